From an optimization exercise on the open Yosys and OpenROAD flow, aimed at small area and a short achievable clock period; shortcuts taken in it are not production practice. At most, simulation tests tie the RTL to the original design; equivalence was not proved. Order is by start time. A run may have started before the one above it ended, and the first run may already hold edits. The series may have gaps, and a smaller design here may also do less where the tests do not look. Only the layout flow was run in runs 2, 3, 8, 10, 11 and 14; the RTL was not checked for function there.

[design/flow/design.v]
module FIFO (clk,rst,en,wdata,wr_rd,rdata,valid,full,empty);
  input clk;
  input rst;
  input en;
  input wr_rd;
  input [7:0] wdata;
  output reg [7:0] rdata;
  output valid;
  output full;
  output empty;
  reg [7:0] mem[0:127];
  reg [6:0] wr_adress;
  reg [6:0] rd_adress;
  reg [7:0] status_counter;
  assign full= (status_counter==128);
  assign empty= (status_counter==0);
  assign valid =en & (!wr_rd);
  always @ (posedge clk) begin 
    if (rst) wr_adress<=0;
    else begin 
      if (en && wr_rd && !full) begin 
        mem[wr_adress]<=wdata;
        wr_adress<=wr_adress+1;
      end
    end
  end
  always @ (posedge clk) begin 
    if (rst) begin 
      rd_adress<=0;
      rdata<=0;
    end
    else begin 
      if (en && !wr_rd && !empty) begin 
        rdata<=mem[rd_adress];
        rd_adress<=rd_adress+1;
      end
    end
  end
  always @ (posedge clk) begin 
    if (rst) status_counter<=0;
    else begin 
      if (en && wr_rd && !full) status_counter<=status_counter+1;
      if (en && !wr_rd && !empty) status_counter<=status_counter-1;
    end
  end
endmodule
[design/flow/run.sh]
#!/bin/bash
# synth_recipe.tcl (not shown) runs the flow's synth.tcl, then flattens the netlist and writes it again
# the make line also repeats each setting of config.mk as NAME=value (left out here)
make -C /OpenROAD-flow-scripts/flow DESIGN_CONFIG=/design/flow/config.mk WORK_HOME=/design/flow/orfs CLKGATE_MAP_FILE= SYNTH_SCRIPT=/design/flow/synth_recipe.tcl finish
[design/flow/config.mk]
export PLATFORM = sky130hd
export DESIGN_NAME = FIFO
export DESIGN_NICKNAME = FIFO
export VERILOG_FILES = /design/flow/design.v
export SDC_FILE = /design/flow/constraint.sdc
export NUM_CORES = 4
export LEC_CHECK = 0
export CAP_MARGIN = 20
export CORE_MARGIN = 2
export CORE_UTILIZATION = 40
export SLEW_MARGIN = 20
[design/flow/constraint.sdc]
create_clock -name core_clock -period 3.5 [get_ports {clk}]
set_input_delay 0.7000 -clock core_clock [delete_from_list [all_inputs] [get_ports {clk}]]
set_output_delay 0.7000 -clock core_clock [all_outputs]
set_load 0.01 [all_outputs]
==> results of run 1 <==
-- final timing paths --
kind	from	to	slack [ns]	depth (start not counted)
max reg2reg	rd_adress[2]$_SDFFE_PP0P_	rdata[0]$_SDFFE_PP0P_	0.30	7
max	status_counter[4]$_SDFFE_PP0P_	full	0.22	4
min reg2reg	status_counter[2]$_SDFFE_PP0P_	status_counter[2]$_SDFFE_PP0P_	0.54	2
min	wdata[4]	mem[34][4]$_DFFE_PP_	0.44	1
-- cells in the mapped netlist (4+ instances only) --
cell type | number | area [um2]
a22o_1 | 13 | 114
dfxtp_1 | 30 | 601
inv_1 | 4 | 15.0
clkbuf_1 | 40 | 150
xor2_1 | 8 | 70.1
or3_1 | 9 | 56.3
buf_6 | 10 | 113
or2_2 | 6 | 37.5
edfxtp_1 | 1024 | 30700
a2111oi_0 | 5 | 43.8
o22ai_1 | 40 | 250
and3_1 | 5 | 31.3
nor2b_1 | 11 | 68.8
buf_1 | 4 | 15.0
ha_1 | 8 | 100
a21oi_1 | 41 | 205
a22oi_1 | 45 | 338
o21bai_1 | 4 | 30.0
mux4_2 | 154 | 3470
nand2_1 | 42 | 158
mux2i_1 | 237 | 2370
buf_4 | 26 | 195
o21ai_0 | 15 | 75.1
nor4_1 | 16 | 100
a31oi_1 | 9 | 56.3
o31ai_1 | 5 | 37.5
and2_1 | 4 | 25.0
buf_2 | 44 | 220
o221ai_1 | 18 | 158
nand3b_1 | 9 | 67.6
a221oi_1 | 5 | 43.8
nand2b_1 | 12 | 75.1
a211oi_1 | 35 | 263
nand3_1 | 27 | 135
xnor2_1 | 5 | 43.8
nor3_1 | 4 | 20.0
nor2_1 | 181 | 679
-- layout by cell type, fill, tap and decap left out, drive strengths merged, types with 15 or more instances in the layout --
cell type  synthesis  final
mux4             154    154
a21oi             41     41
a211oi            35     35
clkbuf            40    117
o21ai             15     15
mux2i            237    237
a22oi             45     45
o22ai             40     40
nor4              16     16
clkinv             0     47
bufinv             0     18
nor2             183    183
dfxtp             30     30
nand2             42     42
edfxtp          1024   1024
o221ai            18     18
buf               86    264
nand3             27     27
-- state kept, by name (all words and copies together) (netlist names) --
| signal | count |
|---|---|
| rd_adress | 7 |
| mem | 1024 |
| status_counter | 8 |
| wr_adress | 7 |
| rdata | 8 |
-- critical path, cell delays in order (launching register included) --
cell and delay (ns):
dfxtp_1 0.35, nor4_1 0.44, nand2_1 0.12, nor2_1 0.38, clkdlybuf4s50_1 0.63
-- metrics by stage --
step                area, um2  setup WS, ns
global route            48400         0.134
CTS                     48400         0.284
floorplan               41500         0.215
global placement        44900         0.142
finish                  48400         0.216
detailed placement      44900        0.0991
-- per-layer routing --
layer / track usage / part of all wire
met5: 0 / 0.000099
met4: 0.0623 / 0.028
met1: 0.266 / 0.43
met2: 0.308 / 0.48
met3: 0.0272 / 0.064
-- cell type report --
type	instances	area (um2)	area share
flip-flops and latches	1054	31400	0.648
well taps	1380	1730	0.0357
clock inverters	73	816	0.0168
inverters	4	15.0	0.000310
repair buffers	278	2420	0.0500
multi-input cells	1004	9420	0.195
clock buffers	117	2660	0.0549
-- cell families (layout without fill, tap and decap cells) --
group                      after synthesis  in the layout
DFF                                   1054           1054
muxes                                  391            391
and+or+nand+nor                        340            340
AOI/OAI and AO/OA                      251            251
buffers and inverters                  130            472
xor gates and xnor gates                13             13
adders and majority gates                9              9
==> Flow_metrics.wiki, run 1 <==
{| class="wikitable"
! Metric !! Value
|-
| Remaining antenna violation count || 0
|-
| # port buffers || 22
|-
| Final worst path period share || 0.938
|-
| Startpoint-to-endpoint class of the critical path || reg -> out
|-
| Clock transition at the register clock pins on the worst setup and hold paths after CTS || 0.06 ns
|-
| Via/cell ratio || 5.53
|-
| Most used flip-flop cell after synthesis || edfxtp_1
|-
| Number of diodes added for antenna fixing || 0
|-
| Number of clock sinks || 1054
|-
| Clock buffers created by TritonCTS || 101
|-
| CTS tree || built
|-
| Remaining global-route overflow || 0
|-
| Wire per inst || 26.0 um
|-
| Number of global-route vias before repair || 22100
|-
| Final sum of negative setup slack || 0 ns
|-
| Die span in y || ~330 um
|-
| Biggest fanout along the worst timing path || 4
|-
| Mapped Nets || 2209
|-
| Number of unique standard cell types used by synthesis || 56
|-
| Largest net degree at the start of global routing || 81
|-
| Utilization after layout || 0.469
|-
| Wire length of the first global-routing pass || 149000 um
|-
| Clock latency on the worst-skew pair || 0.68 ns
|-
| Flip-flop and latch count after synthesis || 1054
|-
| Number of fillers in the final layout || 8569
|-
| Actual transition at the worst max-transition pin || 0.947 ns
|-
| Worst hold slack || 0.437 ns
|-
| Root Driver || clkbuf_16
|-
| Share of final-layout standard cells stronger than drive strength 1 || 0.236
|-
| Type of the worst min-delay path || in -> reg
|-
| Synth Area in Compound Gates || 0.0426
|-
| Worst clock skew || around 0.023 ns
|-
| Post-synthesis adder-cell area fraction || 0.00289
|-
| Share of flip-flops with an asynchronous set or reset after synthesis || 0
|-
| RSZ-0062 raised after global routing || no
|-
| Die extent in x || around 330 um
|-
| Layout area overhead || 16.7%
|-
| Core Box Area || a little over 0.1 mm2
|-
| Gpl congestion || approximately 0.9
|-
| Warnings from Yosys || 1
|-
| Summed instance area of the synthesized netlist || 0.0415 mm2
|-
| Data arrival time at the worst-slack endpoint || about 2.6 ns
|-
| Relative slew slack || 0.368
|-
| Die area || 0.106 mm2
|-
| DRC errors left || 0
|-
| Starting utilization of the core area || 0.402
|-
| Min cycle time layout || 3.28 ns
|-
| Kind of start point of the critical path || register
|-
| Antenna violations before repair || 2
|-
| Hold bufs inserted after CTS || 0
|-
| Final hold vios || 0
|-
| Final non-filler cell total || 3910
|-
| Placement row count || between 100 and 150
|-
| Number of DRC markers after the initial detailed-route iteration || between 2000 and 2500
|-
| Final setup violation count || 0
|-
| Number of max-slew violations in the final report || 0
|-
| Synthesized instance count || approximately 2200
|-
| Combinational family with the most area after synthesis || multiplexers
|-
| TritonRoute pass-1 iters || 6
|-
| Overall track demand over capacity in global routing || 0.190
|-
| Sequential element share of the synthesized area || 0.756
|-
| Placed Cells || 3720
|-
| Average cell area after synthesis || 19.0 um2
|-
| Number of enable-type register cells in the synthesized netlist || between 1000 and 1500
|-
| Required time at the worst-slack endpoint || 2.80 ns
|-
| Overall routed net length || between 100000 and 150000 um
|-
| Achievable clock frequency || 0.305 GHz
|-
| Total via count in the routed design || 21600
|-
| Area fraction in and, or, nand and nor cells after synthesis || 0.0377
|-
| Max-Cap Viols || 0
|-
| CTS Buffer Depth || 3
|-
| Total I/O pin count || 23
|-
| Post-CTS setup buffers || 0
|-
| Count of cells resized by post-cts repair || 0
|-
| Mux cell area share after synthesis || 0.141
|-
| Endpoint class of the critical path || output port
|-
| Outcome || timing/DRC/antenna clean
|-
| Fraction of synthesized cell area in xor and xnor cells || 0.00274
|-
| Post-layout net count || 2464
|-
| Final HPWL from detailed placement || between 60000 and 70000 um
|-
| H-tree level count || 3
|}
Power of run 1 is not shown: the default activity estimate is doubtful for this run.
==> run 2: changes to the inputs <==
==> design/flow/design.v (replaced) <==
module FIFO (clk,rst,en,wdata,wr_rd,rdata,valid,full,empty);
  input clk;
  input rst;
  input en;
  input wr_rd;
  input [7:0] wdata;
  output reg [7:0] rdata;
  output valid;
  output reg full;
  output reg empty;
  reg [7:0] mem[0:127];
  reg [6:0] head;
  wire wr = en & wr_rd & ~full;
  wire rd = en & ~wr_rd & ~empty;
  assign valid = en & ~wr_rd;
  integer i;
  always @(posedge clk) begin
    if (wr) begin
      mem[0] <= wdata;
      for (i = 1; i < 128; i = i + 1) mem[i] <= mem[i-1];
    end
  end
  always @(posedge clk) begin
    if (rst) begin
      head  <= 7'd127;
      full  <= 1'b0;
      empty <= 1'b1;
      rdata <= 8'd0;
    end else if (wr) begin
      head  <= head + 7'd1;
      empty <= 1'b0;
      full  <= (head == 7'd126);
    end else if (rd) begin
      head  <= head - 7'd1;
      full  <= 1'b0;
      empty <= (head == 7'd0);
      rdata <= mem[head];
    end
  end
endmodule
==> run 2 against run 1 <==
Compared with the run above: the layout now fails its checks (setup timing); design area is 0.45% lower; sequential share of layout area shrank 0.25 points; global-route usage grew 22 points; largest cell class unchanged; routed wire length grew 100%; critical path type is now reg -> reg; via count is 34% higher; utilization up 3.0 points.
==> Flow_metrics.wiki, run 2 <==
{| class="wikitable"
! Metric !! Value
|-
| Final worst path period share || 1.01
|-
| Largest cells by area after synthesis || edfxtp_1 (79%), a22oi_1 (7.1%), nor2_1 (1.3%)
|-
| Synthesized instance count || 2246
|-
| Final hold vios || 0
|-
| Clock transition at the register clock pins on the worst setup and hold paths after CTS || around 0.070 ns
|-
| Type of the worst min-delay path || reg -> reg
|-
| Register with the most flip-flops || mem
|-
| Antenna violations before repair || 26
|-
| Hold bufs inserted after CTS || 0
|-
| Critical-path cell with the highest stage delay || nor3b_1
|-
| Worst Min Path Start || mem[58][0]$_DFFE_PP_
|-
| Starting utilization of the core area || 0.403
|-
| Most used flip-flop cell after synthesis || edfxtp_1
|-
| H-tree level count || 3
|-
| Startpoint-to-endpoint class of the critical path || reg -> reg
|-
| RSZ-0062 raised after global routing || no
|-
| Flip-flop count of the largest register after layout || 1024
|-
| Summed instance area of the synthesized netlist || ~0.039 mm2
|-
| Relative slew slack || 0.121
|-
| Kind of start point of the critical path || register
|-
| Slowest Stage Delay on Critical Path || 0.99 ns
|-
| Via/cell ratio || around 7
|-
| Commonest non-fill, non-tap cells in the layout || edfxtp_1 (1024), buf_4 (391), a22oi_1 (364)
|-
| Layout area overhead || 23.7%
|-
| # port buffers || 22
|-
| Number of unique standard cell types used by synthesis || about 70
|-
| Origin of the critical flop-to-flop path || head[0]$_SDFFE_PP1P_
|-
| Worst hold slack || approximately 0.43 ns
|-
| Endpoint class of the critical path || register
|-
| Crit path cell chain || buf_4, ha_2, buf_12, nor3b_1, buf_4, mux2i_1, nor2_1, nand4b_1, a2111o_1, buf_4, nor4b_4, buf_12, a221o_1
|-
| CTS Buffer Depth || 3
|-
| Final setup violation count || 5
|-
| Actual transition at the worst max-transition pin || 1.31 ns
|-
| Average cell area after synthesis || 17.3 um2
|-
| Number of enable-type register cells in the synthesized netlist || 1024
|-
| End of the worst register-to-register path || rdata[1]$_SDFFE_PP0P_
|-
| Number of max-slew violations in the final report || 0
|-
| Hold-critical path depth || 0
|-
| Share of final-layout standard cells stronger than drive strength 1 || 0.235
|-
| Remaining global-route overflow || 0
|-
| Flip-flop and latch count after synthesis || 1041
|-
| Largest area contributor in the netlist || edfxtp_1
|-
| Sequential element share of the synthesized area || 0.798
|-
| Post-layout worst setup margin || -0.0237 ns
|-
| Clock buffers created by TritonCTS || 107
|-
| Remaining antenna violation count || 0
|-
| Placement row count || 114
|-
| Overall track demand over capacity in global routing || 0.407
|-
| Wire per inst || 49.6 um
|-
| CTS tree || built
|-
| Gpl congestion || 1.10
|-
| Die area || ~0.10 mm2
|-
| Core Box Area || approximately 0.097 mm2
|-
| Final non-filler cell total || a little over 4000
|-
| Cell count of the worst reg-to-reg path || 13
|-
| Crit path max-delay family || simple AND/OR/NAND/NOR gates
|-
| Violated layout checks || setup timing
|-
| Placed Cells || 3915
|-
| R2R setup slack || -0.02 ns
|-
| Die span in y || between 300 and 400 um
|-
| Achievable clock frequency || 0.284 GHz
|-
| Biggest fanout along the worst timing path || 18
|-
| Total I/O pin count || 23
|-
| Overall routed net length || 205000 um
|-
| Number of global-route vias before repair || between 20000 and 30000
|-
| Leading post-synthesis cells by instance count || edfxtp_1 (1024), a22oi_1 (366), nor2_1 (139)
|-
| Required time at the worst-slack endpoint || 4.11 ns
|-
| Number of DRC markers after the initial detailed-route iteration || 6289
|-
| Final HPWL from detailed placement || 153000 um
|-
| Cell repeated most along the worst path || buf_4
|-
| Outcome || failed layout checks
|-
| Worst clock skew || 0.0244 ns
|-
| TritonRoute pass-1 iters || 9
|-
| Clock latency on the worst-skew pair || 0.74 ns
|-
| Utilization after layout || 0.499
|-
| Most common cell after layout, fill and taps aside || edfxtp_1
|-
| Hold path endpoint || mem[59][0]$_DFFE_PP_
|-
| Mapped Nets || between 2000 and 2500
|-
| Wire length of the first global-routing pass || 261000 um
|-
| Warnings from Yosys || 2
|-
| Post-layout net count || about 2800
|-
| Die extent in x || 316 um
|-
| Min cycle time layout || 3.52 ns
|-
| Area share of the largest cell type after synthesis || 0.789
|-
| DRC errors left || 0
|-
| Max-Cap Viols || 0
|-
| Largest net degree at the start of global routing || 113
|-
| Number of clock sinks || 1041
|-
| Buffer and inverter count on the worst path || 5
|-
| Share of flip-flops with an asynchronous set or reset after synthesis || 0
|-
| Data arrival time at the worst-slack endpoint || 4.14 ns
|-
| Top-count cell post-synth || edfxtp_1
|-
| Top flop regs || mem x1024, rdata x8, head x7
|-
| Root Driver || clkbuf_16
|-
| Total via count in the routed design || about 29000
|-
| Post-CTS setup buffers || 0
|}
## run 2: cell types whose count changed after synthesis, sizes merged, moves of 34 or more
cell / delta
nor2: -42
o22ai: -34
mux2i: -228
a22oi: +321
mux4: -154
nand4: +56
buf: -60
## run 2: logic make-up (layout without fill, tap and decap cells)
group | Yosys count | in the layout | share of synthesized area
AO/OA/AOI/OAI | 576 | 576 | 0.114
XOR/XNOR | 6 | 6 | 0.00135
adder cells (fa/ha/maj) | 6 | 6 | 0.00186
buffers and inverters | 89 | 669 | 0.00973
flip-flops | 1041 | 1041 | 0.798
multiplexers | 18 | 18 | 0.00491
other | 0 | 24 | 0
AND/OR/NAND/NOR | 510 | 510 | 0.0702
## run 2: layout make-up
type | count | area (um2)
fill | 8062 | 48400
sequential | 1041 | 31100
multi-input combinational | 1116 | 7670
timing repair buffer | 472 | 4320
clock buffer | 121 | 2750
tap | 1276 | 1600
clock inverter | 66 | 673
antenna | 24 | 60.1
inverter | 10 | 37.5
## run 2: repair_timing
action                     4_1_cts  5_1_grt
pin swaps                        0        3
gates cloned                     0        0
setup endpoints to repair        8        8
gates resized for setup          1       20
## run 2: how the worst max path moves through the flow
stage	depth (start not counted)	startpoint	slack (ns)	end
5_1_grt	13	head[0]$_SDFFE_PP1P_	0.004	rdata[6]$_SDFFE_PP0P_
3_5_place_dp	12	head[4]$_SDFFE_PP1P_	-0.04	rdata[0]$_SDFFE_PP0P_
3_3_place_gp	12	head[0]$_SDFFE_PP1P_	-0.23	rdata[3]$_SDFFE_PP0P_
6_report	13	head[0]$_SDFFE_PP1P_	-0.02	rdata[1]$_SDFFE_PP0P_
4_1_cts	11	head[1]$_SDFFE_PP1P_	0.01	rdata[6]$_SDFFE_PP0P_
2_1_floorplan	6	en	-0.74	head[2]$_SDFFE_PP1P_
## run 2: stage by stage
step	cell area [um2]	setup slack, ns	setup TNS [ns]
6_report	48200	-0.0237	-0.0718
3_3_place_gp	44600	-0.233	-1.26
2_1_floorplan	39000	-0.739	-378.77
3_5_place_dp	44700	-0.0356	-0.135
5_1_grt	48100	0.00368	0
4_1_cts	48100	0.0129	0
## run 2: per-layer routing
metal,GRT usage,part of all wire
met1,0.545,0.37
met2,0.552,0.41
met3,0.155,0.14
met4,0.269,0.078
met5,0,0.00082
Power of run 2 is not shown: the default activity estimate is doubtful for this run.
==> run 3: changes to the inputs <==
==> design/flow/design.v (replaced) <==
module FIFO (clk,rst,en,wdata,wr_rd,rdata,valid,full,empty);
  input clk;
  input rst;
  input en;
  input wr_rd;
  input [7:0] wdata;
  output reg [7:0] rdata;
  output valid;
  output reg full;
  output reg empty;
  reg [7:0] mem[0:127];
  reg [6:0] wp;
  reg [6:0] rp;
  wire wr = en & wr_rd & ~full;
  wire rd = en & ~wr_rd & ~empty;
  assign valid = en & ~wr_rd;
  always @(posedge clk)
    if (wr) mem[wp] <= wdata;
  always @(posedge clk) begin
    if (rst) begin
      wp    <= 7'd0;
      rp    <= 7'd0;
      full  <= 1'b0;
      empty <= 1'b1;
      rdata <= 8'd0;
    end else if (wr) begin
      wp    <= wp + 7'd1;
      empty <= 1'b0;
      full  <= (wp + 7'd1 == rp);
    end else if (rd) begin
      rp    <= rp + 7'd1;
      full  <= 1'b0;
      empty <= (rp + 7'd1 == wp);
      rdata <= mem[rp];
    end
  end
endmodule
--- a/design/flow/config.mk
+++ b/design/flow/config.mk
@@ -8,4 +8,5 @@
 export CAP_MARGIN = 20
 export CORE_MARGIN = 2
 export CORE_UTILIZATION = 40
+export SETUP_SLACK_MARGIN = 1.6
 export SLEW_MARGIN = 20
==> run 3 against run 2 <==
Compared with the run above: now clean on timing, DRC and antenna; die area rose by 5.7%; non-clock buffer count down 272; largest cell class unchanged; clock-buffer cell count is 9 higher; first-iteration DRC count down 63%; final cell count decreased by 8.7%; routed wire length is 50% lower; clock skew up 0.0080 ns; synthesized cell count shrank 5.6%; via count decreased by 27%.
==> Flow_metrics.wiki, run 3 <==
{| class="wikitable"
! Metric !! Value
|-
| RSZ-0062 raised after global routing || yes
|-
| Top flop regs || mem x1024, rdata x8
|-
| CTS Buffer Depth || 3
|-
| Number of clock sinks || roughly 1000
|-
| Required time at the worst-slack endpoint || 4.05 ns
|-
| Wire length of the first global-routing pass || roughly 150000 um
|-
| Number of enable-type register cells in the synthesized netlist || roughly 1000
|-
| Average cell area after synthesis || 19.4 um2
|-
| End of the worst register-to-register path || rdata[2]$_SDFFE_PP0P_
|-
| Outcome || timing/DRC/antenna clean
|-
| Synthesized instance count || 2120
|-
| Largest net degree at the start of global routing || 81
|-
| Largest area contributor in the netlist || edfxtp_1
|-
| Hold bufs inserted after CTS || 0
|-
| Most used flip-flop cell after synthesis || edfxtp_1
|-
| Endpoint class of the critical path || register
|-
| Overall track demand over capacity in global routing || 0.193
|-
| Via/cell ratio || 5.62
|-
| TritonRoute pass-1 iters || 6
|-
| Flip-flop and latch count after synthesis || 1048
|-
| Flip-flop count of the largest register after layout || 1024
|-
| Cell Area, Placed || 0.0442 mm2
|-
| Final sum of negative setup slack || 0 ns
|-
| Final worst path period share || 0.721
|-
| Relative slew slack || 0.418
|-
| Area share of the largest cell type after synthesis || 0.746
|-
| Biggest fanout along the worst timing path || 8
|-
| End point of the critical path || rdata[2]$_SDFFE_PP0P_
|-
| Number of unique standard cell types used by synthesis || 55
|-
| Largest cells by area after synthesis || edfxtp_1 (75%), mux4_2 (8.6%), mux2i_1 (4.9%)
|-
| Number of max-slew violations in the final report || 0
|-
| Die extent in x || approximately 320 um
|-
| Die area || approximately 0.11 mm2
|-
| DRC errors left || 0
|-
| Layout area overhead || 20.0%
|-
| Commonest non-fill, non-tap cells in the layout || edfxtp_1 (1024), mux2i_1 (200), mux4_2 (167)
|-
| H-tree level count || 3
|-
| Placement row count || 117
|-
| Most common cell after layout, fill and taps aside || edfxtp_1
|-
| Antenna violations before repair || 0
|-
| Startpoint-to-endpoint class of the critical path || reg -> reg
|-
| Length of routed met2 wiring || 50000 um
|-
| Worst Setup Slack post-DPL || approximately 0.32 ns
|-
| Root Driver || clkbuf_16
|-
| Sequential element share of the synthesized area || 0.758
|-
| Data arrival time at the worst-slack endpoint || 3.08 ns
|-
| Final HPWL from detailed placement || 63600 um
|-
| Clock buffers created by TritonCTS || 106
|-
| Cell count of the worst reg-to-reg path || 7
|-
| Register with the most flip-flops || mem
|-
| Total via count in the routed design || 21200
|-
| Wire per inst || 27.2 um
|-
| Clock transition at the register clock pins on the worst setup and hold paths after CTS || 0.06 ns
|-
| Post-layout net count || 2320
|-
| Top layer reached by signal wires || met4
|-
| Remaining antenna violation count || 0
|-
| Final setup violation count || 0
|-
| Actual transition at the worst max-transition pin || between 0.8 and 0.9 ns
|-
| # port buffers || 22
|-
| Final instance area || 0.0494 mm2
|-
| Starting utilization of the core area || 0.404
|-
| Achievable clock frequency || 0.396 GHz
|-
| Setup crit start || rp[0]$_SDFFE_PP0P_
|-
| Origin of the critical flop-to-flop path || rp[0]$_SDFFE_PP0P_
|-
| Number of global-route vias before repair || 21400
|-
| Share of flip-flops with an asynchronous set or reset after synthesis || 0
|-
| Gpl congestion || ~0.9
|-
| Min cycle time layout || around 2.5 ns
|-
| Hold-critical path depth || 1
|-
| Max-Cap Viols || 0
|-
| Die span in y || 325 um
|-
| Post-layout worst setup margin || 0.976 ns
|-
| Clock latency on the worst-skew pair || 0.69 ns
|-
| CTS tree || built
|-
| Core Box Area || just over 0.1 mm2
|-
| Number of DRC markers after the initial detailed-route iteration || 2321
|-
| Final hold vios || 0
|-
| Worst clock skew || 0.0324 ns
|-
| Met3 wire len || 6610 um
|-
| Type of the worst min-delay path || in -> reg
|-
| Leading post-synthesis cells by instance count || edfxtp_1 (1024), mux2i_1 (202), mux4_2 (157)
|-
| Remaining global-route overflow || 0
|-
| Overall routed net length || 103000 um
|-
| R2R setup slack || 0.98 ns
|-
| Summed instance area of the synthesized netlist || 0.0412 mm2
|-
| Met1 routed wirelength after detailed routing || 43600 um
|-
| Top-count cell post-synth || edfxtp_1
|-
| Warnings from Yosys || 1
|-
| Kind of start point of the critical path || register
|-
| Total I/O pin count || 23
|-
| Share of final-layout standard cells stronger than drive strength 1 || 0.310
|-
| Mapped Nets || 2134
|}
## run 3: cell types whose count changed in the layout (fill, tap and decap cells not counted), moves of 33 or more
cell and delta:
a221oi_1 -33, a22oi_1 -273, nand4_1 -42, nor2_4 +117
nor2_1 -88, mux2i_1 +191, mux4_2 +167, buf_4 -278
a22o_1 -38
## run 3: how the worst min path moves through the flow
stage,slack (ns),end,from
2_1_floorplan,0.49,rdata[1]$_SDFFE_PP0P_,rdata[1]$_SDFFE_PP0P_
3_3_place_gp,0.55,rdata[1]$_SDFFE_PP0P_,rdata[1]$_SDFFE_PP0P_
3_5_place_dp,0.55,rdata[1]$_SDFFE_PP0P_,rdata[1]$_SDFFE_PP0P_
4_1_cts,0.42,mem[13][4]$_DFFE_PP_,wdata[4]
5_1_grt,0.45,mem[22][4]$_DFFE_PP_,wdata[4]
6_report,0.45,mem[13][4]$_DFFE_PP_,wdata[4]
## run 3: cells by family (layout without fill, tap and decap cells)
| kind of cell | count (synthesis) | count (layout) | share of synthesized area |
|---|---|---|---|
| AOI/OAI and AO/OA | 198 | 198 | 0.0342 |
| xor gates and xnor gates | 21 | 21 | 0.00446 |
| adders and majority gates | 2 | 2 | 0.000607 |
| buffers and inverters | 123 | 399 | 0.0170 |
| DFF | 1048 | 1048 | 0.758 |
| muxes | 377 | 377 | 0.146 |
| other | 0 | 1 | 0 |
| and+or+nand+nor | 351 | 351 | 0.0395 |
## run 3: critical path: stages, from the launching register on
cell and delay, ns:
dfxtp_4 0.36, buf_12 0.17, buf_16 0.16, mux4_2 0.54
mux4_2 0.60, nor2b_4 0.18, o211ai_4 0.24, nand3_1 0.10
## run 3: area by class of cell
type,instances,area (um2)
Timing Repair Buffer,200,2450
Inverter,1,3.75
Tap cell,1368,1710
Clock buffer,130,2780
Clock inverter,68,579
Antenna cell,1,2.50
Fill cell,8297,52600
Multi-Input combinational cell,949,10600
Sequential cell,1048,31300
## run 3: routing by layer
layer  vias up  GRT usage
li1       9069          -
met2       815      0.315
met4         0     0.0506
met3       158     0.0315
met1     11100      0.271
met5         -          0
## run 3: what timing repair did
| item | CTS | global route |
|---|---|---|
| setup endpoints to repair | 1052 | 701 |
| cloned | 5 | 1 |
| resized for setup | 229 | 44 |
| setup buffers | 54 | 22 |
| pin swaps | 34 | 22 |
## run 3: through the flow
step                      utilization  hold WS, ns  instances
after floorplan                     -        0.492       2120
after global placement          0.433        0.553       3484
after detailed placement        0.433        0.554       3484
after CTS                       0.480        0.423       3741
after global routing            0.485        0.450       3764
final                           0.485        0.455       3765
Power of run 3 is not shown: the default activity estimate is doubtful for this run.
==> run 4: changes to the inputs <==
==> design/flow/design.v (replaced) <==
module FIFO (clk,rst,en,wdata,wr_rd,rdata,valid,full,empty);
  input clk;
  input rst;
  input en;
  input wr_rd;
  input [7:0] wdata;
  output reg [7:0] rdata;
  output valid;
  output reg full;
  output reg empty;
  reg [7:0] mem[0:127];
  reg [7:0]  lo;    
  reg [15:0] hi;    
  wire wr = en & wr_rd & ~full;
  wire rd = en & ~wr_rd & ~empty;
  assign valid = en & ~wr_rd;
  integer i;
  always @(posedge clk) begin
    if (wr) begin
      mem[0] <= wdata;
      for (i = 1; i < 128; i = i + 1) mem[i] <= mem[i-1];
    end
  end
  reg [7:0] grp[0:15];
  reg [7:0] q;
  integer g, k;
  always @* begin
    for (g = 0; g < 16; g = g + 1) begin
      grp[g] = 8'd0;
      for (k = 0; k < 8; k = k + 1)
        grp[g] = grp[g] | (mem[8*g+k] & {8{lo[k]}});
    end
    q = 8'd0;
    for (g = 0; g < 16; g = g + 1)
      q = q | (grp[g] & {8{hi[g]}});
  end
  always @(posedge clk) begin
    if (rst) begin
      lo    <= 8'h80;
      hi    <= 16'h8000;
      full  <= 1'b0;
      empty <= 1'b1;
      rdata <= 8'd0;
    end else if (wr) begin
      lo    <= {lo[6:0], lo[7]};
      if (lo[7]) hi <= {hi[14:0], hi[15]};
      empty <= 1'b0;
      full  <= lo[6] & hi[15];
    end else if (rd) begin
      lo    <= {lo[0], lo[7:1]};
      if (lo[0]) hi <= {hi[0], hi[15:1]};
      full  <= 1'b0;
      empty <= lo[0] & hi[0];
      rdata <= q;
    end
  end
endmodule
--- a/design/flow/config.mk
+++ b/design/flow/config.mk
@@ -7,6 +7,8 @@
 export LEC_CHECK = 0
 export CAP_MARGIN = 20
 export CORE_MARGIN = 2
-export CORE_UTILIZATION = 40
-export SETUP_SLACK_MARGIN = 1.6
+export CORE_UTILIZATION = 65
+export CTS_CLUSTER_DIAMETER = 60
+export CTS_CLUSTER_SIZE = 30
+export SETUP_SLACK_MARGIN = 1.8
 export SLEW_MARGIN = 20
==> run 4 against run 3 <==
Compared with the run above: synthesized area is 7.1% lower; global-route usage is 16 points higher; worst setup slack better by 0.21 ns; first-iteration DRC count is 78% higher; clock skew hardly changed; die area is 42% lower; register-to-register slack better by 0.21 ns; sequential cell count is 10 higher; via count is 17% higher; largest cell class unchanged; still clean; sequential share of layout area is 0.41 points lower; non-clock buffer count is 293 higher.
==> Flow_metrics.wiki, run 4 <==
{| class="wikitable"
! Metric !! Value
|-
| Overall track demand over capacity in global routing || 0.357
|-
| Die span in y || 247 um
|-
| Clock buffers created by TritonCTS || 52
|-
| H-tree level count || 2
|-
| Worst clock skew || 0.0320 ns
|-
| Number of max-slew violations in the final report || 0
|-
| Final worst path period share || 0.660
|-
| Area fraction in and, or, nand and nor cells after synthesis || 0.0277
|-
| Kind of start point of the critical path || register
|-
| Mux cell area share after synthesis || 0
|-
| Most used flip-flop cell after synthesis || edfxtp_1
|-
| Overall routed net length || 119000 um
|-
| Number of unique standard cell types used by synthesis || 33
|-
| Commonest non-fill, non-tap cells in the layout || edfxtp_1 (1024), a22oi_1 (483), buf_16 (121)
|-
| Post-synthesis adder-cell area fraction || 0
|-
| Setup crit start || lo[1]$_SDFFE_PP0P_
|-
| Starting utilization of the core area || 0.660
|-
| Crit path cell chain || buf_12, buf_4, a22oi_1, a41oi_1, nor4_4, nand4_1, o21a_1
|-
| # port buffers || 22
|-
| Remaining global-route overflow || 0
|-
| CTS Buffer Depth || 3
|-
| Post-layout worst setup margin || 1.19 ns
|-
| R2R setup slack || 1.19 ns
|-
| Die area || around 0.061 mm2
|-
| Number of global-route vias before repair || 23000
|-
| Core Box Area || between 0.05 and 0.06 mm2
|-
| Flip-flop and latch count after synthesis || about 1100
|-
| Die extent in x || around 250 um
|-
| Summed instance area of the synthesized netlist || 0.0383 mm2
|-
| Endpoint class of the critical path || register
|-
| Final hold vios || 0
|-
| Achievable clock frequency || 0.433 GHz
|-
| Post-layout net count || about 2500
|-
| Mapped Nets || 2066
|-
| Fraction of synthesized cell area in xor and xnor cells || 0
|-
| Final HPWL from detailed placement || 48300 um
|-
| Data arrival time at the worst-slack endpoint || 2.86 ns
|-
| Top-count cell post-synth || edfxtp_1
|-
| Flip-flop count of the largest register after layout || 1024
|-
| DRC errors left || 0
|-
| Actual transition at the worst max-transition pin || 1.37 ns
|-
| End point of the critical path || rdata[5]$_SDFFE_PP0P_
|-
| CTS tree || built
|-
| Type of the worst min-delay path || reg -> reg
|-
| Critical-path cell with the highest stage delay || nor4_4
|-
| Clock latency on the worst-skew pair || between 0.6 and 0.7 ns
|-
| Share of final-layout standard cells stronger than drive strength 1 || 0.284
|-
| Origin of the critical flop-to-flop path || lo[1]$_SDFFE_PP0P_
|-
| TritonRoute pass-1 iters || 8
|-
| Largest cells by area after synthesis || edfxtp_1 (80%), a22oi_1 (10%), dfxtp_1 (1.8%)
|-
| Leading post-synthesis cells by instance count || edfxtp_1 (1024), a22oi_1 (527), nand4_1 (99)
|-
| Top flop regs || mem x1024, hi x16
|-
| Number of fillers in the final layout || 2225
|-
| Number of DRC markers after the initial detailed-route iteration || 4123
|-
| Combinational family with the most area after synthesis || compound AO/OA/AOI/OAI gates
|-
| RSZ-0062 raised after global routing || yes
|-
| Via/cell ratio || 7.58
|-
| Relative slew slack || 0.0851
|-
| Gpl congestion || 0.809
|-
| Register with the most flip-flops || mem
|-
| Wire per inst || 36.5 um
|-
| Hold bufs inserted after CTS || 0
|-
| End of the worst register-to-register path || rdata[5]$_SDFFE_PP0P_
|-
| Remaining antenna violation count || 0
|-
| Antenna violations before repair || 1
|-
| Clock transition at the register clock pins on the worst setup and hold paths after CTS || 0.11 ns
|-
| Final setup violation count || 0
|-
| Largest net degree at the start of global routing || 52
|-
| Synth Area in Compound Gates || 0.128
|-
| Number of enable-type register cells in the synthesized netlist || slightly above 1000
|-
| Sequential element share of the synthesized area || 0.821
|-
| Total via count in the routed design || 24700
|-
| Most common cell after layout, fill and taps aside || edfxtp_1
|-
| Total I/O pin count || 23
|-
| Number of diodes added for antenna fixing || 0
|-
| Synthesized instance count || 2054
|-
| Area share of the largest cell type after synthesis || 0.803
|-
| Min cycle time layout || 2.31 ns
|-
| Number of clock sinks || 1058
|-
| Average cell area after synthesis || 18.6 um2
|-
| Startpoint-to-endpoint class of the critical path || reg -> reg
|-
| Share of flip-flops with an asynchronous set or reset after synthesis || 0
|-
| Root Driver || clkbuf_16
|-
| Required time at the worst-slack endpoint || 4.05 ns
|-
| Largest area contributor in the netlist || edfxtp_1
|-
| Biggest fanout along the worst timing path || 8
|-
| Placement row count || 88
|-
| Worst Setup Slack post-DPL || 0.563 ns
|-
| Slowest Stage Delay on Critical Path || 0.46 ns
|-
| Cell count of the worst reg-to-reg path || 7
|-
| Warnings from Yosys || 3
|-
| Outcome || timing/DRC/antenna clean
|-
| Max-Cap Viols || 0
|-
| Layout area overhead || 30.8%
|-
| Wire length of the first global-routing pass || 157000 um
|}
[run 4: layer usage]
metal  up-vias  GRT usage  routed length (um)  share of wire
met1     12500      0.515               41600           0.35
met5         -          0                   0              0
met4         0      0.135                6850          0.057
met3       470     0.0765               16100           0.13
met2      2227      0.545               54800           0.46
li1       9577          -                   -              -
[run 4: area by class of cell]
| class | instances | area (um2) | share of cell area |
|---|---|---|---|
| Clock inverter | 35 | 455 | 0.00910 |
| Sequential cell | 1058 | 31500 | 0.629 |
| Tap cell | 765 | 957 | 0.0191 |
| Multi-Input combinational cell | 844 | 6530 | 0.130 |
| Inverter | 6 | 53.8 | 0.00107 |
| Clock buffer | 61 | 1400 | 0.0279 |
| Timing Repair Buffer | 493 | 9160 | 0.183 |
| Timing Repair inverter | 2 | 20.0 | 0.000400 |
[run 4: through the flow]
step	utilization	std cells	setup TNS (ns)	cell area, um2	hold slack [ns]
2_1_floorplan	-	2054	-440.52	38300	0.427
3_3_place_gp	0.683	2778	0	39600	0.428
3_5_place_dp	0.683	2778	0	39600	0.434
4_1_cts	0.820	3160	0	47600	0.444
5_1_grt	0.863	3264	0	50100	0.453
6_report	0.863	3264	0	50100	0.439
[run 4: what timing repair did]
item	4_1_cts	5_1_grt
endpoints found under the setup margin	1051	987
setup buffers	188	42
gates cloned	98	62
pin swaps	44	57
resized for setup	365	183
hold endpoints to repair	0	0
[run 4: worst min path at each step]
| stage | from | endpoint | slack (ns) | cells after the start |
|---|---|---|---|---|
| final | mem[77][4]$_DFFE_PP_ | mem[78][4]$_DFFE_PP_ | 0.44 | 0 |
| after global routing | mem[13][6]$_DFFE_PP_ | mem[14][6]$_DFFE_PP_ | 0.45 | 0 |
| after CTS | mem[13][6]$_DFFE_PP_ | mem[14][6]$_DFFE_PP_ | 0.44 | 0 |
| after detailed placement | mem[101][3]$_DFFE_PP_ | mem[102][3]$_DFFE_PP_ | 0.43 | 0 |
| after global placement | mem[116][1]$_DFFE_PP_ | mem[117][1]$_DFFE_PP_ | 0.43 | 0 |
| after floorplan | mem[99][0]$_DFFE_PP_ | mem[100][0]$_DFFE_PP_ | 0.43 | 0 |
[run 4: worst max-delay path, delay by kind of cell, from the launching register on]
kind / cells / cell delay (ns)
flip-flops: 1 / 0.45
AO/OA/AOI/OAI: 3 / 0.77
buffers and inverters: 2 / 0.35
AND/OR/NAND/NOR: 2 / 0.63
[run 4: cells by family after synthesis]
| kind of cell | after synthesis |
|---|---|
| AND/OR/NAND/NOR | 204 |
| buffers and inverters | 152 |
| flip-flops | 1058 |
| AO/OA/AOI/OAI | 640 |
Power of run 4 is not shown: the default activity estimate is doubtful for this run.
==> run 5: changes to the inputs <==
==> design/flow/config.mk (replaced) <==
export PLATFORM = sky130hd
export DESIGN_NAME = FIFO
export DESIGN_NICKNAME = FIFO
export VERILOG_FILES = /design/flow/design.v
export SDC_FILE = /design/flow/constraint.sdc
export NUM_CORES = 4
export LEC_CHECK = 0
export CAP_MARGIN = 20
export CORE_MARGIN = 2
export CORE_UTILIZATION = 40
export SETUP_SLACK_MARGIN = 1.6
export SLEW_MARGIN = 20
==> run 5 against run 4 <==
Compared with the run above: utilization decreased by 38 points; worst hold slack better by 0.0018 ns; register-to-register slack better by 0.27 ns; synthesized area unchanged; still clean on timing, DRC and antenna.
==> Flow_metrics.wiki, run 5 <==
{| class="wikitable"
! Metric !! Value
|-
| Final HPWL from detailed placement || roughly 48000 um
|-
| Biggest fanout along the worst timing path || 8
|-
| Share of final-layout standard cells stronger than drive strength 1 || 0.184
|-
| Placement row count || 113
|-
| Most used flip-flop cell after synthesis || edfxtp_1
|-
| Startpoint-to-endpoint class of the critical path || reg -> reg
|-
| Crit path max-delay family || buffers and inverters
|-
| Number of diodes added for antenna fixing || 0
|-
| Number of enable-type register cells in the synthesized netlist || slightly above 1000
|-
| DRC errors left || 0
|-
| Top-count cell post-synth || edfxtp_1
|-
| Crit path cell chain || inv_1, a41oi_1, nor4_2, nand4_1, o21a_1
|-
| TritonRoute pass-1 iters || 6
|-
| Summed instance area of the synthesized netlist || 0.0383 mm2
|-
| Number of max-slew violations in the final report || 0
|-
| Antenna violations before repair || 3
|-
| Largest area contributor in the netlist || edfxtp_1
|-
| Mapped Nets || 2066
|-
| Average cell area after synthesis || 18.6 um2
|-
| Outcome || timing/DRC/antenna clean
|-
| Met3 wire len || roughly 11000 um
|-
| Most common cell after layout, fill and taps aside || edfxtp_1
|-
| Final sum of negative setup slack || 0 ns
|-
| Remaining antenna violation count || 0
|-
| Actual transition at the worst max-transition pin || between 1 and 1.5 ns
|-
| Gpl congestion || 0.789
|-
| Die area || 0.0982 mm2
|-
| Sequential element share of the synthesized area || 0.821
|-
| Die span in y || 313 um
|-
| Post-layout net count || 2214
|-
| Commonest non-fill, non-tap cells in the layout || edfxtp_1 (1024), a22oi_1 (479), clkbuf_16 (106)
|-
| Layout area overhead || 18.5%
|-
| Clock latency on the worst-skew pair || 0.67 ns
|-
| Synthesized instance count || 2054
|-
| Die extent in x || 313 um
|-
| Number of DRC markers after the initial detailed-route iteration || 3062
|-
| Root Driver || clkbuf_16
|-
| Number of global-route vias before repair || 21700
|-
| Max-Cap Viols || 0
|-
| Wire length of the first global-routing pass || about 150000 um
|-
| Clock transition at the register clock pins on the worst setup and hold paths after CTS || 0.06 ns
|-
| Length of routed met2 wiring || 44800 um
|-
| Endpoint class of the critical path || register
|-
| Worst Setup Slack post-DPL || 0.683 ns
|-
| Relative slew slack || 0.278
|-
| Final worst path period share || 0.582
|-
| Number of unique standard cell types used by synthesis || 33
|-
| Wire per inst || 28.4 um
|-
| Required time at the worst-slack endpoint || 4.06 ns
|-
| Final setup violation count || 0
|-
| H-tree level count || 3
|-
| Min cycle time layout || 2.04 ns
|-
| Largest cells by area after synthesis || edfxtp_1 (80%), a22oi_1 (10%), dfxtp_1 (1.8%)
|-
| Final hold vios || 0
|-
| Overall routed net length || about 100000 um
|-
| Type of the worst min-delay path || reg -> reg
|-
| # port buffers || 22
|-
| Data arrival time at the worst-slack endpoint || 2.60 ns
|-
| Warnings from Yosys || 3
|-
| Core Box Area || 0.0949 mm2
|-
| Slowest Stage Delay on Critical Path || between 0.6 and 0.7 ns
|-
| Post-layout worst setup margin || 1.46 ns
|-
| CTS Buffer Depth || 3
|-
| Via/cell ratio || 6.19
|-
| CTS tree || built
|-
| Number of clock sinks || 1058
|-
| Total I/O pin count || 23
|-
| Achievable clock frequency || 0.491 GHz
|-
| Starting utilization of the core area || 0.404
|-
| RSZ-0062 raised after global routing || yes
|-
| Met1 routed wirelength after detailed routing || 41600 um
|-
| Area share of the largest cell type after synthesis || 0.803
|-
| Kind of start point of the critical path || register
|-
| Top flop regs || mem x1024, hi x16
|-
| Register with the most flip-flops || mem
|-
| Clock buffers created by TritonCTS || 103
|-
| Critical-path cell with the highest stage delay || inv_1
|-
| Top layer reached by signal wires || met4
|-
| Largest net degree at the start of global routing || 84
|-
| Flip-flop and latch count after synthesis || 1058
|-
| Remaining global-route overflow || 0
|-
| Overall track demand over capacity in global routing || 0.200
|-
| Flip-flop count of the largest register after layout || 1024
|-
| Worst clock skew || 0.0166 ns
|-
| Share of flip-flops with an asynchronous set or reset after synthesis || 0
|-
| Buffer and inverter count on the worst path || 1
|-
| Total via count in the routed design || 22000
|-
| Leading post-synthesis cells by instance count || edfxtp_1 (1024), a22oi_1 (527), nand4_1 (99)
|}
-- run 5: metal layers --
metal | global-route usage | up-vias
met4 | 0.0620 | 0
met3 | 0.0554 | 217
met1 | 0.288 | 11400
li1 | - | 9037
met5 | 0 | -
met2 | 0.296 | 1334
-- run 5: layout make-up --
| type | count | area [um2] |
|---|---|---|
| fillers | 7690 | 49500 |
| flip-flops and latches | 1058 | 31500 |
| multi-input cells | 844 | 6320 |
| clock buffers | 145 | 2810 |
| repair buffers | 188 | 2660 |
| well taps | 1265 | 1580 |
| clock inverters | 45 | 445 |
| inverters | 6 | 58.8 |
| repair inverters | 1 | 8.76 |
-- run 5: worst paths after layout --
| check | cells past startpoint | slack [ns] | endpoint | startpoint |
|---|---|---|---|---|
| setup / recovery | 5 | 1.46 | rdata[7]$_SDFFE_PP0P_ | hi[12]$_SDFFE_PP0P_ |
| hold reg to reg | 0 | 0.44 | mem[100][2]$_DFFE_PP_ | mem[99][2]$_DFFE_PP_ |
| setup reg to reg | 5 | 1.46 | rdata[7]$_SDFFE_PP0P_ | hi[12]$_SDFFE_PP0P_ |
| hold / removal | 0 | 0.44 | mem[100][2]$_DFFE_PP_ | mem[99][2]$_DFFE_PP_ |
-- run 5: stage by stage --
stage                     hold WS [ns]  std cells  utilization  area, um2
after floorplan                  0.427       2054            -      38300
after global placement           0.428       3272        0.424      40200
after detailed placement         0.433       3272        0.424      40200
after CTS                        0.445       3539        0.473      44900
after global routing             0.454       3552        0.478      45400
final                            0.441       3552        0.478      45400
-- run 5: cell families (layout without fill, tap and decap cells) --
| group | after synthesis | count (layout) | synth area share |
|---|---|---|---|
| DFF | 1058 | 1058 | 0.821 |
| AOI/OAI and AO/OA | 640 | 640 | 0.128 |
| buffers and inverters | 152 | 385 | 0.0234 |
| and+or+nand+nor | 204 | 204 | 0.0277 |
-- run 5: timing repair --
item,CTS,global route
hold buffers,0,0
endpoints found under the hold margin,0,0
pin swaps,43,41
setup buffers,69,10
endpoints found under the setup margin,935,161
resized for setup,129,74
cloned,8,3
Power of run 5 is not shown: the default activity estimate is doubtful for this run.
==> run 6: changes to the inputs <==
==> design/flow/flow/run.sh (new file) <==
#!/bin/bash
set -euo pipefail
export CTS_ARGS="-sink_clustering_enable -repair_clock_nets -dont_use_dummy_load -sink_clustering_size 24 -sink_clustering_max_diameter 80"
bash standard.sh finish > standard_flow.log 2>&1
==> design/flow/standard.sh (new file) <==
#!/bin/bash
# synth_recipe.tcl (not shown) runs the flow's synth.tcl, then flattens the netlist and writes it again
# the make line also repeats each setting of config.mk as NAME=value (left out here)
make -C /OpenROAD-flow-scripts/flow DESIGN_CONFIG=/design/flow/config.mk WORK_HOME=/design/flow/orfs CLKGATE_MAP_FILE= SYNTH_SCRIPT=/design/flow/synth_recipe.tcl "${@:-finish}"
--- a/design/flow/config.mk
+++ b/design/flow/config.mk
@@ -7,6 +7,6 @@
 export LEC_CHECK = 0
 export CAP_MARGIN = 20
 export CORE_MARGIN = 2
-export CORE_UTILIZATION = 40
+export CORE_UTILIZATION = 65
 export SETUP_SLACK_MARGIN = 1.6
 export SLEW_MARGIN = 20
removed: design/flow/run.sh
==> run 6 against run 5 <==
Compared with the run above: sequential share of layout area grew 4.6 points; sequential cell count unchanged; worst setup slack got worse by 0.024 ns; routed wire length down 5.1%; register-to-register slack worse by 0.02 ns; clock-buffer cell count decreased by 95; non-clock buffer count down 3; synthesized cell count stayed put; worst hold slack got worse by 0.016 ns; critical path depth grew 2; via count shrank 2.0%; critical path type unchanged; critical endpoint is now rdata[3]$_SDFFE_PP0P_.
==> Flow_metrics.wiki, run 6 <==
{| class="wikitable"
! Metric !! Value
|-
| Min cycle time layout || 2.06 ns
|-
| Core Box Area || 0.0580 mm2
|-
| Layout area overhead || 11.1%
|-
| Number of diodes added for antenna fixing || 0
|-
| Post-layout net count || 2157
|-
| Area share of the largest cell type after synthesis || 0.803
|-
| Sequential element share of the synthesized area || 0.821
|-
| Die area || 0.0609 mm2
|-
| Clock buffers created by TritonCTS || 50
|-
| Worst clock skew || 0.0388 ns
|-
| Utilization after layout || 0.733
|-
| Placement row count || 88
|-
| # port buffers || 22
|-
| Synthesized instance count || 2054
|-
| Worst hold slack || 0.425 ns
|-
| Relative slew slack || 0.234
|-
| Commonest non-fill, non-tap cells in the layout || edfxtp_1 (1024), a22oi_1 (490), nand4_1 (99)
|-
| Via/cell ratio || 7.41
|-
| Largest cells by area after synthesis || edfxtp_1 (80%), a22oi_1 (10%), dfxtp_1 (1.8%)
|-
| Largest net degree at the start of global routing || 123
|-
| Remaining global-route overflow || 0
|-
| Area of all sequential standard cells || about 0.031 mm2
|-
| Data arrival time at the worst-slack endpoint || 2.57 ns
|-
| CTS Buffer Depth || 3
|-
| Max-Cap Viols || 0
|-
| Root Driver || clkbuf_16
|-
| Average cell area after synthesis || 18.6 um2
|-
| Endpoint class of the critical path || register
|-
| Clock transition at the register clock pins on the worst setup and hold paths after CTS || ~0.10 ns
|-
| Biggest fanout along the worst timing path || 8
|-
| Most used flip-flop cell after synthesis || edfxtp_1
|-
| Clock latency on the worst-skew pair || 0.64 ns
|-
| Antenna violations before repair || 0
|-
| Hold path endpoint || mem[29][2]$_DFFE_PP_
|-
| Overall track demand over capacity in global routing || 0.313
|-
| R2R setup slack || 1.44 ns
|-
| Gpl congestion || a little under 0.8
|-
| Required time at the worst-slack endpoint || 4.01 ns
|-
| Number of max-slew violations in the final report || 0
|-
| Flip-flop count of the largest register after layout || 1024
|-
| Largest area contributor in the netlist || edfxtp_1
|-
| Actual transition at the worst max-transition pin || 1.15 ns
|-
| Share of final-layout standard cells stronger than drive strength 1 || 0.146
|-
| Top-count cell post-synth || edfxtp_1
|-
| Number of enable-type register cells in the synthesized netlist || 1024
|-
| Wire per inst || 32.9 um
|-
| Cell count of the worst reg-to-reg path || 7
|-
| Flip-flop and latch count after synthesis || 1058
|-
| Type of the worst min-delay path || reg -> reg
|-
| Warnings from Yosys || 3
|-
| Final hold vios || 0
|-
| Summed instance area of the synthesized netlist || 0.0383 mm2
|-
| Top flop regs || mem x1024, hi x16
|-
| Register with the most flip-flops || mem
|-
| Remaining antenna violation count || 0
|-
| TritonRoute pass-1 iters || 5
|-
| Final setup violation count || 0
|-
| Share of flip-flops with an asynchronous set or reset after synthesis || 0
|-
| RSZ-0062 raised after global routing || yes
|-
| Hold-critical path depth || 0
|-
| Mapped Nets || 2066
|-
| Final worst path period share || 0.589
|-
| H-tree level count || 2
|-
| Wire length of the first global-routing pass || around 140000 um
|-
| Total area of multi-input combinational cells || 0.00624 mm2
|-
| Hold bufs inserted after CTS || 0
|-
| Total I/O pin count || 23
|-
| Final HPWL from detailed placement || 46000 um
|-
| Number of clock sinks || 1058
|-
| Total via count in the routed design || ~22000
|-
| Number of DRC markers after the initial detailed-route iteration || approximately 3200
|-
| Startpoint-to-endpoint class of the critical path || reg -> reg
|-
| Outcome || timing/DRC/antenna clean
|-
| Worst Min Path Start || mem[28][2]$_DFFE_PP_
|-
| Overall routed net length || 95500 um
|-
| Number of global-route vias before repair || 20700
|-
| End of the worst register-to-register path || rdata[3]$_SDFFE_PP0P_
|-
| Most common cell after layout, fill and taps aside || edfxtp_1
|-
| Die span in y || 247 um
|-
| Achievable clock frequency || 0.485 GHz
|-
| DRC errors left || 0
|-
| Die extent in x || 247 um
|-
| Leading post-synthesis cells by instance count || edfxtp_1 (1024), a22oi_1 (527), nand4_1 (99)
|-
| Number of fillers in the final layout || 3379
|-
| Kind of start point of the critical path || register
|-
| CTS tree || built
|-
| Number of unique standard cell types used by synthesis || 33
|-
| Origin of the critical flop-to-flop path || lo[5]$_SDFFE_PP0P_
|-
| Starting utilization of the core area || 0.660
|}
## run 6: cell counts after synthesis
Identical to the previous run, type by type.
## run 6: logic make-up after synthesis
kind of cell	count (synthesis)	share of synthesized area
and+or+nand+nor	204	0.0277
DFF	1058	0.821
AOI/OAI and AO/OA	640	0.128
buffers and inverters	152	0.0234
## run 6: stage by stage
| step | area (um2) | TNS (ns) | std cells | setup WS (ns) |
|---|---|---|---|---|
| detailed placement | 39500 | 0 | 2764 | 0.684 |
| CTS | 42000 | 0 | 2883 | 1.48 |
| global placement | 39500 | 0 | 2764 | 0.754 |
| floorplan | 38300 | -440.52 | 2054 | -0.458 |
| global route | 42600 | 0 | 2908 | 1.37 |
| finish | 42600 | 0 | 2908 | 1.44 |
## run 6: what timing repair did
| action | 4_1_cts | 5_1_grt |
|---|---|---|
| gates cloned | 7 | 8 |
| resized for setup | 127 | 44 |
| endpoints found under the setup margin | 932 | 478 |
| pin swaps | 55 | 23 |
| setup buffers | 62 | 17 |
## run 6: area by class of cell
| class | instances | share of cell area |
|---|---|---|
| Clock buffer | 50 | 0.0294 |
| Sequential cell | 1058 | 0.740 |
| Multi-Input combinational cell | 844 | 0.147 |
| Timing Repair Buffer | 185 | 0.0601 |
| Tap cell | 765 | 0.0225 |
| Inverter | 6 | 0.00147 |
## run 6: how the worst max path moves through the flow
stage	startpoint	to	slack (ns)
finish	lo[5]$_SDFFE_PP0P_	rdata[3]$_SDFFE_PP0P_	1.44
global route	lo[5]$_SDFFE_PP0P_	rdata[6]$_SDFFE_PP0P_	1.37
CTS	lo[2]$_SDFFE_PP0P_	rdata[3]$_SDFFE_PP0P_	1.48
detailed placement	wr_rd	mem[94][2]$_DFFE_PP_	0.68
global placement	wr_rd	mem[94][2]$_DFFE_PP_	0.75
floorplan	wr_rd	hi[13]$_SDFFE_PP0P_	-0.46
## run 6: critical path: stages, from the launching register on
cell,delay (ns)
dfxtp_4,0.44
buf_12,0.18
buf_6,0.12
a22oi_2,0.14
nand4_1,0.16
a222oi_1,0.39
nand4_1,0.26
o21a_1,0.24
## run 6: per-layer routing
| layer | up-vias | part of all wire | GRT usage | wire (um) |
|---|---|---|---|---|
| met2 | 1451 | 0.46 | 0.466 | 44000 |
| li1 | 8835 | - | - | - |
| met4 | 0 | 0.031 | 0.102 | 2950 |
| met3 | 167 | 0.11 | 0.0532 | 10800 |
| met1 | 11100 | 0.40 | 0.480 | 37800 |
| met5 | - | 0 | 0 | 0 |
Power of run 6 is not shown: the default activity estimate is doubtful for this run.
==> run 7: changes to the inputs <==
==> design/flow/design.v (replaced) <==
module FIFO (clk,rst,en,wdata,wr_rd,rdata,valid,full,empty);
  input clk;
  input rst;
  input en;
  input wr_rd;
  input [7:0] wdata;
  output reg [7:0] rdata;
  output valid;
  output reg full;
  output reg empty;
  reg [7:0] mem[0:127];
  reg [7:0]  lo[0:3];   
  reg [15:0] hi;        
  wire wr = en & wr_rd & ~full;
  wire rd = en & ~wr_rd & ~empty;
  assign valid = en & ~wr_rd;
  integer i;
  always @(posedge clk) begin
    if (wr) begin
      mem[0] <= wdata;
      for (i = 1; i < 128; i = i + 1) mem[i] <= mem[i-1];
    end
  end
  reg [7:0] grp[0:15];
  reg [7:0] q;
  integer g, k;
  always @* begin
    for (g = 0; g < 16; g = g + 1) begin
      grp[g] = 8'd0;
      for (k = 0; k < 8; k = k + 1)
        grp[g] = grp[g] | (mem[8*g+k] & {{2{lo[3][k]}}, {2{lo[2][k]}}, {2{lo[1][k]}}, {2{lo[0][k]}}});
    end
    q = 8'd0;
    for (g = 0; g < 16; g = g + 1)
      q = q | (grp[g] & {8{hi[g]}});
  end
  integer c;
  always @(posedge clk) begin
    if (rst) begin
      for (c = 0; c < 4; c = c + 1) lo[c] <= 8'h80;
      hi    <= 16'h8000;
      full  <= 1'b0;
      empty <= 1'b1;
      rdata <= 8'd0;
    end else if (wr) begin
      for (c = 0; c < 4; c = c + 1) lo[c] <= {lo[c][6:0], lo[c][7]};
      if (lo[0][7]) hi <= {hi[14:0], hi[15]};
      empty <= 1'b0;
      full  <= lo[0][6] & hi[15];
    end else if (rd) begin
      for (c = 0; c < 4; c = c + 1) lo[c] <= {lo[c][0], lo[c][7:1]};
      if (lo[0][0]) hi <= {hi[0], hi[15:1]};
      full  <= 1'b0;
      empty <= lo[0][0] & hi[0];
      rdata <= q;
    end
  end
endmodule
==> run 7 against run 6 <==
Compared with the run above: utilization shrank 1.6 points; final cell count grew 4.3%; fmax is 7.9% higher; critical endpoint is now rdata[2]$_SDFFE_PP0P_; critical path type unchanged; sequential share of layout area increased by 0.26 points; first-iteration DRC count is 14% lower; global-route usage fell by 3.2 points; synthesized area grew 3.0%.
==> Flow_metrics.wiki, run 7 <==
{| class="wikitable"
! Metric !! Value
|-
| Outcome || timing/DRC/antenna clean
|-
| Final HPWL from detailed placement || about 50000 um
|-
| Number of fillers in the final layout || between 3000 and 4000
|-
| Total via count in the routed design || 21500
|-
| Actual transition at the worst max-transition pin || 1.19 ns
|-
| Kind of start point of the critical path || register
|-
| Placed Cells || 2908
|-
| Type of the worst min-delay path || reg -> reg
|-
| Final non-filler cell total || slightly above 3000
|-
| DRC errors left || 0
|-
| # port buffers || 22
|-
| Cell Area, Placed || 0.0406 mm2
|-
| Die extent in x || 250 um
|-
| RSZ-0062 raised after global routing || yes
|-
| Endpoint class of the critical path || register
|-
| Top flop regs || mem x1024, lo x32, hi x16
|-
| Antenna violations before repair || 2
|-
| CTS Buffer Depth || 3
|-
| Largest area contributor in the netlist || edfxtp_1
|-
| Average cell area after synthesis || 18.2 um2
|-
| Number of diodes added for antenna fixing || 0
|-
| Gpl congestion || 0.794
|-
| Area of all sequential standard cells || 0.0320 mm2
|-
| Worst clock skew || 0.0366 ns
|-
| Sequential element share of the synthesized area || 0.809
|-
| Warnings from Yosys || 4
|-
| Mapped Nets || approximately 2200
|-
| Top-count cell post-synth || edfxtp_1
|-
| Most used flip-flop cell after synthesis || edfxtp_1
|-
| Leading post-synthesis cells by instance count || edfxtp_1 (1024), a22oi_1 (536), nand4_1 (98)
|-
| CTS tree || built
|-
| Max-Cap Viols || 0
|-
| Summed instance area of the synthesized netlist || 0.0394 mm2
|-
| Number of enable-type register cells in the synthesized netlist || 1024
|-
| Remaining antenna violation count || 0
|-
| Remaining global-route overflow || 0
|-
| Total area of multi-input combinational cells || 0.00670 mm2
|-
| Register with the most flip-flops || mem
|-
| Placement row count || 90
|-
| Share of final-layout standard cells stronger than drive strength 1 || 0.155
|-
| Number of DRC markers after the initial detailed-route iteration || 2725
|-
| Die span in y || 250 um
|-
| Flip-flop and latch count after synthesis || 1082
|-
| Core Box Area || 0.0601 mm2
|-
| Die area || 0.0626 mm2
|-
| Largest net degree at the start of global routing || 120
|-
| Achievable clock frequency || 0.524 GHz
|-
| Number of unique standard cell types used by synthesis || 33
|-
| H-tree level count || 2
|-
| Post-layout net count || 2265
|-
| Number of max-slew violations in the final report || 0
|-
| Number of global-route vias before repair || 21100
|-
| Commonest non-fill, non-tap cells in the layout || edfxtp_1 (1024), a22oi_1 (503), buf_4 (102)
|-
| Clock latency on the worst-skew pair || 0.63 ns
|-
| Relative slew slack || 0.206
|-
| Data arrival time at the worst-slack endpoint || 2.43 ns
|-
| Area share of the largest cell type after synthesis || 0.780
|-
| Clock transition at the register clock pins on the worst setup and hold paths after CTS || 0.10 ns
|-
| Final hold vios || 0
|-
| Layout area overhead || 9.44%
|-
| Share of flip-flops with an asynchronous set or reset after synthesis || 0
|-
| Post-layout worst setup margin || 1.59 ns
|-
| Number of clock sinks || approximately 1100
|-
| Min cycle time layout || 1.91 ns
|-
| Wire length of the first global-routing pass || 132000 um
|-
| Root Driver || clkbuf_16
|-
| Final sum of negative setup slack || 0 ns
|-
| Worst Setup Slack post-DPL || 0.644 ns
|-
| Flip-flop count of the largest register after layout || 1024
|-
| Most common cell after layout, fill and taps aside || edfxtp_1
|-
| Synthesized instance count || 2170
|-
| Final instance area || 0.0431 mm2
|-
| TritonRoute pass-1 iters || 6
|-
| Biggest fanout along the worst timing path || 11
|-
| Startpoint-to-endpoint class of the critical path || reg -> reg
|-
| Wire per inst || 29.6 um
|-
| Overall track demand over capacity in global routing || 0.280
|-
| Total I/O pin count || 23
|-
| Starting utilization of the core area || 0.656
|-
| Via/cell ratio || a little over 7
|-
| Largest cells by area after synthesis || edfxtp_1 (78%), a22oi_1 (10%), dfxtp_1 (2.9%)
|-
| Clock buffers created by TritonCTS || just over 50
|-
| Overall routed net length || 89800 um
|-
| Hold bufs inserted after CTS || 0
|-
| Final worst path period share || 0.546
|-
| Required time at the worst-slack endpoint || 4.02 ns
|-
| Final setup violation count || 0
|}
==> run 7: changes by cell type after synthesis, moves of 4 or more <==
cell,delta
buf_1,+10
nand2_1,+33
buf_6,+20
nor2_1,-7
nand2b_1,+4
buf_2,-11
a211oi_1,-5
a22oi_2,+14
a22oi_1,+9
dfxtp_1,+24
a21oi_1,+18
==> run 7: final cells by class <==
| cell class | count | share of cell area |
|---|---|---|
| well taps | 782 | 0.0227 |
| repair buffers | 192 | 0.0480 |
| multi-input cells | 918 | 0.155 |
| repair inverters | 2 | 0.000406 |
| inverters | 6 | 0.00157 |
| flip-flops and latches | 1082 | 0.743 |
| clock buffers | 51 | 0.0296 |
==> run 7: what timing repair did <==
item	in CTS	in global routing
resized for setup	140	77
pin swaps	7	33
setup endpoints to repair	1012	248
gates cloned	0	6
buffers inserted	12	56
endpoints found under the hold margin	0	0
==> run 7: routing by layer <==
layer / global-route usage / vias up / part of all wire / wire length (um)
li1: - / 9198 / - / -
met1: 0.416 / 11000 / 0.41 / 36600
met2: 0.423 / 1102 / 0.46 / 41600
met3: 0.0560 / 189 / 0.094 / 8410
met4: 0.100 / 4 / 0.035 / 3190
met5: 0 / - / 0.00020 / 18
==> run 7: metrics by stage <==
| stage | hold slack (ns) | util |
|---|---|---|
| final | 0.422 | 0.718 |
| after global routing | 0.423 | 0.718 |
| after CTS | 0.399 | 0.701 |
| after detailed placement | 0.435 | 0.675 |
| after global placement | 0.429 | 0.675 |
| after floorplan | 0.427 | - |
==> run 7: worst paths after layout <==
kind | slack, ns | depth (start not counted) | startpoint | to
hold / removal | 0.42 | 0 | mem[5][4]$_DFFE_PP_ | mem[6][4]$_DFFE_PP_
setup / recovery | 1.59 | 7 | lo[1][5]$_SDFFE_PP0P_ | rdata[2]$_SDFFE_PP0P_
hold reg to reg | 0.42 | 0 | mem[5][4]$_DFFE_PP_ | mem[6][4]$_DFFE_PP_
setup reg to reg | 1.59 | 7 | lo[1][5]$_SDFFE_PP0P_ | rdata[2]$_SDFFE_PP0P_
==> run 7: cells by family (layout without fill, tap and decap cells) <==
| logic type | after synthesis | after routing | synth area share |
|---|---|---|---|
| DFF | 1082 | 1082 | 0.809 |
| AOI/OAI and AO/OA | 683 | 683 | 0.133 |
| buffers and inverters | 170 | 251 | 0.0276 |
| and+or+nand+nor | 235 | 235 | 0.0301 |
==> run 7: critical path, stage by stage (launching register included) <==
cell and delay [ns]:
dfxtp_4 0.38, buf_6 0.16, buf_4 0.19, a22oi_2 0.17, a41oi_2 0.18, a2111oi_4 0.32
nand4_1 0.16, o21a_1 0.22
Power of run 7 is not shown: the default activity estimate is doubtful for this run.
==> run 8: changes to the inputs <==
--- a/design/flow/design.v
+++ b/design/flow/design.v
@@ -9,7 +9,7 @@
   output reg full;
   output reg empty;
   reg [7:0] mem[0:127];
-  reg [7:0]  lo[0:3];   
+  reg [7:0]  lo[0:7];   
   reg [15:0] hi;        
   wire wr = en & wr_rd & ~full;
   wire rd = en & ~wr_rd & ~empty;
@@ -28,7 +28,7 @@
     for (g = 0; g < 16; g = g + 1) begin
       grp[g] = 8'd0;
       for (k = 0; k < 8; k = k + 1)
-        grp[g] = grp[g] | (mem[8*g+k] & {{2{lo[3][k]}}, {2{lo[2][k]}}, {2{lo[1][k]}}, {2{lo[0][k]}}});
+        grp[g] = grp[g] | (mem[8*g+k] & {lo[7][k], lo[6][k], lo[5][k], lo[4][k], lo[3][k], lo[2][k], lo[1][k], lo[0][k]});
     end
     q = 8'd0;
     for (g = 0; g < 16; g = g + 1)
@@ -37,18 +37,18 @@
   integer c;
   always @(posedge clk) begin
     if (rst) begin
-      for (c = 0; c < 4; c = c + 1) lo[c] <= 8'h80;
+      for (c = 0; c < 8; c = c + 1) lo[c] <= 8'h80;
       hi    <= 16'h8000;
       full  <= 1'b0;
       empty <= 1'b1;
       rdata <= 8'd0;
     end else if (wr) begin
-      for (c = 0; c < 4; c = c + 1) lo[c] <= {lo[c][6:0], lo[c][7]};
+      for (c = 0; c < 8; c = c + 1) lo[c] <= {lo[c][6:0], lo[c][7]};
       if (lo[0][7]) hi <= {hi[14:0], hi[15]};
       empty <= 1'b0;
       full  <= lo[0][6] & hi[15];
     end else if (rd) begin
-      for (c = 0; c < 4; c = c + 1) lo[c] <= {lo[c][0], lo[c][7:1]};
+      for (c = 0; c < 8; c = c + 1) lo[c] <= {lo[c][0], lo[c][7:1]};
       if (lo[0][0]) hi <= {hi[0], hi[15:1]};
       full  <= 1'b0;
       empty <= lo[0][0] & hi[0];
==> run 8 against run 7 <==
Compared with the run above: first-iteration DRC count grew 3.6%; critical path type unchanged; sequential share of layout area is 1.9 points higher; critical path depth shrank 4; die area increased by 2.9%; utilization fell by 2.2 points; register-to-register slack barely moved; worst hold slack better by 0.019 ns; final cell count increased by 2.2%; clock skew decreased by 0.0074 ns; clock-buffer cell count grew 1; synthesized cell count grew 6.9%; still clean.
==> Flow_metrics.wiki, run 8 <==
{| class="wikitable"
! Metric !! Value
|-
| Sequential element share of the synthesized area || 0.802
|-
| Worst Setup Slack post-DPL || 0.588 ns
|-
| Largest cells by area after synthesis || edfxtp_1 (76%), a22oi_1 (11%), dfxtp_1 (4.4%)
|-
| Setup crit start || full$_SDFFE_PP0P_
|-
| Mapped Nets || 2332
|-
| Total I/O pin count || 23
|-
| Relative slew slack || 0.195
|-
| Actual transition at the worst max-transition pin || between 1 and 1.5 ns
|-
| Core Box Area || 0.0617 mm2
|-
| Number of global-route vias before repair || 21200
|-
| Die area || roughly 0.064 mm2
|-
| Met1 routed wirelength after detailed routing || 37200 um
|-
| Remaining antenna violation count || 0
|-
| Via/cell ratio || 7.07
|-
| Clock transition at the register clock pins on the worst setup and hold paths after CTS || 0.09 ns
|-
| Overall routed net length || 86000 um
|-
| Post-layout worst setup margin || 1.59 ns
|-
| Commonest non-fill, non-tap cells in the layout || edfxtp_1 (1024), a22oi_1 (575), nand2_1 (109)
|-
| Data arrival time at the worst-slack endpoint || 2.16 ns
|-
| Required time at the worst-slack endpoint || 3.75 ns
|-
| Met3 wire len || approximately 7000 um
|-
| Number of diodes added for antenna fixing || 0
|-
| Flip-flop and latch count after synthesis || 1114
|-
| Top layer reached by signal wires || met5
|-
| Synthesized instance count || roughly 2300
|-
| Number of clock sinks || 1114
|-
| Worst Min Path Start || mem[24][2]$_DFFE_PP_
|-
| H-tree level count || 2
|-
| Endpoint class of the critical path || register
|-
| Antenna violations before repair || 1
|-
| Die extent in x || 254 um
|-
| Largest area contributor in the netlist || edfxtp_1
|-
| Remaining global-route overflow || 0
|-
| Type of the worst min-delay path || reg -> reg
|-
| Achievable clock frequency || 0.524 GHz
|-
| Warnings from Yosys || 4
|-
| Average cell area after synthesis || 17.5 um2
|-
| Outcome || timing/DRC/antenna clean
|-
| Number of max-slew violations in the final report || 0
|-
| Min cycle time layout || 1.91 ns
|-
| Wire per inst || 27.7 um
|-
| Flip-flop count of the largest register after layout || 1024
|-
| Overall track demand over capacity in global routing || 0.266
|-
| Final worst path period share || 0.545
|-
| Gpl congestion || 0.798
|-
| TritonRoute pass-1 iters || 6
|-
| Placement row count || 91
|-
| Register with the most flip-flops || mem
|-
| Leading post-synthesis cells by instance count || edfxtp_1 (1024), a22oi_1 (585), nand2_1 (109)
|-
| Top flop regs || mem x1024, lo x64, hi x16
|-
| Final HPWL from detailed placement || 45600 um
|-
| Root Driver || clkbuf_16
|-
| Final hold vios || 0
|-
| Final setup violation count || 0
|-
| Post-layout net count || 2276
|-
| Worst clock skew || 0.0293 ns
|-
| Total via count in the routed design || 21900
|-
| Top-count cell post-synth || edfxtp_1
|-
| Clock buffers created by TritonCTS || 52
|-
| Share of final-layout standard cells stronger than drive strength 1 || 0.101
|-
| Biggest fanout along the worst timing path || 117
|-
| Starting utilization of the core area || 0.658
|-
| Layout area overhead || 5.76%
|-
| Summed instance area of the synthesized netlist || 0.0406 mm2
|-
| Number of enable-type register cells in the synthesized netlist || slightly above 1000
|-
| Startpoint-to-endpoint class of the critical path || reg -> reg
|-
| Most used flip-flop cell after synthesis || edfxtp_1
|-
| Clock latency on the worst-skew pair || 0.64 ns
|-
| CTS Buffer Depth || 3
|-
| Area share of the largest cell type after synthesis || 0.758
|-
| Most common cell after layout, fill and taps aside || edfxtp_1
|-
| Origin of the critical flop-to-flop path || full$_SDFFE_PP0P_
|-
| Share of flip-flops with an asynchronous set or reset after synthesis || 0
|-
| # port buffers || 22
|-
| Number of DRC markers after the initial detailed-route iteration || 2822
|-
| Hold bufs inserted after CTS || 0
|-
| Length of routed met2 wiring || 40000 um
|-
| DRC errors left || 0
|-
| Max-Cap Viols || 0
|-
| CTS tree || built
|-
| Kind of start point of the critical path || register
|-
| Die span in y || 254 um
|-
| Number of unique standard cell types used by synthesis || 32
|-
| RSZ-0062 raised after global routing || yes
|-
| Largest net degree at the start of global routing || 140
|-
| Wire length of the first global-routing pass || 130000 um
|}
## run 8: per-layer routing
| metal | track usage | vias to the layer above |
|---|---|---|
| li1 | - | 9451 |
| met1 | 0.414 | 11300 |
| met2 | 0.402 | 1000 |
| met3 | 0.0379 | 116 |
| met4 | 0.0714 | 6 |
| met5 | 0 | - |
## run 8: repair_timing
action / in CTS / in global routing
gates resized for setup: 134 / 28
setup endpoints to repair: 639 / 337
pin swaps: 2 / 6
setup buffers: 2 / 6
cloned: 2 / 1
## run 8: cells by family after synthesis
kind of cell,count (synthesis),share of synthesized area
AO/OA/AOI/OAI,743,0.139
buffers and inverters,184,0.0256
AND/OR/NAND/NOR,279,0.0338
flip-flops,1114,0.802
## run 8: layout make-up
class                   count  area, um2
multi-input cells        1023       7110
clock buffers              52       1300
flip-flops and latches   1114      32700
well taps                 837       1050
repair buffers             68        737
inverters                   5       50.0
fillers                  3968      18800
## run 8: per-stage QoR
stage           util  cell area [um2]  hold WS (ns)  setup TNS [ns]  std cells
3_3_place_gp   0.670            41300         0.429               0       3036
6_report       0.696            42900         0.442               0       3099
3_5_place_dp   0.670            41300         0.433               0       3036
2_1_floorplan      -            40700         0.427         -515.50       2320
4_1_cts        0.693            42700         0.441               0       3092
5_1_grt        0.696            42900         0.456               0       3099
## run 8: final timing paths
check / end / slack, ns / cells past startpoint
max: mem[24][2]$_DFFE_PP_ / 1.59 / 3
min: mem[25][2]$_DFFE_PP_ / 0.44 / 0
max reg2reg: mem[24][2]$_DFFE_PP_ / 1.59 / 3
min reg2reg: mem[25][2]$_DFFE_PP_ / 0.44 / 0
## run 8: critical path: stages, from the launching register on
cell and delay, ns:
dfxtp_2 0.34, nand3b_4 0.22, inv_16 0.30, buf_12 0.47
Power of run 8 is not shown: the default activity estimate is doubtful for this run.
==> run 9: changes to the inputs <==
--- a/design/flow/design.v
+++ b/design/flow/design.v
@@ -11,15 +11,18 @@
   reg [7:0] mem[0:127];
   reg [7:0]  lo[0:7];   
   reg [15:0] hi;        
+  reg  [7:0] fullc;    
   wire wr = en & wr_rd & ~full;
+  wire [7:0] wrb = {8{en & wr_rd}} & ~fullc;   
   wire rd = en & ~wr_rd & ~empty;
   assign valid = en & ~wr_rd;
-  integer i;
+  integer i, b;
   always @(posedge clk) begin
-    if (wr) begin
-      mem[0] <= wdata;
-      for (i = 1; i < 128; i = i + 1) mem[i] <= mem[i-1];
-    end
+    for (b = 0; b < 8; b = b + 1)
+      if (wrb[b]) begin
+        mem[0][b] <= wdata[b];
+        for (i = 1; i < 128; i = i + 1) mem[i][b] <= mem[i-1][b];
+      end
   end
   reg [7:0] grp[0:15];
   reg [7:0] q;
@@ -40,6 +43,7 @@
       for (c = 0; c < 8; c = c + 1) lo[c] <= 8'h80;
       hi    <= 16'h8000;
       full  <= 1'b0;
+      fullc <= 8'd0;
       empty <= 1'b1;
       rdata <= 8'd0;
     end else if (wr) begin
@@ -47,10 +51,12 @@
       if (lo[0][7]) hi <= {hi[14:0], hi[15]};
       empty <= 1'b0;
       full  <= lo[0][6] & hi[15];
+      for (c = 0; c < 8; c = c + 1) fullc[c] <= lo[c][6] & hi[15];
     end else if (rd) begin
       for (c = 0; c < 8; c = c + 1) lo[c] <= {lo[c][0], lo[c][7:1]};
       if (lo[0][0]) hi <= {hi[0], hi[15:1]};
       full  <= 1'b0;
+      fullc <= 8'd0;
       empty <= lo[0][0] & hi[0];
       rdata <= q;
     end
==> run 9 against run 8 <==
Compared with the run above: still clean on timing, DRC and antenna; fmax rose by 2.4%; design area rose by 1.0%; worst setup slack improved by 0.044 ns; via count rose by 2.3%; critical path depth fell by 2; clock skew fell by 0.0063 ns; routed wire length rose by 2.7%; utilization rose by 0.58 points; global-route usage rose by 0.54 points; worst hold slack improved by 0.0025 ns; synthesized area rose by 0.33%; final cell count rose by 1.2%; critical path type is now reg -> out; largest cell class unchanged.
==> Flow_metrics.wiki, run 9 <==
{| class="wikitable"
! Metric !! Value
|-
| Outcome || timing/DRC/antenna clean
|-
| Number of DRC markers after the initial detailed-route iteration || 3471
|-
| Die span in y || 254 um
|-
| Largest cells by area after synthesis || edfxtp_1 (76%), a22oi_1 (11%), dfxtp_1 (4.8%)
|-
| Average cell area after synthesis || 17.4 um2
|-
| Area share of the largest cell type after synthesis || 0.755
|-
| Number of max-slew violations in the final report || 0
|-
| Final worst path period share || 0.533
|-
| Total I/O pin count || 23
|-
| Largest net degree at the start of global routing || 129
|-
| Final hold vios || 0
|-
| Most common cell after layout, fill and taps aside || edfxtp_1
|-
| Min cycle time layout || 1.86 ns
|-
| Endpoint class of the critical path || output port
|-
| Worst Min Path Start || mem[20][2]$_DFFE_PP_
|-
| Remaining global-route overflow || 0
|-
| Synthesized instance count || around 2300
|-
| Crit path cell chain || buf_4
|-
| Register with the most flip-flops || mem
|-
| Number of global-route vias before repair || 21500
|-
| Number of fillers in the final layout || ~4000
|-
| Type of the worst min-delay path || reg -> reg
|-
| Cell count of the worst reg-to-reg path || 4
|-
| Kind of start point of the critical path || register
|-
| CTS tree || built
|-
| Required time at the worst-slack endpoint || 2.80 ns
|-
| Number of clock sinks || 1121
|-
| Wire per inst || approximately 28 um
|-
| Number of unique standard cell types used by synthesis || 35
|-
| Summed instance area of the synthesized netlist || 0.0407 mm2
|-
| Gpl congestion || 0.796
|-
| Worst hold slack || 0.444 ns
|-
| Worst clock skew || between 0.02 and 0.025 ns
|-
| Total via count in the routed design || around 22000
|-
| Max-Cap Viols || 0
|-
| Flip-flop count of the largest register after layout || 1024
|-
| RSZ-0062 raised after global routing || yes
|-
| Largest area contributor in the netlist || edfxtp_1
|-
| Clock buffers created by TritonCTS || 52
|-
| Area of all sequential standard cells || roughly 0.033 mm2
|-
| Die extent in x || 254 um
|-
| Remaining antenna violation count || 0
|-
| Most used flip-flop cell after synthesis || edfxtp_1
|-
| Top-count cell post-synth || edfxtp_1
|-
| Post-layout worst setup margin || approximately 1.6 ns
|-
| Critical-path cell with the highest stage delay || dfxtp_4
|-
| Origin of the critical flop-to-flop path || hi[2]$_SDFFE_PP0P_
|-
| Die area || 0.0647 mm2
|-
| Antenna violations before repair || 3
|-
| Via/cell ratio || 7.15
|-
| Clock transition at the register clock pins on the worst setup and hold paths after CTS || around 0.10 ns
|-
| Top flop regs || mem x1024, lo x64, hi x16
|-
| Layout area overhead || 6.48%
|-
| Wire length of the first global-routing pass || 132000 um
|-
| Crit path max-delay family || flip-flops
|-
| Hold bufs inserted after CTS || 0
|-
| CTS Buffer Depth || 3
|-
| Commonest non-fill, non-tap cells in the layout || edfxtp_1 (1024), a22oi_1 (589), nand4_1 (109)
|-
| Achievable clock frequency || 0.537 GHz
|-
| Leading post-synthesis cells by instance count || edfxtp_1 (1024), a22oi_1 (590), nand4_1 (109)
|-
| Root Driver || clkbuf_16
|-
| Share of flip-flops with an asynchronous set or reset after synthesis || 0
|-
| Share of final-layout standard cells stronger than drive strength 1 || 0.102
|-
| Placement row count || 91
|-
| Starting utilization of the core area || 0.659
|-
| Data arrival time at the worst-slack endpoint || approximately 1.2 ns
|-
| Clock latency on the worst-skew pair || roughly 0.64 ns
|-
| Warnings from Yosys || 4
|-
| End of the worst register-to-register path || rdata[4]$_SDFFE_PP0P_
|-
| Final setup violation count || 0
|-
| Buffer and inverter count on the worst path || 1
|-
| Total area of multi-input combinational cells || 0.00711 mm2
|-
| Hold path endpoint || mem[21][2]$_DFFE_PP_
|-
| Count of cell instances traversed by the critical path || 1
|-
| Final HPWL from detailed placement || 48100 um
|-
| Core Box Area || 0.0618 mm2
|-
| Overall track demand over capacity in global routing || 0.272
|-
| Mapped Nets || 2346
|-
| Biggest fanout along the worst timing path || 2
|-
| # port buffers || 22
|-
| Post-layout net count || approximately 2300
|-
| DRC errors left || 0
|-
| Sequential element share of the synthesized area || 0.803
|-
| Number of enable-type register cells in the synthesized netlist || 1024
|-
| R2R setup slack || 1.66 ns
|-
| Worst Setup Slack post-DPL || approximately 0.55 ns
|-
| Actual transition at the worst max-transition pin || 1.18 ns
|-
| Relative slew slack || 0.212
|-
| Hold-critical path depth || 0
|-
| H-tree level count || 2
|-
| Overall routed net length || approximately 88000 um
|-
| Startpoint-to-endpoint class of the critical path || reg -> out
|-
| Final sum of negative setup slack || 0 ns
|-
| Slowest Stage Delay on Critical Path || about 0.36 ns
|-
| TritonRoute pass-1 iters || 5
|-
| Flip-flop and latch count after synthesis || 1121
|}
run 9: cell count changes after synthesis, moves of 7 or more:
cell / before / now
a311oi_2: 11 / 0
nor2_1: 37 / 54
dfxtp_1: 90 / 97
a221oi_1: 1 / 8
nand2_1: 109 / 90
nand2b_1: 9 / 0
nand3_1: 16 / 0
run 9: how the worst max path moves through the flow:
stage / from / to / slack, ns
after floorplan: wr_rd / mem[0][1]$_DFFE_PP_ / 0.24
after global placement: wr_rd / lo[6][4]$_SDFFE_PP0P_ / 0.63
after detailed placement: wr_rd / lo[6][5]$_SDFFE_PP0P_ / 0.55
after CTS: en / valid / 1.54
after global routing: lo[1][0]$_SDFFE_PP0P_ / rdata[1]$_SDFFE_PP0P_ / 1.57
final: fullc[0]$_SDFFE_PP0P_ / full / 1.64
run 9: what timing repair did:
action,CTS,global route
endpoints found under the setup margin,1054,17
resized for setup,132,19
pin swaps,4,10
setup buffers,5,3
cloned,0,1
run 9: cell families (layout without fill, tap and decap cells):
kind of cell,count (synthesis),count (layout),synth area share
AND/OR/NAND/NOR,263,263,0.0318
buffers and inverters,187,151,0.0260
other,0,1,0
multiplexers,1,1,0.000246
flip-flops,1121,1121,0.803
AO/OA/AOI/OAI,762,762,0.139
run 9: routing by layer:
layer | share of wire | up-vias | wire, um | global-route usage
met5 | 0 | - | 0 | 0
met4 | 0.025 | 0 | 2230 | 0.0837
met3 | 0.092 | 134 | 8110 | 0.0502
met2 | 0.46 | 1113 | 40400 | 0.405
met1 | 0.43 | 11600 | 37600 | 0.414
li1 | - | 9573 | - | -
run 9: through the flow:
stage | util | instance area (um2) | std cells
after floorplan | - | 40800 | 2334
after global placement | 0.676 | 41800 | 3074
after detailed placement | 0.676 | 41800 | 3074
after CTS | 0.699 | 43200 | 3131
after global routing | 0.701 | 43400 | 3135
final | 0.701 | 43400 | 3136
run 9: area by class of cell:
class / instances / area share
well taps: 837 / 0.0242
flip-flops and latches: 1121 / 0.757
multi-input cells: 1026 / 0.164
diodes: 1 / 0.0000577
clock buffers: 52 / 0.0300
repair buffers: 94 / 0.0245
inverters: 5 / 0.000664
Power of run 9 is not shown: the default activity estimate is doubtful for this run.
==> run 10: changes to the inputs <==
--- a/design/flow/design.v
+++ b/design/flow/design.v
@@ -9,7 +9,7 @@
   output reg full;
   output reg empty;
   reg [7:0] mem[0:127];
-  reg [7:0]  lo[0:7];   
+  reg [7:0]  lo[0:3];   
   reg [15:0] hi;        
   reg  [7:0] fullc;    
   wire wr = en & wr_rd & ~full;
@@ -31,7 +31,7 @@
     for (g = 0; g < 16; g = g + 1) begin
       grp[g] = 8'd0;
       for (k = 0; k < 8; k = k + 1)
-        grp[g] = grp[g] | (mem[8*g+k] & {lo[7][k], lo[6][k], lo[5][k], lo[4][k], lo[3][k], lo[2][k], lo[1][k], lo[0][k]});
+        grp[g] = grp[g] | (mem[8*g+k] & {{2{lo[3][k]}}, {2{lo[2][k]}}, {2{lo[1][k]}}, {2{lo[0][k]}}});
     end
     q = 8'd0;
     for (g = 0; g < 16; g = g + 1)
@@ -40,20 +40,20 @@
   integer c;
   always @(posedge clk) begin
     if (rst) begin
-      for (c = 0; c < 8; c = c + 1) lo[c] <= 8'h80;
+      for (c = 0; c < 4; c = c + 1) lo[c] <= 8'h80;
       hi    <= 16'h8000;
       full  <= 1'b0;
       fullc <= 8'd0;
       empty <= 1'b1;
       rdata <= 8'd0;
     end else if (wr) begin
-      for (c = 0; c < 8; c = c + 1) lo[c] <= {lo[c][6:0], lo[c][7]};
+      for (c = 0; c < 4; c = c + 1) lo[c] <= {lo[c][6:0], lo[c][7]};
       if (lo[0][7]) hi <= {hi[14:0], hi[15]};
       empty <= 1'b0;
       full  <= lo[0][6] & hi[15];
-      for (c = 0; c < 8; c = c + 1) fullc[c] <= lo[c][6] & hi[15];
+      for (c = 0; c < 8; c = c + 1) fullc[c] <= lo[c/2][6] & hi[15];
     end else if (rd) begin
-      for (c = 0; c < 8; c = c + 1) lo[c] <= {lo[c][0], lo[c][7:1]};
+      for (c = 0; c < 4; c = c + 1) lo[c] <= {lo[c][0], lo[c][7:1]};
       if (lo[0][0]) hi <= {hi[0], hi[15:1]};
       full  <= 1'b0;
       fullc <= 8'd0;
==> run 10 against run 9 <==
Compared with the run above: utilization rose by 0.53 points; via count decreased by 3.3%; synthesized area decreased by 3.4%; critical endpoint is now rdata[3]$_SDFFE_PP0P_; still clean on timing, DRC and antenna; worst hold slack got worse by 0.011 ns; non-clock buffer count grew 68.
==> Flow_metrics.wiki, run 10 <==
{| class="wikitable"
! Metric !! Value
|-
| Post-layout net count || 2236
|-
| Share of flip-flops with an asynchronous set or reset after synthesis || 0
|-
| Flip-flop count of the largest register after layout || 1024
|-
| Wire length of the first global-routing pass || 131000 um
|-
| Most common cell after layout, fill and taps aside || edfxtp_1
|-
| Overall track demand over capacity in global routing || 0.279
|-
| Leading post-synthesis cells by instance count || edfxtp_1 (1024), a22oi_1 (559), nand4_1 (99)
|-
| Layout area overhead || 8.07%
|-
| Register with the most flip-flops || mem
|-
| Final hold vios || 0
|-
| Starting utilization of the core area || 0.654
|-
| Top-count cell post-synth || edfxtp_1
|-
| Final worst path period share || 0.543
|-
| Top flop regs || mem x1024, lo x32, hi x16
|-
| Commonest non-fill, non-tap cells in the layout || edfxtp_1 (1024), a22oi_1 (551), nand4_1 (99)
|-
| Placement row count || 90
|-
| Largest cells by area after synthesis || edfxtp_1 (78%), a22oi_1 (11%), dfxtp_1 (3.1%)
|-
| Min cycle time layout || around 1.9 ns
|-
| Overall routed net length || between 80000 and 90000 um
|-
| Die area || 0.0625 mm2
|-
| Data arrival time at the worst-slack endpoint || 2.42 ns
|-
| Area of all sequential standard cells || around 0.032 mm2
|-
| Total I/O pin count || 23
|-
| Cell Area, Placed || 0.0406 mm2
|-
| Warnings from Yosys || 4
|-
| Startpoint-to-endpoint class of the critical path || reg -> reg
|-
| Clock transition at the register clock pins on the worst setup and hold paths after CTS || 0.09 ns
|-
| Remaining global-route overflow || 0
|-
| Share of final-layout standard cells stronger than drive strength 1 || 0.122
|-
| Number of DRC markers after the initial detailed-route iteration || 2938
|-
| Clock buffers created by TritonCTS || 51
|-
| Placed Cells || 2911
|-
| Number of enable-type register cells in the synthesized netlist || 1024
|-
| Number of diodes added for antenna fixing || 0
|-
| Largest net degree at the start of global routing || a little under 100
|-
| Flip-flop and latch count after synthesis || 1085
|-
| Die span in y || 250 um
|-
| Summed instance area of the synthesized netlist || between 0.03 and 0.04 mm2
|-
| Remaining antenna violation count || 0
|-
| CTS tree || built
|-
| Number of global-route vias before repair || 20900
|-
| Kind of start point of the critical path || register
|-
| Antenna violations before repair || 0
|-
| Hold-critical path depth || 0
|-
| Actual transition at the worst max-transition pin || 1.14 ns
|-
| Most used flip-flop cell after synthesis || edfxtp_1
|-
| Largest area contributor in the netlist || edfxtp_1
|-
| Total area of multi-input combinational cells || 0.00654 mm2
|-
| Number of unique standard cell types used by synthesis || 38
|-
| Wire per inst || 29.4 um
|-
| Gpl congestion || roughly 0.8
|-
| Relative slew slack || 0.242
|-
| Final non-filler cell total || 3004
|-
| DRC errors left || 0
|-
| Die extent in x || 250 um
|-
| RSZ-0062 raised after global routing || yes
|-
| Type of the worst min-delay path || reg -> reg
|-
| Number of max-slew violations in the final report || 0
|-
| Endpoint class of the critical path || register
|-
| Via/cell ratio || 7.21
|-
| Cell count of the worst reg-to-reg path || 6
|-
| # port buffers || 22
|-
| Final setup violation count || 0
|-
| Sequential element share of the synthesized area || 0.813
|-
| CTS Buffer Depth || 3
|-
| Area share of the largest cell type after synthesis || 0.782
|-
| Max-Cap Viols || 0
|-
| Outcome || timing/DRC/antenna clean
|-
| TritonRoute pass-1 iters || 5
|-
| Synthesized instance count || 2174
|-
| Worst clock skew || 0.0254 ns
|-
| Final instance area || 0.0425 mm2
|-
| Average cell area after synthesis || 18.1 um2
|-
| Achievable clock frequency || approximately 0.53 GHz
|-
| Core Box Area || 0.0601 mm2
|-
| Biggest fanout along the worst timing path || 13
|-
| Final HPWL from detailed placement || between 40000 and 50000 um
|-
| Number of fillers in the final layout || between 3000 and 4000
|-
| Total via count in the routed design || 21700
|-
| Clock latency on the worst-skew pair || between 0.6 and 0.7 ns
|-
| Mapped Nets || about 2200
|-
| Required time at the worst-slack endpoint || 4.02 ns
|-
| Root Driver || clkbuf_16
|-
| H-tree level count || 2
|-
| Number of clock sinks || 1085
|}
==> run 10: cell count changes after synthesis, sizes merged, moves of 3 or more <==
cell	change
a21oi	-22
a221oi	-4
a22oi	-29
a32oi	-3
buf	-43
clkbuf	+26
dfxtp	-36
nand2	-31
nand3	+8
nand4	-10
nor2	-10
o21ai	-10
==> run 10: worst max-delay path, cell delays in order, from the launching register on <==
cell and delay (ns):
dfxtp_4 0.42, buf_4 0.22, a22oi_1 0.26, a41oi_2 0.22
nor4_4 0.37, nand4_1 0.12, o21a_1 0.17
==> run 10: metrics by stage <==
| step | hold WS (ns) | setup slack (ns) | TNS, ns | utilization |
|---|---|---|---|---|
| finish | 0.433 | 1.60 | 0 | 0.707 |
| CTS | 0.433 | 1.52 | 0 | 0.700 |
| global route | 0.436 | 1.53 | 0 | 0.707 |
| global placement | 0.428 | 0.579 | 0 | 0.675 |
| detailed placement | 0.434 | 0.497 | 0 | 0.675 |
| floorplan | 0.427 | -1.46 | -1114.28 | - |
==> run 10: final timing paths <==
path | to | slack (ns) | start
min reg2reg | mem[20][5]$_DFFE_PP_ | 0.43 | mem[19][5]$_DFFE_PP_
max | rdata[3]$_SDFFE_PP0P_ | 1.60 | lo[1][0]$_SDFFE_PP0P_
max reg2reg | rdata[3]$_SDFFE_PP0P_ | 1.60 | lo[1][0]$_SDFFE_PP0P_
min | mem[20][5]$_DFFE_PP_ | 0.43 | mem[19][5]$_DFFE_PP_
==> run 10: layout make-up <==
type / count / area share
multi-input cells: 918 / 0.154
flip-flops and latches: 1085 / 0.755
well taps: 782 / 0.0230
repair buffers: 162 / 0.0371
inverters: 6 / 0.000913
clock buffers: 51 / 0.0300
==> run 10: timing repair <==
action / in CTS / in global routing
hold buffers: 0 / 0
setup buffers: 14 / 28
gates resized for setup: 117 / 51
hold endpoints to repair: 0 / 0
setup endpoints to repair: 846 / 31
pin swaps: 8 / 17
==> run 10: logic make-up (layout without fill, tap and decap cells) <==
kind of cell / Yosys count / after routing / share of synthesized area
AOI/OAI and AO/OA: 694 / 694 / 0.133
buffers and inverters: 171 / 219 / 0.0250
and+or+nand+nor: 223 / 223 / 0.0287
DFF: 1085 / 1085 / 0.813
muxes: 1 / 1 / 0.000255
==> run 10: layer usage <==
| layer | routed length [um] | GRT usage | vias to the layer above |
|---|---|---|---|
| li1 | - | - | 9164 |
| met1 | 37800 | 0.436 | 11200 |
| met4 | 2490 | 0.0873 | 0 |
| met5 | 0 | 0 | - |
| met3 | 7830 | 0.0419 | 147 |
| met2 | 40300 | 0.413 | 1136 |
Power of run 10 is not shown: the default activity estimate is doubtful for this run.
==> run 11: changes to the inputs <==
==> design/flow/flow/run.sh (replaced) <==
#!/bin/bash
set -euo pipefail
export CTS_ARGS="-sink_clustering_enable -repair_clock_nets -dont_use_dummy_load -sink_clustering_size 24 -sink_clustering_max_diameter 80"
export IO_CONSTRAINTS="$(pwd)/flow/io.tcl"
bash standard.sh finish > standard_flow.log 2>&1
==> design/flow/flow/io.tcl (new file) <==
set_io_pin_constraint -pin_names {clk} -region left:115-140
--- a/design/flow/config.mk
+++ b/design/flow/config.mk
@@ -8,5 +8,5 @@
 export CAP_MARGIN = 20
 export CORE_MARGIN = 2
 export CORE_UTILIZATION = 65
-export SETUP_SLACK_MARGIN = 1.6
+export SETUP_SLACK_MARGIN = 1.7
 export SLEW_MARGIN = 20
==> run 11 against run 10 <==
Compared with the run above: die area did not move; non-clock buffer count up 60; via count grew 1.3%; routed wire length rose by 3.5%; sequential cell count did not move; synthesized cell count unchanged; fmax rose by 1.8%; clock-buffer cell count unchanged; worst setup slack better by 0.033 ns; utilization rose by 2.6 points; worst hold slack better by 0.0085 ns.
==> Flow_metrics.wiki, run 11 <==
{| class="wikitable"
! Metric !! Value
|-
| Final non-filler cell total || 3067
|-
| Overall track demand over capacity in global routing || 0.282
|-
| Relative slew slack || 0.133
|-
| Warnings from Yosys || 4
|-
| Number of clock sinks || 1085
|-
| Type of the worst min-delay path || reg -> reg
|-
| Wire per inst || approximately 30 um
|-
| Number of enable-type register cells in the synthesized netlist || 1024
|-
| Post-layout net count || ~2300
|-
| Cell repeated most along the worst path || nand4_1
|-
| Most common cell after layout, fill and taps aside || edfxtp_1
|-
| Largest cells by area after synthesis || edfxtp_1 (78%), a22oi_1 (11%), dfxtp_1 (3.1%)
|-
| Core Box Area || 0.0601 mm2
|-
| Total I/O pin count || 23
|-
| Final HPWL from detailed placement || 48400 um
|-
| Number of DRC markers after the initial detailed-route iteration || slightly above 3000
|-
| Post-layout worst setup margin || about 1.6 ns
|-
| Sequential element share of the synthesized area || 0.813
|-
| Worst clock skew || between 0.04 and 0.05 ns
|-
| RSZ-0062 raised after global routing || yes
|-
| Crit path cell chain || buf_12, a22oi_2, nand4_1, a2111oi_4, nand4_1, o21a_1
|-
| Max-Cap Viols || 0
|-
| Data arrival time at the worst-slack endpoint || 2.40 ns
|-
| Flip-flop count of the largest register after layout || 1024
|-
| Worst Setup Slack post-DPL || 0.504 ns
|-
| Cell count of the worst reg-to-reg path || 6
|-
| CTS tree || built
|-
| Number of diodes added for antenna fixing || 0
|-
| Average cell area after synthesis || 18.1 um2
|-
| Total via count in the routed design || 21900
|-
| Largest net degree at the start of global routing || between 100 and 150
|-
| DRC errors left || 0
|-
| Min cycle time layout || 1.87 ns
|-
| Mapped Nets || 2186
|-
| Remaining global-route overflow || 0
|-
| Top flop regs || mem x1024, lo x32, hi x16
|-
| Outcome || timing/DRC/antenna clean
|-
| Clock buffers created by TritonCTS || about 50
|-
| Die area || roughly 0.062 mm2
|-
| Achievable clock frequency || ~0.54 GHz
|-
| Number of max-slew violations in the final report || 0
|-
| Clock transition at the register clock pins on the worst setup and hold paths after CTS || ~0.1 ns
|-
| Final hold vios || 0
|-
| Layout area overhead || 12.1%
|-
| Number of global-route vias before repair || 21100
|-
| Kind of start point of the critical path || register
|-
| Antenna violations before repair || 0
|-
| Share of final-layout standard cells stronger than drive strength 1 || 0.179
|-
| Actual transition at the worst max-transition pin || approximately 1.3 ns
|-
| Final sum of negative setup slack || 0 ns
|-
| Gpl congestion || 0.793
|-
| Wire length of the first global-routing pass || between 100000 and 150000 um
|-
| Flip-flop and latch count after synthesis || 1085
|-
| Placed Cells || just under 3000
|-
| Most used flip-flop cell after synthesis || edfxtp_1
|-
| Remaining antenna violation count || 0
|-
| # port buffers || 22
|-
| Biggest fanout along the worst timing path || 15
|-
| Placement row count || 90
|-
| Commonest non-fill, non-tap cells in the layout || edfxtp_1 (1024), a22oi_1 (497), buf_4 (115)
|-
| Number of unique standard cell types used by synthesis || 38
|-
| Synthesized instance count || between 2000 and 2500
|-
| Share of flip-flops with an asynchronous set or reset after synthesis || 0
|-
| Hold-critical path depth || 0
|-
| Summed instance area of the synthesized netlist || just under 0.04 mm2
|-
| Endpoint class of the critical path || register
|-
| Clock latency on the worst-skew pair || 0.64 ns
|-
| Largest area contributor in the netlist || edfxtp_1
|-
| Startpoint-to-endpoint class of the critical path || reg -> reg
|-
| Final worst path period share || 0.534
|-
| Top-count cell post-synth || edfxtp_1
|-
| Leading post-synthesis cells by instance count || edfxtp_1 (1024), a22oi_1 (559), nand4_1 (99)
|-
| Die extent in x || 250 um
|-
| Slowest Stage Delay on Critical Path || between 0.4 and 0.5 ns
|-
| Hold bufs inserted after CTS || 0
|-
| Root Driver || clkbuf_16
|-
| Critical-path cell with the highest stage delay || a2111oi_4
|-
| Area share of the largest cell type after synthesis || 0.782
|-
| Die span in y || 250 um
|-
| Overall routed net length || 91500 um
|-
| Starting utilization of the core area || 0.654
|-
| CTS Buffer Depth || 3
|-
| Final setup violation count || 0
|-
| TritonRoute pass-1 iters || 6
|-
| Required time at the worst-slack endpoint || 4.03 ns
|-
| H-tree level count || 2
|-
| Register with the most flip-flops || mem
|-
| Via/cell ratio || 7.15
|}
[run 11: cell count changes in the layout (fill, tap and decap cells not counted), sizes merged]
cell / change
a22o: +1
buf: +51
bufbuf: +4
bufinv: +1
clkbuf: +5
clkinv: -1
clkinvlp: +2
[run 11: layer usage]
| metal | routed length, um | track usage |
|---|---|---|
| met5 | 0 | 0 |
| met4 | 1980 | 0.0741 |
| met3 | 8460 | 0.0431 |
| met2 | 42300 | 0.426 |
| met1 | 38700 | 0.440 |
[run 11: kinds of logic after synthesis]
family                 Yosys count  synth area share
multiplexers                     1          0.000255
AO/OA/AOI/OAI                  694             0.133
buffers and inverters          171            0.0250
AND/OR/NAND/NOR                223            0.0287
flip-flops                    1085             0.813
[run 11: cell type report]
cell class | instances | area (um2)
clock buffers | 51 | 1280
fillers | 3611 | 16100
inverters | 6 | 62.6
multi-input cells | 919 | 6910
flip-flops and latches | 1085 | 32100
well taps | 782 | 978
repair buffers | 222 | 2720
repair inverters | 2 | 17.5
[run 11: critical path, delay by kind of cell, from the launching register on]
family	cells	cell delay, ns
AOI/OAI and AO/OA	3	0.77
and+or+nand+nor	2	0.43
DFF	1	0.39
buffers and inverters	1	0.16
[run 11: worst paths after layout]
path / end / slack, ns / start
worst max-delay path: rdata[7]$_SDFFE_PP0P_ / 1.63 / lo[3][7]$_SDFFE_PP1P_
worst min-delay path: mem[16][5]$_DFFE_PP_ / 0.44 / mem[15][5]$_DFFE_PP_
worst max register to register: rdata[7]$_SDFFE_PP0P_ / 1.63 / lo[3][7]$_SDFFE_PP1P_
worst min register to register: mem[16][5]$_DFFE_PP_ / 0.44 / mem[15][5]$_DFFE_PP_
[run 11: what timing repair did]
item | CTS | global route
endpoints found under the setup margin | 1026 | 127
cloned | 6 | 11
buffers inserted | 58 | 41
pin swaps | 23 | 42
resized for setup | 205 | 118
[run 11: per-stage QoR]
| stage | hold slack [ns] | area [um2] | utilization |
|---|---|---|---|
| after detailed placement | 0.434 | 40500 | 0.673 |
| after global placement | 0.428 | 40500 | 0.673 |
| final | 0.442 | 44100 | 0.733 |
| after CTS | 0.442 | 42900 | 0.714 |
| after global routing | 0.450 | 44100 | 0.733 |
| after floorplan | 0.427 | 39400 | - |
Power of run 11 is not shown: the default activity estimate is doubtful for this run.
==> run 12: changes to the inputs <==
--- a/design/flow/design.v
+++ b/design/flow/design.v
@@ -9,7 +9,7 @@
   output reg full;
   output reg empty;
   reg [7:0] mem[0:127];
-  reg [7:0]  lo[0:3];   
+  reg [7:0]  lo[0:7];   
   reg [15:0] hi;        
   reg  [7:0] fullc;    
   wire wr = en & wr_rd & ~full;
@@ -31,7 +31,7 @@
     for (g = 0; g < 16; g = g + 1) begin
       grp[g] = 8'd0;
       for (k = 0; k < 8; k = k + 1)
-        grp[g] = grp[g] | (mem[8*g+k] & {{2{lo[3][k]}}, {2{lo[2][k]}}, {2{lo[1][k]}}, {2{lo[0][k]}}});
+        grp[g] = grp[g] | (mem[8*g+k] & {lo[7][k], lo[6][k], lo[5][k], lo[4][k], lo[3][k], lo[2][k], lo[1][k], lo[0][k]});
     end
     q = 8'd0;
     for (g = 0; g < 16; g = g + 1)
@@ -40,20 +40,20 @@
   integer c;
   always @(posedge clk) begin
     if (rst) begin
-      for (c = 0; c < 4; c = c + 1) lo[c] <= 8'h80;
+      for (c = 0; c < 8; c = c + 1) lo[c] <= 8'h80;
       hi    <= 16'h8000;
       full  <= 1'b0;
       fullc <= 8'd0;
       empty <= 1'b1;
       rdata <= 8'd0;
     end else if (wr) begin
-      for (c = 0; c < 4; c = c + 1) lo[c] <= {lo[c][6:0], lo[c][7]};
+      for (c = 0; c < 8; c = c + 1) lo[c] <= {lo[c][6:0], lo[c][7]};
       if (lo[0][7]) hi <= {hi[14:0], hi[15]};
       empty <= 1'b0;
       full  <= lo[0][6] & hi[15];
-      for (c = 0; c < 8; c = c + 1) fullc[c] <= lo[c/2][6] & hi[15];
+      for (c = 0; c < 8; c = c + 1) fullc[c] <= lo[c][6] & hi[15];
     end else if (rd) begin
-      for (c = 0; c < 4; c = c + 1) lo[c] <= {lo[c][0], lo[c][7:1]};
+      for (c = 0; c < 8; c = c + 1) lo[c] <= {lo[c][0], lo[c][7:1]};
       if (lo[0][0]) hi <= {hi[0], hi[15:1]};
       full  <= 1'b0;
       fullc <= 8'd0;
==> run 12 against run 11 <==
Compared with the run above: clock-buffer cell count up 1; design area down 0.50%; non-clock buffer count fell by 94; die area rose by 3.5%; first-iteration DRC count increased by 9.4%; still clean on timing, DRC and antenna; clock skew decreased by 0.010 ns; register-to-register slack better by 0.09 ns; fmax grew 0.81%; critical endpoint is now empty; synthesized cell count rose by 7.4%; sequential share of layout area increased by 2.3 points.
==> Flow_metrics.wiki, run 12 <==
{| class="wikitable"
! Metric !! Value
|-
| Die span in y || 254 um
|-
| Most common cell after layout, fill and taps aside || edfxtp_1
|-
| Clock transition at the register clock pins on the worst setup and hold paths after CTS || 0.09 ns
|-
| CTS Buffer Depth || 3
|-
| Largest net degree at the start of global routing || around 130
|-
| Slowest Stage Delay on Critical Path || about 0.39 ns
|-
| Crit path max-delay family || flip-flops
|-
| Flip-flop count of the largest register after layout || 1024
|-
| Data arrival time at the worst-slack endpoint || 1.15 ns
|-
| Area of all sequential standard cells || 0.0329 mm2
|-
| Starting utilization of the core area || 0.659
|-
| Number of DRC markers after the initial detailed-route iteration || between 3000 and 4000
|-
| Startpoint-to-endpoint class of the critical path || reg -> out
|-
| Flip-flop and latch count after synthesis || ~1100
|-
| H-tree level count || 2
|-
| Register with the most flip-flops || mem
|-
| Final setup violation count || 0
|-
| Kind of start point of the critical path || register
|-
| Total I/O pin count || 23
|-
| Warnings from Yosys || 4
|-
| Synthesized instance count || 2334
|-
| RSZ-0062 raised after global routing || yes
|-
| CTS tree || built
|-
| Die area || 0.0647 mm2
|-
| Min cycle time layout || 1.85 ns
|-
| DRC errors left || 0
|-
| Most used flip-flop cell after synthesis || edfxtp_1
|-
| Overall routed net length || about 89000 um
|-
| Gpl congestion || slightly above 0.8
|-
| Post-layout net count || 2347
|-
| Worst clock skew || 0.0304 ns
|-
| Overall track demand over capacity in global routing || 0.270
|-
| Total via count in the routed design || 22500
|-
| Number of fillers in the final layout || 3869
|-
| Summed instance area of the synthesized netlist || slightly above 0.04 mm2
|-
| Number of global-route vias before repair || 21500
|-
| Antenna violations before repair || 1
|-
| Largest area contributor in the netlist || edfxtp_1
|-
| Final hold vios || 0
|-
| Mapped Nets || 2346
|-
| Wire length of the first global-routing pass || 132000 um
|-
| Via/cell ratio || 7.11
|-
| Clock buffers created by TritonCTS || 52
|-
| Actual transition at the worst max-transition pin || between 1 and 1.5 ns
|-
| Area share of the largest cell type after synthesis || 0.755
|-
| Average cell area after synthesis || 17.4 um2
|-
| Crit path cell chain || buf_6
|-
| Final sum of negative setup slack || 0 ns
|-
| Clock latency on the worst-skew pair || 0.63 ns
|-
| Outcome || timing/DRC/antenna clean
|-
| Top-count cell post-synth || edfxtp_1
|-
| Number of clock sinks || 1121
|-
| Commonest non-fill, non-tap cells in the layout || edfxtp_1 (1024), a22oi_1 (585), nand4_1 (109)
|-
| Top flop regs || mem x1024, lo x64, hi x16
|-
| Remaining global-route overflow || 0
|-
| TritonRoute pass-1 iters || 6
|-
| Wire per inst || between 20 and 30 um
|-
| Number of enable-type register cells in the synthesized netlist || roughly 1000
|-
| Max-Cap Viols || 0
|-
| Type of the worst min-delay path || reg -> reg
|-
| Final worst path period share || 0.530
|-
| Remaining antenna violation count || 0
|-
| Number of max-slew violations in the final report || 0
|-
| Layout area overhead || 7.68%
|-
| Buffer and inverter count on the worst path || 1
|-
| Relative slew slack || 0.199
|-
| Required time at the worst-slack endpoint || 2.80 ns
|-
| Achievable clock frequency || 0.539 GHz
|-
| Number of unique standard cell types used by synthesis || 35
|-
| Leading post-synthesis cells by instance count || edfxtp_1 (1024), a22oi_1 (590), nand4_1 (109)
|-
| Endpoint class of the critical path || output port
|-
| Root Driver || clkbuf_16
|-
| Core Box Area || 0.0618 mm2
|-
| Biggest fanout along the worst timing path || 3
|-
| Share of flip-flops with an asynchronous set or reset after synthesis || 0
|-
| Utilization after layout || 0.709
|-
| # port buffers || 22
|-
| Largest cells by area after synthesis || edfxtp_1 (76%), a22oi_1 (11%), dfxtp_1 (4.8%)
|-
| Final HPWL from detailed placement || 47600 um
|-
| Share of final-layout standard cells stronger than drive strength 1 || 0.122
|-
| Total area of multi-input combinational cells || 0.00714 mm2
|-
| Critical-path cell with the highest stage delay || dfxtp_4
|-
| Die extent in x || 254 um
|-
| Sequential element share of the synthesized area || 0.803
|-
| Placement row count || 91
|}
[run 12: final timing paths]
path                         startpoint                    end  slack [ns]  depth (start not counted)
setup / recovery     empty$_SDFFE_PP1P_                  empty        1.65                          1
hold / removal     mem[93][1]$_DFFE_PP_   mem[94][1]$_DFFE_PP_        0.44                          0
setup reg to reg  lo[1][0]$_SDFFE_PP0P_  rdata[1]$_SDFFE_PP0P_        1.72                          6
hold reg to reg    mem[93][1]$_DFFE_PP_   mem[94][1]$_DFFE_PP_        0.44                          0
[run 12: final cells by class]
type	count	share of cell area
Timing Repair Buffer	128	0.0318
Sequential cell	1121	0.751
Multi-Input combinational cell	1027	0.163
Clock buffer	52	0.0297
Inverter	5	0.000685
Antenna cell	1	0.0000571
Tap cell	837	0.0239
[run 12: cells by family (layout without fill, tap and decap cells)]
group                  Yosys count  in the layout  synth area share
AO/OA/AOI/OAI                  762            763             0.139
AND/OR/NAND/NOR                263            263            0.0318
multiplexers                     1              1          0.000246
flip-flops                    1121           1121             0.803
other                            0              1                 0
buffers and inverters          187            185            0.0260
[run 12: repair_timing]
action / 4_1_cts / 5_1_grt
endpoints found under the setup margin: 1117 / 41
setup buffers: 11 / 46
gates resized for setup: 182 / 54
hold buffers: 0 / 0
pin swaps: 5 / 20
cloned: 0 / 2
[run 12: metal layers]
layer	global-route usage	up-vias	wire length, um
met1	0.427	11600	38400
met3	0.0345	115	7940
met5	0	-	0
li1	-	9652	-
met4	0.0704	0	1880
met2	0.405	1183	40900
[run 12: stage by stage]
step	hold slack (ns)	worst slack (ns)	instances	cell area, um2
after floorplan	0.427	0.242	2334	40800
after global placement	0.429	0.471	3058	41600
after detailed placement	0.434	0.492	3058	41600
after CTS	0.436	1.62	3121	43200
after global routing	0.445	1.60	3170	43800
final	0.442	1.65	3171	43800
Power of run 12 is not shown: the default activity estimate is doubtful for this run.
==> run 13: changes to the inputs <==
--- a/design/flow/config.mk
+++ b/design/flow/config.mk
@@ -8,5 +8,5 @@
 export CAP_MARGIN = 20
 export CORE_MARGIN = 2
 export CORE_UTILIZATION = 65
-export SETUP_SLACK_MARGIN = 1.7
+export SETUP_SLACK_MARGIN = 1.6
 export SLEW_MARGIN = 20
==> run 13 against run 12 <==
Compared with the run above: still clean on timing, DRC and antenna; critical path depth increased by 4; global-route usage fell by 0.090 points; worst setup slack worse by 0.015 ns; routed wire length shrank 1.9%; fmax shrank 0.80%; synthesized cell count is the same; design area is 0.94% lower; register-to-register slack got worse by 0.09 ns; final cell count is 0.85% lower; clock-buffer cell count is the same; utilization is 0.67 points lower; largest cell class unchanged; highest routed layer unchanged.
==> Flow_metrics.wiki, run 13 <==
{| class="wikitable"
! Metric !! Value
|-
| Total I/O pin count || 23
|-
| Summed instance area of the synthesized netlist || 0.0407 mm2
|-
| Kind of start point of the critical path || register
|-
| # port buffers || 22
|-
| R2R setup slack || 1.63 ns
|-
| Type of the worst min-delay path || reg -> reg
|-
| Starting utilization of the core area || 0.659
|-
| Wire length of the first global-routing pass || about 130000 um
|-
| Startpoint-to-endpoint class of the critical path || reg -> reg
|-
| Origin of the critical flop-to-flop path || lo[1][1]$_SDFFE_PP0P_
|-
| Wire per inst || 27.8 um
|-
| Mapped Nets || 2346
|-
| Top flop regs || mem x1024, lo x64, hi x16
|-
| Remaining global-route overflow || 0
|-
| Area share of the largest cell type after synthesis || 0.755
|-
| Number of enable-type register cells in the synthesized netlist || 1024
|-
| End of the worst register-to-register path || rdata[1]$_SDFFE_PP0P_
|-
| Cell Area, Placed || 0.0417 mm2
|-
| Required time at the worst-slack endpoint || 4.03 ns
|-
| RSZ-0062 raised after global routing || no
|-
| End point of the critical path || rdata[1]$_SDFFE_PP0P_
|-
| Register with the most flip-flops || mem
|-
| Die area || between 0.06 and 0.07 mm2
|-
| Die span in y || 254 um
|-
| Max-Cap Viols || 0
|-
| Setup crit start || lo[1][1]$_SDFFE_PP0P_
|-
| Endpoint class of the critical path || register
|-
| Most used flip-flop cell after synthesis || edfxtp_1
|-
| Clock transition at the register clock pins on the worst setup and hold paths after CTS || 0.09 ns
|-
| Actual transition at the worst max-transition pin || 1.23 ns
|-
| Final setup violation count || 0
|-
| Leading post-synthesis cells by instance count || edfxtp_1 (1024), a22oi_1 (590), nand4_1 (109)
|-
| Synthesized instance count || 2334
|-
| Number of unique standard cell types used by synthesis || 35
|-
| Post-layout net count || 2321
|-
| Commonest non-fill, non-tap cells in the layout || edfxtp_1 (1024), a22oi_1 (585), nand4_1 (109)
|-
| Warnings from Yosys || 4
|-
| Clock latency on the worst-skew pair || about 0.63 ns
|-
| Final worst path period share || 0.534
|-
| Achievable clock frequency || about 0.54 GHz
|-
| DRC errors left || 0
|-
| Clock buffers created by TritonCTS || 52
|-
| Die extent in x || ~250 um
|-
| Overall track demand over capacity in global routing || 0.269
|-
| Fraction of synthesized cell area in xor and xnor cells || 0
|-
| Core Box Area || 0.0618 mm2
|-
| Number of global-route vias before repair || about 22000
|-
| Synth Area in Compound Gates || 0.139
|-
| Number of clock sinks || approximately 1100
|-
| Worst Setup Slack post-DPL || 0.508 ns
|-
| Relative slew slack || 0.176
|-
| Final hold vios || 0
|-
| Overall routed net length || 87500 um
|-
| TritonRoute pass-1 iters || 5
|-
| Final sum of negative setup slack || 0 ns
|-
| Most common cell after layout, fill and taps aside || edfxtp_1
|-
| Biggest fanout along the worst timing path || 19
|-
| Placement row count || 91
|-
| Post-layout worst setup margin || approximately 1.6 ns
|-
| Root Driver || clkbuf_16
|-
| Share of flip-flops with an asynchronous set or reset after synthesis || 0
|-
| Flip-flop and latch count after synthesis || 1121
|-
| Number of diodes added for antenna fixing || 0
|-
| Combinational family with the most area after synthesis || compound AO/OA/AOI/OAI gates
|-
| Top-count cell post-synth || edfxtp_1
|-
| Largest cells by area after synthesis || edfxtp_1 (76%), a22oi_1 (11%), dfxtp_1 (4.8%)
|-
| Mux cell area share after synthesis || 0.000246
|-
| Cell count of the worst reg-to-reg path || 5
|-
| CTS tree || built
|-
| Flip-flop count of the largest register after layout || slightly above 1000
|-
| Total via count in the routed design || roughly 22000
|-
| Post-synthesis adder-cell area fraction || 0
|-
| Sequential element share of the synthesized area || 0.803
|-
| Final HPWL from detailed placement || 48000 um
|-
| Worst clock skew || 0.0272 ns
|-
| Average cell area after synthesis || 17.4 um2
|-
| CTS Buffer Depth || 3
|-
| Number of DRC markers after the initial detailed-route iteration || roughly 3000
|-
| Final instance area || 0.0434 mm2
|-
| Gpl congestion || 0.794
|-
| Hold bufs inserted after CTS || 0
|-
| Data arrival time at the worst-slack endpoint || 2.40 ns
|-
| Remaining antenna violation count || 0
|-
| Via/cell ratio || 7.09
|-
| Largest area contributor in the netlist || edfxtp_1
|-
| H-tree level count || 2
|-
| Number of max-slew violations in the final report || 0
|-
| Antenna violations before repair || 0
|-
| Layout area overhead || 6.66%
|-
| Min cycle time layout || between 1.5 and 2 ns
|-
| Share of final-layout standard cells stronger than drive strength 1 || 0.110
|-
| Area fraction in and, or, nand and nor cells after synthesis || 0.0318
|-
| Outcome || timing/DRC/antenna clean
|-
| Largest net degree at the start of global routing || 129
|}
## run 13: layout make-up
| cell class | count | area, um2 |
|---|---|---|
| flip-flops and latches | 1121 | 32900 |
| repair buffers | 103 | 1050 |
| well taps | 837 | 1050 |
| fillers | 3935 | 18400 |
| multi-input cells | 1026 | 7150 |
| clock buffers | 52 | 1300 |
| inverters | 5 | 28.8 |
## run 13: stage by stage
| stage | util | std cells | hold slack (ns) |
|---|---|---|---|
| after floorplan | - | 2334 | 0.427 |
| after global placement | 0.674 | 3066 | 0.429 |
| after detailed placement | 0.674 | 3066 | 0.433 |
| after CTS | 0.697 | 3122 | 0.437 |
| after global routing | 0.703 | 3144 | 0.455 |
| final | 0.703 | 3144 | 0.441 |
## run 13: layer usage
layer,GRT usage,vias up,share of wire
met2,0.404,1107,0.46
met4,0.0709,0,0.025
li1,-,9603,-
met1,0.420,11500,0.44
met3,0.0414,132,0.083
met5,0,-,0
## run 13: what timing repair did
item / 4_1_cts / 5_1_grt
cloned: 0 / 0
gates resized for setup: 134 / 46
pin swaps: 2 / 15
setup buffers: 4 / 22
endpoints found under the setup margin: 882 / 24
## run 13: logic make-up after synthesis
group | after synthesis
AO/OA/AOI/OAI | 762
buffers and inverters | 187
flip-flops | 1121
multiplexers | 1
AND/OR/NAND/NOR | 263
## run 13: worst min path at each step
stage | startpoint | endpoint | slack [ns] | depth (start not counted)
final | mem[19][3]$_DFFE_PP_ | mem[20][3]$_DFFE_PP_ | 0.44 | 0
after global placement | mem[124][2]$_DFFE_PP_ | mem[125][2]$_DFFE_PP_ | 0.43 | 0
after floorplan | mem[99][0]$_DFFE_PP_ | mem[100][0]$_DFFE_PP_ | 0.43 | 0
after global routing | mem[19][3]$_DFFE_PP_ | mem[20][3]$_DFFE_PP_ | 0.46 | 0
after CTS | mem[19][3]$_DFFE_PP_ | mem[20][3]$_DFFE_PP_ | 0.44 | 0
after detailed placement | mem[23][3]$_DFFE_PP_ | mem[24][3]$_DFFE_PP_ | 0.43 | 0
## run 13: critical path: stages, from the launching register on
cell       delay [ns]
dfxtp_2          0.50
a22oi_1          0.23
nand4_1          0.27
a2111oi_4        0.44
nand4_1          0.14
o21a_1           0.19
Power of run 13 is not shown: the default activity estimate is doubtful for this run.
==> run 14: changes to the inputs <==
--- a/design/flow/design.v
+++ b/design/flow/design.v
@@ -10,7 +10,8 @@
   output reg empty;
   reg [7:0] mem[0:127];
   reg [7:0]  lo[0:7];   
-  reg [15:0] hi;        
+  reg [3:0]  hb;        
+  wire [15:0] hi = 16'd1 << hb;   
   reg  [7:0] fullc;    
   wire wr = en & wr_rd & ~full;
   wire [7:0] wrb = {8{en & wr_rd}} & ~fullc;   
@@ -41,20 +42,20 @@
   always @(posedge clk) begin
     if (rst) begin
       for (c = 0; c < 8; c = c + 1) lo[c] <= 8'h80;
-      hi    <= 16'h8000;
+      hb    <= 4'd15;
       full  <= 1'b0;
       fullc <= 8'd0;
       empty <= 1'b1;
       rdata <= 8'd0;
     end else if (wr) begin
       for (c = 0; c < 8; c = c + 1) lo[c] <= {lo[c][6:0], lo[c][7]};
-      if (lo[0][7]) hi <= {hi[14:0], hi[15]};
+      if (lo[0][7]) hb <= hb + 4'd1;
       empty <= 1'b0;
       full  <= lo[0][6] & hi[15];
       for (c = 0; c < 8; c = c + 1) fullc[c] <= lo[c][6] & hi[15];
     end else if (rd) begin
       for (c = 0; c < 8; c = c + 1) lo[c] <= {lo[c][0], lo[c][7:1]};
-      if (lo[0][0]) hi <= {hi[0], hi[15:1]};
+      if (lo[0][0]) hb <= hb - 4'd1;
       full  <= 1'b0;
       fullc <= 8'd0;
       empty <= lo[0][0] & hi[0];
--- a/design/flow/config.mk
+++ b/design/flow/config.mk
@@ -8,5 +8,5 @@
 export CAP_MARGIN = 20
 export CORE_MARGIN = 2
 export CORE_UTILIZATION = 65
-export SETUP_SLACK_MARGIN = 1.6
+export SETUP_SLACK_MARGIN = 1.7
 export SLEW_MARGIN = 20
==> run 14 against run 13 <==
Compared with the run above: critical path depth increased by 2; clock skew rose by 0.020 ns; non-clock buffer count rose by 18; register-to-register slack got worse by 0.07 ns; global-route usage grew 0.28 points; utilization grew 1.0 points; critical path type unchanged; die area decreased by 1.6%; first-iteration DRC count up 5.4%; sequential share of layout area is 1.2 points lower; final cell count shrank 3.6%; via count fell by 1.7%; synthesized cell count is 3.9% lower.
==> Flow_metrics.wiki, run 14 <==
{| class="wikitable"
! Metric !! Value
|-
| Number of DRC markers after the initial detailed-route iteration || 3173
|-
| Leading post-synthesis cells by instance count || edfxtp_1 (1024), a22oi_1 (574), clkbuf_1 (124)
|-
| Type of the worst min-delay path || reg -> reg
|-
| Layout area overhead || 9.20%
|-
| Origin of the critical flop-to-flop path || hb[1]$_SDFFE_PP1P_
|-
| Die area || 0.0636 mm2
|-
| Mapped Nets || 2257
|-
| Die span in y || 252 um
|-
| Outcome || timing/DRC/antenna clean
|-
| Warnings from Yosys || 4
|-
| Share of flip-flops with an asynchronous set or reset after synthesis || 0
|-
| DRC errors left || 0
|-
| Commonest non-fill, non-tap cells in the layout || edfxtp_1 (1024), a22oi_1 (561), a41oi_1 (99)
|-
| Register with the most flip-flops || mem
|-
| Biggest fanout along the worst timing path || 6
|-
| Achievable clock frequency || just over 0.5 GHz
|-
| Root Driver || clkbuf_16
|-
| Setup crit start || hb[1]$_SDFFE_PP1P_
|-
| Number of global-route vias before repair || 21100
|-
| Final setup violation count || 0
|-
| Final instance area || 0.0438 mm2
|-
| Post-layout net count || 2256
|-
| Largest area contributor in the netlist || edfxtp_1
|-
| Cell count of the worst reg-to-reg path || 7
|-
| Gpl congestion || 0.802
|-
| # port buffers || 22
|-
| Sequential element share of the synthesized area || 0.810
|-
| Final hold vios || 0
|-
| Summed instance area of the synthesized netlist || 0.0401 mm2
|-
| End of the worst register-to-register path || rdata[3]$_SDFFE_PP0P_
|-
| Share of final-layout standard cells stronger than drive strength 1 || 0.146
|-
| Clock transition at the register clock pins on the worst setup and hold paths after CTS || 0.09 ns
|-
| Remaining antenna violation count || 0
|-
| Placement row count || between 90 and 100
|-
| Cell Area, Placed || ~0.041 mm2
|-
| H-tree level count || 2
|-
| Remaining global-route overflow || 0
|-
| Overall track demand over capacity in global routing || 0.272
|-
| Worst clock skew || about 0.047 ns
|-
| RSZ-0062 raised after global routing || yes
|-
| Endpoint class of the critical path || register
|-
| Relative slew slack || 0.255
|-
| Number of unique standard cell types used by synthesis || 39
|-
| Final HPWL from detailed placement || slightly below 50000 um
|-
| Largest cells by area after synthesis || edfxtp_1 (77%), a22oi_1 (11%), dfxtp_1 (4.2%)
|-
| Max-Cap Viols || 0
|-
| Flip-flop and latch count after synthesis || 1109
|-
| Data arrival time at the worst-slack endpoint || 2.50 ns
|-
| Hold bufs inserted after CTS || 0
|-
| Flip-flop count of the largest register after layout || around 1000
|-
| Startpoint-to-endpoint class of the critical path || reg -> reg
|-
| Total I/O pin count || 23
|-
| Clock buffers created by TritonCTS || 52
|-
| Largest net degree at the start of global routing || 86
|-
| Top flop regs || mem x1024, lo x64
|-
| Synthesized instance count || about 2200
|-
| TritonRoute pass-1 iters || 5
|-
| Most common cell after layout, fill and taps aside || edfxtp_1
|-
| Overall routed net length || around 90000 um
|-
| Kind of start point of the critical path || register
|-
| Average cell area after synthesis || 17.9 um2
|-
| Starting utilization of the core area || 0.653
|-
| Number of enable-type register cells in the synthesized netlist || 1024
|-
| Number of clock sinks || 1109
|-
| Antenna violations before repair || 2
|-
| Final worst path period share || 0.553
|-
| Total via count in the routed design || 21900
|-
| End point of the critical path || rdata[3]$_SDFFE_PP0P_
|-
| Final sum of negative setup slack || 0 ns
|-
| Wire per inst || approximately 29 um
|-
| Wire length of the first global-routing pass || 131000 um
|-
| Number of max-slew violations in the final report || 0
|-
| Top-count cell post-synth || edfxtp_1
|-
| Required time at the worst-slack endpoint || 4.07 ns
|-
| Actual transition at the worst max-transition pin || between 1 and 1.5 ns
|-
| CTS tree || built
|-
| Clock latency on the worst-skew pair || 0.63 ns
|-
| Most used flip-flop cell after synthesis || edfxtp_1
|-
| Utilization after layout || 0.713
|-
| Area share of the largest cell type after synthesis || 0.767
|-
| Min cycle time layout || roughly 1.9 ns
|-
| R2R setup slack || 1.57 ns
|-
| CTS Buffer Depth || 3
|-
| Core Box Area || between 0.06 and 0.07 mm2
|-
| Die extent in x || 252 um
|-
| Via/cell ratio || 7.23
|}
run 14: changes by cell type after synthesis, sizes merged, moves of 16 or more:
cell,before,now
clkbuf,41,124
nand3,0,17
a22oi,591,574
nand2,91,75
a41oi,35,120
nand4,109,1
nor2,56,18
nor4,3,24
buf,141,52
run 14: repair_timing:
| item | in CTS | in global routing |
|---|---|---|
| setup buffers | 26 | 20 |
| gates cloned | 0 | 1 |
| resized for setup | 191 | 62 |
| setup endpoints to repair | 877 | 78 |
| pin swaps | 10 | 31 |
run 14: worst min path at each step:
| stage | start | end | slack [ns] | cells past startpoint |
|---|---|---|---|---|
| after global routing | mem[20][2]$_DFFE_PP_ | mem[21][2]$_DFFE_PP_ | 0.44 | 0 |
| final | mem[30][2]$_DFFE_PP_ | mem[31][2]$_DFFE_PP_ | 0.42 | 0 |
| after global placement | mem[30][5]$_DFFE_PP_ | mem[31][5]$_DFFE_PP_ | 0.43 | 0 |
| after detailed placement | mem[78][0]$_DFFE_PP_ | mem[79][0]$_DFFE_PP_ | 0.43 | 0 |
| after floorplan | mem[99][0]$_DFFE_PP_ | mem[100][0]$_DFFE_PP_ | 0.43 | 0 |
| after CTS | mem[17][2]$_DFFE_PP_ | mem[18][2]$_DFFE_PP_ | 0.43 | 0 |
run 14: per-stage QoR:
stage / hold WS, ns / cells / setup WS (ns)
2_1_floorplan: 0.427 / 2242 / 0.372
3_3_place_gp: 0.429 / 2930 / 0.329
3_5_place_dp: 0.433 / 2930 / 0.337
4_1_cts: 0.428 / 3008 / 1.59
5_1_grt: 0.444 / 3029 / 1.53
6_report: 0.422 / 3031 / 1.57
run 14: metal layers:
metal / routed length [um] / up-vias / GRT usage
met4: 2740 / 0 / 0.0879
li1: - / 9384 / -
met5: 0 / - / 0
met2: 40900 / 1046 / 0.409
met1: 37300 / 11400 / 0.413
met3: 7470 / 132 / 0.0486
run 14: kinds of logic (layout without fill, tap and decap cells):
family | Yosys count | after routing | synth area share
AOI/OAI and AO/OA | 782 | 782 | 0.149
adders and majority gates | 3 | 3 | 0.00112
DFF | 1109 | 1109 | 0.810
xor gates and xnor gates | 3 | 3 | 0.000656
and+or+nand+nor | 163 | 163 | 0.0205
muxes | 3 | 3 | 0.000749
other | 0 | 2 | 0
buffers and inverters | 179 | 176 | 0.0182
run 14: cell type report:
| type | count | area, um2 |
|---|---|---|
| multi-input combinational | 954 | 7400 |
| sequential | 1109 | 32600 |
| clock buffer | 52 | 1300 |
| antenna | 2 | 5.00 |
| tap | 790 | 988 |
| inverter | 3 | 16.3 |
| fill | 3744 | 17600 |
| timing repair buffer | 121 | 1450 |
run 14: critical path: stages, from the launching register on:
cell,delay [ns]
dfxtp_4,0.38
buf_6,0.13
or4b_4,0.56
buf_8,0.18
buf_6,0.13
a41o_1,0.22
nand3_1,0.08
o221a_2,0.17
Power of run 14 is not shown: the default activity estimate is doubtful for this run.
==> run 15: changes to the inputs <==
--- a/design/flow/design.v
+++ b/design/flow/design.v
@@ -10,8 +10,7 @@
   output reg empty;
   reg [7:0] mem[0:127];
   reg [7:0]  lo[0:7];   
-  reg [3:0]  hb;        
-  wire [15:0] hi = 16'd1 << hb;   
+  reg [15:0] hi;        
   reg  [7:0] fullc;    
   wire wr = en & wr_rd & ~full;
   wire [7:0] wrb = {8{en & wr_rd}} & ~fullc;   
@@ -42,20 +41,20 @@
   always @(posedge clk) begin
     if (rst) begin
       for (c = 0; c < 8; c = c + 1) lo[c] <= 8'h80;
-      hb    <= 4'd15;
+      hi    <= 16'h8000;
       full  <= 1'b0;
       fullc <= 8'd0;
       empty <= 1'b1;
       rdata <= 8'd0;
     end else if (wr) begin
       for (c = 0; c < 8; c = c + 1) lo[c] <= {lo[c][6:0], lo[c][7]};
-      if (lo[0][7]) hb <= hb + 4'd1;
+      if (lo[0][7]) hi <= {hi[14:0], hi[15]};
       empty <= 1'b0;
       full  <= lo[0][6] & hi[15];
       for (c = 0; c < 8; c = c + 1) fullc[c] <= lo[c][6] & hi[15];
     end else if (rd) begin
       for (c = 0; c < 8; c = c + 1) lo[c] <= {lo[c][0], lo[c][7:1]};
-      if (lo[0][0]) hb <= hb - 4'd1;
+      if (lo[0][0]) hi <= {hi[0], hi[15:1]};
       full  <= 1'b0;
       fullc <= 8'd0;
       empty <= lo[0][0] & hi[0];
--- a/design/flow/config.mk
+++ b/design/flow/config.mk
@@ -7,6 +7,6 @@
 export LEC_CHECK = 0
 export CAP_MARGIN = 20
 export CORE_MARGIN = 2
-export CORE_UTILIZATION = 65
+export CORE_UTILIZATION = 70
 export SETUP_SLACK_MARGIN = 1.7
 export SLEW_MARGIN = 20
==> run 15 against run 14 <==
Compared with the run above: die area shrank 5.5%; clock skew shrank 0.017 ns; largest cell class unchanged; still clean on timing, DRC and antenna; via count grew 3.2%; first-iteration DRC count grew 6.8%.
==> Flow_metrics.wiki, run 15 <==
{| class="wikitable"
! Metric !! Value
|-
| Remaining global-route overflow || 0
|-
| Commonest non-fill, non-tap cells in the layout || edfxtp_1 (1024), a22oi_1 (584), nand4_1 (109)
|-
| Wire per inst || 28.7 um
|-
| Die extent in x || around 250 um
|-
| Crit path max-delay family || flip-flops
|-
| Core Box Area || 0.0576 mm2
|-
| Overall routed net length || between 80000 and 90000 um
|-
| Required time at the worst-slack endpoint || 2.80 ns
|-
| Starting utilization of the core area || 0.707
|-
| Largest area contributor in the netlist || edfxtp_1
|-
| Number of DRC markers after the initial detailed-route iteration || 3388
|-
| Worst Setup Slack post-DPL || 0.623 ns
|-
| Slowest Stage Delay on Critical Path || 0.36 ns
|-
| Buffer and inverter count on the worst path || 1
|-
| Area share of the largest cell type after synthesis || 0.755
|-
| Number of enable-type register cells in the synthesized netlist || 1024
|-
| Warnings from Yosys || 4
|-
| Synthesized instance count || 2334
|-
| CTS Buffer Depth || 3
|-
| Number of global-route vias before repair || 22000
|-
| Outcome || timing/DRC/antenna clean
|-
| Min cycle time layout || 1.84 ns
|-
| Gpl congestion || a little over 0.8
|-
| Summed instance area of the synthesized netlist || 0.0407 mm2
|-
| Clock latency on the worst-skew pair || about 0.64 ns
|-
| Critical-path cell with the highest stage delay || dfxtp_4
|-
| # port buffers || 22
|-
| Most used flip-flop cell after synthesis || edfxtp_1
|-
| Area of all sequential standard cells || ~0.033 mm2
|-
| H-tree level count || 2
|-
| Total via count in the routed design || 22600
|-
| Die span in y || 245 um
|-
| Final hold vios || 0
|-
| Overall track demand over capacity in global routing || 0.294
|-
| Via/cell ratio || 7.32
|-
| Die area || 0.0601 mm2
|-
| Worst hold slack || around 0.44 ns
|-
| Wire length of the first global-routing pass || 134000 um
|-
| Final sum of negative setup slack || 0 ns
|-
| Clock transition at the register clock pins on the worst setup and hold paths after CTS || 0.10 ns
|-
| Endpoint class of the critical path || output port
|-
| Relative slew slack || 0.193
|-
| Root Driver || clkbuf_16
|-
| Post-layout net count || 2339
|-
| Kind of start point of the critical path || register
|-
| Mapped Nets || ~2300
|-
| CTS tree || built
|-
| Largest net degree at the start of global routing || 111
|-
| Leading post-synthesis cells by instance count || edfxtp_1 (1024), a22oi_1 (590), nand4_1 (109)
|-
| Layout area overhead || 7.38%
|-
| Top-count cell post-synth || edfxtp_1
|-
| Startpoint-to-endpoint class of the critical path || reg -> out
|-
| TritonRoute pass-1 iters || 6
|-
| Register with the most flip-flops || mem
|-
| Number of fillers in the final layout || 3192
|-
| Final HPWL from detailed placement || 47500 um
|-
| Utilization after layout || 0.759
|-
| Number of clock sinks || between 1000 and 1500
|-
| Post-layout worst setup margin || 1.66 ns
|-
| Type of the worst min-delay path || reg -> reg
|-
| Most common cell after layout, fill and taps aside || edfxtp_1
|-
| Final setup violation count || 0
|-
| Clock buffers created by TritonCTS || 52
|-
| Share of flip-flops with an asynchronous set or reset after synthesis || 0
|-
| DRC errors left || 0
|-
| Final worst path period share || 0.525
|-
| Crit path cell chain || buf_6
|-
| Actual transition at the worst max-transition pin || ~1.2 ns
|-
| Biggest fanout along the worst timing path || 2
|-
| Total I/O pin count || 23
|-
| Sequential element share of the synthesized area || 0.803
|-
| Antenna violations before repair || 1
|-
| Remaining antenna violation count || 0
|-
| Largest cells by area after synthesis || edfxtp_1 (76%), a22oi_1 (11%), dfxtp_1 (4.8%)
|-
| Top flop regs || mem x1024, lo x64, hi x16
|-
| Share of final-layout standard cells stronger than drive strength 1 || 0.118
|-
| Achievable clock frequency || between 0.5 and 0.6 GHz
|-
| Average cell area after synthesis || 17.4 um2
|-
| Flip-flop count of the largest register after layout || between 1000 and 1500
|-
| Total area of multi-input combinational cells || 0.00714 mm2
|-
| Max-Cap Viols || 0
|-
| Flip-flop and latch count after synthesis || 1121
|-
| Placement row count || between 80 and 90
|-
| Worst clock skew || 0.0298 ns
|-
| Data arrival time at the worst-slack endpoint || 1.14 ns
|-
| Number of unique standard cell types used by synthesis || 35
|-
| RSZ-0062 raised after global routing || yes
|-
| Number of max-slew violations in the final report || 0
|}
## run 15: cell count changes in the layout (fill, tap and decap cells not counted), moves of 13 or more
| cell | previous run | this run |
|---|---|---|
| a41oi_1 | 99 | 34 |
| nand4_1 | 1 | 109 |
| nor2_1 | 10 | 47 |
| dfxtp_2 | 61 | 19 |
| a41oi_2 | 18 | 1 |
| nor4_2 | 15 | 2 |
| dfxtp_1 | 7 | 21 |
| a22oi_1 | 561 | 584 |
| dfxtp_4 | 17 | 57 |
| nand2_1 | 74 | 90 |
| buf_4 | 50 | 64 |
| nand3_1 | 17 | 0 |
## run 15: cell type report
| class | instances | share of cell area |
|---|---|---|
| antenna | 1 | 0.0000572 |
| clock buffer | 52 | 0.0298 |
| inverter | 5 | 0.000687 |
| multi-input combinational | 1027 | 0.163 |
| sequential | 1121 | 0.753 |
| tap | 765 | 0.0219 |
| timing repair buffer | 120 | 0.0312 |
## run 15: stage by stage
stage | cell area, um2 | instances
final | 43700 | 3091
after global routing | 43700 | 3090
after CTS | 43200 | 3055
after detailed placement | 41600 | 2992
after global placement | 41600 | 2992
after floorplan | 40800 | 2334
## run 15: metal layers
metal | wire (um) | global-route usage | share of wire
met4 | 2330 | 0.0811 | 0.026
met2 | 40900 | 0.444 | 0.46
met5 | 0 | 0 | 0
met3 | 9240 | 0.0542 | 0.10
met1 | 36300 | 0.449 | 0.41
## run 15: what timing repair did
item	CTS	global route
gates resized for setup	159	75
gates cloned	3	2
buffers inserted	8	33
hold buffers	0	0
endpoints found under the setup margin	1042	78
pin swaps	12	17
## run 15: logic make-up (layout without fill, tap and decap cells)
family	after synthesis	in the layout	synth area share
flops	1121	1121	0.803
compound gates	762	763	0.139
simple gates	263	263	0.0318
buf+inv	187	177	0.0260
mux	1	1	0.000246
other cells	0	1	0
## run 15: worst reg2reg max path: cells and delay by family (launching register included)
| kind | cells | cell delay [ns] |
|---|---|---|
| and+or+nand+nor | 2 | 0.38 |
| AOI/OAI and AO/OA | 3 | 0.79 |
| DFF | 1 | 0.38 |
| buffers and inverters | 1 | 0.14 |
## run 15: final timing paths
check | startpoint | endpoint | slack (ns) | cells after the start
worst max-delay path | fullc[0]$_SDFFE_PP0P_ | full | 1.66 | 1
worst max register to register | lo[1][1]$_SDFFE_PP0P_ | rdata[1]$_SDFFE_PP0P_ | 1.70 | 6
worst min-delay path | mem[87][1]$_DFFE_PP_ | mem[88][1]$_DFFE_PP_ | 0.44 | 0
worst min register to register | mem[87][1]$_DFFE_PP_ | mem[88][1]$_DFFE_PP_ | 0.44 | 0
Power of run 15 is not shown: the default activity estimate is doubtful for this run.
==> run 16: changes to the inputs <==
--- a/design/flow/config.mk
+++ b/design/flow/config.mk
@@ -7,6 +7,6 @@
 export LEC_CHECK = 0
 export CAP_MARGIN = 20
 export CORE_MARGIN = 2
-export CORE_UTILIZATION = 70
-export SETUP_SLACK_MARGIN = 1.7
+export CORE_UTILIZATION = 65
+export SETUP_SLACK_MARGIN = 1.65
 export SLEW_MARGIN = 20
==> run 16 against run 15 <==
Compared with the run above: synthesized area unchanged; register-to-register slack worse by 0.02 ns; sequential cell count unchanged; fmax up 0.67%; sequential share of layout area up 0.14 points.
==> Flow_metrics.wiki, run 16 <==
{| class="wikitable"
! Metric !! Value
|-
| Number of DRC markers after the initial detailed-route iteration || 2981
|-
| Number of max-slew violations in the final report || 0
|-
| Sequential element share of the synthesized area || 0.803
|-
| Final sum of negative setup slack || 0 ns
|-
| Final hold vios || 0
|-
| Final non-filler cell total || 3145
|-
| Antenna violations before repair || 0
|-
| Most used flip-flop cell after synthesis || edfxtp_1
|-
| Wire per inst || 28.1 um
|-
| # port buffers || 22
|-
| RSZ-0062 raised after global routing || yes
|-
| Number of fillers in the final layout || 3940
|-
| DRC errors left || 0
|-
| Worst clock skew || approximately 0.022 ns
|-
| Placed Cells || 3066
|-
| Total I/O pin count || 23
|-
| Number of clock sinks || 1121
|-
| Required time at the worst-slack endpoint || 2.80 ns
|-
| Outcome || timing/DRC/antenna clean
|-
| Gpl congestion || 0.796
|-
| CTS Buffer Depth || 3
|-
| Clock latency on the worst-skew pair || 0.63 ns
|-
| R2R setup slack || between 1.5 and 2 ns
|-
| Warnings from Yosys || 4
|-
| Most common cell after layout, fill and taps aside || edfxtp_1
|-
| Wire length of the first global-routing pass || 133000 um
|-
| Largest net degree at the start of global routing || 109
|-
| Number of global-route vias before repair || between 20000 and 25000
|-
| Final worst path period share || 0.521
|-
| Mapped Nets || 2346
|-
| Biggest fanout along the worst timing path || 3
|-
| H-tree level count || 2
|-
| Achievable clock frequency || about 0.55 GHz
|-
| Overall routed net length || just under 90000 um
|-
| Kind of start point of the critical path || input pin
|-
| Total via count in the routed design || 22400
|-
| Summed instance area of the synthesized netlist || 0.0407 mm2
|-
| Register with the most flip-flops || mem
|-
| Startpoint-to-endpoint class of the critical path || in -> out
|-
| Starting utilization of the core area || 0.659
|-
| Flip-flop count of the largest register after layout || between 1000 and 1500
|-
| Placement row count || about 90
|-
| Via/cell ratio || 7.13
|-
| Leading post-synthesis cells by instance count || edfxtp_1 (1024), a22oi_1 (590), nand4_1 (109)
|-
| Clock buffers created by TritonCTS || 52
|-
| Die area || 0.0647 mm2
|-
| Die extent in x || 254 um
|-
| Min cycle time layout || 1.82 ns
|-
| Largest cells by area after synthesis || edfxtp_1 (76%), a22oi_1 (11%), dfxtp_1 (4.8%)
|-
| Area of all sequential standard cells || roughly 0.033 mm2
|-
| Layout area overhead || 7.01%
|-
| Type of the worst min-delay path || reg -> reg
|-
| Overall track demand over capacity in global routing || 0.271
|-
| Final setup violation count || 0
|-
| Remaining global-route overflow || 0
|-
| Flip-flop and latch count after synthesis || 1121
|-
| Largest area contributor in the netlist || edfxtp_1
|-
| Max-Cap Viols || 0
|-
| Final HPWL from detailed placement || 48200 um
|-
| Clock transition at the register clock pins on the worst setup and hold paths after CTS || 0.09 ns
|-
| Synthesized instance count || around 2300
|-
| Actual transition at the worst max-transition pin || 1.07 ns
|-
| Top flop regs || mem x1024, lo x64, hi x16
|-
| Remaining antenna violation count || 0
|-
| Root Driver || clkbuf_16
|-
| Share of flip-flops with an asynchronous set or reset after synthesis || 0
|-
| Worst hold slack || roughly 0.44 ns
|-
| Total area of multi-input combinational cells || approximately 0.007 mm2
|-
| Number of unique standard cell types used by synthesis || 35
|-
| Core Box Area || 0.0618 mm2
|-
| Number of enable-type register cells in the synthesized netlist || roughly 1000
|-
| Post-layout net count || 2322
|-
| Endpoint class of the critical path || output port
|-
| Commonest non-fill, non-tap cells in the layout || edfxtp_1 (1024), a22oi_1 (584), nand4_1 (109)
|-
| TritonRoute pass-1 iters || 6
|-
| Top-count cell post-synth || edfxtp_1
|-
| Area share of the largest cell type after synthesis || 0.755
|-
| Die span in y || 254 um
|-
| Number of diodes added for antenna fixing || 0
|-
| Data arrival time at the worst-slack endpoint || 1.12 ns
|-
| Relative slew slack || 0.285
|-
| CTS tree || built
|-
| Share of final-layout standard cells stronger than drive strength 1 || 0.111
|-
| Average cell area after synthesis || 17.4 um2
|}
-- run 16: cell counts after synthesis --
No cell type changed its count.
-- run 16: cells by family (layout without fill, tap and decap cells) --
logic type | after synthesis | count (layout) | synth area share
buffers and inverters | 187 | 161 | 0.0260
muxes | 1 | 1 | 0.000246
DFF | 1121 | 1121 | 0.803
and+or+nand+nor | 263 | 263 | 0.0318
AOI/OAI and AO/OA | 762 | 762 | 0.139
-- run 16: cell type report --
cell class | instances | area share
multi-input combinational | 1026 | 0.163
inverter | 5 | 0.000660
clock buffer | 52 | 0.0299
tap | 837 | 0.0240
timing repair buffer | 104 | 0.0275
sequential | 1121 | 0.755
-- run 16: per-layer routing --
metal  up-vias  part of all wire  track usage
met1     11600              0.42        0.421
li1       9588                 -            -
met4         0             0.025       0.0760
met3       147             0.085       0.0341
met5         -                 0            0
met2      1126              0.46        0.413
-- run 16: worst paths after layout --
kind | to | cells after the start | from
worst max-delay path | valid | 3 | wr_rd
worst min-delay path | mem[82][1]$_DFFE_PP_ | 0 | mem[81][1]$_DFFE_PP_
worst max register to register | rdata[5]$_SDFFE_PP0P_ | 6 | lo[5][7]$_SDFFE_PP1P_
worst min register to register | mem[82][1]$_DFFE_PP_ | 0 | mem[81][1]$_DFFE_PP_
-- run 16: critical path, cell delays in order --
cell and delay [ns]:
clkbuf_4 0.16, nor2b_4 0.13, buf_2 0.13
-- run 16: repair_timing --
| action | in CTS | in global routing |
|---|---|---|
| gates resized for setup | 157 | 38 |
| buffers inserted | 12 | 12 |
| hold buffers | 0 | 0 |
| pin swaps | 4 | 11 |
| endpoints found under the setup margin | 1078 | 16 |
| gates cloned | 0 | 1 |
-- run 16: through the flow --
stage / instance area [um2] / utilization / setup slack [ns]
CTS: 43300 / 0.700 / 1.58
global placement: 41700 / 0.675 / 0.596
floorplan: 40800 / - / 0.242
global route: 43600 / 0.705 / 1.60
finish: 43600 / 0.705 / 1.68
detailed placement: 41700 / 0.675 / 0.591
Power of run 16 is not shown: the default activity estimate is doubtful for this run.

-- afterwards: timing with drivers on the ports --
In the flow no input, the clock included, has a driving cell. The finished layouts below were timed again as built, in two steps. Step 1 (the two cells are an assumption about what drives the block):
set clk [get_ports {clk}]
set_driving_cell -lib_cell sky130_fd_sc_hd__clkbuf_16 $clk
set_driving_cell -lib_cell sky130_fd_sc_hd__buf_2 [delete_from_list [all_inputs] $clk]
Step 2 adds t to the input delays and takes it off the output delays; t is the mean of the earliest and latest rising clock arrival at the registers after step 1. Input paths then give back, and output paths get back, about the clock's delay inside the block. a / b / c = ideal / step 1 / step 2; a / b = the first two.
run | shift t [ns] | setup slack, ns | worst register clock-pin slew, ns | worst slew at a driven data input, ns | pins driven straight from the clock port
run 1 | 0.736 | 0.216 / 0.151 / 0.060 | 0.07 / 0.07 | 0.06 | 1
run 2 | 0.793 | -0.024 / -0.024 / -0.024 | 0.07 / 0.07 | 0.05 | 1
run 3 | 0.744 | 0.976 / 0.976 / 0.775 | 0.07 / 0.07 | 0.05 | 1
run 4 | 0.720 | 1.191 / 1.191 / 1.026 | 0.12 / 0.12 | 0.05 | 1
run 5 | 0.730 | 1.464 / 1.464 / 1.114 | 0.07 / 0.07 | 0.03 | 1
run 6 | 0.670 | 1.440 / 1.440 / 1.246 | 0.10 / 0.10 | 0.05 | 1
run 7 | 0.674 | 1.590 / 1.588 / 1.160 | 0.10 / 0.10 | 0.07 | 1
run 8 | 0.682 | 1.592 / 1.588 / 1.084 | 0.10 / 0.10 | 0.07 | 1
run 9 | 0.690 | 1.636 / 1.571 / 1.031 | 0.10 / 0.10 | 0.05 | 1
run 10 | 0.690 | 1.598 / 1.579 / 1.002 | 0.10 / 0.10 | 0.03 | 1
run 11 | 0.659 | 1.631 / 1.631 / 1.134 | 0.10 / 0.10 | 0.04 | 1
run 12 | 0.663 | 1.646 / 1.495 / 1.008 | 0.10 / 0.10 | 0.18 | 1
run 13 | 0.663 | 1.631 / 1.608 / 1.192 | 0.10 / 0.10 | 0.05 | 1
run 14 | 0.661 | 1.566 / 1.566 / 1.120 | 0.10 / 0.10 | 0.04 | 1
run 15 | 0.666 | 1.663 / 1.615 / 1.186 | 0.10 / 0.10 | 0.04 | 1
run 16 | 0.667 | 1.676 / 1.631 / 1.149 | 0.10 / 0.10 | 0.05 | 1
The setup slack of run 12, which loses most, moves by -0.151 ns with the drivers and by -0.638 ns with both steps.
